Background: an optimization exercise with open tools, aiming at small area. Do not read the settings as production practice. RTL that was checked went through simulation tests only; none was proved equivalent to the original. Runs are listed by start time; runs that overlapped did not see each other's results, and the first one shown may already differ from the original design. Some runs may be left out. An edit can pass the tests and still lose a function that they never use. Function not checked in run 2: the RTL went through the layout flow alone. No driver is modelled on the clock port, so clocking that relies on it looks cheaper here than on a real chip. Power figures rest on the tool's default switching activity, not on a simulated workload.

==> design/flow/run.sh <==
#!/bin/bash
# synth_recipe.tcl (not shown) runs the flow's synth.tcl, then flattens the netlist and writes it again
# the make line also repeats each setting of config.mk as NAME=value (left out here)
make -C /OpenROAD-flow-scripts/flow DESIGN_CONFIG=/design/flow/config.mk WORK_HOME=/design/flow/orfs CLKGATE_MAP_FILE= SYNTH_SCRIPT=/design/flow/synth_recipe.tcl finish
==> design/flow/design.v <==
module UART_SYS
(
 input   wire                          CLK,
 input   wire                          RST_N,
 input   wire                          UART_RX_IN,
 output  wire                          UART_TX_O,
 output  reg                           parity_error,
 output  reg                           framing_error
);
reg  [6:0]  pos;
wire        tick = &pos[3:0];
wire        wrap = &pos;
reg         clr;             
always @(posedge CLK or negedge RST_N)
  if (!RST_N) begin
    pos <= 7'd32;
    clr <= 1'b1;
  end else begin
    pos <= wrap ? 7'd32 : pos + 7'd1;
    if (wrap) clr <= 1'b0;
  end
reg        act;
reg  [3:0] ph, bc;
reg  [7:0] rxd;
reg        rpar;
reg        rxv;
always @(posedge CLK or negedge RST_N)
  if (!RST_N) begin
    act <= 1'b0;
    rxv <= 1'b0;
    parity_error  <= 1'b0;
    framing_error <= 1'b0;
  end else begin
    rxv <= 1'b0;
    if (!act) begin
      if (!UART_RX_IN) act <= 1'b1;
    end else if (ph == 4'd15) begin
      if (bc == 4'd0 && UART_RX_IN) act <= 1'b0;
      if (bc == 4'd9) parity_error <= rpar ^ UART_RX_IN;
      if (bc == 4'd10) begin
        framing_error <= !UART_RX_IN;
        rxv <= UART_RX_IN & !parity_error;
        act <= 1'b0;
      end
    end
  end
always @(posedge CLK)
  if (!act) begin
    ph   <= 4'd1;
    bc   <= 4'd0;
    rpar <= 1'b0;
  end else begin
    ph <= ph + 4'd1;
    if (ph == 4'd15) bc <= bc + 4'd1;
    if (ph == 4'd15 && bc != 4'd0 && bc <= 4'd8) begin
      rxd  <= {UART_RX_IN, rxd[7:1]};
      rpar <= rpar ^ UART_RX_IN;
    end
  end
localparam [2:0] S_IDLE = 3'd0, S_AA1 = 3'd1, S_AA2 = 3'd2, S_BB1 = 3'd3,
                 S_CC1  = 3'd4, S_CC2 = 3'd5, S_FN  = 3'd6;
localparam [2:0] E_IDLE = 3'd0, E_WR = 3'd1, E_RD = 3'd2, E_ALU = 3'd3,
                 E_STEP = 3'd4;
reg  [2:0]  ps;
reg  [2:0]  es;
reg  [3:0]  arg;
reg  [7:0]  ra, rb;           
reg  [15:0] P;
reg  [2:0]  cnt;
reg         arm;
reg  [3:0]  tb;               
reg         req, two, hi, tpar;
reg  [95:0] ring;
wire [7:0]  H = P[15:8];
wire [7:0]  L = P[7:0];
wire        txdata = (tb >= 4'd2) && (tb <= 4'd9);
wire        pfree  = !req && !hi && !(tb != 4'd0 && tb <= 4'd9);
wire        ringst = (es == E_WR) || (es == E_RD && arg[3:2] != 2'b00);
wire        match  = (pos[6:3] == arg);
wire        xfer   = ringst && arm && match;
always @(posedge CLK or negedge RST_N)
  if (!RST_N) begin
    ps <= S_IDLE;
    ra <= 8'd0;
    rb <= 8'd0;
  end else if (rxv) begin
    case (ps)
      S_IDLE: ps <= (rxd == 8'hAA) ? S_AA1 :
                    (rxd == 8'hBB) ? S_BB1 :
                    (rxd == 8'hCC) ? S_CC1 :
                    (rxd == 8'hDD) ? S_FN  : S_IDLE;
      S_AA1:  ps <= S_AA2;
      S_AA2:  begin
                if (arg == 4'd0) ra <= rxd;
                if (arg == 4'd1) rb <= rxd;
                ps <= S_IDLE;
              end
      S_CC1:  begin ra <= rxd; ps <= S_CC2; end
      S_CC2:  begin rb <= rxd; ps <= S_FN;  end
      default: ps <= S_IDLE;
    endcase
  end
always @(posedge CLK)
  if (rxv && (ps == S_AA1 || ps == S_BB1 || ps == S_FN))
    arg <= rxd[3:0];
wire        mulst = (es == E_STEP) && !arg[0];
wire        divst = (es == E_STEP) &&  arg[0];
wire        subop = (arg != 4'd0);
wire [7:0]  ax = mulst ? H : divst ? {H[6:0], L[7]} : ra;
wire [7:0]  ay = mulst ? (L[0] ? ra : 8'd0) : (divst | subop) ? ~rb : rb;
wire        acin = divst | (subop && !mulst);
wire [8:0]  asum = {1'b0, ax} + {1'b0, ay} + {8'd0, acin};
wire [7:0]  s  = asum[7:0];
wire        co = asum[8];
wire        ge = H[7] | co;
wire        eq = (s == 8'd0);
reg  [15:0] res;
always @(*)
  case (arg)
    4'd0:  res = {7'd0, co, s};
    4'd1:  res = {{8{!co}}, s};
    4'd4:  res = {8'h00, ra & rb};
    4'd5:  res = {8'h00, ra | rb};
    4'd6:  res = {8'hFF, ~(ra & rb)};
    4'd7:  res = {8'hFF, ~(ra | rb)};
    4'd8:  res = {8'h00, ra ^ rb};
    4'd9:  res = {8'hFF, ~(ra ^ rb)};
    4'd10: res = {15'd0, eq};
    4'd11: res = {14'd0, co & !eq, 1'b0};
    4'd12: res = {14'd0, !co, !co};
    4'd13: res = {9'd0, ra[7:1]};
    4'd14: res = {7'd0, ra, 1'b0};
    default: res = 16'd0;
  endcase
reg  [7:0]  rdc;
always @(*)
  case (arg[1:0])
    2'd0: rdc = ra;
    2'd1: rdc = rb;
    2'd2: rdc = 8'h41;
    default: rdc = 8'h10;
  endcase
always @(posedge CLK or negedge RST_N)
  if (!RST_N) begin
    es  <= E_IDLE;
    arm <= 1'b0;
    req <= 1'b0;
  end else begin
    if (rxv && ps == S_AA2 && arg[3:2] != 2'b00) es <= E_WR;
    if (rxv && ps == S_BB1) es <= E_RD;
    if (rxv && ps == S_FN)  es <= E_ALU;
    arm <= ringst && pfree && (pos[2:0] == 3'd7 ? 1'b1 : arm);
    if (tick && (tb == 4'd0 || tb == 4'd11) && !hi) req <= 1'b0;
    case (es)
      E_WR: if (xfer && pos[2:0] == 3'd7) es <= E_IDLE;
      E_RD: if (pfree) begin
              if (arg[3:2] == 2'b00) begin
                req <= 1'b1;
                es  <= E_IDLE;
              end else if (xfer && pos[2:0] == 3'd7) begin
                req <= 1'b1;
                es  <= E_IDLE;
              end
            end
      E_ALU: if (pfree) begin
               if (arg[3:1] == 3'd1) es <= E_STEP;
               else begin
                 req <= 1'b1;
                 es  <= E_IDLE;
               end
             end
      E_STEP: if (cnt == 3'd7) begin
                req <= 1'b1;
                es  <= E_IDLE;
              end
      default: ;
    endcase
  end
always @(posedge CLK) begin
  if (es == E_STEP) cnt <= cnt + 3'd1;
  else              cnt <= 3'd0;
  if (rxv && ps == S_AA2) two <= 1'b0;
  if (rxv && ps == S_BB1) two <= 1'b0;
  if (rxv && ps == S_FN)  two <= 1'b1;
end
always @(posedge CLK) begin
  if (rxv && ps == S_AA2)
    P[7:0] <= rxd;
  else if (xfer)
    P[7:0] <= {ring[0], L[7:1]};
  else if (es == E_RD && pfree && arg[3:2] == 2'b00)
    P[7:0] <= rdc;
  else if (es == E_ALU && pfree) begin
    if (arg[3:1] == 3'd1) P <= {8'd0, arg[0] ? ra : rb};
    else                  P <= res;
  end else if (mulst)
    P <= {co, s, L[7:1]};
  else if (divst) begin
    if (cnt == 3'd7) begin
      P[15:8] <= 8'd0;
      P[7:0]  <= (rb == 8'd0) ? 8'd0 : {L[6:0], ge};
    end else begin
      P[15:8] <= ge ? s : ax;
      P[7:0]  <= {L[6:0], ge};
    end
  end else if (tick && txdata)
    P <= {1'b0, P[15:1]};
end
always @(posedge CLK)
  ring <= {clr ? 1'b0 : (xfer && es == E_WR) ? L[0] : ring[0], ring[95:1]};
always @(posedge CLK or negedge RST_N)
  if (!RST_N) begin
    tb <= 4'd0;
    hi <= 1'b0;
  end else if (tick) begin
    if (tb == 4'd0 || tb == 4'd11) begin
      if (hi) begin
        tb <= 4'd1;
        hi <= 1'b0;
      end else if (req) begin
        tb <= 4'd1;
        hi <= two;
      end else
        tb <= 4'd0;
    end else
      tb <= tb + 4'd1;
  end
always @(posedge CLK)
  if (tick) begin
    if (tb == 4'd1) tpar <= 1'b0;
    else if (txdata) tpar <= tpar ^ P[0];
  end
assign UART_TX_O = (tb == 4'd1) ? 1'b0 :
                   txdata       ? P[0] :
                   (tb == 4'd10) ? tpar : 1'b1;
endmodule
==> design/flow/config.mk <==
export PLATFORM = sky130hd
export DESIGN_NAME = UART_SYS
export DESIGN_NICKNAME = UART_SYS
export VERILOG_FILES = /design/flow/design.v
export SDC_FILE = /design/flow/constraint.sdc
export NUM_CORES = 4
export LEC_CHECK = 0
export CAP_MARGIN = 20
export CORE_MARGIN = 2
export CORE_UTILIZATION = 40
export SLEW_MARGIN = 20
==> design/flow/constraint.sdc <==
create_clock -name core_clock -period 32.0 [get_ports {CLK}]
set_input_delay 6.4000 -clock core_clock [delete_from_list [all_inputs] [get_ports {CLK}]]
set_output_delay 6.4000 -clock core_clock [all_outputs]
set_load 0.01 [all_outputs]
==> flow_metrics.py, run 1 <==
metrics = {
    "global_route": {
        "grt_overflow": 0,
        "groute.usage.overall_pct": 18.8,
        "grt_start_max_net_pins": 46,
        "via_count_of_the_first_global_routing_pass": 5856,
        "first_pass_grt_wire_length_um": 32200,
        "grt_antenna_before_repair": 0,
    },
    "sta": {
        "skew_ns": 0.0102,
        "setup_tns_ns": 0,
        "layout_setup_ws_ns": 23.01,
        "fin_crit_ns": 8.99,
        "final_hold_viol_count": 0,
        "min_period_over_period_pct": 28.1,
        "tightestPinTransition_ns": 0.978,
        "maxSlewViolCount": 0,
        "setup_viol": 0,
        "fmax_mhz": 111,
        "max_slew_margin_pct": 34.8,
        "unrepaired_setup_endpoints_after_global_routing": "false",
    },
    "setup_path": {
        "worst-endpoint-arrival_ns": 2.59,
        "worstPathRequired_ns": 25.60,
        "top_fanout_value_on_the_critical_path": 6,
        "crit_chain": "inv_1, ha_1, or4_1, o21ai_0, nor2_1, a21oi_1, clkdlybuf4s50_1",
        "cp_endpoint_kind": "output port",
        "critical_path.max_stage_delay_ns": 0.56,
        "timing.setup.critical_path_class": "reg -> out",
        "slowest_stage": "sky130_fd_sc_hd__clkdlybuf4s50_1",
        "critical_path.startpoint_type": "flop",
    },
    "power_and_ir_drop": {
        "worst_ir_drop_vdd_mv": 0.0549,
        "power_per_cell_area_mw_per_mm2": 51.5,
        "switching_share_pct": 23.8,
        "power.clock.fraction_pct": 44.4,
        "p_switching_mw": 0.112,
        "internal_power_mw": 0.359,
        "p_leak_nw": 3.55,
        "fin_total_pwr_mw": 0.471,
        "comb_power_share_pct": 4.2,
        "sequentialPowerShare_pct": 51.4,
    },
    "floorplanning": {
        "dieHeight_um": 148,
        "starting_density_pct": 41.0,
        "die_w_um": 148,
        "floorplan.die_area_mm2": 0.0220,
        "top_level_ports": 6,
        "floorplan.rows": 52,
        "floorplan.core_area_mm2": 0.0203,
    },
    "outcome": {
        "status": "finished clean",
    },
    "place": {
        "port-buffer-count": 5,
        "gp_congestion": 0.908,
        "dp_cells": 1068,
        "dpl.hpwl_um": 13800,
        "dp_slack_ns": 23.45,
    },
    "clocking": {
        "cts_repair_resize_count": 0,
        "max-clock-path-buffers": 2,
        "clk_root_buffer_cell": "sky130_fd_sc_hd__clkbuf_16",
        "cts_made_buffers": 17,
        "path_clk_slew_ns": 0.08,
        "cts.repair_timing.setup_buffer_count": 0,
        "htree_levels": 4,
        "cts_hold_buf": 0,
        "cts_num_sinks": 179,
        "cts_tree": "built",
        "insertion_delay_ns": 0.43,
    },
    "final_layout": {
        "final_core_util_pct": 45.1,
        "post_route_cells_drive_above_1_share_pct": 7.95,
        "stdcell_count": 1100,
        "layout-area-overhead-vs-synth_pct": 10.1,
        "num-nets-final": 857,
        "insertedDiodeCount": 0,
    },
    "drt": {
        "drcViolationCount": 0,
        "violation_count_after_the_first_detailed_route_iteration": 490,
        "average_detailed_routed_wire_length_per_instance_um": 18.2,
        "final_antenna_net_count": 0,
        "vias_after_detailed_routing": 6248,
        "finalWirelength_um": 20000,
        "vias_per_cell": 5.68,
        "detailedRoute.firstPassIterationCount": 5,
    },
    "yosys": {
        "ys.warnings.count": 1,
        "post_synth_top_area_cell": "sky130_fd_sc_hd__dfxtp_1",
        "syn-num-nets": 872,
        "synth_edf_count": 29,
        "sequential_share_of_the_synthesized_area_pct": 49.1,
        "synthTopCellsByArea": "sky130_fd_sc_hd__dfxtp_1 (26%), sky130_fd_sc_hd__dfrtp_1 (12%), sky130_fd_sc_hd__edfxtp_1 (10%), sky130_fd_sc_hd__ha_1 (5.4%), sky130_fd_sc_hd__o21ai_0 (3.4%)",
        "yosysMostFrequentCell": "sky130_fd_sc_hd__dfxtp_1",
        "synth_area_per_cell_um2": 9.99,
        "yosys-top-cells-count": "sky130_fd_sc_hd__dfxtp_1 (109), sky130_fd_sc_hd__nand2_1 (66), sky130_fd_sc_hd__o21ai_0 (57)",
        "synthDominantCellAreaShare_pct": 26.2,
        "post_synth_num_cell_types": 84,
        "asyncSetResetFlopFracSynth_pct": 22.9,
        "postSynthRegisterBits": 179,
        "syn-instance-count": 832,
        "synth.cell_area_mm2": 0.00831,
        "postSynth.topFlopCell": "sky130_fd_sc_hd__dfxtp_1",
    },
    "job": {
        "timing.max_cap.violations": 0,
    },
    "min_path": {
        "holdCritPathClass": "reg -> reg",
    },
}
power by group through the flow:
stage                     Sequential, mW  Combinational [mW]  Clock, mW
final                              0.242              0.0196      0.209
after global routing               0.243              0.0232      0.222
after CTS                          0.242              0.0201      0.214
after detailed placement           0.247              0.0200          0
after global placement             0.247              0.0195          0
after floorplan                    0.245              0.0165          0
metal layers:
layer	wire [µm]	part of all wire, %	global-route usage [%]
met1	9480	47	27.4
met2	8740	44	27.7
met3	1340	6.7	4.20
met4	424	2.1	5.95
met5	0	0	0
state kept, by name, summed over array words and instances (netlist names), 3 cells and up:
register  flops
ring         96
P            16
ra            8
rb            8
rxd           8
pos           7
arg           4
bc            4
ph            4
tb            4
cnt           3
es            3
ps            3
worst paths after layout:
| path | cells after the start | slack (ns) | to | startpoint |
|---|---|---|---|---|
| min | 0 | 0.32 | ring[55]$_DFF_P_ | ring[56]$_DFF_P_ |
| max | 7 | 23.01 | UART_TX_O | tb[0]$_DFFE_PN0P_ |
| max in group asynchronous | 1 | 25.66 | clr$_DFFE_PN1P_ | RST_N |
| max reg2reg | 13 | 27.41 | P[1]$_DFFE_PP_ | arg[3]$_DFFE_PP_ |
| min reg2reg | 0 | 0.32 | ring[55]$_DFF_P_ | ring[56]$_DFF_P_ |
| min in group asynchronous | 1 | 5.96 | ps[1]$_DFFE_PN0P_ | RST_N |
kinds of logic after synthesis:
logic type      synth area share [%]
simple gates                    16.2
compound gates                  15.9
flops                           49.1
buf+inv                         4.33
xor+xnor                        4.43
fa+ha+maj                       5.66
mux                             4.46
metrics by stage:
stage / cell area [µm²] / hold slack (ns)
after floorplan: 8310 / 0.310
final: 9160 / 0.319
after global placement: 8540 / 0.311
after detailed placement: 8540 / 0.312
after global routing: 9160 / 0.327
after CTS: 9150 / 0.321
placed cells by master, fill, tap and decap left out, types with 10 or more instances in the layout:
cell / n
sky130_fd_sc_hd__xnor2_1: 32
sky130_fd_sc_hd__edfxtp_1: 29
sky130_fd_sc_hd__buf_4: 11
sky130_fd_sc_hd__dfrtp_1: 39
sky130_fd_sc_hd__and3_1: 11
sky130_fd_sc_hd__nand2_1: 66
sky130_fd_sc_hd__nor3_1: 18
sky130_fd_sc_hd__a21oi_1: 27
sky130_fd_sc_hd__o21ai_0: 57
sky130_fd_sc_hd__xor2_1: 10
sky130_fd_sc_hd__nand3_1: 36
sky130_fd_sc_hd__a31oi_1: 11
sky130_fd_sc_hd__inv_1: 33
sky130_fd_sc_hd__nor2_1: 49
sky130_fd_sc_hd__ha_1: 36
sky130_fd_sc_hd__mux2i_1: 28
sky130_fd_sc_hd__and2_1: 20
sky130_fd_sc_hd__clkbuf_16: 18
sky130_fd_sc_hd__dfxtp_1: 109
sky130_fd_sc_hd__nand4_1: 10
worst max-delay path: cells and delay by family (launching register included):
kind	cells	cell delay [ns]
AND/OR/NAND/NOR	2	0.53
buffers and inverters	2	0.67
AO/OA/AOI/OAI	2	0.32
flip-flops	1	0.43
adder cells (fa/ha/maj)	1	0.21
layout make-up:
type / instances / area [µm²]
Sequential cell: 179 / 4080
Inverter: 35 / 131
Clock buffer: 20 / 478
Multi-Input combinational cell: 569 / 3870
Timing Repair Buffer: 15 / 123
Clock inverter: 12 / 133
Tap cell: 270 / 338
Fill cell: 1954 / 11100
==> run 2: changes to the inputs <==
==> design/flow/design.v (replaced) <==
module UART_SYS
(
 input   wire                          CLK,
 input   wire                          RST_N,
 input   wire                          UART_RX_IN,
 output  wire                          UART_TX_O,
 output  reg                           parity_error,
 output  reg                           framing_error
);
reg  [6:0]  pos;
wire        tick = &pos[3:0];
wire        wrap = &pos;
reg         clr;             
always @(posedge CLK or negedge RST_N)
  if (!RST_N) begin
    pos <= 7'd32;
    clr <= 1'b1;
  end else begin
    pos <= wrap ? 7'd32 : pos + 7'd1;
    if (wrap) clr <= 1'b0;
  end
reg        act;
reg  [3:0] ph, bc;
reg  [7:0] rxd;
reg        rpar;
wire       last = act && (ph == 4'd15);
wire       rxv  = last && (bc == 4'd10) && UART_RX_IN && !parity_error;
always @(posedge CLK or negedge RST_N)
  if (!RST_N) begin
    act <= 1'b0;
    parity_error  <= 1'b0;
    framing_error <= 1'b0;
  end else begin
    if (!act) begin
      if (!UART_RX_IN) act <= 1'b1;
    end else if (ph == 4'd15) begin
      if (bc == 4'd0 && UART_RX_IN) act <= 1'b0;
      if (bc == 4'd9) parity_error <= rpar ^ UART_RX_IN;
      if (bc == 4'd10) begin
        framing_error <= !UART_RX_IN;
        act <= 1'b0;
      end
    end
  end
always @(posedge CLK)
  if (!act) begin
    ph   <= 4'd1;
    bc   <= 4'd0;
    rpar <= 1'b0;
  end else begin
    ph <= ph + 4'd1;
    if (ph == 4'd15) bc <= bc + 4'd1;
    if (ph == 4'd15 && bc != 4'd0 && bc <= 4'd8) begin
      rxd  <= {UART_RX_IN, rxd[7:1]};
      rpar <= rpar ^ UART_RX_IN;
    end
  end
localparam [2:0] S_IDLE = 3'd0, S_AA1 = 3'd1, S_AA2 = 3'd2, S_BB1 = 3'd3,
                 S_CC1  = 3'd4, S_CC2 = 3'd5, S_FN  = 3'd6;
localparam [1:0] E_IDLE = 2'd0, E_WR = 2'd1, E_RD = 2'd2, E_STEP = 2'd3;
reg  [2:0]  ps;
reg  [1:0]  es;
reg  [3:0]  arg;
reg  [7:0]  ra, rb;           
reg  [15:0] P;
reg  [2:0]  cnt;
reg         arm;
reg  [3:0]  tb;               
reg         req, hi, tpar;
reg         c, z;
reg  [95:0] ring;
wire [7:0]  H = P[15:8];
wire [7:0]  L = P[7:0];
wire [3:0]  fn = rxd[3:0];
wire        do_wr  = rxv && ps == S_AA2;               
wire        do_rd  = rxv && ps == S_BB1;               
wire        do_alu = rxv && ps == S_FN;                
wire        ringst = es == E_WR || es == E_RD;
wire        match  = pos[6:3] == arg;
wire        xfer   = ringst && arm && match;
always @(posedge CLK or negedge RST_N)
  if (!RST_N)
    ps <= S_IDLE;
  else if (rxv)
    case (ps)
      S_IDLE: ps <= (rxd == 8'hAA) ? S_AA1 :
                    (rxd == 8'hBB) ? S_BB1 :
                    (rxd == 8'hCC) ? S_CC1 :
                    (rxd == 8'hDD) ? S_FN  : S_IDLE;
      S_AA1:  ps <= S_AA2;
      S_CC1:  ps <= S_CC2;
      S_CC2:  ps <= S_FN;
      default: ps <= S_IDLE;
    endcase
always @(posedge CLK) begin
  if (rxv && (ps == S_AA1 || ps == S_BB1 || ps == S_FN))
    arg <= fn;
  if (clr || (rxv && (ps == S_CC1 || (ps == S_AA2 && arg == 4'd0))))
    ra <= clr ? 8'd0 : rxd;
  if (clr || (rxv && (ps == S_CC2 || (ps == S_AA2 && arg == 4'd1))))
    rb <= clr ? 8'd0 : rxd;
end
wire        step  = es == E_STEP;
wire        mulst = step && arg == 4'd2;
wire        divst = step && arg == 4'd3;
wire        last7 = cnt == 3'd7;
wire [7:0]  ax = divst ? {H[6:0], L[7]} : H;
wire [7:0]  ay = divst ? ~rb : (mulst && L[0]) ? ra : 8'd0;
wire [8:0]  asum = {1'b0, ax} + {1'b0, ay} + {8'd0, divst};
wire [7:0]  s  = asum[7:0];
wire        co = asum[8];
wire        ge = H[7] | co;
wire        sa  = H[0];
wire        sb  = L[0];
wire        sbx = (arg == 4'd0) ? sb : !sb;           
wire        cn  = (arg == 4'd14) ? sa : ((sa & sbx) | (sa & c) | (sbx & c));
wire        zn  = z & !(sa ^ sb);
reg         fb;
always @(*)
  case (arg)
    4'd0, 4'd1: fb = sa ^ sbx ^ c;
    4'd4:  fb = sa & sb;
    4'd5:  fb = sa | sb;
    4'd6:  fb = !(sa & sb);
    4'd7:  fb = !(sa | sb);
    4'd8:  fb = sa ^ sb;
    4'd9:  fb = !(sa ^ sb);
    4'd13: fb = H[1];
    4'd14: fb = c;
    default: fb = 1'b0;
  endcase
reg  [7:0]  hip;         
always @(*)
  case (arg)
    4'd0, 4'd14: hip = {7'd0, cn};
    4'd1:        hip = {8{!cn}};
    4'd6, 4'd7, 4'd9: hip = 8'hFF;
    default:     hip = 8'h00;
  endcase
reg  [7:0]  rdc;
always @(*)
  case (fn[1:0])
    2'd0: rdc = ra;
    2'd1: rdc = rb;
    2'd2: rdc = 8'h41;
    default: rdc = 8'h10;
  endcase
wire        txdata = (tb >= 4'd2) && (tb <= 4'd9);
wire        txnext = tick && (tb == 4'd0 || tb == 4'd11);
always @(posedge CLK or negedge RST_N)
  if (!RST_N) begin
    es  <= E_IDLE;
    arm <= 1'b0;
    req <= 1'b0;
    hi  <= 1'b0;
  end else begin
    arm <= ringst && (arm || pos[2:0] == 3'd7);
    if (txnext) begin
      if (req)     req <= 1'b0;
      else if (hi) hi  <= 1'b0;
    end
    if (do_wr && arg[3:2] != 2'b00) es <= E_WR;
    if (do_rd) begin
      if (fn[3:2] != 2'b00) es  <= E_RD;
      else                  req <= 1'b1;
    end
    if (do_alu) es <= E_STEP;
    if (xfer && pos[2:0] == 3'd7) begin
      es  <= E_IDLE;
      if (es == E_RD) req <= 1'b1;
    end
    if (step && last7) begin
      es  <= E_IDLE;
      req <= 1'b1;
      hi  <= 1'b1;
    end
  end
always @(posedge CLK) begin
  if (step) cnt <= cnt + 3'd1;
  else      cnt <= 3'd0;
  if (do_alu) begin
    c <= (fn == 4'd0 || fn == 4'd14) ? 1'b0 : 1'b1;
    z <= 1'b1;
  end else if (step) begin
    c <= cn;
    z <= zn;
  end
end
always @(posedge CLK) begin
  if (do_wr)
    P[7:0] <= rxd;
  else if (do_rd)
    P[7:0] <= rdc;
  else if (do_alu)
    P <= {(fn[3:1] == 3'd1) ? 8'd0 : ra, (fn == 4'd3) ? ra : rb};
  else if (divst) begin
    if (last7) begin
      P[15:8] <= 8'd0;
      P[7:0]  <= (rb == 8'd0) ? 8'd0 : {L[6:0], ge};
    end else begin
      P[15:8] <= ge ? s : ax;
      P[7:0]  <= {L[6:0], ge};
    end
  end else if (step && !mulst) begin
    P[15:8] <= last7 ? hip : {1'b0, H[7:1]};
    if (last7 && arg == 4'd10)      P[7:0] <= {7'd0, zn};
    else if (last7 && arg == 4'd11) P[7:0] <= {6'd0, cn & !zn, 1'b0};
    else if (last7 && arg == 4'd12) P[7:0] <= {6'd0, !cn, !cn};
    else                            P[7:0] <= {fb, L[7:1]};
  end else if (mulst || xfer || (tick && txdata))
    P <= {co, s[7:1], xfer ? ring[0] : s[0], L[7:1]};
end
always @(posedge CLK)
  ring <= {clr ? 1'b0 : (xfer && es == E_WR) ? L[0] : ring[0], ring[95:1]};
always @(posedge CLK or negedge RST_N)
  if (!RST_N)
    tb <= 4'd0;
  else if (tick) begin
    if (tb == 4'd0 || tb == 4'd11)
      tb <= (req || hi) ? 4'd1 : 4'd0;
    else
      tb <= tb + 4'd1;
  end
always @(posedge CLK)
  if (tick) begin
    if (tb == 4'd1) tpar <= 1'b0;
    else if (txdata) tpar <= tpar ^ P[0];
  end
assign UART_TX_O = (tb == 4'd1) ? 1'b0 :
                   txdata       ? P[0] :
                   (tb == 4'd10) ? tpar : 1'b1;
endmodule
--- a/design/flow/config.mk
+++ b/design/flow/config.mk
@@ -6,6 +6,8 @@
 export NUM_CORES = 4
 export LEC_CHECK = 0
+export ABC_AREA = 1
 export CAP_MARGIN = 20
 export CORE_MARGIN = 2
 export CORE_UTILIZATION = 40
+export CTS_BUF_LIST = sky130_fd_sc_hd__clkbuf_4 sky130_fd_sc_hd__clkbuf_8
 export SLEW_MARGIN = 20
==> run 2 against run 1 <==
Compared with the run above: highest routed layer unchanged; clock-buffer cell count grew 2; cell count down 4.0%; flip-flop and latch count is 1 lower; still clean; setup slack gained 0.040 ns; critical path type unchanged.
==> flow_metrics.py, run 2 <==
metrics = {
    "drt": {
        "finalWirelength_um": 15100,
        "detailedRoute.firstPassIterationCount": 5,
        "vias_per_cell": 4.98,
        "violation_count_after_the_first_detailed_route_iteration": 401,
        "average_detailed_routed_wire_length_per_instance_um": 14.3,
        "final_antenna_net_count": 0,
        "vias_after_detailed_routing": 5259,
        "drcViolationCount": 0,
    },
    "sta": {
        "tightestPinTransition_ns": 0.832,
        "fmax_mhz": 112,
        "setup_viol": 0,
        "maxSlewViolCount": 0,
        "max_slew_margin_pct": 44.6,
        "hold_ws_ns": 0.323,
        "unrepaired_setup_endpoints_after_global_routing": "false",
        "skew_ns": 0.0119,
        "min_period_over_period_pct": 28.0,
        "setup_tns_ns": 0,
        "fin_crit_ns": 8.95,
        "final_hold_viol_count": 0,
    },
    "global_route": {
        "grt_start_max_net_pins": 36,
        "groute.usage.overall_pct": 16.2,
        "grt_overflow": 0,
        "grt_antenna_before_repair": 0,
        "via_count_of_the_first_global_routing_pass": 4956,
        "first_pass_grt_wire_length_um": 25200,
    },
    "setup_path": {
        "top_fanout_value_on_the_critical_path": 4,
        "cp_endpoint_kind": "output port",
        "worst_setup_path_startpoint": "tb[1]$_DFFE_PN0P_",
        "worst-endpoint-arrival_ns": 2.55,
        "timing.setup.critical_path_class": "reg -> out",
        "rrSetupSlack_ns": 27.74,
        "rr_startpoint": "arg[0]$_DFFE_PP_",
        "critical_path.startpoint_type": "flop",
        "worstPathRequired_ns": 25.60,
    },
    "yosys": {
        "syn-num-nets": 831,
        "synthDominantCellAreaShare_pct": 29.3,
        "synthTopCellsByArea": "sky130_fd_sc_hd__dfxtp_1 (29%), sky130_fd_sc_hd__edfxtp_1 (19%), sky130_fd_sc_hd__nand2_1 (8.9%), sky130_fd_sc_hd__dfrtp_1 (7.1%), sky130_fd_sc_hd__inv_1 (4.5%)",
        "post_synth_num_cell_types": 53,
        "yosys-top-cells-count": "sky130_fd_sc_hd__nand2_1 (177), sky130_fd_sc_hd__dfxtp_1 (109), sky130_fd_sc_hd__inv_1 (90)",
        "synth_area_per_cell_um2": 9.29,
        "synth.cell_area_mm2": 0.00744,
        "ys.warnings.count": 1,
        "yosysMostFrequentCell": "sky130_fd_sc_hd__nand2_1",
        "sequential_share_of_the_synthesized_area_pct": 55.7,
        "asyncSetResetFlopFracSynth_pct": 12.9,
        "postSynth.topFlopCell": "sky130_fd_sc_hd__dfxtp_1",
        "syn-instance-count": 800,
        "post_synth_top_area_cell": "sky130_fd_sc_hd__dfxtp_1",
        "synth_edf_count": 46,
        "postSynthRegisterBits": 178,
    },
    "place": {
        "gp_congestion": 0.849,
        "dp_cells": 1025,
        "port-buffer-count": 5,
        "dpl.hpwl_um": 11100,
    },
    "clocking": {
        "cts.repair_timing.setup_buffer_count": 0,
        "cts_tree": "built",
        "cts_num_sinks": 178,
        "cts_hold_buf": 0,
        "max-clock-path-buffers": 2,
        "clk_root_buffer_cell": "sky130_fd_sc_hd__clkbuf_8",
        "cts_repair_resize_count": 0,
        "path_clk_slew_ns": 0.09,
        "cts_made_buffers": 17,
        "insertion_delay_ns": 0.45,
        "htree_levels": 4,
    },
    "floorplanning": {
        "dieHeight_um": 140,
        "die_w_um": 140,
        "floorplan.core_area_mm2": 0.0181,
        "floorplan.die_area_mm2": 0.0197,
        "starting_density_pct": 41.1,
        "top_level_ports": 6,
        "floorplan.rows": 49,
    },
    "power_and_ir_drop": {
        "internal_power_mw": 0.318,
        "power.clock.fraction_pct": 34.9,
        "power_per_cell_area_mw_per_mm2": 51.9,
        "p_switching_mw": 0.102,
        "comb_power_share_pct": 6.6,
        "p_leak_nw": 3.63,
        "sequentialPowerShare_pct": 58.5,
        "switching_share_pct": 24.4,
        "fin_total_pwr_mw": 0.420,
        "worst_ir_drop_vdd_mv": 0.0504,
    },
    "final_layout": {
        "layout-area-overhead-vs-synth_pct": 8.93,
        "layout.cells.most_common": "sky130_fd_sc_hd__nand2_1",
        "biggestRegsByFlops": "ring (96), P (16)",
        "insertedDiodeCount": 0,
        "num-nets-final": 846,
        "largest-register": "ring",
        "largest_register_ffs": 96,
        "post_route_cells_drive_above_1_share_pct": 9.67,
        "stdcell_count": 1056,
        "final_core_util_pct": 44.8,
        "mostFrequentLayoutCells": "sky130_fd_sc_hd__nand2_1 (177), sky130_fd_sc_hd__dfxtp_1 (109), sky130_fd_sc_hd__inv_1 (90), sky130_fd_sc_hd__nor2_1 (58), sky130_fd_sc_hd__o21ai_0 (54)",
    },
    "min_path": {
        "hold_path_startpoint": "ring[17]$_DFF_P_",
        "holdCritPathClass": "reg -> reg",
    },
    "outcome": {
        "status": "finished clean",
    },
    "job": {
        "timing.max_cap.violations": 0,
    },
}
run 2: path summary, 6_finish.rpt:
path | endpoint | depth (start not counted)
max | UART_TX_O | 9
min | ring[16]$_DFF_P_ | 0
max reg2reg | P[10]$_DFFE_PP_ | 20
min reg2reg | ring[16]$_DFF_P_ | 0
max in group asynchronous | pos[5]$_DFF_PN1_ | 1
min in group asynchronous | ps[0]$_DFFE_PN0P_ | 1
run 2: cells by family after synthesis:
kind of cell	count (synthesis)	share of synthesized area [%]
compound gates	142	11.3
xor+xnor	8	0.942
fa+ha+maj	28	5.01
buf+inv	115	6.16
flops	178	55.7
simple gates	329	20.9
run 2: final cells by class:
class / count / area (µm²)
clock buffers: 22 / 284
flip-flops and latches: 178 / 4140
repair buffers: 7 / 60.1
inverters: 104 / 395
well taps: 229 / 287
clock inverters: 9 / 96.3
multi-input cells: 507 / 2840
fillers: 1713 / 9990
run 2: power by group through the flow:
stage	Sequential [mW]	Clock [mW]	Combinational [mW]
2_1_floorplan	0.249	0	0.0212
3_3_place_gp	0.251	0	0.0276
3_5_place_dp	0.251	0	0.0277
4_1_cts	0.246	0.152	0.0279
5_1_grt	0.247	0.160	0.0326
6_report	0.246	0.147	0.0276
run 2: metal layers:
| layer | vias up | part of all wire [%] | track usage [%] |
|---|---|---|---|
| met5 | - | 0 | 0 |
| met4 | 0 | 1.8 | 5.53 |
| met3 | 23 | 5.6 | 3.66 |
| met2 | 150 | 42 | 23.8 |
| met1 | 2394 | 50 | 23.5 |
| li1 | 2692 | - | - |
run 2: metrics by stage:
stage / instance area [µm²] / setup slack, ns
after floorplan: 7440 / 24.12
after global placement: 7720 / 23.16
after detailed placement: 7720 / 23.06
after CTS: 8110 / 23.04
after global routing: 8100 / 22.83
final: 8100 / 23.05
run 2: critical path, stage by stage (launching register included):
cell and delay [ns]:
sky130_fd_sc_hd__dfrtp_1 0.42, sky130_fd_sc_hd__inv_1 0.13, sky130_fd_sc_hd__ha_1 0.16, sky130_fd_sc_hd__inv_1 0.05
sky130_fd_sc_hd__nand2_1 0.06, sky130_fd_sc_hd__a21oi_1 0.06, sky130_fd_sc_hd__a31oi_1 0.40, sky130_fd_sc_hd__nor4_1 0.09
sky130_fd_sc_hd__a211oi_1 0.18, sky130_fd_sc_hd__clkdlybuf4s50_1 0.57
==> run 3: changes to the inputs <==
==> design/flow/design.v (replaced) <==
module UART_SYS
(
 input   wire                          CLK,
 input   wire                          RST_N,
 input   wire                          UART_RX_IN,
 output  wire                          UART_TX_O,
 output  reg                           parity_error,
 output  reg                           framing_error
);
reg  [6:0]  pos;
wire        tick = &pos[3:0];
wire        wrap = &pos;
reg         clr;             
always @(posedge CLK or negedge RST_N)
  if (!RST_N) begin
    pos <= 7'd32;
    clr <= 1'b1;
  end else begin
    pos <= wrap ? 7'd32 : pos + 7'd1;
    if (wrap) clr <= 1'b0;
  end
reg        act;              
reg  [3:0] bc;               
reg  [7:0] rxd;
reg        rpar;
wire       rxv  = tick && act && (bc == 4'd10) && UART_RX_IN && !parity_error;
always @(posedge CLK or negedge RST_N)
  if (!RST_N) begin
    act <= 1'b0;
    parity_error  <= 1'b0;
    framing_error <= 1'b0;
  end else if (tick) begin
    if (!act) begin
      if (!UART_RX_IN) act <= 1'b1;
    end else begin
      if (bc == 4'd9) parity_error <= rpar ^ UART_RX_IN;
      if (bc == 4'd10) begin
        framing_error <= !UART_RX_IN;
        act <= 1'b0;
      end
    end
  end
always @(posedge CLK)
  if (tick) begin
    if (!act) begin
      bc   <= 4'd1;
      rpar <= 1'b0;
    end else begin
      bc <= bc + 4'd1;
      if (bc <= 4'd8) begin
        rxd  <= {UART_RX_IN, rxd[7:1]};
        rpar <= rpar ^ UART_RX_IN;
      end
    end
  end
localparam [2:0] S_IDLE = 3'd0, S_AA1 = 3'd1, S_AA2 = 3'd2, S_BB1 = 3'd3,
                 S_CC1  = 3'd4, S_CC2 = 3'd5, S_FN  = 3'd6;
localparam [2:0] E_IDLE = 3'd0, E_WR = 3'd1, E_RD = 3'd2, E_ALU = 3'd3,
                 E_BB = 3'd4;
reg  [2:0]  ps;
reg  [2:0]  es;
reg  [3:0]  arg;
reg  [7:0]  ra, rb;           
reg  [15:0] P;
reg  [3:0]  tb;               
reg         req, hi, tpar;
reg         c, z;
reg  [95:0] ring;
wire [7:0]  H = P[15:8];
wire [7:0]  L = P[7:0];
wire [3:0]  fn = rxd[3:0];
wire        do_wr  = rxv && ps == S_AA2;               
wire        do_rd  = rxv && ps == S_BB1;               
wire        do_alu = rxv && ps == S_FN;                
wire        ringst = es == E_WR || es == E_RD;
wire        xfer   = ringst && pos[6:3] == arg;
always @(posedge CLK or negedge RST_N)
  if (!RST_N)
    ps <= S_IDLE;
  else if (rxv)
    case (ps)
      S_IDLE: ps <= (rxd == 8'hAA) ? S_AA1 :
                    (rxd == 8'hBB) ? S_BB1 :
                    (rxd == 8'hCC) ? S_CC1 :
                    (rxd == 8'hDD) ? S_FN  : S_IDLE;
      S_AA1:  ps <= S_AA2;
      S_CC1:  ps <= S_CC2;
      S_CC2:  ps <= S_FN;
      default: ps <= S_IDLE;
    endcase
always @(posedge CLK) begin
  if (rxv && (ps == S_AA1 || ps == S_BB1 || ps == S_FN))
    arg <= fn;
  if (clr || (rxv && (ps == S_CC1 || (ps == S_AA2 && arg == 4'd0))))
    ra <= clr ? 8'd0 : rxd;
  if (clr || (rxv && (ps == S_CC2 || (ps == S_AA2 && arg == 4'd1))))
    rb <= clr ? 8'd0 : rxd;
end
wire        alust = es == E_ALU;
wire        bbst  = es == E_BB;
wire        mulst = alust && arg == 4'd2;
wire        divst = alust && arg == 4'd3;
wire        last7 = pos[2:0] == 3'd7;
wire [7:0]  ax = divst ? {H[6:0], L[7]} : H;
wire [7:0]  ay = divst ? ~rb : (mulst && L[0]) ? ra : 8'd0;
wire [8:0]  asum = {1'b0, ax} + {1'b0, ay} + {8'd0, divst};
wire [7:0]  s  = asum[7:0];
wire        co = asum[8];
wire        bnz = |rb;
wire        ge = (H[7] | co) & bnz;            
wire        sa  = H[0];
wire        sb  = L[0];
wire        sbx = (arg == 4'd0) ? sb : !sb;           
wire        cn  = (arg == 4'd14) ? sa : ((sa & sbx) | (sa & c) | (sbx & c));
wire        zn  = z & !(sa ^ sb);
reg         fb;
always @(*)
  if (bbst)
    case (arg[1:0])
      2'd0: fb = sa;
      2'd1: fb = sb;
      2'd2: fb = pos[2:0] == 3'd0 || pos[2:0] == 3'd6;    
      default: fb = pos[2:0] == 3'd4;                    
    endcase
  else
    case (arg)
      4'd0, 4'd1: fb = sa ^ sbx ^ c;
      4'd4:  fb = sa & sb;
      4'd5:  fb = sa | sb;
      4'd6:  fb = !(sa & sb);
      4'd7:  fb = !(sa | sb);
      4'd8:  fb = sa ^ sb;
      4'd9:  fb = !(sa ^ sb);
      4'd13: fb = H[1];
      4'd14: fb = c;
      default: fb = 1'b0;
    endcase
reg  [7:0]  hip;         
always @(*)
  case (arg)
    4'd0, 4'd14: hip = {7'd0, cn};
    4'd1:        hip = {8{!cn}};
    4'd6, 4'd7, 4'd9: hip = 8'hFF;
    default:     hip = 8'h00;
  endcase
wire        txdata = (tb >= 4'd2) && (tb <= 4'd9);
wire        txnext = tick && (tb == 4'd0 || tb == 4'd11);
always @(posedge CLK or negedge RST_N)
  if (!RST_N) begin
    es  <= E_IDLE;
    req <= 1'b0;
    hi  <= 1'b0;
  end else begin
    if (txnext) begin
      if (req)     req <= 1'b0;
      else if (hi) hi  <= 1'b0;
    end
    if (do_wr && arg[3:2] != 2'b00) es <= E_WR;
    if (do_rd) es <= (fn[3:2] != 2'b00) ? E_RD : E_BB;
    if (do_alu) es <= E_ALU;
    if ((xfer || bbst || alust) && last7) begin
      es  <= E_IDLE;
      if (es != E_WR) req <= 1'b1;
      if (alust)      hi  <= 1'b1;
    end
  end
always @(posedge CLK)
  if (do_alu || do_rd) begin
    c <= (fn == 4'd0 || fn == 4'd14) ? 1'b0 : 1'b1;
    z <= 1'b1;
  end else begin
    c <= cn;
    z <= zn;
  end
wire        serst = bbst || (alust && !mulst);         
wire        alul  = alust && last7;                    
wire        lin   = xfer ? ring[0] : serst ? fb : s[0];
wire        cx    = alul && arg == 4'd11 && cn && !zn;
wire        cy    = alul && ((arg == 4'd10 && zn) || (arg == 4'd12 && !cn));
always @(posedge CLK) begin
  if (do_wr)
    P[7:0] <= rxd;
  else if (do_alu || do_rd)
    P <= {(fn[3:1] == 3'd1) ? 8'd0 : ra, (fn == 4'd3) ? ra : rb};
  else if (divst) begin
    P[15:8] <= last7 ? 8'd0 : ge ? s : ax;
    P[7:0]  <= {L[6:0], ge};
  end else if (serst || mulst || xfer || (tick && txdata)) begin
    P[15:8] <= {co, s[7:1]} | (alul ? hip : 8'd0);
    P[7:0]  <= {lin, L[7:3], L[2] | cx | cy & arg[2], L[1] | cy};
  end
end
always @(posedge CLK)
  ring <= {clr ? 1'b0 : (xfer && es == E_WR) ? L[0] : ring[0], ring[95:1]};
always @(posedge CLK or negedge RST_N)
  if (!RST_N)
    tb <= 4'd0;
  else if (tick) begin
    if (tb == 4'd0 || tb == 4'd11)
      tb <= (req || hi) ? 4'd1 : 4'd0;
    else
      tb <= tb + 4'd1;
  end
always @(posedge CLK)
  if (tick) begin
    if (tb == 4'd1) tpar <= 1'b0;
    else if (txdata) tpar <= tpar ^ P[0];
  end
assign UART_TX_O = (tb == 4'd1) ? 1'b0 :
                   txdata       ? P[0] :
                   (tb == 4'd10) ? tpar : 1'b1;
endmodule
==> run 3 against run 2 <==
Compared with the run above: clock-buffer cell count fell by 1; wire length fell by 9.4%; global-route usage fell by 0.33 points; via count fell by 7.3%; worst hold slack improved by 0.0030 ns; largest cell class unchanged; highest routed layer unchanged.
==> flow_metrics.py, run 3 <==
metrics = {
    "outcome": {
        "status": "finished clean",
    },
    "yosys": {
        "synth_edf_count": 50,
        "synthDominantCellAreaShare_pct": 28.8,
        "post_synth_top_area_cell": "sky130_fd_sc_hd__dfxtp_1",
        "post_synth_num_cell_types": 42,
        "syn-instance-count": 726,
        "postSynthRegisterBits": 171,
        "syn-num-nets": 753,
        "simple_gate_share_of_the_synthesized_area_pct": 17.3,
        "yosys-top-cells-count": "sky130_fd_sc_hd__nand2_1 (133), sky130_fd_sc_hd__inv_1 (102), sky130_fd_sc_hd__dfxtp_1 (98)",
        "synth_area_per_cell_um2": 9.37,
        "yosys-mux-area-fraction_pct": 0,
        "area_share_of_xor_xnor_cells_in_the_synthesized_design_pct": 1.03,
        "synthTopCellsByArea": "sky130_fd_sc_hd__dfxtp_1 (29%), sky130_fd_sc_hd__edfxtp_1 (22%), sky130_fd_sc_hd__dfrtp_1 (7.7%), sky130_fd_sc_hd__nand2_1 (7.3%), sky130_fd_sc_hd__inv_1 (5.6%)",
        "synth_compound_area_share_pct": 10.9,
        "ys.warnings.count": 1,
        "sequential_share_of_the_synthesized_area_pct": 59.4,
        "main_combinational_cell_family_by_area_after_synthesis": "simple AND/OR/NAND/NOR gates",
        "synth.cell_area_mm2": 0.00681,
        "asyncSetResetFlopFracSynth_pct": 13.5,
        "postSynth.topFlopCell": "sky130_fd_sc_hd__dfxtp_1",
        "synth-adder-area-share_pct": 4.74,
        "yosysMostFrequentCell": "sky130_fd_sc_hd__nand2_1",
    },
    "global_route": {
        "grt_overflow": 0,
        "grt_antenna_before_repair": 0,
        "grt_start_max_net_pins": 28,
        "first_pass_grt_wire_length_um": 22500,
        "via_count_of_the_first_global_routing_pass": 4568,
        "groute.usage.overall_pct": 15.8,
    },
    "floorplanning": {
        "die_w_um": 134,
        "starting_density_pct": 41.0,
        "top_level_ports": 6,
        "floorplan.core_area_mm2": 0.0166,
        "dieHeight_um": 134,
        "floorplan.rows": 47,
        "floorplan.die_area_mm2": 0.0181,
    },
    "final_layout": {
        "largest_register_ffs": 96,
        "stdcell_count": 970,
        "fill_cells": 1621,
        "num-nets-final": 764,
        "post_route_cells_drive_above_1_share_pct": 6.00,
        "insertedDiodeCount": 0,
        "layout.cells.most_common": "sky130_fd_sc_hd__nand2_1",
        "mostFrequentLayoutCells": "sky130_fd_sc_hd__nand2_1 (133), sky130_fd_sc_hd__inv_1 (102), sky130_fd_sc_hd__dfxtp_1 (98), sky130_fd_sc_hd__nor2_1 (64), sky130_fd_sc_hd__edfxtp_1 (50)",
        "largest-register": "ring",
        "biggestRegsByFlops": "ring (96), P (16)",
        "layout-area-overhead-vs-synth_pct": 9.71,
    },
    "setup_path": {
        "worst-endpoint-arrival_ns": 2.56,
        "critical_path.max_stage_delay_ns": 0.58,
        "top_fanout_value_on_the_critical_path": 4,
        "timing.setup.critical_path_class": "reg -> out",
        "worstPathBufferInverterCount": 3,
        "rrSetupSlack_ns": 27.39,
        "critical-path-top-delay-family": "buffers and inverters",
        "slowest_stage": "sky130_fd_sc_hd__clkdlybuf4s50_1",
        "cp_num_cells": 9,
        "crit_chain": "inv_1, ha_1, inv_1, nand2_1, a21oi_1, a31oi_1, nor4_1, a211oi_1, clkdlybuf4s50_1",
        "cp_endpoint_kind": "output port",
        "rr_worst_depth": 14,
        "critical_path.startpoint_type": "flop",
        "worstPathRequired_ns": 25.60,
        "crit_top_cell": "sky130_fd_sc_hd__inv_1",
    },
    "min_path": {
        "holdCritPathClass": "reg -> reg",
        "holdPathStages": 0,
    },
    "job": {
        "timing.max_cap.violations": 0,
    },
    "clocking": {
        "cts.repair_timing.setup_buffer_count": 0,
        "cts_repair_resize_count": 0,
        "cts_made_buffers": 17,
        "clk_root_buffer_cell": "sky130_fd_sc_hd__clkbuf_8",
        "path_clk_slew_ns": 0.09,
        "htree_levels": 4,
        "cts_tree": "built",
        "cts_hold_buf": 0,
        "insertion_delay_ns": 0.44,
        "cts_num_sinks": 171,
        "max-clock-path-buffers": 2,
    },
    "drt": {
        "vias_per_cell": 5.03,
        "drcViolationCount": 0,
        "violation_count_after_the_first_detailed_route_iteration": 466,
        "average_detailed_routed_wire_length_per_instance_um": 14.1,
        "finalWirelength_um": 13700,
        "vias_after_detailed_routing": 4875,
        "detailedRoute.firstPassIterationCount": 6,
        "final_antenna_net_count": 0,
    },
    "sta": {
        "unrepaired_setup_endpoints_after_global_routing": "false",
        "final_hold_viol_count": 0,
        "min_period_over_period_pct": 28.0,
        "fmax_mhz": 112,
        "max_slew_margin_pct": 31.2,
        "fin_crit_ns": 8.96,
        "maxSlewViolCount": 0,
        "skew_ns": 0.0137,
        "setup_viol": 0,
        "tightestPinTransition_ns": 1.03,
        "setup_tns_ns": 0,
    },
    "place": {
        "dp_cells": 938,
        "port-buffer-count": 5,
        "dpl.hpwl_um": 9950,
        "gp_congestion": 0.913,
    },
}
[run 3: cell count changes after synthesis, moves of 7 or more]
| cell | previous run | this run |
|---|---|---|
| sky130_fd_sc_hd__a21oi_1 | 39 | 46 |
| sky130_fd_sc_hd__dfxtp_1 | 109 | 98 |
| sky130_fd_sc_hd__inv_1 | 90 | 102 |
| sky130_fd_sc_hd__inv_2 | 11 | 0 |
| sky130_fd_sc_hd__nand2_1 | 177 | 133 |
| sky130_fd_sc_hd__o211ai_1 | 13 | 3 |
[run 3: path summary, 6_finish.rpt]
check                             startpoint               end
setup / recovery           tb[1]$_DFFE_PN0P_         UART_TX_O
hold / removal              ring[64]$_DFF_P_  ring[63]$_DFF_P_
setup reg to reg            arg[2]$_DFFE_PP_   P[14]$_DFFE_PP_
hold reg to reg             ring[64]$_DFF_P_  ring[63]$_DFF_P_
max in group asynchronous              RST_N  pos[5]$_DFF_PN1_
min in group asynchronous              RST_N   act$_DFFE_PN0P_
[run 3: final cells by class]
type	count	area [µm²]	area share, %
Tap cell	220	275	3.69
Multi-Input combinational cell	438	2310	31.0
Timing Repair Buffer	5	45.0	0.603
Inverter	104	390	5.23
Clock inverter	11	125	1.68
Sequential cell	171	4040	54.1
Clock buffer	21	277	3.70
[run 3: cell families after synthesis]
group,Yosys count
buf+inv,117
flops,171
xor+xnor,8
fa+ha+maj,24
simple gates,272
compound gates,134
[run 3: per-stage QoR]
| step | hold WS (ns) | instance area [µm²] | setup WS [ns] | util, % |
|---|---|---|---|---|
| floorplan | 0.310 | 6810 | 24.05 | - |
| global placement | 0.312 | 7060 | 23.13 | 42.6 |
| detailed placement | 0.312 | 7060 | 23.05 | 42.6 |
| CTS | 0.329 | 7470 | 22.99 | 45.0 |
| global route | 0.324 | 7470 | 22.85 | 45.0 |
| finish | 0.326 | 7470 | 23.04 | 45.0 |
[run 3: routing by layer]
layer	vias up	share of wire [%]	global-route usage (%)	wire length (µm)
met2	147	47	25.3	6370
met4	0	1.2	4.80	162
met3	14	5.5	3.93	748
met1	2300	47	21.4	6410
li1	2414	-	-	-
met5	-	0	0	0
[run 3: worst reg2reg max path, stage by stage, from the launching register on]
cell	delay, ns
sky130_fd_sc_hd__edfxtp_1	0.51
sky130_fd_sc_hd__nor2_2	0.44
sky130_fd_sc_hd__nand3_1	0.77
sky130_fd_sc_hd__o22ai_1	0.43
sky130_fd_sc_hd__inv_1	0.10
sky130_fd_sc_hd__fa_1	0.43
sky130_fd_sc_hd__fa_1	0.42
sky130_fd_sc_hd__o21ai_1	0.27
sky130_fd_sc_hd__nand3_1	0.16
sky130_fd_sc_hd__nand3_2	0.16
sky130_fd_sc_hd__nand2_1	0.27
sky130_fd_sc_hd__a21oi_1	0.22
sky130_fd_sc_hd__nor2_1	0.06
sky130_fd_sc_hd__nor2_1	0.09
sky130_fd_sc_hd__nor2_1	0.04
Power of run 3 is not shown: the default activity estimate is doubtful for this run.
==> run 4: changes to the inputs <==
--- a/design/flow/config.mk
+++ b/design/flow/config.mk
@@ -10,4 +10,5 @@
 export CORE_MARGIN = 2
 export CORE_UTILIZATION = 40
-export CTS_BUF_LIST = sky130_fd_sc_hd__clkbuf_4 sky130_fd_sc_hd__clkbuf_8
+export CTS_BUF_LIST = sky130_fd_sc_hd__clkbuf_8
+export CTS_CLUSTER_SIZE = 20
 export SLEW_MARGIN = 20
==> run 4 against run 3 <==
Compared with the run above: core utilization about the same; worst hold slack about the same; via count down 0.41%; synthesized area unchanged; clock skew up 0.00062 ns; fmax about the same; wire length up 0.13%; largest cell class unchanged; register-to-register slack about the same; synthesized cell count unchanged.
==> flow_metrics.py, run 4 <==
metrics = {
    "outcome": {
        "status": "finished clean",
    },
    "place": {
        "port-buffer-count": 5,
        "dp_cells": 938,
        "dpl.hpwl_um": 9950,
        "gp_congestion": 0.913,
        "postPlaceCellArea_mm2": 0.00706,
    },
    "yosys": {
        "synth.cell_area_mm2": 0.00681,
        "synth_edf_count": 50,
        "sequential_share_of_the_synthesized_area_pct": 59.4,
        "post_synth_num_cell_types": 42,
        "asyncSetResetFlopFracSynth_pct": 13.5,
        "syn-num-nets": 753,
        "ys.warnings.count": 1,
        "synthTopCellsByArea": "sky130_fd_sc_hd__dfxtp_1 (29%), sky130_fd_sc_hd__edfxtp_1 (22%), sky130_fd_sc_hd__dfrtp_1 (7.7%), sky130_fd_sc_hd__nand2_1 (7.3%), sky130_fd_sc_hd__inv_1 (5.6%)",
        "synthDominantCellAreaShare_pct": 28.8,
        "postSynth.topFlopCell": "sky130_fd_sc_hd__dfxtp_1",
        "postSynthRegisterBits": 171,
        "yosysMostFrequentCell": "sky130_fd_sc_hd__nand2_1",
        "post_synth_top_area_cell": "sky130_fd_sc_hd__dfxtp_1",
        "synth_area_per_cell_um2": 9.37,
        "yosys-top-cells-count": "sky130_fd_sc_hd__nand2_1 (133), sky130_fd_sc_hd__inv_1 (102), sky130_fd_sc_hd__dfxtp_1 (98)",
        "syn-instance-count": 726,
    },
    "setup_path": {
        "timing.setup.critical_path_class": "reg -> out",
        "critical_path.startpoint_type": "flop",
        "rr_endpoint": "P[14]$_DFFE_PP_",
        "worstPathBufferInverterCount": 3,
        "rr_startpoint": "arg[2]$_DFFE_PP_",
        "worstPathRequired_ns": 25.60,
        "top_fanout_value_on_the_critical_path": 4,
        "rr_worst_depth": 14,
        "rrSetupSlack_ns": 27.39,
        "crit_chain": "inv_1, ha_1, inv_1, nand2_1, a21oi_1, a31oi_1, nor4_1, a211oi_1, clkdlybuf4s50_1",
        "cp_endpoint_kind": "output port",
        "worst-endpoint-arrival_ns": 2.56,
        "worst_setup_path_startpoint": "tb[1]$_DFFE_PN0P_",
        "slowest_stage": "sky130_fd_sc_hd__clkdlybuf4s50_1",
        "cp_num_cells": 9,
        "critical-path-top-delay-family": "buffers and inverters",
        "crit_top_cell": "sky130_fd_sc_hd__inv_1",
        "critical_path.max_stage_delay_ns": 0.58,
    },
    "drt": {
        "average_detailed_routed_wire_length_per_instance_um": 14.1,
        "drcViolationCount": 0,
        "detailedRoute.firstPassIterationCount": 5,
        "finalWirelength_um": 13700,
        "violation_count_after_the_first_detailed_route_iteration": 421,
        "vias_per_cell": 5.01,
        "final_antenna_net_count": 0,
        "vias_after_detailed_routing": 4855,
    },
    "global_route": {
        "via_count_of_the_first_global_routing_pass": 4571,
        "grt_antenna_before_repair": 0,
        "first_pass_grt_wire_length_um": 22500,
        "grt_overflow": 0,
        "grt_start_max_net_pins": 28,
        "groute.usage.overall_pct": 15.8,
    },
    "final_layout": {
        "insertedDiodeCount": 0,
        "post_route_cells_drive_above_1_share_pct": 5.73,
        "biggestRegsByFlops": "ring (96), P (16)",
        "layout-area-overhead-vs-synth_pct": 9.60,
        "largest_register_ffs": 96,
        "design_area_mm2": 0.00746,
        "largest-register": "ring",
        "stdcell_count": 970,
        "num-nets-final": 764,
        "mostFrequentLayoutCells": "sky130_fd_sc_hd__nand2_1 (133), sky130_fd_sc_hd__inv_1 (104), sky130_fd_sc_hd__dfxtp_1 (98), sky130_fd_sc_hd__nor2_1 (64), sky130_fd_sc_hd__edfxtp_1 (50)",
        "layout.cells.most_common": "sky130_fd_sc_hd__nand2_1",
    },
    "floorplanning": {
        "die_w_um": 134,
        "floorplan.rows": 47,
        "dieHeight_um": 134,
        "floorplan.core_area_mm2": 0.0166,
        "top_level_ports": 6,
        "floorplan.die_area_mm2": 0.0181,
        "starting_density_pct": 41.0,
    },
    "clocking": {
        "htree_levels": 4,
        "cts_num_sinks": 171,
        "cts_made_buffers": 17,
        "clk_root_buffer_cell": "sky130_fd_sc_hd__clkbuf_8",
        "path_clk_slew_ns": 0.09,
        "insertion_delay_ns": 0.45,
        "max-clock-path-buffers": 2,
        "cts_hold_buf": 0,
        "cts_tree": "built",
        "cts.repair_timing.setup_buffer_count": 0,
        "cts_repair_resize_count": 0,
    },
    "job": {
        "timing.max_cap.violations": 0,
    },
    "sta": {
        "tightestPinTransition_ns": 1.03,
        "final_hold_viol_count": 0,
        "setup_tns_ns": 0,
        "unrepaired_setup_endpoints_after_global_routing": "false",
        "fmax_mhz": 112,
        "skew_ns": 0.0143,
        "setup_viol": 0,
        "maxSlewViolCount": 0,
        "min_period_over_period_pct": 28.0,
        "max_slew_margin_pct": 31.4,
        "hold_ws_ns": 0.326,
        "fin_crit_ns": 8.96,
    },
    "min_path": {
        "hold_path_startpoint": "ring[64]$_DFF_P_",
        "holdPathStages": 0,
        "whs_endpoint": "ring[63]$_DFF_P_",
        "holdCritPathClass": "reg -> reg",
    },
}
## run 4: cell counts after synthesis
No cell type changed its count.
## run 4: logic make-up (layout without fill, tap and decap cells)
family | count (synthesis) | in the layout | share of synthesized area (%)
and+or+nand+nor | 272 | 272 | 17.3
DFF | 171 | 171 | 59.4
AOI/OAI and AO/OA | 134 | 134 | 10.9
buffers and inverters | 117 | 141 | 6.71
adders and majority gates | 24 | 24 | 4.74
xor gates and xnor gates | 8 | 8 | 1.03
## run 4: final cells by class
class                           count  area, µm²
Clock buffer                       19        262
Clock inverter                     13        133
Fill cell                        1624       9130
Inverter                          104        390
Multi-Input combinational cell    438       2310
Sequential cell                   171       4040
Tap cell                          220        275
Timing Repair Buffer                5       45.0
## run 4: routing by layer
metal	track usage (%)	routed length, µm	vias up
li1	-	-	2419
met4	4.80	177	0
met1	21.4	6440	2285
met5	0	0	-
met2	25.3	6380	136
met3	3.93	708	15
## run 4: how the worst max path moves through the flow
stage	end
5_1_grt	UART_TX_O
2_1_floorplan	rb[0]$_DFFE_PP_
4_1_cts	UART_TX_O
3_3_place_gp	P[12]$_DFFE_PP_
6_report	UART_TX_O
3_5_place_dp	rb[5]$_DFFE_PP_
## run 4: metrics by stage
step	worst slack, ns	util, %
4_1_cts	22.99	45.0
5_1_grt	22.85	45.0
6_report	23.04	45.0
2_1_floorplan	24.05	-
3_3_place_gp	23.13	42.6
3_5_place_dp	23.05	42.6
Power of run 4 is not shown: the default activity estimate is doubtful for this run.
==> run 5: changes to the inputs <==
--- a/design/flow/config.mk
+++ b/design/flow/config.mk
@@ -11,4 +11,5 @@
 export CORE_UTILIZATION = 40
 export CTS_BUF_LIST = sky130_fd_sc_hd__clkbuf_8
-export CTS_CLUSTER_SIZE = 20
+export CTS_CLUSTER_DIAMETER = 80
+export CTS_CLUSTER_SIZE = 30
 export SLEW_MARGIN = 20
==> run 5 against run 4 <==
Compared with the run above: first-iteration DRC count is the same; synthesized cell count is the same; synthesized area is the same; cell count is the same; register-to-register slack is essentially flat; critical path depth is the same; highest routed layer unchanged; clock-buffer cell count is the same; via count is the same; worst hold slack is the same; sequential share of layout area is the same; cell area is the same; non-clock buffer count is the same.
==> flow_metrics.py, run 5 <==
metrics = {
    "final_layout": {
        "mostFrequentLayoutCells": "sky130_fd_sc_hd__nand2_1 (133), sky130_fd_sc_hd__inv_1 (104), sky130_fd_sc_hd__dfxtp_1 (98), sky130_fd_sc_hd__nor2_1 (64), sky130_fd_sc_hd__edfxtp_1 (50)",
        "largest_register_ffs": 96,
        "layout.cells.most_common": "sky130_fd_sc_hd__nand2_1",
        "biggestRegsByFlops": "ring (96), P (16)",
        "insertedDiodeCount": 0,
        "layout-area-overhead-vs-synth_pct": 9.60,
        "num-nets-final": 764,
        "largest-register": "ring",
        "post_route_cells_drive_above_1_share_pct": 5.73,
    },
    "yosys": {
        "syn-instance-count": 726,
        "sequential_share_of_the_synthesized_area_pct": 59.4,
        "synthTopCellsByArea": "sky130_fd_sc_hd__dfxtp_1 (29%), sky130_fd_sc_hd__edfxtp_1 (22%), sky130_fd_sc_hd__dfrtp_1 (7.7%), sky130_fd_sc_hd__nand2_1 (7.3%), sky130_fd_sc_hd__inv_1 (5.6%)",
        "asyncSetResetFlopFracSynth_pct": 13.5,
        "postSynth.topFlopCell": "sky130_fd_sc_hd__dfxtp_1",
        "post_synth_num_cell_types": 42,
        "synth_edf_count": 50,
        "post_synth_top_area_cell": "sky130_fd_sc_hd__dfxtp_1",
        "synth.cell_area_mm2": 0.00681,
        "syn-num-nets": 753,
        "yosysMostFrequentCell": "sky130_fd_sc_hd__nand2_1",
        "ys.warnings.count": 1,
        "synthDominantCellAreaShare_pct": 28.8,
        "yosys-top-cells-count": "sky130_fd_sc_hd__nand2_1 (133), sky130_fd_sc_hd__inv_1 (102), sky130_fd_sc_hd__dfxtp_1 (98)",
        "synth_area_per_cell_um2": 9.37,
        "postSynthRegisterBits": 171,
    },
    "outcome": {
        "status": "finished clean",
    },
    "global_route": {
        "via_count_of_the_first_global_routing_pass": 4571,
        "grt_antenna_before_repair": 0,
        "groute.usage.overall_pct": 15.8,
        "grt_overflow": 0,
        "first_pass_grt_wire_length_um": 22500,
        "grt_start_max_net_pins": 28,
    },
    "floorplanning": {
        "die_w_um": 134,
        "starting_density_pct": 41.0,
        "floorplan.die_area_mm2": 0.0181,
        "floorplan.core_area_mm2": 0.0166,
        "dieHeight_um": 134,
        "top_level_ports": 6,
        "floorplan.rows": 47,
    },
    "clocking": {
        "cts_tree": "built",
        "htree_levels": 4,
        "cts_hold_buf": 0,
        "cts_repair_resize_count": 0,
        "path_clk_slew_ns": 0.09,
        "cts_num_sinks": 171,
        "cts.repair_timing.setup_buffer_count": 0,
        "clk_root_buffer_cell": "sky130_fd_sc_hd__clkbuf_8",
        "max-clock-path-buffers": 2,
        "cts_made_buffers": 17,
        "insertion_delay_ns": 0.45,
    },
    "setup_path": {
        "worstPathRequired_ns": 25.60,
        "critical-path-top-delay-family": "buffers and inverters",
        "cp_num_cells": 9,
        "cp_endpoint_kind": "output port",
        "rr_worst_depth": 14,
        "worst_setup_path_startpoint": "tb[1]$_DFFE_PN0P_",
        "rr_startpoint": "arg[2]$_DFFE_PP_",
        "top_fanout_value_on_the_critical_path": 4,
        "crit_top_cell": "sky130_fd_sc_hd__inv_1",
        "crit_chain": "inv_1, ha_1, inv_1, nand2_1, a21oi_1, a31oi_1, nor4_1, a211oi_1, clkdlybuf4s50_1",
        "timing.setup.critical_path_class": "reg -> out",
        "critical_path.max_stage_delay_ns": 0.58,
        "worstPathBufferInverterCount": 3,
        "slowest_stage": "sky130_fd_sc_hd__clkdlybuf4s50_1",
        "worst-endpoint-arrival_ns": 2.56,
        "critical_path.startpoint_type": "flop",
    },
    "sta": {
        "skew_ns": 0.0143,
        "setup_tns_ns": 0,
        "max_slew_margin_pct": 31.4,
        "tightestPinTransition_ns": 1.03,
        "fin_crit_ns": 8.96,
        "unrepaired_setup_endpoints_after_global_routing": "false",
        "maxSlewViolCount": 0,
        "min_period_over_period_pct": 28.0,
        "setup_viol": 0,
        "fmax_mhz": 112,
        "final_hold_viol_count": 0,
    },
    "job": {
        "timing.max_cap.violations": 0,
    },
    "drt": {
        "final_antenna_net_count": 0,
        "violation_count_after_the_first_detailed_route_iteration": 421,
        "vias_after_detailed_routing": 4855,
        "detailedRoute.firstPassIterationCount": 5,
        "finalWirelength_um": 13700,
        "average_detailed_routed_wire_length_per_instance_um": 14.1,
        "vias_per_cell": 5.01,
        "drcViolationCount": 0,
    },
    "place": {
        "port-buffer-count": 5,
        "dpl.hpwl_um": 9950,
        "gp_congestion": 0.913,
    },
    "min_path": {
        "hold_path_startpoint": "ring[64]$_DFF_P_",
        "holdPathStages": 0,
        "holdCritPathClass": "reg -> reg",
    },
}
## run 5: cell counts after synthesis
Identical to the previous run, type by type.
## run 5: kinds of logic after synthesis
group | share of synthesized area (%)
buf+inv | 6.71
fa+ha+maj | 4.74
simple gates | 17.3
xor+xnor | 1.03
flops | 59.4
compound gates | 10.9
## run 5: path summary, 6_finish.rpt
| path | slack [ns] | endpoint |
|---|---|---|
| max | 23.04 | UART_TX_O |
| max in group asynchronous | 25.70 | pos[5]$_DFF_PN1_ |
| min | 0.33 | ring[63]$_DFF_P_ |
| min reg2reg | 0.33 | ring[63]$_DFF_P_ |
| min in group asynchronous | 5.92 | act$_DFFE_PN0P_ |
| max reg2reg | 27.39 | P[14]$_DFFE_PP_ |
## run 5: stage by stage
stage | utilization, % | hold WS, ns | instance area, µm² | std cells | setup slack, ns
after floorplan | - | 0.310 | 6810 | 726 | 24.05
after CTS | 45.0 | 0.329 | 7460 | 970 | 22.99
final | 45.0 | 0.326 | 7460 | 970 | 23.04
after global routing | 45.0 | 0.328 | 7460 | 970 | 22.85
after global placement | 42.6 | 0.312 | 7060 | 938 | 23.13
after detailed placement | 42.6 | 0.312 | 7060 | 938 | 23.05
## run 5: final cells by class
| type | instances | area, µm² |
|---|---|---|
| Clock inverter | 13 | 133 |
| Timing Repair Buffer | 5 | 45.0 |
| Fill cell | 1624 | 9130 |
| Inverter | 104 | 390 |
| Clock buffer | 19 | 262 |
| Multi-Input combinational cell | 438 | 2310 |
| Tap cell | 220 | 275 |
| Sequential cell | 171 | 4040 |
## run 5: layer usage
layer | track usage, % | share of wire, %
met1 | 21.4 | 47
met2 | 25.3 | 47
met3 | 3.93 | 5.2
met4 | 4.80 | 1.3
met5 | 0 | 0
## run 5: worst reg2reg max path: stages (launching register included)
cell and delay [ns]:
sky130_fd_sc_hd__edfxtp_1 0.51, sky130_fd_sc_hd__nor2_2 0.43, sky130_fd_sc_hd__nand3_1 0.78, sky130_fd_sc_hd__o22ai_1 0.43, sky130_fd_sc_hd__inv_1 0.10, sky130_fd_sc_hd__fa_1 0.43, sky130_fd_sc_hd__fa_1 0.42, sky130_fd_sc_hd__o21ai_1 0.27
sky130_fd_sc_hd__nand3_1 0.16, sky130_fd_sc_hd__nand3_2 0.16, sky130_fd_sc_hd__nand2_1 0.26, sky130_fd_sc_hd__a21oi_1 0.22, sky130_fd_sc_hd__nor2_1 0.06, sky130_fd_sc_hd__nor2_1 0.09, sky130_fd_sc_hd__nor2_1 0.04
Power of run 5 is not shown: the default activity estimate is doubtful for this run.
==> run 6: changes to the inputs <==
--- a/design/flow/design.v
+++ b/design/flow/design.v
@@ -11,4 +11,5 @@
 wire        tick = &pos[3:0];
 wire        wrap = &pos;
+wire        last7 = pos[2:0] == 3'd7;
 reg         clr;             
 always @(posedge CLK or negedge RST_N)
@@ -54,10 +55,9 @@
     end
   end
-localparam [2:0] S_IDLE = 3'd0, S_AA1 = 3'd1, S_AA2 = 3'd2, S_BB1 = 3'd3,
-                 S_CC1  = 3'd4, S_CC2 = 3'd5, S_FN  = 3'd6;
-localparam [2:0] E_IDLE = 3'd0, E_WR = 3'd1, E_RD = 3'd2, E_ALU = 3'd3,
-                 E_BB = 3'd4;
-reg  [2:0]  ps;
-reg  [2:0]  es;
+localparam [3:0] S_IDLE = 4'd0, S_AA1 = 4'd1, S_AA2 = 4'd2, S_BB1 = 4'd3,
+                 S_CC1  = 4'd4, S_CC2 = 4'd5, S_FN  = 4'd6,
+                 E_WR   = 4'd8, E_RD  = 4'd9, E_ALU = 4'd10, E_BB = 4'd11;
+reg  [3:0]  ps;
+wire [3:0]  es = ps;
 reg  [3:0]  arg;
 reg  [7:0]  ra, rb;           
@@ -85,10 +85,15 @@
                     (rxd == 8'hDD) ? S_FN  : S_IDLE;
       S_AA1:  ps <= S_AA2;
+      S_AA2:  ps <= (arg[3:2] != 2'b00) ? E_WR : S_IDLE;
+      S_BB1:  ps <= (fn[3:2] != 2'b00) ? E_RD : E_BB;
       S_CC1:  ps <= S_CC2;
       S_CC2:  ps <= S_FN;
+      S_FN:   ps <= E_ALU;
       default: ps <= S_IDLE;
     endcase
+  else if (last7 && (ps[3:1] == 3'b101 || (ps[3:1] == 3'b100 && xfer)))
+    ps <= S_IDLE;
 always @(posedge CLK) begin
-  if (rxv && (ps == S_AA1 || ps == S_BB1 || ps == S_FN))
+  if (rxv && ps != S_AA2)
     arg <= fn;
   if (clr || (rxv && (ps == S_CC1 || (ps == S_AA2 && arg == 4'd0))))
@@ -101,5 +106,4 @@
 wire        mulst = alust && arg == 4'd2;
 wire        divst = alust && arg == 4'd3;
-wire        last7 = pos[2:0] == 3'd7;
 wire [7:0]  ax = divst ? {H[6:0], L[7]} : H;
 wire [7:0]  ay = divst ? ~rb : (mulst && L[0]) ? ra : 8'd0;
@@ -148,5 +152,4 @@
 always @(posedge CLK or negedge RST_N)
   if (!RST_N) begin
-    es  <= E_IDLE;
     req <= 1'b0;
     hi  <= 1'b0;
@@ -156,9 +159,5 @@
       else if (hi) hi  <= 1'b0;
     end
-    if (do_wr && arg[3:2] != 2'b00) es <= E_WR;
-    if (do_rd) es <= (fn[3:2] != 2'b00) ? E_RD : E_BB;
-    if (do_alu) es <= E_ALU;
     if ((xfer || bbst || alust) && last7) begin
-      es  <= E_IDLE;
       if (es != E_WR) req <= 1'b1;
       if (alust)      hi  <= 1'b1;
==> design/flow/flow/run.sh (new file) <==
#!/bin/bash
# Standard layout, with clock tree synthesis told not to add dummy loads.
set -euo pipefail
bash standard.sh "CTS_ARGS=-sink_clustering_enable -repair_clock_nets -buf_list sky130_fd_sc_hd__clkbuf_8 -dont_use_dummy_load" finish > orfs_flow.log 2>&1
==> design/flow/standard.sh (new file) <==
#!/bin/bash
# synth_recipe.tcl (not shown) runs the flow's synth.tcl, then flattens the netlist and writes it again
# the make line also repeats each setting of config.mk as NAME=value (left out here)
make -C /OpenROAD-flow-scripts/flow DESIGN_CONFIG=/design/flow/config.mk WORK_HOME=/design/flow/orfs CLKGATE_MAP_FILE= SYNTH_SCRIPT=/design/flow/synth_recipe.tcl "${@:-finish}"
--- a/design/flow/config.mk
+++ b/design/flow/config.mk
@@ -11,5 +11,3 @@
 export CORE_UTILIZATION = 40
 export CTS_BUF_LIST = sky130_fd_sc_hd__clkbuf_8
-export CTS_CLUSTER_DIAMETER = 80
-export CTS_CLUSTER_SIZE = 30
 export SLEW_MARGIN = 20
removed: design/flow/run.sh
==> run 6 against run 5 <==
Compared with the run above: fmax grew 1.5%; synthesized cell count shrank 0.28%; die area shrank 0.20%; worst hold slack lost 0.020 ns; core utilization shrank 1.0 points; non-clock buffer count is the same; synthesized area shrank 0.20%; flip-flop and latch count shrank 2; global-route usage is essentially flat; wire length shrank 3.9%; first-iteration DRC count shrank 28%; highest routed layer unchanged.
==> flow_metrics.py, run 6 <==
metrics = {
    "min_path": {
        "holdPathStages": 0,
        "hold_path_startpoint": "ring[13]$_DFF_P_",
        "whs_endpoint": "ring[12]$_DFF_P_",
        "holdCritPathClass": "reg -> reg",
    },
    "drt": {
        "finalWirelength_um": 13200,
        "final_antenna_net_count": 0,
        "vias_after_detailed_routing": 4719,
        "detailedRoute.firstPassIterationCount": 5,
        "violation_count_after_the_first_detailed_route_iteration": 304,
        "average_detailed_routed_wire_length_per_instance_um": 13.8,
        "drcViolationCount": 0,
        "vias_per_cell": 4.94,
    },
    "sta": {
        "final_hold_viol_count": 0,
        "max_slew_margin_pct": 26.4,
        "tightestPinTransition_ns": 1.09,
        "min_period_over_period_pct": 27.6,
        "setup_tns_ns": 0,
        "skew_ns": 0.0246,
        "setup_viol": 0,
        "unrepaired_setup_endpoints_after_global_routing": "false",
        "fmax_mhz": 113,
        "fin_crit_ns": 8.83,
        "maxSlewViolCount": 0,
        "layout_setup_ws_ns": 23.17,
    },
    "setup_path": {
        "worstPathRequired_ns": 25.60,
        "cp_endpoint_kind": "output port",
        "critical_path.startpoint_type": "flop",
        "timing.setup.critical_path_class": "reg -> out",
        "rr_endpoint": "P[9]$_DFFE_PP_",
        "top_fanout_value_on_the_critical_path": 5,
        "worst-endpoint-arrival_ns": 2.43,
        "rr_worst_depth": 14,
        "rrSetupSlack_ns": 28.19,
        "rr_startpoint": "arg[2]$_DFFE_PP_",
    },
    "yosys": {
        "post_synth_top_area_cell": "sky130_fd_sc_hd__dfxtp_1",
        "syn-instance-count": 724,
        "synthTopCellsByArea": "sky130_fd_sc_hd__dfxtp_1 (29%), sky130_fd_sc_hd__edfxtp_1 (22%), sky130_fd_sc_hd__nand2_1 (9.1%), sky130_fd_sc_hd__dfrtp_1 (7.0%), sky130_fd_sc_hd__inv_1 (4.4%)",
        "post_synth_num_cell_types": 45,
        "yosys-top-cells-count": "sky130_fd_sc_hd__nand2_1 (164), sky130_fd_sc_hd__dfxtp_1 (98), sky130_fd_sc_hd__inv_1 (79)",
        "synth.cell_area_mm2": 0.00679,
        "asyncSetResetFlopFracSynth_pct": 12.4,
        "sequential_share_of_the_synthesized_area_pct": 58.8,
        "synthDominantCellAreaShare_pct": 28.9,
        "postSynth.topFlopCell": "sky130_fd_sc_hd__dfxtp_1",
        "yosysMostFrequentCell": "sky130_fd_sc_hd__nand2_1",
        "postSynthRegisterBits": 169,
        "synth_area_per_cell_um2": 9.38,
        "syn-num-nets": 751,
        "synth_edf_count": 50,
        "ys.warnings.count": 1,
    },
    "clocking": {
        "cts_num_sinks": 169,
        "cts_repair_resize_count": 0,
        "max-clock-path-buffers": 2,
        "cts_tree": "built",
        "cts_hold_buf": 0,
        "insertion_delay_ns": 0.44,
        "path_clk_slew_ns": 0.08,
        "cts.repair_timing.setup_buffer_count": 0,
        "clk_root_buffer_cell": "sky130_fd_sc_hd__clkbuf_8",
        "htree_levels": 4,
        "cts_made_buffers": 17,
    },
    "place": {
        "port-buffer-count": 5,
        "dp_slack_ns": 22.99,
        "dpl.hpwl_um": 9700,
        "gp_congestion": 0.884,
    },
    "final_layout": {
        "largest_register_ffs": 96,
        "mostFrequentLayoutCells": "sky130_fd_sc_hd__nand2_1 (164), sky130_fd_sc_hd__dfxtp_1 (98), sky130_fd_sc_hd__inv_1 (79), sky130_fd_sc_hd__nor2_1 (64), sky130_fd_sc_hd__edfxtp_1 (50)",
        "insertedDiodeCount": 0,
        "layout-area-overhead-vs-synth_pct": 7.30,
        "post_route_cells_drive_above_1_share_pct": 7.61,
        "num-nets-final": 765,
        "largest-register": "ring",
        "layout.cells.most_common": "sky130_fd_sc_hd__nand2_1",
        "biggestRegsByFlops": "ring (96), P (16)",
    },
    "global_route": {
        "grt_antenna_before_repair": 0,
        "via_count_of_the_first_global_routing_pass": 4548,
        "grt_overflow": 0,
        "grt_start_max_net_pins": 38,
        "first_pass_grt_wire_length_um": 22700,
        "groute.usage.overall_pct": 15.9,
    },
    "floorplanning": {
        "die_w_um": 134,
        "top_level_ports": 6,
        "floorplan.die_area_mm2": 0.0180,
        "starting_density_pct": 41.0,
        "floorplan.core_area_mm2": 0.0166,
        "dieHeight_um": 134,
        "floorplan.rows": 47,
    },
    "job": {
        "timing.max_cap.violations": 0,
    },
    "outcome": {
        "status": "finished clean",
    },
}
## run 6: layout make-up
class	count	area, µm²
clock buffers	17	234
multi-input cells	454	2400
well taps	220	275
fillers	1621	9300
repair buffers	5	45.0
flip-flops and latches	169	3990
inverters	91	342
## run 6: logic make-up after synthesis
kind of cell,synth area share (%)
xor gates and xnor gates,1.42
AOI/OAI and AO/OA,7.50
and+or+nand+nor,21.6
adders and majority gates,4.75
DFF,58.8
buffers and inverters,5.97
## run 6: stage by stage
step                utilization, %  area, µm²  std cells  hold slack, ns
finish                        43.9       7290        956           0.306
global route                  43.9       7290        956           0.311
CTS                           43.9       7290        956           0.309
detailed placement            42.5       7050        939           0.312
global placement              42.5       7050        939           0.311
floorplan                        -       6790        724           0.310
## run 6: how the worst max path moves through the flow
| stage | slack [ns] | start | cells past startpoint | endpoint |
|---|---|---|---|---|
| 6_report | 23.17 | tb[0]$_DFFE_PN0P_ | 6 | UART_TX_O |
| 5_1_grt | 22.92 | tb[0]$_DFFE_PN0P_ | 6 | UART_TX_O |
| 4_1_cts | 23.14 | tb[0]$_DFFE_PN0P_ | 6 | UART_TX_O |
| 3_5_place_dp | 22.99 | UART_RX_IN | 7 | P[15]$_DFFE_PP_ |
| 3_3_place_gp | 23.06 | UART_RX_IN | 7 | P[15]$_DFFE_PP_ |
| 2_1_floorplan | 24.08 | UART_RX_IN | 5 | ra[0]$_DFFE_PP_ |
## run 6: routing by layer
layer  wire length (µm)  GRT usage [%]  up-vias
met5                  0              0        -
li1                   -              -     2373
met1               6410           22.0     2234
met4                172           5.26        0
met3                564           3.70       14
met2               6030           24.6       98
## run 6: critical path, stage by stage, from the launching register on
cell and delay [ns]:
sky130_fd_sc_hd__dfrtp_1 0.41, sky130_fd_sc_hd__inv_1 0.09, sky130_fd_sc_hd__ha_1 0.21, sky130_fd_sc_hd__o31ai_1 0.43, sky130_fd_sc_hd__o21ai_0 0.16, sky130_fd_sc_hd__a31oi_1 0.15, sky130_fd_sc_hd__clkdlybuf4s50_1 0.56
Power of run 6 is not shown: the default activity estimate is doubtful for this run.
==> run 7: changes to the inputs <==
==> design/flow/flow/run.sh (replaced) <==
#!/bin/bash
# Standard layout, with clock tree synthesis told not to add dummy loads.
set -euo pipefail
bash standard.sh "CTS_ARGS=-sink_clustering_enable -repair_clock_nets -sink_clustering_size 30 -sink_clustering_max_diameter 200 -buf_list sky130_fd_sc_hd__clkbuf_8 -dont_use_dummy_load" finish > orfs_flow.log 2>&1
==> run 7 against run 6 <==
Compared with the run above: still clean; die area is the same; clock-buffer cell count is the same; setup slack is the same; flip-flop and latch count is the same; core utilization is the same.
==> flow_metrics.py, run 7 <==
metrics = {
    "final_layout": {
        "layout-area-overhead-vs-synth_pct": 7.30,
        "num-nets-final": 765,
        "largest-register": "ring",
        "layout.cells.most_common": "sky130_fd_sc_hd__nand2_1",
        "final_core_util_pct": 43.9,
        "mostFrequentLayoutCells": "sky130_fd_sc_hd__nand2_1 (164), sky130_fd_sc_hd__dfxtp_1 (98), sky130_fd_sc_hd__inv_1 (79), sky130_fd_sc_hd__nor2_1 (64), sky130_fd_sc_hd__edfxtp_1 (50)",
        "largest_register_ffs": 96,
        "biggestRegsByFlops": "ring (96), P (16)",
        "design_area_mm2": 0.00729,
        "insertedDiodeCount": 0,
        "post_route_cells_drive_above_1_share_pct": 7.61,
    },
    "yosys": {
        "synthTopCellsByArea": "sky130_fd_sc_hd__dfxtp_1 (29%), sky130_fd_sc_hd__edfxtp_1 (22%), sky130_fd_sc_hd__nand2_1 (9.1%), sky130_fd_sc_hd__dfrtp_1 (7.0%), sky130_fd_sc_hd__inv_1 (4.4%)",
        "yosys-mux-area-fraction_pct": 0,
        "synth_edf_count": 50,
        "yosysMostFrequentCell": "sky130_fd_sc_hd__nand2_1",
        "post_synth_num_cell_types": 45,
        "postSynthRegisterBits": 169,
        "main_combinational_cell_family_by_area_after_synthesis": "simple AND/OR/NAND/NOR gates",
        "area_share_of_xor_xnor_cells_in_the_synthesized_design_pct": 1.42,
        "simple_gate_share_of_the_synthesized_area_pct": 21.6,
        "asyncSetResetFlopFracSynth_pct": 12.4,
        "synth.cell_area_mm2": 0.00679,
        "sequential_share_of_the_synthesized_area_pct": 58.8,
        "synth_compound_area_share_pct": 7.50,
        "yosys-top-cells-count": "sky130_fd_sc_hd__nand2_1 (164), sky130_fd_sc_hd__dfxtp_1 (98), sky130_fd_sc_hd__inv_1 (79)",
        "ys.warnings.count": 1,
        "syn-instance-count": 724,
        "post_synth_top_area_cell": "sky130_fd_sc_hd__dfxtp_1",
        "synth-adder-area-share_pct": 4.75,
        "synthDominantCellAreaShare_pct": 28.9,
        "postSynth.topFlopCell": "sky130_fd_sc_hd__dfxtp_1",
        "synth_area_per_cell_um2": 9.38,
        "syn-num-nets": 751,
    },
    "global_route": {
        "grt_start_max_net_pins": 38,
        "via_count_of_the_first_global_routing_pass": 4548,
        "first_pass_grt_wire_length_um": 22700,
        "groute.usage.overall_pct": 15.9,
        "grt_overflow": 0,
        "grt_antenna_before_repair": 0,
    },
    "setup_path": {
        "top_fanout_value_on_the_critical_path": 5,
        "worst-endpoint-arrival_ns": 2.43,
        "rr_endpoint": "P[9]$_DFFE_PP_",
        "worstPathRequired_ns": 25.60,
        "cp_endpoint_kind": "output port",
        "critical_path.startpoint_type": "flop",
        "rr_worst_depth": 14,
        "timing.setup.critical_path_class": "reg -> out",
        "rr_startpoint": "arg[2]$_DFFE_PP_",
        "rrSetupSlack_ns": 28.19,
    },
    "job": {
        "timing.max_cap.violations": 0,
    },
    "sta": {
        "min_period_over_period_pct": 27.6,
        "fmax_mhz": 113,
        "tightestPinTransition_ns": 1.09,
        "setup_viol": 0,
        "final_hold_viol_count": 0,
        "skew_ns": 0.0246,
        "max_slew_margin_pct": 26.4,
        "unrepaired_setup_endpoints_after_global_routing": "false",
        "maxSlewViolCount": 0,
        "setup_tns_ns": 0,
        "fin_crit_ns": 8.83,
        "layout_setup_ws_ns": 23.17,
    },
    "outcome": {
        "status": "finished clean",
    },
    "place": {
        "dp_slack_ns": 22.99,
        "gp_congestion": 0.884,
        "postPlaceCellArea_mm2": 0.00705,
        "dpl.hpwl_um": 9700,
        "port-buffer-count": 5,
    },
    "min_path": {
        "holdPathStages": 0,
        "holdCritPathClass": "reg -> reg",
        "hold_path_startpoint": "ring[13]$_DFF_P_",
        "whs_endpoint": "ring[12]$_DFF_P_",
    },
    "drt": {
        "detailedRoute.firstPassIterationCount": 5,
        "average_detailed_routed_wire_length_per_instance_um": 13.8,
        "finalWirelength_um": 13200,
        "violation_count_after_the_first_detailed_route_iteration": 304,
        "final_antenna_net_count": 0,
        "vias_per_cell": 4.94,
        "drcViolationCount": 0,
        "vias_after_detailed_routing": 4719,
    },
    "floorplanning": {
        "die_w_um": 134,
        "top_level_ports": 6,
        "starting_density_pct": 41.0,
        "floorplan.core_area_mm2": 0.0166,
        "dieHeight_um": 134,
        "floorplan.rows": 47,
        "floorplan.die_area_mm2": 0.0180,
    },
    "clocking": {
        "cts_made_buffers": 17,
        "insertion_delay_ns": 0.44,
        "htree_levels": 4,
        "cts_repair_resize_count": 0,
        "cts_tree": "built",
        "cts_hold_buf": 0,
        "path_clk_slew_ns": 0.08,
        "clk_root_buffer_cell": "sky130_fd_sc_hd__clkbuf_8",
        "cts.repair_timing.setup_buffer_count": 0,
        "cts_num_sinks": 169,
        "max-clock-path-buffers": 2,
    },
}
## run 7: cell counts after synthesis
No cell type changed its count.
## run 7: how the worst max path moves through the flow
stage	endpoint	slack [ns]	start
after floorplan	ra[0]$_DFFE_PP_	24.08	UART_RX_IN
after global placement	P[15]$_DFFE_PP_	23.06	UART_RX_IN
after detailed placement	P[15]$_DFFE_PP_	22.99	UART_RX_IN
after CTS	UART_TX_O	23.14	tb[0]$_DFFE_PN0P_
after global routing	UART_TX_O	22.92	tb[0]$_DFFE_PN0P_
final	UART_TX_O	23.17	tb[0]$_DFFE_PN0P_
## run 7: worst max-delay path: stages, from the launching register on
cell and delay (ns):
sky130_fd_sc_hd__dfrtp_1 0.41, sky130_fd_sc_hd__inv_1 0.09, sky130_fd_sc_hd__ha_1 0.21, sky130_fd_sc_hd__o31ai_1 0.43, sky130_fd_sc_hd__o21ai_0 0.16, sky130_fd_sc_hd__a31oi_1 0.15, sky130_fd_sc_hd__clkdlybuf4s50_1 0.56
## run 7: per-layer routing
layer / global-route usage [%] / share of wire [%] / up-vias
met5: 0 / 0 / -
met4: 5.26 / 1.3 / 0
met3: 3.70 / 4.3 / 14
met2: 24.6 / 46 / 98
met1: 22.0 / 49 / 2234
li1: - / - / 2373
## run 7: final cells by class
cell class | instances | area (µm²)
Clock buffer | 17 | 234
Inverter | 91 | 342
Fill cell | 1621 | 9300
Timing Repair Buffer | 5 | 45.0
Tap cell | 220 | 275
Multi-Input combinational cell | 454 | 2400
Sequential cell | 169 | 3990
## run 7: per-stage QoR
step,hold WS [ns],cells
global route,0.311,956
detailed placement,0.312,939
floorplan,0.310,724
CTS,0.309,956
global placement,0.311,939
finish,0.306,956
## run 7: logic make-up after synthesis
| family | after synthesis |
|---|---|
| AND/OR/NAND/NOR | 329 |
| flip-flops | 169 |
| adder cells (fa/ha/maj) | 24 |
| XOR/XNOR | 11 |
| AO/OA/AOI/OAI | 90 |
| buffers and inverters | 101 |
Power of run 7 is not shown: the default activity estimate is doubtful for this run.
==> run 8: changes to the inputs <==
==> design/flow/flow/run.sh (replaced) <==
#!/bin/bash
# Standard layout, with clock tree synthesis told not to add dummy loads.
set -euo pipefail
bash standard.sh "CTS_ARGS=-sink_clustering_enable -repair_clock_nets -buf_list sky130_fd_sc_hd__clkbuf_8 -dont_use_dummy_load" finish > orfs_flow.log 2>&1
--- a/design/flow/config.mk
+++ b/design/flow/config.mk
@@ -6,5 +6,4 @@
 export NUM_CORES = 4
 export LEC_CHECK = 0
-export ABC_AREA = 1
 export CAP_MARGIN = 20
 export CORE_MARGIN = 2
==> run 8 against run 7 <==
Compared with the run above: flip-flop and latch count unchanged; critical endpoint unchanged; register-to-register slack got worse by 0.91 ns; first-iteration DRC count increased by 16%; non-clock buffer count unchanged; sequential share of layout area increased by 0.78 points; core utilization decreased by 0.62 points; fmax about the same.
==> flow_metrics.py, run 8 <==
metrics = {
    "outcome": {
        "status": "finished clean",
    },
    "clocking": {
        "cts_num_sinks": 169,
        "clk_root_buffer_cell": "sky130_fd_sc_hd__clkbuf_8",
        "cts_tree": "built",
        "cts_hold_buf": 0,
        "htree_levels": 4,
        "max-clock-path-buffers": 2,
        "cts_repair_resize_count": 0,
        "cts_made_buffers": 17,
        "insertion_delay_ns": 0.43,
        "cts.repair_timing.setup_buffer_count": 0,
        "path_clk_slew_ns": 0.07,
    },
    "sta": {
        "setup_viol": 0,
        "fmax_mhz": 113,
        "unrepaired_setup_endpoints_after_global_routing": "false",
        "fin_crit_ns": 8.84,
        "layout_setup_ws_ns": 23.16,
        "max_slew_margin_pct": 45.1,
        "min_period_over_period_pct": 27.6,
        "tightestPinTransition_ns": 0.824,
        "setup_tns_ns": 0,
        "skew_ns": 0.0287,
        "final_hold_viol_count": 0,
        "maxSlewViolCount": 0,
    },
    "yosys": {
        "sequential_share_of_the_synthesized_area_pct": 59.0,
        "synth.cell_area_mm2": 0.00676,
        "synth_edf_count": 50,
        "ys.warnings.count": 1,
        "syn-num-nets": 625,
        "synth_area_per_cell_um2": 11.3,
        "asyncSetResetFlopFracSynth_pct": 12.4,
        "post_synth_top_area_cell": "sky130_fd_sc_hd__dfxtp_1",
        "syn-instance-count": 598,
        "postSynthRegisterBits": 169,
        "yosys-mux-area-fraction_pct": 3.40,
        "post_synth_num_cell_types": 72,
        "synthTopCellsByArea": "sky130_fd_sc_hd__dfxtp_1 (29%), sky130_fd_sc_hd__edfxtp_1 (22%), sky130_fd_sc_hd__dfrtp_1 (7.0%), sky130_fd_sc_hd__ha_1 (3.9%), sky130_fd_sc_hd__nand2_1 (3.8%)",
        "area_share_of_xor_xnor_cells_in_the_synthesized_design_pct": 2.85,
        "synth-adder-area-share_pct": 4.77,
        "synth_compound_area_share_pct": 11.7,
        "synthDominantCellAreaShare_pct": 29.0,
        "yosys-top-cells-count": "sky130_fd_sc_hd__dfxtp_1 (98), sky130_fd_sc_hd__nand2_1 (69), sky130_fd_sc_hd__edfxtp_1 (50)",
        "postSynth.topFlopCell": "sky130_fd_sc_hd__dfxtp_1",
        "main_combinational_cell_family_by_area_after_synthesis": "simple AND/OR/NAND/NOR gates",
        "simple_gate_share_of_the_synthesized_area_pct": 15.0,
        "yosysMostFrequentCell": "sky130_fd_sc_hd__dfxtp_1",
    },
    "final_layout": {
        "layout.cells.most_common": "sky130_fd_sc_hd__dfxtp_1",
        "largest_register_ffs": 96,
        "mostFrequentLayoutCells": "sky130_fd_sc_hd__dfxtp_1 (98), sky130_fd_sc_hd__nand2_1 (69), sky130_fd_sc_hd__edfxtp_1 (50), sky130_fd_sc_hd__o21ai_0 (44), sky130_fd_sc_hd__nor2_1 (33)",
        "fill_cells": 1594,
        "stdcell_count": 816,
        "register_area_mm2": 0.00399,
        "post_route_cells_drive_above_1_share_pct": 7.38,
        "largest-register": "ring",
        "biggestRegsByFlops": "ring (96), P (16)",
        "multi_input_comb_area_mm2": 0.00255,
        "layout-area-overhead-vs-synth_pct": 6.23,
        "insertedDiodeCount": 0,
        "num-nets-final": 625,
    },
    "drt": {
        "drcViolationCount": 0,
        "vias_per_cell": 5.20,
        "violation_count_after_the_first_detailed_route_iteration": 353,
        "final_antenna_net_count": 0,
        "average_detailed_routed_wire_length_per_instance_um": 15.8,
        "vias_after_detailed_routing": 4247,
        "detailedRoute.firstPassIterationCount": 5,
        "finalWirelength_um": 12900,
    },
    "setup_path": {
        "timing.setup.critical_path_class": "reg -> out",
        "cp_endpoint_kind": "output port",
        "worstPathRequired_ns": 25.60,
        "critical_path.startpoint_type": "flop",
        "worst-endpoint-arrival_ns": 2.44,
        "top_fanout_value_on_the_critical_path": 6,
    },
    "floorplanning": {
        "dieHeight_um": 134,
        "floorplan.die_area_mm2": 0.0180,
        "die_w_um": 134,
        "top_level_ports": 6,
        "starting_density_pct": 40.8,
        "floorplan.rows": 47,
        "floorplan.core_area_mm2": 0.0166,
    },
    "global_route": {
        "grt_overflow": 0,
        "grt_start_max_net_pins": 31,
        "first_pass_grt_wire_length_um": 22000,
        "grt_antenna_before_repair": 0,
        "grtUsageMet2_pct": 25.3,
        "grt.busiest_layer": "met2",
        "via_count_of_the_first_global_routing_pass": 4334,
        "global_route.usage.met3_pct": 4.57,
        "groute.usage.overall_pct": 15.7,
        "global_route.usage.met1_pct": 20.6,
    },
    "place": {
        "dp_cells": 799,
        "port-buffer-count": 5,
        "gp_congestion": 0.852,
        "dpl.hpwl_um": 8960,
        "dp_slack_ns": 22.99,
    },
    "job": {
        "timing.max_cap.violations": 0,
    },
    "min_path": {
        "holdCritPathClass": "reg -> reg",
    },
}
[run 8: cell count changes after synthesis, moves of 7 or more]
cell,previous run,this run
sky130_fd_sc_hd__nand2_1,164,69
sky130_fd_sc_hd__inv_1,79,23
sky130_fd_sc_hd__nand3_1,48,15
sky130_fd_sc_hd__nor2_1,64,33
sky130_fd_sc_hd__mux2i_1,0,14
sky130_fd_sc_hd__nor2b_1,0,13
sky130_fd_sc_hd__inv_2,11,1
sky130_fd_sc_hd__a21oi_1,23,15
sky130_fd_sc_hd__mux2_2,0,8
sky130_fd_sc_hd__clkbuf_1,2,9
sky130_fd_sc_hd__nand4_1,10,3
[run 8: logic make-up after synthesis]
kind of cell,count (synthesis)
flip-flops,169
AO/OA/AOI/OAI,121
buffers and inverters,48
multiplexers,22
XOR/XNOR,22
adder cells (fa/ha/maj),24
AND/OR/NAND/NOR,192
[run 8: metrics by stage]
step	area (µm²)	utilization, %	hold slack, ns
floorplan	6760	-	0.310
global placement	6960	41.9	0.311
detailed placement	6960	41.9	0.312
CTS	7190	43.4	0.315
global route	7180	43.3	0.323
finish	7180	43.3	0.314
[run 8: cell type report]
| class | instances | area share, % |
|---|---|---|
| repair buffers | 5 | 0.627 |
| flip-flops and latches | 169 | 55.6 |
| well taps | 220 | 3.83 |
| clock buffers | 17 | 3.26 |
| inverters | 24 | 1.25 |
| multi-input cells | 381 | 35.5 |
[run 8: path summary, 6_finish.rpt]
kind                                         from                       end  slack [ns]  depth (start not counted)
min in group asynchronous                   RST_N  parity_error$_DFFE_PN0P_        5.92                          1
worst min-delay path             ring[32]$_DFF_P_          ring[31]$_DFF_P_        0.31                          0
worst max-delay path            tb[0]$_DFFE_PN0P_                 UART_TX_O       23.16                          5
worst min register to register   ring[32]$_DFF_P_          ring[31]$_DFF_P_        0.31                          0
max in group asynchronous                   RST_N           clr$_DFFE_PN1P_       25.68                          1
worst max register to register   arg[0]$_DFFE_PP_           P[13]$_DFFE_PP_       27.28                         11
[run 8: critical path, stage by stage (launching register included)]
cell	delay, ns
sky130_fd_sc_hd__dfrtp_1	0.45
sky130_fd_sc_hd__inv_1	0.12
sky130_fd_sc_hd__ha_1	0.23
sky130_fd_sc_hd__o41ai_1	0.49
sky130_fd_sc_hd__o22a_1	0.21
sky130_fd_sc_hd__clkdlybuf4s50_1	0.53
[run 8: layer usage]
| layer | vias to the layer above | part of all wire, % |
|---|---|---|
| li1 | 2101 | - |
| met1 | 2052 | 48 |
| met2 | 84 | 47 |
| met3 | 10 | 3.3 |
| met4 | 0 | 0.98 |
| met5 | - | 0 |
Power of run 8 is not shown: the default activity estimate is doubtful for this run.
==> run 9: changes to the inputs <==
--- a/design/flow/config.mk
+++ b/design/flow/config.mk
@@ -8,5 +8,5 @@
 export CAP_MARGIN = 20
 export CORE_MARGIN = 2
-export CORE_UTILIZATION = 40
+export CORE_UTILIZATION = 70
 export CTS_BUF_LIST = sky130_fd_sc_hd__clkbuf_8
 export SLEW_MARGIN = 20
==> run 9 against run 8 <==
Compared with the run above: critical path type unchanged; sequential share of layout area up 0.79 points; synthesized area unchanged; critical endpoint unchanged; still clean; critical path depth unchanged; core utilization up 33 points; clock skew up 0.011 ns; flip-flop and latch count unchanged.
==> flow_metrics.py, run 9 <==
metrics = {
    "outcome": {
        "status": "finished clean",
    },
    "floorplanning": {
        "floorplan.rows": 35,
        "dieHeight_um": 102,
        "starting_density_pct": 72.5,
        "top_level_ports": 6,
        "floorplan.die_area_mm2": 0.0105,
        "floorplan.core_area_mm2": 0.00933,
        "die_w_um": 102,
    },
    "final_layout": {
        "fill_cells": 636,
        "largest-register": "ring",
        "stdcell_count": 726,
        "insertedDiodeCount": 0,
        "layout-area-overhead-vs-synth_pct": 4.74,
        "layout.cells.most_common": "sky130_fd_sc_hd__dfxtp_1",
        "largest_register_ffs": 96,
        "post_route_cells_drive_above_1_share_pct": 7.37,
        "num-nets-final": 626,
        "mostFrequentLayoutCells": "sky130_fd_sc_hd__dfxtp_1 (98), sky130_fd_sc_hd__nand2_1 (69), sky130_fd_sc_hd__edfxtp_1 (50), sky130_fd_sc_hd__o21ai_0 (44), sky130_fd_sc_hd__nor2_1 (33)",
        "biggestRegsByFlops": "ring (96), P (16)",
    },
    "yosys": {
        "synth_edf_count": 50,
        "synthDominantCellAreaShare_pct": 29.0,
        "yosys-top-cells-count": "sky130_fd_sc_hd__dfxtp_1 (98), sky130_fd_sc_hd__nand2_1 (69), sky130_fd_sc_hd__edfxtp_1 (50)",
        "synth_area_per_cell_um2": 11.3,
        "syn-num-nets": 625,
        "syn-instance-count": 598,
        "yosysMostFrequentCell": "sky130_fd_sc_hd__dfxtp_1",
        "ys.warnings.count": 1,
        "synth.cell_area_mm2": 0.00676,
        "post_synth_top_area_cell": "sky130_fd_sc_hd__dfxtp_1",
        "post_synth_num_cell_types": 72,
        "sequential_share_of_the_synthesized_area_pct": 59.0,
        "synthTopCellsByArea": "sky130_fd_sc_hd__dfxtp_1 (29%), sky130_fd_sc_hd__edfxtp_1 (22%), sky130_fd_sc_hd__dfrtp_1 (7.0%), sky130_fd_sc_hd__ha_1 (3.9%), sky130_fd_sc_hd__nand2_1 (3.8%)",
        "postSynth.topFlopCell": "sky130_fd_sc_hd__dfxtp_1",
        "asyncSetResetFlopFracSynth_pct": 12.4,
        "postSynthRegisterBits": 169,
    },
    "clocking": {
        "cts_tree": "built",
        "insertion_delay_ns": 0.44,
        "path_clk_slew_ns": 0.09,
        "htree_levels": 4,
        "cts_made_buffers": 17,
        "cts_hold_buf": 0,
        "cts_num_sinks": 169,
        "cts_repair_resize_count": 0,
        "cts.repair_timing.setup_buffer_count": 0,
        "max-clock-path-buffers": 2,
        "clk_root_buffer_cell": "sky130_fd_sc_hd__clkbuf_8",
    },
    "sta": {
        "skew_ns": 0.0394,
        "final_hold_viol_count": 0,
        "tightestPinTransition_ns": 0.969,
        "setup_tns_ns": 0,
        "max_slew_margin_pct": 35.2,
        "unrepaired_setup_endpoints_after_global_routing": "false",
        "fin_crit_ns": 8.85,
        "setup_viol": 0,
        "maxSlewViolCount": 0,
        "fmax_mhz": 113,
        "layout_setup_ws_ns": 23.15,
        "min_period_over_period_pct": 27.7,
        "hold_ws_ns": 0.297,
    },
    "global_route": {
        "grt_overflow": 0,
        "grt_antenna_before_repair": 0,
        "first_pass_grt_wire_length_um": 21700,
        "groute.usage.overall_pct": 27.7,
        "grt_start_max_net_pins": 31,
        "via_count_of_the_first_global_routing_pass": 4271,
    },
    "place": {
        "dp_cells": 709,
        "port-buffer-count": 5,
        "dp_slack_ns": 23.00,
        "gp_congestion": 0.942,
        "dpl.hpwl_um": 9380,
    },
    "job": {
        "timing.max_cap.violations": 0,
    },
    "setup_path": {
        "top_fanout_value_on_the_critical_path": 6,
        "worst-endpoint-arrival_ns": 2.45,
        "critical_path.startpoint_type": "flop",
        "worstPathRequired_ns": 25.60,
        "timing.setup.critical_path_class": "reg -> out",
        "cp_endpoint_kind": "output port",
    },
    "drt": {
        "violation_count_after_the_first_detailed_route_iteration": 337,
        "detailedRoute.firstPassIterationCount": 5,
        "finalWirelength_um": 13300,
        "drcViolationCount": 0,
        "vias_per_cell": 6.08,
        "final_antenna_net_count": 0,
        "vias_after_detailed_routing": 4412,
        "average_detailed_routed_wire_length_per_instance_um": 18.3,
    },
    "min_path": {
        "holdCritPathClass": "reg -> reg",
    },
}
## run 9: changes by cell type in the layout (fill, tap and decap cells not counted)
| cell | delta |
|---|---|
| sky130_fd_sc_hd__buf_4 | +1 |
| sky130_fd_sc_hd__clkdlybuf4s50_1 | +1 |
| sky130_fd_sc_hd__buf_2 | -1 |
## run 9: cell type report
| type | instances | area [µm²] | share of cell area [%] |
|---|---|---|---|
| clock buffers | 17 | 234 | 3.30 |
| inverters | 24 | 90.1 | 1.27 |
| multi-input cells | 381 | 2550 | 36.0 |
| flip-flops and latches | 169 | 3990 | 56.4 |
| well taps | 129 | 161 | 2.28 |
| repair buffers | 6 | 57.6 | 0.813 |
## run 9: logic make-up (layout without fill, tap and decap cells)
| family | count (synthesis) | count (layout) | share of synthesized area [%] |
|---|---|---|---|
| simple gates | 192 | 192 | 15.0 |
| flops | 169 | 169 | 59.0 |
| compound gates | 121 | 121 | 11.7 |
| buf+inv | 48 | 47 | 3.29 |
| fa+ha+maj | 24 | 24 | 4.77 |
| xor+xnor | 22 | 22 | 2.85 |
| mux | 22 | 22 | 3.40 |
## run 9: critical path, cell delays in order (launching register included)
cell                              delay, ns
sky130_fd_sc_hd__dfrtp_1               0.44
sky130_fd_sc_hd__inv_1                 0.11
sky130_fd_sc_hd__ha_1                  0.23
sky130_fd_sc_hd__o41ai_1               0.49
sky130_fd_sc_hd__o22a_1                0.22
sky130_fd_sc_hd__clkdlybuf4s50_1       0.53
## run 9: per-layer routing
layer | routed length [µm] | share of wire [%] | GRT usage [%]
met1 | 5970 | 45 | 38.5
met2 | 6140 | 46 | 42.7
met3 | 760 | 5.7 | 6.16
met4 | 413 | 3.1 | 11.4
met5 | 0 | 0 | 0
## run 9: worst paths after layout
check,to,cells after the start,startpoint,slack (ns)
worst max-delay path,UART_TX_O,5,tb[0]$_DFFE_PN0P_,23.15
worst min-delay path,ring[37]$_DFF_P_,0,ring[38]$_DFF_P_,0.30
worst max register to register,P[13]$_DFFE_PP_,12,ps[0]$_DFFE_PN0P_,27.26
worst min register to register,ring[37]$_DFF_P_,0,ring[38]$_DFF_P_,0.30
max in group asynchronous,req$_DFF_PN0_,1,RST_N,24.89
min in group asynchronous,pos[6]$_DFF_PN0_,1,RST_N,6.49
## run 9: stage by stage
step	util [%]	cell area, µm²
2_1_floorplan	-	6760
3_3_place_gp	73.4	6850
4_1_cts	75.9	7080
3_5_place_dp	73.4	6850
6_report	75.9	7080
5_1_grt	75.9	7080
Power of run 9 is not shown: the default activity estimate is doubtful for this run.
==> run 10: changes to the inputs <==
==> design/flow/flow/run.sh (replaced) <==
#!/bin/bash
# Standard layout, with clock tree synthesis told not to add dummy loads and
# the port buffers made from the smallest buffer cell.
set -euo pipefail
bash standard.sh "CTS_ARGS=-sink_clustering_enable -repair_clock_nets -buf_list sky130_fd_sc_hd__clkbuf_8 -dont_use_dummy_load" "BUFFER_PORTS_ARGS=-buffer_cell sky130_fd_sc_hd__buf_1" finish > orfs_flow.log 2>&1
--- a/design/flow/config.mk
+++ b/design/flow/config.mk
@@ -8,5 +8,5 @@
 export CAP_MARGIN = 20
 export CORE_MARGIN = 2
-export CORE_UTILIZATION = 70
+export CORE_UTILIZATION = 40
 export CTS_BUF_LIST = sky130_fd_sc_hd__clkbuf_8
 export SLEW_MARGIN = 20
==> run 10 against run 9 <==
Compared with the run above: still clean; die area increased by 72%; cell count increased by 13%; sequential share of layout area decreased by 0.65 points; non-clock buffer count unchanged; synthesized cell count unchanged; cell area increased by 1.2%; register-to-register slack about the same; critical path type unchanged; highest routed layer unchanged.
==> flow_metrics.py, run 10 <==
metrics = {
    "outcome": {
        "status": "finished clean",
    },
    "drt": {
        "vias_after_detailed_routing": 4254,
        "finalWirelength_um": 12900,
        "violation_count_after_the_first_detailed_route_iteration": 311,
        "average_detailed_routed_wire_length_per_instance_um": 15.8,
        "detailedRoute.firstPassIterationCount": 4,
        "final_antenna_net_count": 0,
        "vias_per_cell": 5.21,
        "drcViolationCount": 0,
    },
    "final_layout": {
        "design_area_mm2": 0.00717,
        "layout.cells.most_common": "sky130_fd_sc_hd__dfxtp_1",
        "num-nets-final": 626,
        "post_route_cells_drive_above_1_share_pct": 7.37,
        "fill_cells": 1616,
        "layout-area-overhead-vs-synth_pct": 5.96,
        "largest-register": "ring",
        "biggestRegsByFlops": "ring (96), P (16)",
        "largest_register_ffs": 96,
        "insertedDiodeCount": 0,
        "mostFrequentLayoutCells": "sky130_fd_sc_hd__dfxtp_1 (98), sky130_fd_sc_hd__nand2_1 (69), sky130_fd_sc_hd__edfxtp_1 (50), sky130_fd_sc_hd__o21ai_0 (44), sky130_fd_sc_hd__nor2_1 (33)",
    },
    "sta": {
        "unrepaired_setup_endpoints_after_global_routing": "false",
        "skew_ns": 0.0322,
        "setup_tns_ns": 0,
        "min_period_over_period_pct": 26.2,
        "setup_viol": 0,
        "maxSlewViolCount": 0,
        "max_slew_margin_pct": 46.9,
        "tightestPinTransition_ns": 0.797,
        "fin_crit_ns": 8.39,
        "final_hold_viol_count": 0,
        "fmax_mhz": 119,
    },
    "setup_path": {
        "rr_endpoint": "P[13]$_DFFE_PP_",
        "rrSetupSlack_ns": 27.27,
        "rr_startpoint": "arg[0]$_DFFE_PP_",
        "cp_endpoint_kind": "output port",
        "worstPathRequired_ns": 25.60,
        "worst-endpoint-arrival_ns": 1.99,
        "top_fanout_value_on_the_critical_path": 6,
        "rr_worst_depth": 11,
        "timing.setup.critical_path_class": "reg -> out",
        "critical_path.startpoint_type": "flop",
    },
    "yosys": {
        "asyncSetResetFlopFracSynth_pct": 12.4,
        "postSynthRegisterBits": 169,
        "yosysMostFrequentCell": "sky130_fd_sc_hd__dfxtp_1",
        "post_synth_top_area_cell": "sky130_fd_sc_hd__dfxtp_1",
        "post_synth_num_cell_types": 72,
        "yosys-top-cells-count": "sky130_fd_sc_hd__dfxtp_1 (98), sky130_fd_sc_hd__nand2_1 (69), sky130_fd_sc_hd__edfxtp_1 (50)",
        "ys.warnings.count": 1,
        "syn-num-nets": 625,
        "synth_edf_count": 50,
        "postSynth.topFlopCell": "sky130_fd_sc_hd__dfxtp_1",
        "sequential_share_of_the_synthesized_area_pct": 59.0,
        "synth.cell_area_mm2": 0.00676,
        "synth_area_per_cell_um2": 11.3,
        "synthDominantCellAreaShare_pct": 29.0,
        "syn-instance-count": 598,
        "synthTopCellsByArea": "sky130_fd_sc_hd__dfxtp_1 (29%), sky130_fd_sc_hd__edfxtp_1 (22%), sky130_fd_sc_hd__dfrtp_1 (7.0%), sky130_fd_sc_hd__ha_1 (3.9%), sky130_fd_sc_hd__nand2_1 (3.8%)",
    },
    "global_route": {
        "via_count_of_the_first_global_routing_pass": 4253,
        "groute.usage.overall_pct": 15.4,
        "grt_overflow": 0,
        "grt_antenna_before_repair": 0,
        "grt_start_max_net_pins": 31,
        "first_pass_grt_wire_length_um": 21600,
    },
    "place": {
        "gp_congestion": 0.870,
        "port-buffer-count": 5,
        "dpl.hpwl_um": 8930,
        "postPlaceCellArea_mm2": 0.00693,
    },
    "clocking": {
        "htree_levels": 4,
        "cts_num_sinks": 169,
        "cts.repair_timing.setup_buffer_count": 0,
        "cts_made_buffers": 17,
        "clk_root_buffer_cell": "sky130_fd_sc_hd__clkbuf_8",
        "path_clk_slew_ns": 0.08,
        "cts_tree": "built",
        "cts_hold_buf": 0,
        "max-clock-path-buffers": 2,
        "insertion_delay_ns": 0.45,
        "cts_repair_resize_count": 0,
    },
    "floorplanning": {
        "die_w_um": 134,
        "starting_density_pct": 40.8,
        "floorplan.die_area_mm2": 0.0180,
        "floorplan.core_area_mm2": 0.0166,
        "top_level_ports": 6,
        "floorplan.rows": 47,
        "dieHeight_um": 134,
    },
    "min_path": {
        "holdPathStages": 0,
        "whs_endpoint": "ring[21]$_DFF_P_",
        "holdCritPathClass": "reg -> reg",
        "hold_path_startpoint": "ring[22]$_DFF_P_",
    },
    "job": {
        "timing.max_cap.violations": 0,
    },
}
==> run 10: logic make-up after synthesis <==
family,synth area share (%)
mux,3.40
compound gates,11.7
buf+inv,3.29
flops,59.0
fa+ha+maj,4.77
simple gates,15.0
xor+xnor,2.85
==> run 10: critical path, cell delays in order, from the launching register on <==
cell and delay (ns):
sky130_fd_sc_hd__dfrtp_1 0.44, sky130_fd_sc_hd__inv_1 0.11, sky130_fd_sc_hd__ha_1 0.22, sky130_fd_sc_hd__o41ai_1 0.44, sky130_fd_sc_hd__o22a_1 0.20, sky130_fd_sc_hd__buf_1 0.14
==> run 10: stage by stage <==
step | utilization [%] | setup slack [ns] | instances | hold WS, ns
2_1_floorplan | - | 23.98 | 598 | 0.310
3_3_place_gp | 41.8 | 23.47 | 800 | 0.311
3_5_place_dp | 41.8 | 23.40 | 800 | 0.312
4_1_cts | 43.2 | 23.54 | 817 | 0.307
5_1_grt | 43.2 | 23.43 | 817 | 0.317
6_report | 43.2 | 23.61 | 817 | 0.303
==> run 10: routing by layer <==
| metal | wire [µm] | GRT usage (%) |
|---|---|---|
| met3 | 667 | 4.42 |
| met1 | 6140 | 20.6 |
| met4 | 223 | 6.08 |
| met5 | 0 | 0 |
| met2 | 5870 | 23.8 |
==> run 10: worst max-delay path by stage <==
| stage | start | to | slack, ns | cells after the start |
|---|---|---|---|---|
| CTS | tb[0]$_DFFE_PN0P_ | UART_TX_O | 23.54 | 5 |
| global placement | UART_RX_IN | P[11]$_DFFE_PP_ | 23.47 | 7 |
| finish | tb[0]$_DFFE_PN0P_ | UART_TX_O | 23.61 | 5 |
| detailed placement | UART_RX_IN | P[8]$_DFFE_PP_ | 23.40 | 7 |
| floorplan | UART_RX_IN | P[10]$_DFFE_PP_ | 23.98 | 7 |
| global route | tb[0]$_DFFE_PN0P_ | UART_TX_O | 23.43 | 5 |
==> run 10: layout make-up <==
| class | count | area, µm² | area share [%] |
|---|---|---|---|
| sequential | 169 | 3990 | 55.7 |
| multi-input combinational | 381 | 2550 | 35.6 |
| tap | 220 | 275 | 3.84 |
| clock buffer | 17 | 234 | 3.27 |
| inverter | 24 | 90.1 | 1.26 |
| timing repair buffer | 6 | 26.3 | 0.367 |
Power of run 10 is not shown: the default activity estimate is doubtful for this run.
==> run 11: changes to the inputs <==
==> design/flow/flow/run.sh (replaced) <==
#!/bin/bash
# Standard layout, with three changes: clock tree synthesis adds no dummy
# loads, the port buffers use the smallest buffer cell, and after clock tree
# synthesis flow/down.tcl downsizes clock buffers while every flip-flop clock
# pin keeps a slew of at most 110 ps.
set -euo pipefail
bash standard.sh \
  "CTS_ARGS=-sink_clustering_enable -repair_clock_nets -buf_list sky130_fd_sc_hd__clkbuf_8 -dont_use_dummy_load" \
  "BUFFER_PORTS_ARGS=-buffer_cell sky130_fd_sc_hd__buf_1" \
  "POST_CTS_TCL=$(pwd)/flow/down.tcl" \
  finish > orfs_flow.log 2>&1
==> design/flow/flow/down.tcl (new file) <==
# Downsize clock buffers while every flip-flop clock pin keeps a slew of at
# most 110 ps (estimated from placement).
proc clk_worst_slew {} {
  set ws 0
  foreach pin [get_pins -hierarchical */CLK] {
    set s [get_property $pin slew_max]
    if {$s > $ws} { set ws $s }
  }
  return $ws
}
set limit 0.110
estimate_parasitics -placement
foreach inst [get_cells *] {
  set m [get_property $inst ref_name]
  if {![string match "sky130_fd_sc_hd__clkbuf_*" $m]} { continue }
  foreach cand {sky130_fd_sc_hd__clkbuf_2 sky130_fd_sc_hd__clkbuf_4} {
    if {[string equal $cand $m]} { break }
    replace_cell $inst [get_lib_cells */$cand]
    estimate_parasitics -placement
    if {[clk_worst_slew] <= $limit} {
      puts "DOWNSIZE [get_property $inst name] $m -> $cand"
      set m $cand
      break
    }
    replace_cell $inst [get_lib_cells */$m]
    estimate_parasitics -placement
  }
}
puts "WORST_AFTER [clk_worst_slew]"
==> run 11 against run 10 <==
Compared with the run above: die area unchanged; cell count up 0.12%; synthesized area unchanged; clock skew down 0.00053 ns; largest cell class unchanged.
==> flow_metrics.py, run 11 <==
metrics = {
    "outcome": {
        "status": "finished clean",
    },
    "clocking": {
        "path_clk_slew_ns": 0.10,
        "insertion_delay_ns": 0.55,
        "cts_num_sinks": 169,
        "cts_tree": "built",
    },
    "final_layout": {
        "layout.cells.most_common": "sky130_fd_sc_hd__dfxtp_1",
        "stdcell_count": 818,
        "largest_register_ffs": 96,
        "biggestRegsByFlops": "ring (96), P (16)",
        "post_route_cells_drive_above_1_share_pct": 7.37,
        "mostFrequentLayoutCells": "sky130_fd_sc_hd__dfxtp_1 (98), sky130_fd_sc_hd__nand2_1 (69), sky130_fd_sc_hd__edfxtp_1 (50), sky130_fd_sc_hd__o21ai_0 (44), sky130_fd_sc_hd__nor2_1 (33)",
        "layout-area-overhead-vs-synth_pct": 5.07,
        "num-nets-final": 626,
        "fill_cells": 1625,
        "largest-register": "ring",
        "final_core_util_pct": 42.8,
    },
    "min_path": {
        "hold_path_startpoint": "ring[36]$_DFF_P_",
        "holdPathStages": 0,
        "whs_endpoint": "ring[35]$_DFF_P_",
        "holdCritPathClass": "reg -> reg",
    },
    "yosys": {
        "yosys-top-cells-count": "sky130_fd_sc_hd__dfxtp_1 (98), sky130_fd_sc_hd__nand2_1 (69), sky130_fd_sc_hd__edfxtp_1 (50)",
        "syn-num-nets": 625,
        "post_synth_num_cell_types": 72,
        "postSynthRegisterBits": 169,
        "synthDominantCellAreaShare_pct": 29.0,
        "yosysMostFrequentCell": "sky130_fd_sc_hd__dfxtp_1",
        "asyncSetResetFlopFracSynth_pct": 12.4,
        "post_synth_top_area_cell": "sky130_fd_sc_hd__dfxtp_1",
        "syn-instance-count": 598,
        "synthTopCellsByArea": "sky130_fd_sc_hd__dfxtp_1 (29%), sky130_fd_sc_hd__edfxtp_1 (22%), sky130_fd_sc_hd__dfrtp_1 (7.0%), sky130_fd_sc_hd__ha_1 (3.9%), sky130_fd_sc_hd__nand2_1 (3.8%)",
        "sequential_share_of_the_synthesized_area_pct": 59.0,
        "synth_area_per_cell_um2": 11.3,
        "postSynth.topFlopCell": "sky130_fd_sc_hd__dfxtp_1",
        "synth_edf_count": 50,
        "ys.warnings.count": 1,
        "synth.cell_area_mm2": 0.00676,
    },
    "setup_path": {
        "rr_startpoint": "arg[0]$_DFFE_PP_",
        "critical_path.startpoint_type": "flop",
        "cp_endpoint_kind": "output port",
        "slowest_stage": "sky130_fd_sc_hd__dfrtp_1",
        "worstPathRequired_ns": 25.60,
        "timing.setup.critical_path_class": "reg -> out",
        "top_fanout_value_on_the_critical_path": 6,
        "worst-endpoint-arrival_ns": 2.12,
        "crit_chain": "inv_1, ha_1, o41ai_1, o22a_1, buf_1",
        "rr_worst_depth": 11,
        "rrSetupSlack_ns": 27.29,
        "critical_path.max_stage_delay_ns": 0.45,
        "rr_endpoint": "P[9]$_DFFE_PP_",
    },
    "drt": {
        "final_antenna_net_count": 0,
        "average_detailed_routed_wire_length_per_instance_um": 15.8,
        "vias_per_cell": 5.18,
        "finalWirelength_um": 12900,
        "drcViolationCount": 0,
        "detailedRoute.firstPassIterationCount": 4,
        "vias_after_detailed_routing": 4237,
        "violation_count_after_the_first_detailed_route_iteration": 325,
    },
    "sta": {
        "tightestPinTransition_ns": 0.806,
        "final_hold_viol_count": 0,
        "max_slew_margin_pct": 46.2,
        "skew_ns": 0.0317,
        "min_period_over_period_pct": 26.6,
        "fin_crit_ns": 8.52,
        "hold_ws_ns": 0.301,
        "unrepaired_setup_endpoints_after_global_routing": "false",
        "setup_viol": 0,
        "fmax_mhz": 117,
        "setup_tns_ns": 0,
        "maxSlewViolCount": 0,
    },
    "floorplanning": {
        "top_level_ports": 6,
        "floorplan.rows": 47,
        "floorplan.core_area_mm2": 0.0166,
        "die_w_um": 134,
        "dieHeight_um": 134,
        "starting_density_pct": 40.8,
        "floorplan.die_area_mm2": 0.0180,
    },
    "global_route": {
        "grt_antenna_before_repair": 1,
        "first_pass_grt_wire_length_um": 21600,
        "groute.usage.overall_pct": 15.5,
        "via_count_of_the_first_global_routing_pass": 4247,
        "grt_start_max_net_pins": 31,
        "grt_overflow": 0,
    },
    "place": {
        "dpl.hpwl_um": 8930,
        "port-buffer-count": 5,
        "gp_congestion": 0.870,
        "dp_cells": 800,
    },
    "job": {
        "timing.max_cap.violations": 0,
    },
}
-- run 11: cell types whose count changed in the layout (fill, tap and decap cells not counted) --
cell / change
sky130_fd_sc_hd__diode_2: +1
sky130_fd_sc_hd__clkbuf_4: +10
sky130_fd_sc_hd__clkbuf_8: -10
-- run 11: logic make-up (layout without fill, tap and decap cells) --
family	after synthesis	count (layout)	share of synthesized area, %
simple gates	192	192	15.0
flops	169	169	59.0
compound gates	121	121	11.7
buf+inv	48	47	3.29
fa+ha+maj	24	24	4.77
xor+xnor	22	22	2.85
mux	22	22	3.40
other cells	0	1	0
-- run 11: worst max path at each step --
stage | start | endpoint | slack, ns | depth (start not counted)
6_report | tb[0]$_DFFE_PN0P_ | UART_TX_O | 23.48 | 5
5_1_grt | tb[0]$_DFFE_PN0P_ | UART_TX_O | 23.25 | 5
3_5_place_dp | UART_RX_IN | P[8]$_DFFE_PP_ | 23.40 | 7
3_3_place_gp | UART_RX_IN | P[11]$_DFFE_PP_ | 23.47 | 7
2_1_floorplan | UART_RX_IN | P[10]$_DFFE_PP_ | 23.98 | 7
-- run 11: metrics by stage --
step	area [µm²]	setup slack [ns]
after floorplan	6760	23.98
after global placement	6930	23.47
after detailed placement	6930	23.40
after global routing	7110	23.25
final	7110	23.48
-- run 11: layout make-up --
class / count / area (µm²) / share of cell area, %
sequential: 169 / 3990 / 56.2
multi-input combinational: 381 / 2550 / 35.9
tap: 220 / 275 / 3.87
clock buffer: 17 / 171 / 2.41
inverter: 24 / 90.1 / 1.27
timing repair buffer: 6 / 26.3 / 0.370
antenna: 1 / 2.50 / 0.0352
-- run 11: per-layer routing --
metal | vias to the layer above | global-route usage, % | part of all wire (%)
met2 | 87 | 23.9 | 46
met4 | 0 | 5.56 | 1.5
met1 | 2023 | 20.6 | 48
met5 | - | 0 | 0
li1 | 2113 | - | -
met3 | 14 | 4.76 | 5.0
-- run 11: worst max-delay path: cells and delay by family, from the launching register on --
kind                       cells  cell delay [ns]
adders and majority gates      1             0.22
AOI/OAI and AO/OA              2             0.64
buffers and inverters          2             0.25
DFF                            1             0.45
Power of run 11 is not shown: the default activity estimate is doubtful for this run.
==> run 12: changes to the inputs <==
==> design/flow/flow/run.sh (replaced) <==
#!/bin/bash
# Standard layout (standard synthesis unchanged), with these changes:
# - after floorplan, flow/rmp.tcl re-maps the combinational logic for area
#   (OpenROAD restructure) onto the platform's cells less its don't-use cells;
# - clock tree synthesis adds no dummy loads, and flow/down.tcl then downsizes
#   clock buffers while every flip-flop clock pin keeps a slew of at most 110 ps;
# - the port buffers use the smallest buffer cell.
set -euo pipefail
W=$(pwd)
python3 "$W/flow/rmp_lib.py" "$FLOW_HOME" "$W/rmp.lib" > rmp_lib.log 2>&1
export RMP_LIB="$W/rmp.lib"
bash standard.sh \
  "POST_FLOORPLAN_TCL=$W/flow/rmp.tcl" \
  "CTS_ARGS=-sink_clustering_enable -repair_clock_nets -buf_list sky130_fd_sc_hd__clkbuf_8 -dont_use_dummy_load" \
  "BUFFER_PORTS_ARGS=-buffer_cell sky130_fd_sc_hd__buf_1" \
  "POST_CTS_TCL=$W/flow/down.tcl" \
  finish > orfs_flow.log 2>&1
==> design/flow/flow/rmp.tcl (new file) <==
# After floorplan: re-map the combinational logic for area with OpenROAD's
# restructure (ABC); registers and ports are left as they are.
file mkdir $::env(OBJECTS_DIR)/rmp
log_cmd restructure -liberty_file $::env(RMP_LIB) -target area \
  -tielo_port [join $::env(TIELO_CELL_AND_PORT) /] \
  -tiehi_port [join $::env(TIEHI_CELL_AND_PORT) /] \
  -work_dir $::env(OBJECTS_DIR)/rmp \
  -abc_logfile $::env(LOG_DIR)/2_1_rmp_abc.log
==> design/flow/flow/rmp_lib.py (new file) <==
"""Write a copy of the platform's liberty file without the cells the platform
marks don't-use, for the logic restructuring step (flow/rmp.tcl) to map onto.
usage: python3 rmp_lib.py FLOW_HOME OUT_LIB"""
import fnmatch, re, sys

flow_home, out = sys.argv[1], sys.argv[2]
plat = flow_home + "/platforms/sky130hd"
cfg = open(plat + "/config.mk").read()
m = re.search(r"DONT_USE_CELLS\s*\+?=\s*((?:.*\\\n)*.*)", cfg)
pats = m.group(1).replace("\\\n", " ").split() if m else []
src = open(plat + "/lib/sky130_fd_sc_hd__tt_025C_1v80.lib").read()
cell = re.compile(r'\n[ \t]*cell[ \t]*\([ \t]*"?(\w+)"?[ \t]*\)[ \t]*\{')
parts, last, pos = [], 0, 0
while True:
    m = cell.search(src, pos)
    if not m:
        break
    depth, j = 1, m.end()
    while depth:
        j = min(k for k in (src.find("{", j), src.find("}", j)) if k >= 0)
        depth += 1 if src[j] == "{" else -1
        j += 1
    if any(fnmatch.fnmatch(m.group(1), p) for p in pats):
        parts.append(src[last:m.start()])
        last = j
    pos = j
parts.append(src[last:])
open(out, "w").write("".join(parts))
==> run 12 against run 11 <==
Compared with the run above: non-clock buffer count rose by 5; die area unchanged; register-to-register slack got worse by 0.86 ns; flip-flop and latch count stayed put; synthesized cell count did not move; still clean on timing, DRC and antenna; critical path depth increased by 6; setup slack got worse by 0.0026 ns; core utilization decreased by 2.9 points; clock-buffer cell count did not move; sequential share of layout area increased by 4.1 points; global-route usage down 0.57 points; cell area down 6.7%.
==> flow_metrics.py, run 12 <==
metrics = {
    "setup_path": {
        "worstPathRequired_ns": 32.38,
        "top_fanout_value_on_the_critical_path": 11,
        "cp_endpoint_kind": "flop",
        "timing.setup.critical_path_class": "in -> reg",
        "critical_path.startpoint_type": "primary input",
        "worst-endpoint-arrival_ns": 8.90,
    },
    "floorplanning": {
        "floorplan.core_area_mm2": 0.0166,
        "floorplan.die_area_mm2": 0.0180,
        "die_w_um": 134,
        "starting_density_pct": 40.8,
        "dieHeight_um": 134,
        "floorplan.rows": 47,
        "top_level_ports": 6,
    },
    "outcome": {
        "status": "finished clean",
    },
    "drt": {
        "vias_per_cell": 5.43,
        "drcViolationCount": 0,
        "final_antenna_net_count": 0,
        "finalWirelength_um": 12700,
        "vias_after_detailed_routing": 4299,
        "violation_count_after_the_first_detailed_route_iteration": 312,
        "detailedRoute.firstPassIterationCount": 4,
        "average_detailed_routed_wire_length_per_instance_um": 16.1,
    },
    "final_layout": {
        "post_route_cells_drive_above_1_share_pct": 4.55,
        "largest-register": "ring",
        "largest_register_ffs": 96,
        "mostFrequentLayoutCells": "sky130_fd_sc_hd__dfxtp_1 (98), sky130_fd_sc_hd__clkinv_1 (79), sky130_fd_sc_hd__nor2_1 (52), sky130_fd_sc_hd__edfxtp_1 (50), sky130_fd_sc_hd__o22ai_1 (32)",
        "stdcell_count": 792,
        "design_area_mm2": 0.00663,
        "layout.cells.most_common": "sky130_fd_sc_hd__dfxtp_1",
        "multi_input_comb_area_mm2": 0.00181,
        "num-nets-final": 576,
        "register_area_mm2": 0.00399,
        "fill_cells": 1610,
        "biggestRegsByFlops": "ring (96), P (16)",
        "layout-area-overhead-vs-synth_pct": -2.02,
    },
    "yosys": {
        "yosysMostFrequentCell": "sky130_fd_sc_hd__dfxtp_1",
        "synth_area_per_cell_um2": 11.3,
        "synthTopCellsByArea": "sky130_fd_sc_hd__dfxtp_1 (29%), sky130_fd_sc_hd__edfxtp_1 (22%), sky130_fd_sc_hd__dfrtp_1 (7.0%), sky130_fd_sc_hd__ha_1 (3.9%), sky130_fd_sc_hd__nand2_1 (3.8%)",
        "synth.cell_area_mm2": 0.00676,
        "synth_edf_count": 50,
        "synthDominantCellAreaShare_pct": 29.0,
        "syn-instance-count": 598,
        "syn-num-nets": 625,
        "yosys-top-cells-count": "sky130_fd_sc_hd__dfxtp_1 (98), sky130_fd_sc_hd__nand2_1 (69), sky130_fd_sc_hd__edfxtp_1 (50)",
        "sequential_share_of_the_synthesized_area_pct": 59.0,
        "asyncSetResetFlopFracSynth_pct": 12.4,
        "ys.warnings.count": 1,
        "postSynth.topFlopCell": "sky130_fd_sc_hd__dfxtp_1",
        "postSynthRegisterBits": 169,
        "post_synth_num_cell_types": 72,
        "post_synth_top_area_cell": "sky130_fd_sc_hd__dfxtp_1",
    },
    "sta": {
        "max_slew_margin_pct": 28.2,
        "hold_ws_ns": 0.306,
        "fin_crit_ns": 8.52,
        "min_period_over_period_pct": 26.6,
        "fmax_mhz": 117,
        "setup_viol": 0,
        "tightestPinTransition_ns": 1.06,
        "maxSlewViolCount": 0,
        "setup_tns_ns": 0,
        "skew_ns": 0.0329,
        "unrepaired_setup_endpoints_after_global_routing": "false",
        "final_hold_viol_count": 0,
    },
    "global_route": {
        "groute.usage.overall_pct": 14.9,
        "grt_overflow": 0,
        "first_pass_grt_wire_length_um": 21000,
        "via_count_of_the_first_global_routing_pass": 4219,
        "grt_antenna_before_repair": 1,
        "grt_start_max_net_pins": 26,
    },
    "clocking": {
        "cts_num_sinks": 169,
        "path_clk_slew_ns": 0.10,
        "insertion_delay_ns": 0.73,
        "cts_tree": "built",
    },
    "job": {
        "timing.max_cap.violations": 0,
    },
    "min_path": {
        "holdCritPathClass": "reg -> reg",
    },
    "place": {
        "gp_congestion": 0.930,
        "port-buffer-count": 5,
        "postPlaceCellArea_mm2": 0.00643,
        "dpl.hpwl_um": 9010,
        "dp_cells": 773,
    },
}
## run 12: cell count changes in the layout (fill, tap and decap cells not counted), sizes merged, moves of 12 or more
cell    before  now
nor3        10   22
nand2       72   19
clkinv       0   79
o21ai       46   18
inv         24    0
mux2i       14    0
ha          21    0
nor2        33   52
o22ai        2   32
## run 12: worst max-delay path, cell delays in order
cell and delay, ns:
sky130_fd_sc_hd__buf_1 0.15, sky130_fd_sc_hd__clkinv_1 0.14, sky130_fd_sc_hd__nor3_1 0.40, sky130_fd_sc_hd__clkinv_1 0.18, sky130_fd_sc_hd__nor2_1 0.23, sky130_fd_sc_hd__nand2_1 0.27, sky130_fd_sc_hd__clkinv_1 0.24, sky130_fd_sc_hd__nor2_1 0.10
sky130_fd_sc_hd__clkinv_1 0.15, sky130_fd_sc_hd__nor2_1 0.08, sky130_fd_sc_hd__nor2_1 0.54
## run 12: per-layer routing
layer  vias to the layer above  part of all wire (%)  GRT usage [%]
li1                       2095                     -              -
met1                      2051                    47           19.9
met2                       124                    45           22.4
met3                        29                   5.3           4.01
met4                         0                   2.5           7.60
met5                         -                     0              0
## run 12: area by class of cell
cell class                      count  share of cell area, %
Clock buffer                       17                   2.83
Inverter                           79                   4.48
Antenna cell                        1                 0.0378
Sequential cell                   169                   60.2
Multi-Input combinational cell    295                   27.3
Tap cell                          220                   4.15
Timing Repair Buffer               11                  0.982
## run 12: logic make-up after synthesis
family	Yosys count	share of synthesized area, %
XOR/XNOR	22	2.85
buffers and inverters	48	3.29
AO/OA/AOI/OAI	121	11.7
multiplexers	22	3.40
adder cells (fa/ha/maj)	24	4.77
AND/OR/NAND/NOR	192	15.0
flip-flops	169	59.0
## run 12: worst paths after layout
path / start / endpoint / slack, ns / depth (start not counted)
setup / recovery: UART_RX_IN / P[9]$_DFFE_PP_ / 23.48 / 11
setup reg to reg: ps[2]$_DFFE_PN0P_ / P[10]$_DFFE_PP_ / 26.43 / 18
hold / removal: ring[36]$_DFF_P_ / ring[35]$_DFF_P_ / 0.31 / 0
max in group asynchronous: RST_N / pos[5]$_DFF_PN1_ / 25.66 / 2
hold reg to reg: ring[36]$_DFF_P_ / ring[35]$_DFF_P_ / 0.31 / 0
min in group asynchronous: RST_N / act$_DFFE_PN0P_ / 5.70 / 1
## run 12: metrics by stage
step	setup WS (ns)	utilization, %
final	23.48	40.0
after global routing	23.19	40.0
after detailed placement	22.75	38.8
after global placement	22.89	38.7
after floorplan	23.98	-
Power of run 12 is not shown: the default activity estimate is doubtful for this run.
==> run 13: changes to the inputs <==
--- a/design/flow/config.mk
+++ b/design/flow/config.mk
@@ -6,7 +6,8 @@
 export NUM_CORES = 4
 export LEC_CHECK = 0
-export CAP_MARGIN = 20
+export ABC_AREA = 1
+export CAP_MARGIN = 10
 export CORE_MARGIN = 2
 export CORE_UTILIZATION = 40
 export CTS_BUF_LIST = sky130_fd_sc_hd__clkbuf_8
-export SLEW_MARGIN = 20
+export SLEW_MARGIN = 10
==> run 13 against run 12 <==
Compared with the run above: global-route usage rose by 0.068 points; clock skew rose by 0.026 ns; core utilization fell by 0.65 points; sequential share of layout area rose by 0.99 points; worst hold slack improved by 0.0036 ns; flip-flop and latch count did not move; critical endpoint is now P[5]$_DFFE_PP_; first-iteration DRC count rose by 28%; synthesized cell count rose by 21%; clock-buffer cell count did not move; critical path depth fell by 2; highest routed layer unchanged; critical path type unchanged; still clean on timing, DRC and antenna.
==> flow_metrics.py, run 13 <==
metrics = {
    "outcome": {
        "status": "finished clean",
    },
    "sta": {
        "final_hold_viol_count": 0,
        "fin_crit_ns": 8.79,
        "unrepaired_setup_endpoints_after_global_routing": "false",
        "setup_tns_ns": 0,
        "fmax_mhz": 114,
        "min_period_over_period_pct": 27.5,
        "tightestPinTransition_ns": 1.09,
        "setup_viol": 0,
        "skew_ns": 0.0593,
        "max_slew_margin_pct": 26.5,
        "layout_setup_ws_ns": 23.21,
        "maxSlewViolCount": 0,
    },
    "yosys": {
        "synth_edf_count": 50,
        "simple_gate_share_of_the_synthesized_area_pct": 21.6,
        "synth_compound_area_share_pct": 7.50,
        "yosysMostFrequentCell": "sky130_fd_sc_hd__nand2_1",
        "syn-instance-count": 724,
        "synthTopCellsByArea": "sky130_fd_sc_hd__dfxtp_1 (29%), sky130_fd_sc_hd__edfxtp_1 (22%), sky130_fd_sc_hd__nand2_1 (9.1%), sky130_fd_sc_hd__dfrtp_1 (7.0%), sky130_fd_sc_hd__inv_1 (4.4%)",
        "yosys-mux-area-fraction_pct": 0,
        "postSynthRegisterBits": 169,
        "synth-adder-area-share_pct": 4.75,
        "area_share_of_xor_xnor_cells_in_the_synthesized_design_pct": 1.42,
        "post_synth_num_cell_types": 45,
        "synth_area_per_cell_um2": 9.38,
        "post_synth_top_area_cell": "sky130_fd_sc_hd__dfxtp_1",
        "main_combinational_cell_family_by_area_after_synthesis": "simple AND/OR/NAND/NOR gates",
        "postSynth.topFlopCell": "sky130_fd_sc_hd__dfxtp_1",
        "synth.cell_area_mm2": 0.00679,
        "yosys-top-cells-count": "sky130_fd_sc_hd__nand2_1 (164), sky130_fd_sc_hd__dfxtp_1 (98), sky130_fd_sc_hd__inv_1 (79)",
        "sequential_share_of_the_synthesized_area_pct": 58.8,
        "syn-num-nets": 751,
        "asyncSetResetFlopFracSynth_pct": 12.4,
        "ys.warnings.count": 1,
        "synthDominantCellAreaShare_pct": 28.9,
    },
    "drt": {
        "violation_count_after_the_first_detailed_route_iteration": 399,
        "vias_after_detailed_routing": 4222,
        "routed_length_on_met2_um": 5580,
        "vias_per_cell": 5.36,
        "met3RoutedLength_um": 770,
        "finalWirelength_um": 12500,
        "final_antenna_net_count": 0,
        "detailedRoute.firstPassIterationCount": 7,
        "drcViolationCount": 0,
        "route.layer.met1.wl_um": 5800,
        "average_detailed_routed_wire_length_per_instance_um": 15.9,
        "routed.top_layer": "met4",
    },
    "setup_path": {
        "rr_startpoint": "ps[3]$_DFFE_PN0P_",
        "slowest_stage": "sky130_fd_sc_hd__clkinv_1",
        "rr_endpoint": "P[14]$_DFFE_PP_",
        "cp_endpoint_kind": "flop",
        "rrSetupSlack_ns": 25.78,
        "critical_path.startpoint_type": "primary input",
        "worst-endpoint-arrival_ns": 9.17,
        "crit_top_cell": "sky130_fd_sc_hd__clkinv_1",
        "crit_chain": "buf_1, nand2_1, clkinv_1, o21ai_0, clkinv_1, nor2_1, clkinv_1, nor2_1, nand2_1",
        "critical_path.max_stage_delay_ns": 0.57,
        "timing.setup.critical_path_class": "in -> reg",
        "rr_worst_depth": 19,
        "top_fanout_value_on_the_critical_path": 11,
        "worstPathRequired_ns": 32.37,
    },
    "floorplanning": {
        "die_w_um": 134,
        "floorplan.core_area_mm2": 0.0166,
        "floorplan.die_area_mm2": 0.0180,
        "floorplan.rows": 47,
        "dieHeight_um": 134,
        "top_level_ports": 6,
        "starting_density_pct": 41.0,
    },
    "final_layout": {
        "largest_register_ffs": 96,
        "biggestRegsByFlops": "ring (96), P (16)",
        "fill_cells": 1623,
        "design_area_mm2": 0.00652,
        "layout-area-overhead-vs-synth_pct": -4.02,
        "mostFrequentLayoutCells": "sky130_fd_sc_hd__dfxtp_1 (98), sky130_fd_sc_hd__clkinv_1 (78), sky130_fd_sc_hd__nor2_1 (58), sky130_fd_sc_hd__edfxtp_1 (50), sky130_fd_sc_hd__o22ai_1 (40)",
        "num-nets-final": 568,
        "largest-register": "ring",
        "layout.cells.most_common": "sky130_fd_sc_hd__dfxtp_1",
        "post_route_cells_drive_above_1_share_pct": 3.91,
    },
    "min_path": {
        "holdCritPathClass": "reg -> reg",
        "whs_endpoint": "ring[70]$_DFF_P_",
        "holdPathStages": 0,
        "hold_path_startpoint": "ring[71]$_DFF_P_",
    },
    "clocking": {
        "insertion_delay_ns": 0.73,
        "cts_num_sinks": 169,
        "cts_tree": "built",
        "path_clk_slew_ns": 0.10,
    },
    "place": {
        "gp_congestion": 0.858,
        "dp_slack_ns": 22.51,
        "port-buffer-count": 5,
        "postPlaceCellArea_mm2": 0.00632,
        "dpl.hpwl_um": 8810,
    },
    "global_route": {
        "via_count_of_the_first_global_routing_pass": 4128,
        "grt_antenna_before_repair": 1,
        "grt_start_max_net_pins": 26,
        "grt_overflow": 0,
        "groute.usage.overall_pct": 15.0,
        "first_pass_grt_wire_length_um": 21000,
    },
    "job": {
        "timing.max_cap.violations": 0,
    },
}
## run 13: cell types whose count changed after synthesis, moves of 10 or more
cell                      previous run  this run
sky130_fd_sc_hd__inv_1              23        79
sky130_fd_sc_hd__inv_2               1        11
sky130_fd_sc_hd__mux2i_1            14         0
sky130_fd_sc_hd__nand2_1            69       164
sky130_fd_sc_hd__nand3_1            15        48
sky130_fd_sc_hd__nor2_1             33        64
sky130_fd_sc_hd__nor2b_1            13         0
## run 13: logic make-up after synthesis
family | Yosys count
AO/OA/AOI/OAI | 90
XOR/XNOR | 11
adder cells (fa/ha/maj) | 24
buffers and inverters | 101
flip-flops | 169
AND/OR/NAND/NOR | 329
## run 13: final cells by class
type                       count  area [µm²]  share of cell area [%]
sequential                   169        3990                    61.2
multi-input combinational    292        1730                    26.5
inverter                      78         293                    4.49
tap                          220         275                    4.22
clock buffer                  17         185                    2.84
timing repair buffer           7        35.0                   0.537
antenna                        5        12.5                   0.192
## run 13: critical path, delay by kind of cell
family,cells,cell delay (ns)
AOI/OAI and AO/OA,1,0.42
and+or+nand+nor,4,1.27
buffers and inverters,4,1.07
## run 13: how the worst max path moves through the flow
stage,endpoint,depth (start not counted),from,slack (ns)
floorplan,ra[0]$_DFFE_PP_,5,UART_RX_IN,24.08
finish,P[5]$_DFFE_PP_,9,UART_RX_IN,23.21
global placement,P[2]$_DFFE_PP_,9,UART_RX_IN,22.59
global route,P[6]$_DFFE_PP_,9,UART_RX_IN,22.91
detailed placement,P[5]$_DFFE_PP_,9,UART_RX_IN,22.51
## run 13: through the flow
step | cells | hold WS, ns | utilization [%]
final | 788 | 0.309 | 39.3
after global routing | 788 | 0.325 | 39.3
after detailed placement | 766 | 0.312 | 38.1
after global placement | 766 | 0.311 | 38.1
after floorplan | 724 | 0.310 | -
## run 13: layer usage
| layer | vias up | GRT usage [%] |
|---|---|---|
| li1 | 2041 | - |
| met1 | 1989 | 20.2 |
| met2 | 161 | 22.3 |
| met3 | 31 | 4.50 |
| met4 | 0 | 6.67 |
| met5 | - | 0 |
Power of run 13 is not shown: the default activity estimate is doubtful for this run.
==> run 14: changes to the inputs <==
--- a/design/flow/flow/run.sh
+++ b/design/flow/flow/run.sh
@@ -4,5 +4,5 @@
 #   (OpenROAD restructure) onto the platform's cells less its don't-use cells;
 # - clock tree synthesis adds no dummy loads, and flow/down.tcl then downsizes
-#   clock buffers while every flip-flop clock pin keeps a slew of at most 110 ps;
+#   clock buffers while every flip-flop clock pin keeps a slew of at most 120 ps;
 # - the port buffers use the smallest buffer cell.
 set -euo pipefail
--- a/design/flow/flow/down.tcl
+++ b/design/flow/flow/down.tcl
@@ -9,5 +9,5 @@
   return $ws
 }
-set limit 0.110
+set limit 0.120
 estimate_parasitics -placement
 foreach inst [get_cells *] {
==> run 14 against run 13 <==
Compared with the run above: still clean; via count rose by 0.40%; die area unchanged; non-clock buffer count stayed put; setup slack lost 0.042 ns; wire length increased by 0.34%; clock skew increased by 0.0075 ns; synthesized area stayed put; cell area is 0.38% lower; worst hold slack got worse by 0.0049 ns; core utilization down 0.15 points; fmax decreased by 0.47%; first-iteration DRC count shrank 0.50%; critical endpoint is now P[3]$_DFFE_PP_; largest cell class unchanged.
==> flow_metrics.py, run 14 <==
metrics = {
    "min_path": {
        "holdPathStages": 0,
        "hold_path_startpoint": "ring[72]$_DFF_P_",
        "whs_endpoint": "ring[71]$_DFF_P_",
        "holdCritPathClass": "reg -> reg",
    },
    "final_layout": {
        "largest-register": "ring",
        "post_route_cells_drive_above_1_share_pct": 3.91,
        "multi_input_comb_area_mm2": 0.00173,
        "register_area_mm2": 0.00399,
        "stdcell_count": 788,
        "num-nets-final": 568,
        "layout-area-overhead-vs-synth_pct": -4.38,
        "mostFrequentLayoutCells": "sky130_fd_sc_hd__dfxtp_1 (98), sky130_fd_sc_hd__clkinv_1 (78), sky130_fd_sc_hd__nor2_1 (58), sky130_fd_sc_hd__edfxtp_1 (50), sky130_fd_sc_hd__o22ai_1 (40)",
        "fill_cells": 1625,
        "largest_register_ffs": 96,
        "biggestRegsByFlops": "ring (96), P (16)",
        "layout.cells.most_common": "sky130_fd_sc_hd__dfxtp_1",
    },
    "floorplanning": {
        "floorplan.rows": 47,
        "dieHeight_um": 134,
        "floorplan.core_area_mm2": 0.0166,
        "starting_density_pct": 41.0,
        "top_level_ports": 6,
        "floorplan.die_area_mm2": 0.0180,
        "die_w_um": 134,
    },
    "global_route": {
        "grt_antenna_before_repair": 1,
        "grt_start_max_net_pins": 26,
        "groute.usage.overall_pct": 15.0,
        "via_count_of_the_first_global_routing_pass": 4128,
        "grt_overflow": 0,
        "first_pass_grt_wire_length_um": 21000,
    },
    "yosys": {
        "synth.cell_area_mm2": 0.00679,
        "post_synth_num_cell_types": 45,
        "ys.warnings.count": 1,
        "yosys-top-cells-count": "sky130_fd_sc_hd__nand2_1 (164), sky130_fd_sc_hd__dfxtp_1 (98), sky130_fd_sc_hd__inv_1 (79)",
        "asyncSetResetFlopFracSynth_pct": 12.4,
        "sequential_share_of_the_synthesized_area_pct": 58.8,
        "synth_area_per_cell_um2": 9.38,
        "synthTopCellsByArea": "sky130_fd_sc_hd__dfxtp_1 (29%), sky130_fd_sc_hd__edfxtp_1 (22%), sky130_fd_sc_hd__nand2_1 (9.1%), sky130_fd_sc_hd__dfrtp_1 (7.0%), sky130_fd_sc_hd__inv_1 (4.4%)",
        "syn-instance-count": 724,
        "postSynth.topFlopCell": "sky130_fd_sc_hd__dfxtp_1",
        "yosysMostFrequentCell": "sky130_fd_sc_hd__nand2_1",
        "syn-num-nets": 751,
        "synth_edf_count": 50,
        "post_synth_top_area_cell": "sky130_fd_sc_hd__dfxtp_1",
        "postSynthRegisterBits": 169,
        "synthDominantCellAreaShare_pct": 28.9,
    },
    "setup_path": {
        "cp_endpoint_kind": "flop",
        "rr_startpoint": "ps[3]$_DFFE_PN0P_",
        "rrSetupSlack_ns": 25.80,
        "crit_chain": "buf_1, nand2_1, clkinv_1, o21ai_0, clkinv_1, nor2_1, clkinv_1, nor2_1, nand2_1",
        "crit_top_cell": "sky130_fd_sc_hd__clkinv_1",
        "top_fanout_value_on_the_critical_path": 11,
        "critical_path.max_stage_delay_ns": 0.59,
        "timing.setup.critical_path_class": "in -> reg",
        "worstPathRequired_ns": 32.35,
        "rr_worst_depth": 19,
        "critical_path.startpoint_type": "primary input",
        "rr_endpoint": "P[14]$_DFFE_PP_",
        "slowest_stage": "sky130_fd_sc_hd__clkinv_1",
        "worst-endpoint-arrival_ns": 9.18,
        "critical-path-top-delay-family": "simple AND/OR/NAND/NOR gates",
        "worstPathBufferInverterCount": 4,
    },
    "place": {
        "gp_congestion": 0.858,
        "dpl.hpwl_um": 8810,
        "dp_cells": 766,
        "port-buffer-count": 5,
    },
    "clocking": {
        "insertion_delay_ns": 0.71,
        "cts_tree": "built",
        "path_clk_slew_ns": 0.11,
        "cts_num_sinks": 169,
    },
    "sta": {
        "tightestPinTransition_ns": 1.07,
        "setup_tns_ns": 0,
        "unrepaired_setup_endpoints_after_global_routing": "false",
        "max_slew_margin_pct": 27.7,
        "hold_ws_ns": 0.304,
        "skew_ns": 0.0668,
        "maxSlewViolCount": 0,
        "fmax_mhz": 113,
        "setup_viol": 0,
        "min_period_over_period_pct": 27.6,
        "final_hold_viol_count": 0,
        "fin_crit_ns": 8.83,
    },
    "drt": {
        "average_detailed_routed_wire_length_per_instance_um": 15.9,
        "drcViolationCount": 0,
        "detailedRoute.firstPassIterationCount": 5,
        "finalWirelength_um": 12500,
        "vias_after_detailed_routing": 4239,
        "violation_count_after_the_first_detailed_route_iteration": 397,
        "final_antenna_net_count": 0,
        "vias_per_cell": 5.38,
    },
    "job": {
        "timing.max_cap.violations": 0,
    },
    "outcome": {
        "status": "finished clean",
    },
}
run 14: cell counts after synthesis:
No cell type changed its count.
run 14: cell families (layout without fill, tap and decap cells):
group	after synthesis	count (layout)	share of synthesized area, %
adder cells (fa/ha/maj)	24	0	4.75
flip-flops	169	169	58.8
other	0	5	0
buffers and inverters	101	102	5.97
XOR/XNOR	11	3	1.42
AND/OR/NAND/NOR	329	120	21.6
AO/OA/AOI/OAI	90	169	7.50
run 14: layout make-up:
type	count	share of cell area [%]
flip-flops and latches	169	61.5
multi-input cells	292	26.6
inverters	78	4.51
well taps	220	4.24
clock buffers	17	2.47
repair buffers	7	0.539
diodes	5	0.193
run 14: worst reg2reg max path: stages (launching register included):
cell	delay (ns)
sky130_fd_sc_hd__dfrtp_1	0.45
sky130_fd_sc_hd__clkinv_1	0.14
sky130_fd_sc_hd__nor2_1	0.30
sky130_fd_sc_hd__nand3_1	0.19
sky130_fd_sc_hd__nor3_1	0.20
sky130_fd_sc_hd__buf_4	0.28
sky130_fd_sc_hd__clkinv_1	0.62
sky130_fd_sc_hd__o22ai_1	0.55
sky130_fd_sc_hd__clkinv_1	0.11
sky130_fd_sc_hd__o22ai_1	0.23
sky130_fd_sc_hd__a21oi_1	0.17
sky130_fd_sc_hd__o22a_1	0.25
sky130_fd_sc_hd__o22ai_1	0.30
sky130_fd_sc_hd__nand3b_1	0.16
sky130_fd_sc_hd__nor3_1	0.27
sky130_fd_sc_hd__nor3_1	0.10
sky130_fd_sc_hd__a21oi_1	0.70
sky130_fd_sc_hd__clkinv_1	0.47
sky130_fd_sc_hd__o221ai_1	0.31
sky130_fd_sc_hd__o221ai_1	0.15
run 14: routing by layer:
metal | vias to the layer above | track usage, % | share of wire, %
li1 | 2042 | - | -
met1 | 2011 | 20.2 | 46
met2 | 159 | 22.3 | 45
met3 | 27 | 4.50 | 6.2
met4 | 0 | 6.67 | 2.6
met5 | - | 0 | 0
run 14: worst max-delay path by stage:
stage / cells after the start / slack, ns / endpoint / startpoint
2_1_floorplan: 5 / 24.08 / ra[0]$_DFFE_PP_ / UART_RX_IN
3_3_place_gp: 9 / 22.59 / P[2]$_DFFE_PP_ / UART_RX_IN
3_5_place_dp: 9 / 22.51 / P[5]$_DFFE_PP_ / UART_RX_IN
5_1_grt: 9 / 22.89 / P[4]$_DFFE_PP_ / UART_RX_IN
6_report: 9 / 23.17 / P[3]$_DFFE_PP_ / UART_RX_IN
run 14: metrics by stage:
| step | setup slack, ns | util (%) | instance area (µm²) |
|---|---|---|---|
| 2_1_floorplan | 24.08 | - | 6790 |
| 3_3_place_gp | 22.59 | 38.1 | 6320 |
| 3_5_place_dp | 22.51 | 38.1 | 6320 |
| 5_1_grt | 22.89 | 39.2 | 6490 |
| 6_report | 23.17 | 39.2 | 6490 |
Power of run 14 is not shown: the default activity estimate is doubtful for this run.
==> run 15: changes to the inputs <==
--- a/design/flow/flow/down.tcl
+++ b/design/flow/flow/down.tcl
@@ -1,4 +1,4 @@
 # Downsize clock buffers while every flip-flop clock pin keeps a slew of at
-# most 110 ps (estimated from placement).
+# most 120 ps (estimated from placement).
 proc clk_worst_slew {} {
   set ws 0
==> run 15 against run 14 <==
Compared with the run above: still clean on timing, DRC and antenna; core utilization unchanged; clock skew unchanged; register-to-register slack about the same; sequential share of layout area unchanged; critical path depth unchanged; first-iteration DRC count unchanged; wire length unchanged; critical path type unchanged.
==> flow_metrics.py, run 15 <==
metrics = {
    "final_layout": {
        "fill_cells": 1625,
        "biggestRegsByFlops": "ring (96), P (16)",
        "layout-area-overhead-vs-synth_pct": -4.38,
        "layout.cells.most_common": "sky130_fd_sc_hd__dfxtp_1",
        "mostFrequentLayoutCells": "sky130_fd_sc_hd__dfxtp_1 (98), sky130_fd_sc_hd__clkinv_1 (78), sky130_fd_sc_hd__nor2_1 (58), sky130_fd_sc_hd__edfxtp_1 (50), sky130_fd_sc_hd__o22ai_1 (40)",
        "largest_register_ffs": 96,
        "largest-register": "ring",
        "num-nets-final": 568,
        "post_route_cells_drive_above_1_share_pct": 3.91,
        "design_area_mm2": 0.00649,
    },
    "floorplanning": {
        "dieHeight_um": 134,
        "floorplan.die_area_mm2": 0.0180,
        "floorplan.rows": 47,
        "starting_density_pct": 41.0,
        "floorplan.core_area_mm2": 0.0166,
        "die_w_um": 134,
        "top_level_ports": 6,
    },
    "sta": {
        "tightestPinTransition_ns": 1.07,
        "max_slew_margin_pct": 27.7,
        "min_period_over_period_pct": 27.6,
        "fin_crit_ns": 8.83,
        "setup_tns_ns": 0,
        "final_hold_viol_count": 0,
        "fmax_mhz": 113,
        "setup_viol": 0,
        "unrepaired_setup_endpoints_after_global_routing": "false",
        "skew_ns": 0.0668,
        "maxSlewViolCount": 0,
    },
    "job": {
        "timing.max_cap.violations": 0,
    },
    "setup_path": {
        "critical_path.startpoint_type": "primary input",
        "timing.setup.critical_path_class": "in -> reg",
        "worstPathRequired_ns": 32.35,
        "worst-endpoint-arrival_ns": 9.18,
        "rrSetupSlack_ns": 25.80,
        "top_fanout_value_on_the_critical_path": 11,
        "rr_worst_depth": 19,
        "rr_startpoint": "ps[3]$_DFFE_PN0P_",
        "rr_endpoint": "P[14]$_DFFE_PP_",
        "cp_endpoint_kind": "flop",
    },
    "drt": {
        "detailedRoute.firstPassIterationCount": 5,
        "vias_after_detailed_routing": 4239,
        "violation_count_after_the_first_detailed_route_iteration": 397,
        "average_detailed_routed_wire_length_per_instance_um": 15.9,
        "finalWirelength_um": 12500,
        "vias_per_cell": 5.38,
        "drcViolationCount": 0,
        "final_antenna_net_count": 0,
    },
    "clocking": {
        "insertion_delay_ns": 0.71,
        "path_clk_slew_ns": 0.11,
        "cts_tree": "built",
        "cts_num_sinks": 169,
    },
    "yosys": {
        "asyncSetResetFlopFracSynth_pct": 12.4,
        "yosysMostFrequentCell": "sky130_fd_sc_hd__nand2_1",
        "synth_edf_count": 50,
        "synth_area_per_cell_um2": 9.38,
        "synth.cell_area_mm2": 0.00679,
        "syn-instance-count": 724,
        "sequential_share_of_the_synthesized_area_pct": 58.8,
        "post_synth_top_area_cell": "sky130_fd_sc_hd__dfxtp_1",
        "syn-num-nets": 751,
        "synthDominantCellAreaShare_pct": 28.9,
        "yosys-top-cells-count": "sky130_fd_sc_hd__nand2_1 (164), sky130_fd_sc_hd__dfxtp_1 (98), sky130_fd_sc_hd__inv_1 (79)",
        "post_synth_num_cell_types": 45,
        "synthTopCellsByArea": "sky130_fd_sc_hd__dfxtp_1 (29%), sky130_fd_sc_hd__edfxtp_1 (22%), sky130_fd_sc_hd__nand2_1 (9.1%), sky130_fd_sc_hd__dfrtp_1 (7.0%), sky130_fd_sc_hd__inv_1 (4.4%)",
        "postSynth.topFlopCell": "sky130_fd_sc_hd__dfxtp_1",
        "ys.warnings.count": 1,
        "postSynthRegisterBits": 169,
    },
    "global_route": {
        "grt_overflow": 0,
        "grt_antenna_before_repair": 1,
        "grt_start_max_net_pins": 26,
        "via_count_of_the_first_global_routing_pass": 4128,
        "groute.usage.overall_pct": 15.0,
        "first_pass_grt_wire_length_um": 21000,
    },
    "min_path": {
        "hold_path_startpoint": "ring[72]$_DFF_P_",
        "holdCritPathClass": "reg -> reg",
        "whs_endpoint": "ring[71]$_DFF_P_",
        "holdPathStages": 0,
    },
    "outcome": {
        "status": "finished clean",
    },
    "place": {
        "gp_congestion": 0.858,
        "postPlaceCellArea_mm2": 0.00632,
        "port-buffer-count": 5,
        "dpl.hpwl_um": 8810,
    },
}
## run 15: cell counts in the layout (fill, tap and decap cells not counted)
Identical to the previous run, type by type.
## run 15: layer usage
layer  vias up  GRT usage [%]  wire length (µm)
li1       2042              -                 -
met1      2011           20.2              5820
met2       159           22.3              5620
met3        27           4.50               779
met4         0           6.67               329
met5         -              0                 0
## run 15: critical path, stage by stage
cell,delay (ns)
sky130_fd_sc_hd__buf_1,0.14
sky130_fd_sc_hd__nand2_1,0.28
sky130_fd_sc_hd__clkinv_1,0.14
sky130_fd_sc_hd__o21ai_0,0.42
sky130_fd_sc_hd__clkinv_1,0.59
sky130_fd_sc_hd__nor2_1,0.56
sky130_fd_sc_hd__clkinv_1,0.22
sky130_fd_sc_hd__nor2_1,0.17
sky130_fd_sc_hd__nand2_1,0.25
## run 15: layout make-up
cell class                      instances  area [µm²]  share of cell area (%)
Inverter                               78         293                    4.51
Multi-Input combinational cell        292        1730                    26.6
Clock buffer                           17         160                    2.47
Sequential cell                       169        3990                    61.5
Timing Repair Buffer                    7        35.0                   0.539
Antenna cell                            5        12.5                   0.193
Tap cell                              220         275                    4.24
## run 15: how the worst max path moves through the flow
stage,startpoint,end,slack (ns),depth (start not counted)
after global routing,UART_RX_IN,P[4]$_DFFE_PP_,22.89,9
after detailed placement,UART_RX_IN,P[5]$_DFFE_PP_,22.51,9
after global placement,UART_RX_IN,P[2]$_DFFE_PP_,22.59,9
final,UART_RX_IN,P[3]$_DFFE_PP_,23.17,9
after floorplan,UART_RX_IN,ra[0]$_DFFE_PP_,24.08,5
## run 15: cell families after synthesis
group,count (synthesis),share of synthesized area [%]
and+or+nand+nor,329,21.6
AOI/OAI and AO/OA,90,7.50
adders and majority gates,24,4.75
buffers and inverters,101,5.97
xor gates and xnor gates,11,1.42
DFF,169,58.8
## run 15: metrics by stage
step | cells | hold slack, ns | worst slack, ns | util, %
6_report | 788 | 0.304 | 23.17 | 39.2
5_1_grt | 788 | 0.312 | 22.89 | 39.2
3_5_place_dp | 766 | 0.312 | 22.51 | 38.1
3_3_place_gp | 766 | 0.311 | 22.59 | 38.1
2_1_floorplan | 724 | 0.310 | 24.08 | -
Power of run 15 is not shown: the default activity estimate is doubtful for this run.
==> run 16: changes to the inputs <==
--- a/design/flow/config.mk
+++ b/design/flow/config.mk
@@ -9,5 +9,5 @@
 export CAP_MARGIN = 10
 export CORE_MARGIN = 2
-export CORE_UTILIZATION = 40
+export CORE_UTILIZATION = 65
 export CTS_BUF_LIST = sky130_fd_sc_hd__clkbuf_8
 export SLEW_MARGIN = 10
==> run 16 against run 15 <==
Compared with the run above: still clean; synthesized cell count unchanged; clock skew shrank 0.012 ns; via count fell by 0.19%; clock-buffer cell count did not move; core utilization increased by 23 points; worst hold slack lost 0.0056 ns; non-clock buffer count unchanged; register-to-register slack improved by 0.09 ns; first-iteration DRC count up 17%; global-route usage is 7.6 points higher; die area shrank 37%; wire length decreased by 5.8%; critical endpoint is now P[2]$_DFFE_PP_.
==> flow_metrics.py, run 16 <==
metrics = {
    "outcome": {
        "status": "finished clean",
    },
    "sta": {
        "maxSlewViolCount": 0,
        "max_slew_margin_pct": 20.9,
        "final_hold_viol_count": 0,
        "setup_tns_ns": 0,
        "min_period_over_period_pct": 28.4,
        "setup_viol": 0,
        "hold_ws_ns": 0.299,
        "fmax_mhz": 110,
        "tightestPinTransition_ns": 1.17,
        "skew_ns": 0.0545,
        "fin_crit_ns": 9.09,
        "unrepaired_setup_endpoints_after_global_routing": "false",
    },
    "setup_path": {
        "worstPathBufferInverterCount": 4,
        "crit_top_cell": "sky130_fd_sc_hd__clkinv_1",
        "worst-endpoint-arrival_ns": 9.24,
        "slowest_stage": "sky130_fd_sc_hd__clkinv_1",
        "cp_endpoint_kind": "flop",
        "critical_path.max_stage_delay_ns": 0.61,
        "top_fanout_value_on_the_critical_path": 11,
        "rr_worst_depth": 19,
        "critical-path-top-delay-family": "simple AND/OR/NAND/NOR gates",
        "rr_startpoint": "ps[3]$_DFFE_PN0P_",
        "critical_path.startpoint_type": "primary input",
        "timing.setup.critical_path_class": "in -> reg",
        "crit_chain": "buf_1, nand2_1, clkinv_1, o21ai_0, clkinv_1, nor2_1, clkinv_1, nor2_1, nand2_1",
        "rrSetupSlack_ns": 25.89,
        "worstPathRequired_ns": 32.15,
        "rr_endpoint": "P[14]$_DFFE_PP_",
    },
    "floorplanning": {
        "dieHeight_um": 106,
        "floorplan.die_area_mm2": 0.0113,
        "top_level_ports": 6,
        "starting_density_pct": 66.4,
        "floorplan.rows": 37,
        "die_w_um": 106,
        "floorplan.core_area_mm2": 0.0102,
    },
    "drt": {
        "vias_per_cell": 6.05,
        "finalWirelength_um": 11800,
        "violation_count_after_the_first_detailed_route_iteration": 465,
        "vias_after_detailed_routing": 4231,
        "final_antenna_net_count": 0,
        "drcViolationCount": 0,
        "detailedRoute.firstPassIterationCount": 5,
        "average_detailed_routed_wire_length_per_instance_um": 16.9,
    },
    "global_route": {
        "grt_antenna_before_repair": 0,
        "grt_start_max_net_pins": 26,
        "via_count_of_the_first_global_routing_pass": 3825,
        "groute.usage.overall_pct": 22.5,
        "grt_overflow": 0,
        "first_pass_grt_wire_length_um": 19500,
    },
    "final_layout": {
        "layout-area-overhead-vs-synth_pct": -6.28,
        "insertedDiodeCount": 0,
        "largest_register_ffs": 96,
        "layout.cells.most_common": "sky130_fd_sc_hd__dfxtp_1",
        "final_core_util_pct": 62.2,
        "biggestRegsByFlops": "ring (96), P (16)",
        "post_route_cells_drive_above_1_share_pct": 4.09,
        "design_area_mm2": 0.00636,
        "mostFrequentLayoutCells": "sky130_fd_sc_hd__dfxtp_1 (98), sky130_fd_sc_hd__clkinv_1 (78), sky130_fd_sc_hd__nor2_1 (58), sky130_fd_sc_hd__edfxtp_1 (50), sky130_fd_sc_hd__o22ai_1 (40)",
        "largest-register": "ring",
        "num-nets-final": 568,
    },
    "yosys": {
        "syn-num-nets": 751,
        "synth.cell_area_mm2": 0.00679,
        "yosysMostFrequentCell": "sky130_fd_sc_hd__nand2_1",
        "sequential_share_of_the_synthesized_area_pct": 58.8,
        "synth_area_per_cell_um2": 9.38,
        "synthTopCellsByArea": "sky130_fd_sc_hd__dfxtp_1 (29%), sky130_fd_sc_hd__edfxtp_1 (22%), sky130_fd_sc_hd__nand2_1 (9.1%), sky130_fd_sc_hd__dfrtp_1 (7.0%), sky130_fd_sc_hd__inv_1 (4.4%)",
        "syn-instance-count": 724,
        "synth_edf_count": 50,
        "ys.warnings.count": 1,
        "yosys-top-cells-count": "sky130_fd_sc_hd__nand2_1 (164), sky130_fd_sc_hd__dfxtp_1 (98), sky130_fd_sc_hd__inv_1 (79)",
        "post_synth_top_area_cell": "sky130_fd_sc_hd__dfxtp_1",
        "postSynth.topFlopCell": "sky130_fd_sc_hd__dfxtp_1",
        "synthDominantCellAreaShare_pct": 28.9,
        "asyncSetResetFlopFracSynth_pct": 12.4,
        "postSynthRegisterBits": 169,
        "post_synth_num_cell_types": 45,
    },
    "clocking": {
        "insertion_delay_ns": 0.53,
        "path_clk_slew_ns": 0.11,
        "cts_num_sinks": 169,
        "cts_tree": "built",
    },
    "min_path": {
        "holdPathStages": 0,
        "hold_path_startpoint": "ring[65]$_DFF_P_",
        "holdCritPathClass": "reg -> reg",
        "whs_endpoint": "ring[64]$_DFF_P_",
    },
    "place": {
        "dpl.hpwl_um": 8350,
        "gp_congestion": 0.871,
        "port-buffer-count": 5,
        "postPlaceCellArea_mm2": 0.00622,
    },
    "job": {
        "timing.max_cap.violations": 0,
    },
}
[run 16: cells by family (layout without fill, tap and decap cells)]
logic type / after synthesis / after routing / share of synthesized area, %
and+or+nand+nor: 329 / 120 / 21.6
adders and majority gates: 24 / 0 / 4.75
buffers and inverters: 101 / 102 / 5.97
AOI/OAI and AO/OA: 90 / 169 / 7.50
xor gates and xnor gates: 11 / 3 / 1.42
DFF: 169 / 169 / 58.8
[run 16: worst max-delay path by stage]
| stage | depth (start not counted) | startpoint | endpoint |
|---|---|---|---|
| floorplan | 5 | UART_RX_IN | ra[0]$_DFFE_PP_ |
| finish | 9 | UART_RX_IN | P[2]$_DFFE_PP_ |
| global placement | 9 | UART_RX_IN | P[2]$_DFFE_PP_ |
| global route | 9 | UART_RX_IN | P[0]$_DFFE_PP_ |
| detailed placement | 9 | UART_RX_IN | P[3]$_DFFE_PP_ |
[run 16: routing by layer]
metal,routed length [µm],up-vias,global-route usage [%]
li1,-,2030,-
met1,5680,1980,33.6
met2,4990,186,30.6
met3,838,35,5.52
met4,317,0,11.4
met5,0,-,0
[run 16: per-stage QoR]
step / worst slack, ns / instances
floorplan: 24.08 / 724
global placement: 22.69 / 682
detailed placement: 22.60 / 682
global route: 22.70 / 699
finish: 22.91 / 699
[run 16: layout make-up]
cell class,instances,area (µm²)
timing repair buffer,7,35.0
multi-input combinational,292,1730
clock buffer,17,144
sequential,169,3990
inverter,78,293
fill,830,3870
tap,136,170
Power of run 16 is not shown: the default activity estimate is doubtful for this run.
==> run 17: changes to the inputs <==
--- a/design/flow/design.v
+++ b/design/flow/design.v
@@ -22,8 +22,9 @@
   end
 reg        act;              
-reg  [3:0] bc;               
-reg  [7:0] rxd;
+reg  [9:0] R;
 reg        rpar;
-wire       rxv  = tick && act && (bc == 4'd10) && UART_RX_IN && !parity_error;
+wire [7:0] rxd  = R[8:1];
+wire       rstop = act && R[0];                  
+wire       rxv  = tick && rstop && UART_RX_IN && !rpar;
 always @(posedge CLK or negedge RST_N)
   if (!RST_N) begin
@@ -34,10 +35,8 @@
     if (!act) begin
       if (!UART_RX_IN) act <= 1'b1;
-    end else begin
-      if (bc == 4'd9) parity_error <= rpar ^ UART_RX_IN;
-      if (bc == 4'd10) begin
-        framing_error <= !UART_RX_IN;
-        act <= 1'b0;
-      end
+    end else if (R[0]) begin
+      parity_error  <= rpar;
+      framing_error <= !UART_RX_IN;
+      act <= 1'b0;
     end
   end
@@ -45,12 +44,9 @@
   if (tick) begin
     if (!act) begin
-      bc   <= 4'd1;
+      if (!UART_RX_IN) R <= 10'b10_0000_0000;
       rpar <= 1'b0;
     end else begin
-      bc <= bc + 4'd1;
-      if (bc <= 4'd8) begin
-        rxd  <= {UART_RX_IN, rxd[7:1]};
-        rpar <= rpar ^ UART_RX_IN;
-      end
+      R    <= {UART_RX_IN, R[9:1]};
+      rpar <= rpar ^ UART_RX_IN;
     end
   end
==> run 17 against run 16 <==
Compared with the run above: still clean on timing, DRC and antenna; synthesized area fell by 2.0%; synthesized cell count fell by 3.6%; core utilization rose by 1.3 points; sequential share of layout area rose by 0.056 points; cell count fell by 1.1%; fmax rose by 6.0%; via count fell by 2.4%; critical endpoint is now P[14]$_DFFE_PP_; largest cell class unchanged.
==> flow_metrics.py, run 17 <==
metrics = {
    "floorplanning": {
        "floorplan.die_area_mm2": 0.0111,
        "floorplan.core_area_mm2": 0.00986,
        "die_w_um": 105,
        "dieHeight_um": 105,
        "floorplan.rows": 36,
        "starting_density_pct": 67.5,
        "top_level_ports": 6,
    },
    "yosys": {
        "post_synth_num_cell_types": 51,
        "synthDominantCellAreaShare_pct": 29.5,
        "ys.warnings.count": 1,
        "post_synth_top_area_cell": "sky130_fd_sc_hd__dfxtp_1",
        "postSynth.topFlopCell": "sky130_fd_sc_hd__dfxtp_1",
        "synth_edf_count": 48,
        "yosys-top-cells-count": "sky130_fd_sc_hd__nand2_1 (143), sky130_fd_sc_hd__dfxtp_1 (98), sky130_fd_sc_hd__inv_1 (89)",
        "synth_area_per_cell_um2": 9.54,
        "asyncSetResetFlopFracSynth_pct": 12.6,
        "postSynthRegisterBits": 167,
        "yosysMostFrequentCell": "sky130_fd_sc_hd__nand2_1",
        "syn-instance-count": 698,
        "sequential_share_of_the_synthesized_area_pct": 59.0,
        "synthTopCellsByArea": "sky130_fd_sc_hd__dfxtp_1 (29%), sky130_fd_sc_hd__edfxtp_1 (22%), sky130_fd_sc_hd__nand2_1 (8.1%), sky130_fd_sc_hd__dfrtp_1 (7.1%), sky130_fd_sc_hd__inv_1 (5.0%)",
        "synth.cell_area_mm2": 0.00666,
        "syn-num-nets": 721,
    },
    "setup_path": {
        "rrSetupSlack_ns": 26.25,
        "rr_endpoint": "P[0]$_DFFE_PP_",
        "worst-endpoint-arrival_ns": 8.92,
        "slowest_stage": "sky130_fd_sc_hd__nor2_1",
        "worst_setup_path_startpoint": "UART_RX_IN",
        "critical_path.max_stage_delay_ns": 0.59,
        "critical_path.startpoint_type": "primary input",
        "rr_startpoint": "ps[3]$_DFFE_PN0P_",
        "rr_worst_depth": 19,
        "cp_num_cells": 9,
        "top_fanout_value_on_the_critical_path": 11,
        "crit_chain": "buf_1, clkinv_1, nor3_1, o21ai_1, clkinv_1, nor2_1, clkinv_1, nor2_1, nor2_1",
        "worstPathBufferInverterCount": 4,
        "cp_endpoint_kind": "flop",
        "cp-endpoint": "P[14]$_DFFE_PP_",
        "timing.setup.critical_path_class": "in -> reg",
        "worstPathRequired_ns": 32.35,
        "critical-path-top-delay-family": "simple AND/OR/NAND/NOR gates",
    },
    "drt": {
        "vias_per_cell": 5.97,
        "violation_count_after_the_first_detailed_route_iteration": 497,
        "final_antenna_net_count": 0,
        "detailedRoute.firstPassIterationCount": 8,
        "vias_after_detailed_routing": 4128,
        "drcViolationCount": 0,
        "average_detailed_routed_wire_length_per_instance_um": 17.1,
        "finalWirelength_um": 11800,
    },
    "sta": {
        "fin_crit_ns": 8.57,
        "tightestPinTransition_ns": 1.15,
        "fmax_mhz": 117,
        "unrepaired_setup_endpoints_after_global_routing": "false",
        "min_period_over_period_pct": 26.8,
        "maxSlewViolCount": 0,
        "skew_ns": 0.0398,
        "final_hold_viol_count": 0,
        "setup_viol": 0,
        "setup_tns_ns": 0,
        "max_slew_margin_pct": 22.2,
    },
    "place": {
        "port-buffer-count": 5,
        "gp_congestion": 0.877,
        "dpl.hpwl_um": 8380,
    },
    "final_layout": {
        "largest-register": "ring",
        "layout.cells.most_common": "sky130_fd_sc_hd__dfxtp_1",
        "post_route_cells_drive_above_1_share_pct": 3.94,
        "num-nets-final": 563,
        "insertedDiodeCount": 0,
        "biggestRegsByFlops": "ring (96), P (16), R (10)",
        "mostFrequentLayoutCells": "sky130_fd_sc_hd__dfxtp_1 (98), sky130_fd_sc_hd__clkinv_1 (70), sky130_fd_sc_hd__nor2_1 (61), sky130_fd_sc_hd__edfxtp_1 (48), sky130_fd_sc_hd__o22ai_1 (45)",
        "layout-area-overhead-vs-synth_pct": -5.92,
        "largest_register_ffs": 96,
    },
    "global_route": {
        "grt_start_max_net_pins": 26,
        "grt_overflow": 0,
        "via_count_of_the_first_global_routing_pass": 3925,
        "first_pass_grt_wire_length_um": 19700,
        "grt_antenna_before_repair": 0,
        "groute.usage.overall_pct": 23.4,
    },
    "job": {
        "timing.max_cap.violations": 0,
    },
    "outcome": {
        "status": "finished clean",
    },
    "clocking": {
        "cts_tree": "built",
        "cts_num_sinks": 167,
        "insertion_delay_ns": 0.74,
        "path_clk_slew_ns": 0.10,
    },
    "min_path": {
        "holdCritPathClass": "reg -> reg",
    },
}
run 17: cell types whose count changed after synthesis, moves of 5 or more:
| cell | delta |
|---|---|
| sky130_fd_sc_hd__a31oi_1 | +8 |
| sky130_fd_sc_hd__inv_1 | +10 |
| sky130_fd_sc_hd__nand2_1 | -21 |
| sky130_fd_sc_hd__nand3_1 | -13 |
| sky130_fd_sc_hd__nand4_1 | -5 |
| sky130_fd_sc_hd__nor3_1 | -6 |
| sky130_fd_sc_hd__o21ai_0 | -14 |
| sky130_fd_sc_hd__o21ai_2 | +6 |
| sky130_fd_sc_hd__o22ai_1 | +6 |
run 17: layout make-up:
type                       instances  area, µm²
multi-input combinational        298       1710
timing repair buffer               6       27.5
tap                              133        166
sequential                       167       3930
clock buffer                      17        163
fill                             810       3600
inverter                          70        263
run 17: routing by layer:
metal,vias to the layer above,global-route usage [%],part of all wire [%]
li1,2016,-,-
met1,1932,32.6,47
met2,158,34.0,44
met3,22,7.49,7.1
met4,0,8.95,1.9
met5,-,0,0
run 17: worst min-delay path by stage:
stage                      from               end  depth (start not counted)  slack (ns)
3_3_place_gp   ring[22]$_DFF_P_  ring[21]$_DFF_P_                          0        0.31
2_1_floorplan   ring[1]$_DFF_P_   ring[0]$_DFF_P_                          0        0.31
3_5_place_dp   ring[65]$_DFF_P_  ring[64]$_DFF_P_                          0        0.31
6_report       ring[56]$_DFF_P_  ring[55]$_DFF_P_                          0        0.31
5_1_grt        ring[56]$_DFF_P_  ring[55]$_DFF_P_                          0        0.31
run 17: worst reg2reg max path, cell delays in order, from the launching register on:
cell	delay [ns]
sky130_fd_sc_hd__dfrtp_1	0.46
sky130_fd_sc_hd__clkinv_1	0.11
sky130_fd_sc_hd__nor2_1	0.27
sky130_fd_sc_hd__nand3_1	0.26
sky130_fd_sc_hd__nor3_2	0.17
sky130_fd_sc_hd__buf_4	0.27
sky130_fd_sc_hd__clkinv_1	0.61
sky130_fd_sc_hd__o22a_1	0.44
sky130_fd_sc_hd__nor2_1	0.14
sky130_fd_sc_hd__o21ai_0	0.24
sky130_fd_sc_hd__a21oi_1	0.32
sky130_fd_sc_hd__nor2_1	0.11
sky130_fd_sc_hd__o22a_1	0.20
sky130_fd_sc_hd__nand2_1	0.07
sky130_fd_sc_hd__o221ai_1	0.12
sky130_fd_sc_hd__o22ai_1	0.67
sky130_fd_sc_hd__clkinv_1	0.47
sky130_fd_sc_hd__o32ai_1	0.26
sky130_fd_sc_hd__o22ai_1	0.12
sky130_fd_sc_hd__o22a_1	0.20
run 17: cell families (layout without fill, tap and decap cells):
logic type	after synthesis	after routing	share of synthesized area [%]
simple gates	286	126	19.2
flops	167	167	59.0
compound gates	107	170	9.79
buf+inv	107	93	6.37
fa+ha+maj	20	0	4.10
xor+xnor	11	2	1.45
run 17: metrics by stage:
step / worst slack, ns / hold slack, ns / cells / instance area, µm² / utilization, %
finish: 23.43 / 0.306 / 691 / 6260 / 63.5
global route: 23.26 / 0.310 / 691 / 6260 / 63.5
global placement: 22.72 / 0.310 / 674 / 6100 / 61.8
detailed placement: 22.53 / 0.312 / 674 / 6100 / 61.8
floorplan: 24.06 / 0.310 / 698 / 6660 / -
Power of run 17 is not shown: the default activity estimate is doubtful for this run.

==> separate check: timing with driven ports <==
No port has a modelled driver above. Below, the same layouts with a new extraction and two added sets of constraints. Step 1, drivers: a clkbuf_16 drives CLK and a buf_2 each remaining input, both assumed. Step 2 times the ports against the registers' clock, not the clock port: input delays grow and output delays shrink by t, the midpoint of the rising clock arrivals with the driver on. a / b / c = ideal / step 1 / step 2; a / b = the first two.
| run | t (ns) | slack for setup (ns) | latest minus earliest clock arrival (ns) | worst slew at a driven data input, ns |
|---|---|---|---|---|
| run 1 | 0.468 | 23.007 / 22.966 / 23.434 | 0.013 / 0.012 | 0.04 |
| run 2 | 0.480 | 23.047 / 23.009 / 23.096 | 0.013 / 0.013 | 0.03 |
| run 3 | 0.473 | 23.038 / 23.001 / 23.028 | 0.014 / 0.014 | 0.03 |
| run 4 | 0.477 | 23.039 / 23.003 / 23.031 | 0.014 / 0.015 | 0.03 |
| run 5 | 0.477 | 23.039 / 23.003 / 23.031 | 0.014 / 0.015 | 0.03 |
| run 6 | 0.461 | 23.168 / 23.135 / 22.981 | 0.034 / 0.035 | 0.03 |
| run 7 | 0.461 | 23.168 / 23.135 / 22.981 | 0.034 / 0.035 | 0.03 |
| run 8 | 0.452 | 23.164 / 23.129 / 22.957 | 0.030 / 0.030 | 0.03 |
| run 9 | 0.461 | 23.147 / 23.114 / 22.854 | 0.045 / 0.045 | 0.03 |
| run 10 | 0.466 | 23.614 / 23.579 / 23.378 | 0.042 / 0.042 | 0.03 |
| run 11 | 0.569 | 23.481 / 23.446 / 23.418 | 0.037 / 0.038 | 0.03 |
| run 12 | 0.742 | 23.478 / 23.487 / 22.744 | 0.033 / 0.033 | 0.03 |
| run 13 | 0.740 | 23.208 / 23.223 / 22.483 | 0.060 / 0.059 | 0.03 |
| run 14 | 0.713 | 23.167 / 23.182 / 22.469 | 0.067 / 0.066 | 0.03 |
| run 15 | 0.713 | 23.167 / 23.182 / 22.469 | 0.067 / 0.066 | 0.03 |
| run 16 | 0.532 | 22.914 / 22.924 / 22.393 | 0.054 / 0.055 | 0.03 |
| run 17 | 0.755 | 23.431 / 23.438 / 22.683 | 0.040 / 0.040 | 0.03 |
After both steps setup and hold are still met in every run listed. The setup slack of run 17, which loses most, moves by +0.007 ns with the drivers and by -0.748 ns with both steps.
